Context: an optimization exercise on an open-source flow, tuned for small area. The choices shown serve that exercise and are no tape-out recipe.
RTL that was checked went through simulation tests only; none was proved equivalent to the original.
Runs are listed by start time; runs that overlapped did not see each other's results, and the first one shown may already differ from the original design.
Some runs may be left out. An edit can pass the tests and still lose a function that they never use.
Function not checked in runs 5 and 6: the RTL went through the layout flow alone.
Power is estimated from default activity; no workload was simulated.

==> design/flow/run.sh <==
#!/bin/bash
# synth_recipe.tcl (not shown) runs the flow's synth.tcl, then flattens the netlist and writes it again
# the make line also repeats each setting of config.mk as NAME=value (left out here)
make -C /OpenROAD-flow-scripts/flow DESIGN_CONFIG=/design/flow/config.mk WORK_HOME=/design/flow/orfs CLKGATE_MAP_FILE= SYNTH_SCRIPT=/design/flow/synth_recipe.tcl finish
==> design/flow/config.mk <==
export PLATFORM = sky130hd
export DESIGN_NAME = sfi5_rx_if_v6_16bit
export DESIGN_NICKNAME = sfi5_rx_if_v6_16bit
export VERILOG_FILES = /design/flow/design.v
export SDC_FILE = /design/flow/constraint.sdc
export NUM_CORES = 4
export LEC_CHECK = 0
export CAP_MARGIN = 20
export CORE_MARGIN = 2
export CORE_UTILIZATION = 40
export SLEW_MARGIN = 20
==> design/flow/constraint.sdc <==
create_clock -name core_clock -period 5.0 [get_ports {i_CLK}]
set_input_delay 1.0000 -clock core_clock [delete_from_list [all_inputs] [get_ports {i_CLK}]]
set_output_delay 1.0000 -clock core_clock [all_outputs]
set_load 0.01 [all_outputs]
==> design/flow/design.v <==
`timescale  1 ns / 10 ps
module counter_64
(
	clk, 
	rst,
	init_value,
	ceiling_value, 
	count, 
	ud, 
	counter_value
);
input		clk, rst, count, ud;
input	[5:0]	init_value;
input	[5:0]	ceiling_value;
output	[5:0]	counter_value;
wire	[5:0]	counter_value_preserver;
reg	[5:0]	counter_value;
always@(posedge clk)
begin
	if(rst == 1'b1 || counter_value > ceiling_value)
		counter_value <= init_value;
	else begin
	case({count,ud})
		2'b00: counter_value <= counter_value_preserver;
		2'b01: counter_value <= init_value;
		2'b10: counter_value <= counter_value_preserver - 1;
		2'b11: counter_value <= counter_value_preserver + 1;
		default: counter_value <= init_value;
	endcase
	end
end
assign counter_value_preserver = counter_value;
endmodule
`timescale  1 ns / 10 ps
module counter_128
(
	clk, 
	rst, 
	count, 
	ud, 
	counter_value
);
input		clk, rst, count, ud;
output	[6:0]	counter_value;
wire	[6:0]	counter_value_preserver;
reg	[6:0]	counter_value;
always@(posedge clk)
begin
	if(rst == 1'b1)
		counter_value <= 7'h00;
	else begin
	case({count,ud})
		2'b00: counter_value <= counter_value_preserver;
		2'b01: counter_value <= 7'h00;
		2'b10: counter_value <= counter_value_preserver - 1;
		2'b11: counter_value <= counter_value_preserver + 1;
		default: counter_value <= 7'h00;
	endcase
	end
end
assign counter_value_preserver = counter_value;
endmodule
`timescale  1 ns / 10 ps
module counter_16bit
(
	clk, 
	rst, 
	count, 
	ud, 
	counter_value
);
input		clk, rst, count, ud;
output	[15:0]	counter_value;
wire	[15:0]	counter_value_preserver;
reg	[15:0]	counter_value;
always@(posedge clk)
begin
	if(rst == 1'b1)
		counter_value <= 16'h0000;
	else begin
	case({count,ud})
		2'b00: counter_value <= counter_value_preserver;
		2'b01: counter_value <= 16'h0000;
		2'b10: counter_value <= counter_value_preserver - 1;
		2'b11: counter_value <= counter_value_preserver + 1;
		default: counter_value <= 16'h0000;
	endcase
	end
end
assign counter_value_preserver = counter_value;
endmodule
`timescale  1 ns / 10 ps
module sfi5_rx_barrel_shifter_16bit
(
	i_CLK,
	i_SYNC_RST,
	iv_SHIFT_VALUE,
	iv_DATA,
	ov_DATA
);
input			i_CLK;		 
input			i_SYNC_RST;	 
input	[5:0]		iv_SHIFT_VALUE;	 
input	[15:0]		iv_DATA;	 
output	[15:0]		ov_DATA;	 
reg	[15:0]		ov_DATA;
reg	[78:0]		latched_data;	 
wire	[46:0]		data_mux_1;          
wire	[30:0]		data_mux_2;          
reg	[22:0]		data_mux_3;           
wire	[18:0]		data_mux_4;          
wire	[16:0]		data_mux_5;          
reg	[5:0]		shift_value_rt1;
always @ (posedge i_CLK) begin
	if (i_SYNC_RST) begin
		latched_data    <= 79'd0;
		ov_DATA         <= 16'd0;
	end
	else begin
		shift_value_rt1 <= iv_SHIFT_VALUE;					 
		latched_data <= {iv_DATA,latched_data[78:16]};				 
		data_mux_3 <= (~iv_SHIFT_VALUE[3]) ? data_mux_2[30:8] : data_mux_2[22:0]; 
		ov_DATA <= (~shift_value_rt1[0]) ? data_mux_5[16:1] : data_mux_5[15:0];	 
   	end
end
assign data_mux_1 = (~iv_SHIFT_VALUE[5]) ? latched_data[78:32] : latched_data[46:0];	 
assign data_mux_2 = (~iv_SHIFT_VALUE[4]) ? data_mux_1[46:16] : data_mux_1[30:0];	 
assign data_mux_4 = (~shift_value_rt1[2]) ? data_mux_3[22:4] : data_mux_3[18:0];	 
assign data_mux_5 = (~shift_value_rt1[1]) ? data_mux_4[18:2] : data_mux_4[16:0];	 
endmodule
`timescale 1ns / 1ps
module sfi5_rx_frame_sync
(
	i_CLK,
	i_RST,
	i_FRAMES2LOCK,
	i_FRAMES2UNLOCK,
	i_CLEAR_FRAME_ERRORS,
	iv_DESKEW_CHANNEL,
	ov_DESKEW_CHANNEL,
	o_RXLOF,
	o_RXLOF_HISTORY,
	ov_FRAME_ERRORS,
	ov_FRAMES_RECEIVED,
	o_FRAME_START,
	ov_RXFRAME_SHIFT
);
input		i_CLK;			 
input		i_RST;			 
input	[6:0]	i_FRAMES2LOCK;		 
input	[6:0]	i_FRAMES2UNLOCK;	 
input		i_CLEAR_FRAME_ERRORS;	 
input	[15:0]	iv_DESKEW_CHANNEL;	 
output	[15:0]	ov_DESKEW_CHANNEL;	 
output		o_RXLOF;		 
output		o_RXLOF_HISTORY;	 
output	[15:0]	ov_FRAME_ERRORS;	 
output	[15:0]	ov_FRAMES_RECEIVED;	 
output		o_FRAME_START;		 
output	[5:0]	ov_RXFRAME_SHIFT;	 
reg		o_RXLOF_HISTORY;
reg	[3:0]	CURRENT_STATE;
reg	[3:0]	NEXT_STATE;
reg		count_bitslip;
reg		ud_bitslip;
reg		count_timer;
reg		count_frames2lock;
reg		ud_frames2lock;
reg		count_frames2unlock;
reg		ud_frames2unlock;
reg		count_frames_received;
reg		ud_frames_received;
wire	[5:0]	shift_value;
wire	[6:0]	count_value;
wire	[6:0]	frames2lock;
wire	[15:0]	frames2unlock;
parameter	RESET		= 4'h0;
parameter	FRAME_FIND1	= 4'h1;
parameter	FRAME_FIND2	= 4'h2;
parameter	BITSLIP		= 4'h3;
parameter	WAIT_FRAME_LOCK1= 4'h4;
parameter	WAIT_FRAME_LOCK2= 4'h5;
parameter	FRAME_LOCK1	= 4'h6;
parameter	FRAME_LOCK2	= 4'h7;
parameter	FRAME1_MISMATCH	= 4'h8;
parameter	FRAME2_MISMATCH	= 4'h9;
assign		o_RXLOF		= ~(CURRENT_STATE == 4'h6 || CURRENT_STATE == 4'h7 || CURRENT_STATE == 4'h8 || CURRENT_STATE == 4'h9);
assign		ov_FRAME_ERRORS	= frames2unlock;
assign		o_FRAME_START	= (CURRENT_STATE == FRAME_LOCK2);
assign		ov_RXFRAME_SHIFT = shift_value;
always @(posedge i_CLK) begin
	if (i_CLEAR_FRAME_ERRORS)
		o_RXLOF_HISTORY <= 1'b0;
	else if (o_RXLOF)
		o_RXLOF_HISTORY <= 1'b1;
	else
		o_RXLOF_HISTORY <= o_RXLOF_HISTORY;
end
sfi5_rx_barrel_shifter_16bit sfi5_rx_barrel_shifter_16bit_dsc
(
	.i_CLK(i_CLK),
	.i_SYNC_RST(i_RST),
	.iv_SHIFT_VALUE(shift_value),
	.iv_DATA(iv_DESKEW_CHANNEL),
	.ov_DATA(ov_DESKEW_CHANNEL)
);
counter_64 counter_64_0
(
	.clk(i_CLK), 
	.rst(i_RST),
	.init_value(6'd24),
	.ceiling_value(6'd39), 
	.count(count_bitslip), 
	.ud(ud_bitslip), 
	.counter_value(shift_value)
);
counter_128 counter_128_0
(
	.clk(i_CLK), 
	.rst(i_RST), 
	.count(count_timer), 
	.ud(1'b1), 
	.counter_value(count_value)
);
counter_128 counter_128_1
(
	.clk(i_CLK), 
	.rst(i_RST), 
	.count(count_frames2lock), 
	.ud(ud_frames2lock), 
	.counter_value(frames2lock)
);
counter_16bit counter_32bit_0
(
	.clk(i_CLK), 
	.rst(i_RST || i_CLEAR_FRAME_ERRORS), 
	.count(count_frames2unlock), 
	.ud(ud_frames2unlock), 
	.counter_value(frames2unlock)
);
counter_16bit counter_32bit_1
(
	.clk(i_CLK), 
	.rst(i_RST), 
	.count(count_frames_received), 
	.ud(ud_frames_received), 
	.counter_value(ov_FRAMES_RECEIVED)
);
always @ (posedge i_CLK)
begin
	if (i_RST)
		CURRENT_STATE <= RESET;
	else
		CURRENT_STATE <= NEXT_STATE;
end
always @ (CURRENT_STATE or count_value or ov_DESKEW_CHANNEL or frames2lock or frames2unlock or i_FRAMES2LOCK or i_FRAMES2UNLOCK)
begin
	case (CURRENT_STATE)
		RESET:			NEXT_STATE <= FRAME_FIND1;
		FRAME_FIND1:		begin
					if (ov_DESKEW_CHANNEL == 16'hF6F6)
						NEXT_STATE <= FRAME_FIND2;
					else if (count_value < 7'd127)
						NEXT_STATE <= FRAME_FIND1;
					else
						NEXT_STATE <= BITSLIP;
					end
		FRAME_FIND2:		begin
					if (ov_DESKEW_CHANNEL == 16'h2828)
						NEXT_STATE <= WAIT_FRAME_LOCK1;
					else
						NEXT_STATE <= FRAME_FIND1;
					end
		BITSLIP:		NEXT_STATE <= FRAME_FIND1;
		WAIT_FRAME_LOCK1:	begin					
					if (count_value == 7'd66)
						begin
						if (ov_DESKEW_CHANNEL == 16'hF6F6)
							NEXT_STATE <= WAIT_FRAME_LOCK2;
						else
							NEXT_STATE <= FRAME_FIND1;
						end
					else
						NEXT_STATE <= WAIT_FRAME_LOCK1;
					end	
		WAIT_FRAME_LOCK2:	begin
					if (ov_DESKEW_CHANNEL == 16'h2828) 
						begin
						if (frames2lock == i_FRAMES2LOCK)
							NEXT_STATE <= FRAME_LOCK1;
						else
							NEXT_STATE <= WAIT_FRAME_LOCK1;
						end
					else	
						NEXT_STATE <= FRAME_FIND1;		
					end
		FRAME_LOCK1:		begin					
					if (count_value == 7'd66)
						begin
						if (ov_DESKEW_CHANNEL == 16'hF6F6)
							NEXT_STATE <= FRAME_LOCK2;
						else
							NEXT_STATE <= FRAME1_MISMATCH;
						end
					else
						NEXT_STATE <= FRAME_LOCK1;
					end
		FRAME_LOCK2:		begin
					if (ov_DESKEW_CHANNEL == 16'h2828) 
						NEXT_STATE <= FRAME_LOCK1;
					else	
						NEXT_STATE <= FRAME2_MISMATCH;		
					end
		FRAME1_MISMATCH:	begin
					if (frames2unlock == i_FRAMES2UNLOCK)
						NEXT_STATE <= FRAME_FIND1;
					else
						NEXT_STATE <= FRAME_LOCK1;
					end
		FRAME2_MISMATCH:	begin
					if (frames2unlock == i_FRAMES2UNLOCK)
						NEXT_STATE <= FRAME_FIND1;
					else
						NEXT_STATE <= FRAME_LOCK1;
					end
		default:		NEXT_STATE <= FRAME_FIND1;
	endcase
end
always @ (CURRENT_STATE)
begin
	case (CURRENT_STATE)
		RESET:			begin
					count_bitslip		<= 1'b0;
					ud_bitslip		<= 1'b1;
					count_timer		<= 1'b0;
					count_frames2lock	<= 1'b0;
					ud_frames2lock		<= 1'b1;
					count_frames2unlock	<= 1'b0;
					ud_frames2unlock	<= 1'b1;
					count_frames_received	<= 1'b0;
					ud_frames_received	<= 1'b1;
					end		
		FRAME_FIND1:		begin
					count_bitslip		<= 1'b0;
					ud_bitslip		<= 1'b0;
					count_timer		<= 1'b1;
					count_frames2lock	<= 1'b0;
					ud_frames2lock		<= 1'b1;
					count_frames2unlock	<= 1'b0;
					ud_frames2unlock	<= 1'b1;
					count_frames_received	<= 1'b0;
					ud_frames_received	<= 1'b1;
					end		
		FRAME_FIND2:		begin
					count_bitslip		<= 1'b0;
					ud_bitslip		<= 1'b0;
					count_timer		<= 1'b0;
					count_frames2lock	<= 1'b0;
					ud_frames2lock		<= 1'b1;
					count_frames2unlock	<= 1'b0;
					ud_frames2unlock	<= 1'b1;
					count_frames_received	<= 1'b0;
					ud_frames_received	<= 1'b1;
					end		
		BITSLIP:		begin
					count_bitslip		<= 1'b1;
					ud_bitslip		<= 1'b1;
					count_timer		<= 1'b0;
					count_frames2lock	<= 1'b0;
					ud_frames2lock		<= 1'b1;
					count_frames2unlock	<= 1'b0;
					ud_frames2unlock	<= 1'b1;
					count_frames_received	<= 1'b0;
					ud_frames_received	<= 1'b1;
					end		
		WAIT_FRAME_LOCK1:	begin
					count_bitslip		<= 1'b0;
					ud_bitslip		<= 1'b0;
					count_timer		<= 1'b1;
					count_frames2lock	<= 1'b0;
					ud_frames2lock		<= 1'b0;
					count_frames2unlock	<= 1'b0;
					ud_frames2unlock	<= 1'b1;
					count_frames_received	<= 1'b0;
					ud_frames_received	<= 1'b1;
					end
		WAIT_FRAME_LOCK2:	begin
					count_bitslip		<= 1'b0;
					ud_bitslip		<= 1'b0;
					count_timer		<= 1'b0;
					count_frames2lock	<= 1'b1;
					ud_frames2lock		<= 1'b1;
					count_frames2unlock	<= 1'b0;
					ud_frames2unlock	<= 1'b1;
					count_frames_received	<= 1'b0;
					ud_frames_received	<= 1'b1;
					end
		FRAME_LOCK1:		begin
					count_bitslip		<= 1'b0;
					ud_bitslip		<= 1'b0;
					count_timer		<= 1'b1;
					count_frames2lock	<= 1'b0;
					ud_frames2lock		<= 1'b0;
					count_frames2unlock	<= 1'b0;
					ud_frames2unlock	<= 1'b0;
					count_frames_received	<= 1'b0;
					ud_frames_received	<= 1'b0;
					end
		FRAME_LOCK2:		begin
					count_bitslip		<= 1'b0;
					ud_bitslip		<= 1'b0;
					count_timer		<= 1'b0;
					count_frames2lock	<= 1'b0;
					ud_frames2lock		<= 1'b0;
					count_frames2unlock	<= 1'b0;
					ud_frames2unlock	<= 1'b0;
					count_frames_received	<= 1'b1;
					ud_frames_received	<= 1'b1;
					end				
		FRAME1_MISMATCH:	begin
					count_bitslip		<= 1'b0;
					ud_bitslip		<= 1'b0;
					count_timer		<= 1'b0;
					count_frames2lock	<= 1'b0;
					ud_frames2lock		<= 1'b0;
					count_frames2unlock	<= 1'b1;
					ud_frames2unlock	<= 1'b1;
					count_frames_received	<= 1'b0;
					ud_frames_received	<= 1'b0;
					end
		FRAME2_MISMATCH:	begin
					count_bitslip		<= 1'b0;
					ud_bitslip		<= 1'b0;
					count_timer		<= 1'b1;
					count_frames2lock	<= 1'b0;
					ud_frames2lock		<= 1'b0;
					count_frames2unlock	<= 1'b1;
					ud_frames2unlock	<= 1'b1;
					count_frames_received	<= 1'b0;
					ud_frames_received	<= 1'b0;
					end
		default:		begin
					count_bitslip		<= 1'b0;
					ud_bitslip		<= 1'b1;
					count_timer		<= 1'b0;
					count_frames2lock	<= 1'b0;
					ud_frames2lock		<= 1'b1;
					count_frames2unlock	<= 1'b0;
					ud_frames2unlock	<= 1'b1;
					count_frames_received	<= 1'b0;
					ud_frames_received	<= 1'b1;
					end		
	endcase
end
endmodule
`timescale 1ns / 1ps
module sfi5_rx_data_sync
(
	i_CLK,
	i_RST,
	iv_DATA,
	iv_DSC,
	i_RXLOF,
	i_FRAME_START,
	iv_CHANNEL_OFFSET,
	iv_MISMATCHES_2_UNLOCK,
	i_CLEAR_MISMATCHES,
	ov_DATA,
	o_RXOOA,
	ov_RXDATA_SHIFT,
	ov_DATA_MISMATCHES
);
input		i_CLK;			 
input		i_RST;			 
input	[15:0]	iv_DATA;		 
input	[15:0]	iv_DSC;			 
input		i_RXLOF;		 
input		i_FRAME_START;		 
input	[4:0]	iv_CHANNEL_OFFSET;	 
input	[6:0]	iv_MISMATCHES_2_UNLOCK;	 
input		i_CLEAR_MISMATCHES;	 
output	[15:0]	ov_DATA;		 
output		o_RXOOA;		 
output	[5:0]	ov_RXDATA_SHIFT;	 
output	[15:0]	ov_DATA_MISMATCHES;	 
reg		rxooa;
reg		rxooa_enable;
reg	[3:0]	CURRENT_STATE;
reg	[3:0]	NEXT_STATE;
reg		count_data_position;
reg		count_consec_mismatch;
reg		ud_consec_mismatch;
reg		count_mismatch;
reg		ud_mismatch;
reg		count_shift_data;
reg		ud_shift_data;
wire	[6:0]	consecutive_mismatches;
wire	[6:0]	data_position;
wire	[5:0]	shift_data;
wire	[6:0]	channel_offset;
parameter	WAIT_FRAME_SYNC		= 4'h0;
parameter	WAIT_FRAME_START	= 4'h1;
parameter	WAIT_DATA_POSITION	= 4'h2;
parameter	DATA_MATCH_0		= 4'h3;
parameter	DATA_MATCH_1		= 4'h4;
parameter	DATA_MATCH_2		= 4'h5;
parameter	DATA_MATCH_3		= 4'h6;
parameter	COMPARE_ERROR		= 4'h7;
parameter	DATA_SHIFT		= 4'h8;
assign		channel_offset		= iv_CHANNEL_OFFSET*4 + 2;
assign		ov_RXDATA_SHIFT		= shift_data;
sfi5_rx_barrel_shifter_16bit sfi5_rx_barrel_shifter_16bit_0
(
	.i_CLK(i_CLK),
	.i_SYNC_RST(i_RST),
	.iv_SHIFT_VALUE(shift_data),
	.iv_DATA(iv_DATA),
	.ov_DATA(ov_DATA)
);
counter_64 counter_64_0
(
	.clk(i_CLK), 
	.rst(i_RST),
	.init_value(6'd0),
	.ceiling_value(6'd63), 
	.count(count_shift_data), 
	.ud(ud_shift_data), 
	.counter_value(shift_data)
);
counter_128 counter_128_0
(
	.clk(i_CLK), 
	.rst(i_RST), 
	.count(count_data_position), 
	.ud(1'b1), 
	.counter_value(data_position)
);
counter_128 counter_128_1
(
	.clk(i_CLK), 
	.rst(i_RST), 
	.count(count_consec_mismatch), 
	.ud(ud_consec_mismatch), 
	.counter_value(consecutive_mismatches)
);
counter_16bit counter_32bit_0
(
	.clk(i_CLK), 
	.rst(i_RST || i_CLEAR_MISMATCHES), 
	.count(count_mismatch), 
	.ud(ud_mismatch), 
	.counter_value(ov_DATA_MISMATCHES)
);
reg		o_RXOOA;
always @ (posedge i_CLK)
begin
	if (rxooa_enable)
		o_RXOOA <= rxooa;
end
always @ (posedge i_CLK)
begin
	if (i_RST || i_RXLOF)
		CURRENT_STATE <= WAIT_FRAME_SYNC;
	else
		CURRENT_STATE <= NEXT_STATE;
end
always @ (CURRENT_STATE or i_FRAME_START or channel_offset or data_position or iv_DSC or ov_DATA or consecutive_mismatches or iv_MISMATCHES_2_UNLOCK)
begin
	case (CURRENT_STATE)
		WAIT_FRAME_SYNC:	NEXT_STATE <= WAIT_FRAME_START;
		WAIT_FRAME_START:	begin
					if (i_FRAME_START)
						NEXT_STATE <= WAIT_DATA_POSITION;
					else
						NEXT_STATE <= WAIT_FRAME_START;
					end
		WAIT_DATA_POSITION:	begin
					if (data_position == channel_offset)
						begin
						if (ov_DATA == iv_DSC)
							NEXT_STATE <= DATA_MATCH_0;
						else
							NEXT_STATE <= COMPARE_ERROR;
						end
					else
						NEXT_STATE <= WAIT_DATA_POSITION;
					end
		DATA_MATCH_0:		begin
					if (ov_DATA == iv_DSC)
						NEXT_STATE <= DATA_MATCH_1;
					else
						NEXT_STATE <= COMPARE_ERROR;
					end
		DATA_MATCH_1:		begin
					if (ov_DATA == iv_DSC)
						NEXT_STATE <= DATA_MATCH_2;
					else
						NEXT_STATE <= COMPARE_ERROR;
					end
		DATA_MATCH_2:		begin
					if (ov_DATA == iv_DSC)
						NEXT_STATE <= DATA_MATCH_3;
					else
						NEXT_STATE <= COMPARE_ERROR;
					end
		DATA_MATCH_3:		NEXT_STATE <= WAIT_FRAME_START;
		COMPARE_ERROR:		begin
					if (consecutive_mismatches >= iv_MISMATCHES_2_UNLOCK)
						NEXT_STATE <= DATA_SHIFT;
					else
						NEXT_STATE <= WAIT_FRAME_START;
					end
		DATA_SHIFT:		NEXT_STATE <= WAIT_FRAME_SYNC;
		default:		NEXT_STATE <= WAIT_FRAME_SYNC;
	endcase
end
always @ (CURRENT_STATE)
begin
	case (CURRENT_STATE)
		WAIT_FRAME_SYNC:	begin
					count_data_position	<= 1'b0;
					count_shift_data	<= 1'b0;
					ud_shift_data		<= 1'b0;
					count_consec_mismatch	<= 1'b0;
					ud_consec_mismatch	<= 1'b1;
					count_mismatch		<= 1'b0;
					ud_mismatch		<= 1'b1;
					rxooa			<= 1'b1;
					rxooa_enable		<= 1'b1;
					end
		WAIT_FRAME_START:	begin
					count_data_position	<= 1'b0;
					count_shift_data	<= 1'b0;
					ud_shift_data		<= 1'b0;
					count_consec_mismatch	<= 1'b0;
					ud_consec_mismatch	<= 1'b0;
					count_mismatch		<= 1'b0;
					ud_mismatch		<= 1'b0;
					rxooa			<= 1'b0;
					rxooa_enable		<= 1'b0;
					end
		WAIT_DATA_POSITION:	begin
					count_data_position	<= 1'b1;
					count_shift_data	<= 1'b0;
					ud_shift_data		<= 1'b0;
					count_consec_mismatch	<= 1'b0;
					ud_consec_mismatch	<= 1'b0;
					count_mismatch		<= 1'b0;
					ud_mismatch		<= 1'b0;
					rxooa			<= 1'b0;
					rxooa_enable		<= 1'b0;
					end
		DATA_MATCH_0:		begin
					count_data_position	<= 1'b0;
					count_shift_data	<= 1'b0;
					ud_shift_data		<= 1'b0;
					count_consec_mismatch	<= 1'b0;
					ud_consec_mismatch	<= 1'b0;
					count_mismatch		<= 1'b0;
					ud_mismatch		<= 1'b0;
					rxooa			<= 1'b0;
					rxooa_enable		<= 1'b0;
					end
		DATA_MATCH_1:		begin
					count_data_position	<= 1'b0;
					count_shift_data	<= 1'b0;
					ud_shift_data		<= 1'b0;
					count_consec_mismatch	<= 1'b0;
					ud_consec_mismatch	<= 1'b0;
					count_mismatch		<= 1'b0;
					ud_mismatch		<= 1'b0;
					rxooa			<= 1'b0;
					rxooa_enable		<= 1'b0;
					end
		DATA_MATCH_2:		begin
					count_data_position	<= 1'b0;
					count_shift_data	<= 1'b0;
					ud_shift_data		<= 1'b0;
					count_consec_mismatch	<= 1'b0;
					ud_consec_mismatch	<= 1'b0;
					count_mismatch		<= 1'b0;
					ud_mismatch		<= 1'b0;
					rxooa			<= 1'b0;
					rxooa_enable		<= 1'b0;
					end
		DATA_MATCH_3:		begin
					count_data_position	<= 1'b0;
					count_shift_data	<= 1'b0;
					ud_shift_data		<= 1'b0;
					count_consec_mismatch	<= 1'b0;
					ud_consec_mismatch	<= 1'b1;
					count_mismatch		<= 1'b0;
					ud_mismatch		<= 1'b0;
					rxooa			<= 1'b0;
					rxooa_enable		<= 1'b1;
					end
		COMPARE_ERROR:		begin
					count_data_position	<= 1'b0;
					count_shift_data	<= 1'b0;
					ud_shift_data		<= 1'b0;
					count_consec_mismatch	<= 1'b1;
					ud_consec_mismatch	<= 1'b1;
					count_mismatch		<= 1'b1;
					ud_mismatch		<= 1'b1;
					rxooa			<= 1'b0;
					rxooa_enable		<= 1'b0;
					end
		DATA_SHIFT:		begin
					count_data_position	<= 1'b0;
					count_shift_data	<= 1'b1;
					ud_shift_data		<= 1'b1;
					count_consec_mismatch	<= 1'b0;
					ud_consec_mismatch	<= 1'b1;
					count_mismatch		<= 1'b0;
					ud_mismatch		<= 1'b0;
					rxooa			<= 1'b1;
					rxooa_enable		<= 1'b1;
					end
		default:		begin
					count_data_position	<= 1'b0;
					count_shift_data	<= 1'b0;
					ud_shift_data		<= 1'b0;
					count_consec_mismatch	<= 1'b0;
					ud_consec_mismatch	<= 1'b1;
					count_mismatch		<= 1'b0;
					ud_mismatch		<= 1'b1;
					rxooa			<= 1'b1;
					rxooa_enable		<= 1'b1;
					end
	endcase
end    
endmodule
`timescale 1ns / 1ps
module sfi5_rx_if_v6_16bit
(
	i_CLK,
	i_RST,
	iv_RXDATA00,
	iv_RXDATA01,
	iv_RXDATA02,
	iv_RXDATA03,
	iv_RXDATA04,
	iv_RXDATA05,
	iv_RXDATA06,
	iv_RXDATA07,
	iv_RXDATA08,
	iv_RXDATA09,
	iv_RXDATA10,
	iv_RXDATA11,
	iv_RXDATA12,
	iv_RXDATA13,
	iv_RXDATA14,
	iv_RXDATA15,
	iv_DESKEW_CHANNEL,
	i_FRAMES2LOCK,
	i_FRAMES2UNLOCK,
	iv_MISMATCHES_2_UNLOCK,
	i_CLEAR_FRAME_ERRORS,
	i_CLEAR_MISMATCHES,
	ov_RXDATA00,
	ov_RXDATA01,
	ov_RXDATA02,
	ov_RXDATA03,
	ov_RXDATA04,
	ov_RXDATA05,
	ov_RXDATA06,
	ov_RXDATA07,
	ov_RXDATA08,
	ov_RXDATA09,
	ov_RXDATA10,
	ov_RXDATA11,
	ov_RXDATA12,
	ov_RXDATA13,
	ov_RXDATA14,
	ov_RXDATA15,
	o_RXLOF,
	o_RXLOF_HISTORY,
	ov_FRAME_ERRORS,
	ov_FRAMES_RECEIVED,
	ov_DATA_MISMATCHES_CH00,
	ov_DATA_MISMATCHES_CH01,
	ov_DATA_MISMATCHES_CH02,
	ov_DATA_MISMATCHES_CH03,
	ov_DATA_MISMATCHES_CH04,
	ov_DATA_MISMATCHES_CH05,
	ov_DATA_MISMATCHES_CH06,
	ov_DATA_MISMATCHES_CH07,
	ov_DATA_MISMATCHES_CH08,
	ov_DATA_MISMATCHES_CH09,
	ov_DATA_MISMATCHES_CH10,
	ov_DATA_MISMATCHES_CH11,
	ov_DATA_MISMATCHES_CH12,
	ov_DATA_MISMATCHES_CH13,
	ov_DATA_MISMATCHES_CH14,
	ov_DATA_MISMATCHES_CH15,
	ov_RXFRAME_SHIFT,
	ov_RXDATA_SHIFT_CH00,
	ov_RXDATA_SHIFT_CH01,
	ov_RXDATA_SHIFT_CH02,
	ov_RXDATA_SHIFT_CH03,
	ov_RXDATA_SHIFT_CH04,
	ov_RXDATA_SHIFT_CH05,
	ov_RXDATA_SHIFT_CH06,
	ov_RXDATA_SHIFT_CH07,
	ov_RXDATA_SHIFT_CH08,
	ov_RXDATA_SHIFT_CH09,
	ov_RXDATA_SHIFT_CH10,
	ov_RXDATA_SHIFT_CH11,
	ov_RXDATA_SHIFT_CH12,
	ov_RXDATA_SHIFT_CH13,
	ov_RXDATA_SHIFT_CH14,
	ov_RXDATA_SHIFT_CH15,
	o_RXOOA
);
input		i_CLK;			 
input		i_RST;			 
input	[15:0]	iv_RXDATA00;		 
input	[15:0]	iv_RXDATA01;		 
input	[15:0]	iv_RXDATA02;		 
input	[15:0]	iv_RXDATA03;		 
input	[15:0]	iv_RXDATA04;		 
input	[15:0]	iv_RXDATA05;		 
input	[15:0]	iv_RXDATA06;		 
input	[15:0]	iv_RXDATA07;		 
input	[15:0]	iv_RXDATA08;		 
input	[15:0]	iv_RXDATA09;		 
input	[15:0]	iv_RXDATA10;		 
input	[15:0]	iv_RXDATA11;		 
input	[15:0]	iv_RXDATA12;		 
input	[15:0]	iv_RXDATA13;		 
input	[15:0]	iv_RXDATA14;		 
input	[15:0]	iv_RXDATA15;		 
input	[15:0]	iv_DESKEW_CHANNEL;	 
input	[6:0]	i_FRAMES2LOCK;		 
input	[6:0]	i_FRAMES2UNLOCK;	 
input	[6:0]	iv_MISMATCHES_2_UNLOCK;	 
input		i_CLEAR_FRAME_ERRORS;	 
input		i_CLEAR_MISMATCHES;	 
output	[15:0]	ov_RXDATA00;		 
output	[15:0]	ov_RXDATA01;		 
output	[15:0]	ov_RXDATA02;		 
output	[15:0]	ov_RXDATA03;		 
output	[15:0]	ov_RXDATA04;		 
output	[15:0]	ov_RXDATA05;		 
output	[15:0]	ov_RXDATA06;		 
output	[15:0]	ov_RXDATA07;		 
output	[15:0]	ov_RXDATA08;		 
output	[15:0]	ov_RXDATA09;		 
output	[15:0]	ov_RXDATA10;		 
output	[15:0]	ov_RXDATA11;		 
output	[15:0]	ov_RXDATA12;		 
output	[15:0]	ov_RXDATA13;		 
output	[15:0]	ov_RXDATA14;		 
output	[15:0]	ov_RXDATA15;		 
output		o_RXLOF;		 
output		o_RXLOF_HISTORY;	 
output	[15:0]	ov_FRAME_ERRORS;	 
output	[15:0]	ov_FRAMES_RECEIVED;	 
output	[15:0]	ov_DATA_MISMATCHES_CH00; 
output	[15:0]	ov_DATA_MISMATCHES_CH01; 
output	[15:0]	ov_DATA_MISMATCHES_CH02; 
output	[15:0]	ov_DATA_MISMATCHES_CH03; 
output	[15:0]	ov_DATA_MISMATCHES_CH04; 
output	[15:0]	ov_DATA_MISMATCHES_CH05; 
output	[15:0]	ov_DATA_MISMATCHES_CH06; 
output	[15:0]	ov_DATA_MISMATCHES_CH07; 
output	[15:0]	ov_DATA_MISMATCHES_CH08; 
output	[15:0]	ov_DATA_MISMATCHES_CH09; 
output	[15:0]	ov_DATA_MISMATCHES_CH10; 
output	[15:0]	ov_DATA_MISMATCHES_CH11; 
output	[15:0]	ov_DATA_MISMATCHES_CH12; 
output	[15:0]	ov_DATA_MISMATCHES_CH13; 
output	[15:0]	ov_DATA_MISMATCHES_CH14; 
output	[15:0]	ov_DATA_MISMATCHES_CH15; 
output	[5:0]	ov_RXFRAME_SHIFT;	 
output	[5:0]	ov_RXDATA_SHIFT_CH00;	 
output	[5:0]	ov_RXDATA_SHIFT_CH01;	 
output	[5:0]	ov_RXDATA_SHIFT_CH02;	 
output	[5:0]	ov_RXDATA_SHIFT_CH03;	 
output	[5:0]	ov_RXDATA_SHIFT_CH04;	 
output	[5:0]	ov_RXDATA_SHIFT_CH05;	 
output	[5:0]	ov_RXDATA_SHIFT_CH06;	 
output	[5:0]	ov_RXDATA_SHIFT_CH07;	 
output	[5:0]	ov_RXDATA_SHIFT_CH08;	 
output	[5:0]	ov_RXDATA_SHIFT_CH09;	 
output	[5:0]	ov_RXDATA_SHIFT_CH10;	 
output	[5:0]	ov_RXDATA_SHIFT_CH11;	 
output	[5:0]	ov_RXDATA_SHIFT_CH12;	 
output	[5:0]	ov_RXDATA_SHIFT_CH13;	 
output	[5:0]	ov_RXDATA_SHIFT_CH14;	 
output	[5:0]	ov_RXDATA_SHIFT_CH15;	 
output	[15:0]	o_RXOOA;		 
wire	[15:0]	aligned_deskew_channel;
wire		rxlof;
wire		frame_start;
wire	[3:0]	CURRENT_STATE_OUTPUT;
assign		o_RXLOF		= rxlof;
sfi5_rx_frame_sync sfi5_rx_frame_sync_0
(
	.i_CLK(i_CLK),
	.i_RST(i_RST),
	.i_FRAMES2LOCK(i_FRAMES2LOCK),
	.i_FRAMES2UNLOCK(i_FRAMES2UNLOCK),
	.i_CLEAR_FRAME_ERRORS(i_CLEAR_FRAME_ERRORS),
	.iv_DESKEW_CHANNEL(iv_DESKEW_CHANNEL),
	.ov_DESKEW_CHANNEL(aligned_deskew_channel),
	.o_RXLOF(rxlof),
	.o_RXLOF_HISTORY(o_RXLOF_HISTORY),
	.ov_FRAME_ERRORS(ov_FRAME_ERRORS),
	.ov_FRAMES_RECEIVED(ov_FRAMES_RECEIVED),
	.o_FRAME_START(frame_start),
	.ov_RXFRAME_SHIFT(ov_RXFRAME_SHIFT)
);
sfi5_rx_data_sync sfi5_rx_data_sync_CH00
(
	.i_CLK(i_CLK),
	.i_RST(i_RST),
	.iv_DATA(iv_RXDATA00),
	.iv_DSC(aligned_deskew_channel),
	.i_RXLOF(rxlof),
	.i_FRAME_START(frame_start),
	.iv_CHANNEL_OFFSET(5'd15),
	.iv_MISMATCHES_2_UNLOCK(iv_MISMATCHES_2_UNLOCK),
	.i_CLEAR_MISMATCHES(i_CLEAR_MISMATCHES),
	.ov_DATA(ov_RXDATA00),
	.o_RXOOA(o_RXOOA[0]),
	.ov_RXDATA_SHIFT(ov_RXDATA_SHIFT_CH00),
	.ov_DATA_MISMATCHES(ov_DATA_MISMATCHES_CH00)
);
sfi5_rx_data_sync sfi5_rx_data_sync_CH01
(
	.i_CLK(i_CLK),
	.i_RST(i_RST),
	.iv_DATA(iv_RXDATA01),
	.iv_DSC(aligned_deskew_channel),
	.i_RXLOF(rxlof),
	.i_FRAME_START(frame_start),
	.iv_CHANNEL_OFFSET(5'd14),
	.iv_MISMATCHES_2_UNLOCK(iv_MISMATCHES_2_UNLOCK),
	.i_CLEAR_MISMATCHES(i_CLEAR_MISMATCHES),
	.ov_DATA(ov_RXDATA01),
	.o_RXOOA(o_RXOOA[1]),
	.ov_RXDATA_SHIFT(ov_RXDATA_SHIFT_CH01),
	.ov_DATA_MISMATCHES(ov_DATA_MISMATCHES_CH01)
);
sfi5_rx_data_sync sfi5_rx_data_sync_CH02
(
	.i_CLK(i_CLK),
	.i_RST(i_RST),
	.iv_DATA(iv_RXDATA02),
	.iv_DSC(aligned_deskew_channel),
	.i_RXLOF(rxlof),
	.i_FRAME_START(frame_start),
	.iv_CHANNEL_OFFSET(5'd13),
	.iv_MISMATCHES_2_UNLOCK(iv_MISMATCHES_2_UNLOCK),
	.i_CLEAR_MISMATCHES(i_CLEAR_MISMATCHES),
	.ov_DATA(ov_RXDATA02),
	.o_RXOOA(o_RXOOA[2]),
	.ov_RXDATA_SHIFT(ov_RXDATA_SHIFT_CH02),
	.ov_DATA_MISMATCHES(ov_DATA_MISMATCHES_CH02)
);
sfi5_rx_data_sync sfi5_rx_data_sync_CH03
(
	.i_CLK(i_CLK),
	.i_RST(i_RST),
	.iv_DATA(iv_RXDATA03),
	.iv_DSC(aligned_deskew_channel),
	.i_RXLOF(rxlof),
	.i_FRAME_START(frame_start),
	.iv_CHANNEL_OFFSET(5'd12),
	.iv_MISMATCHES_2_UNLOCK(iv_MISMATCHES_2_UNLOCK),
	.i_CLEAR_MISMATCHES(i_CLEAR_MISMATCHES),
	.ov_DATA(ov_RXDATA03),
	.o_RXOOA(o_RXOOA[3]),
	.ov_RXDATA_SHIFT(ov_RXDATA_SHIFT_CH03),
	.ov_DATA_MISMATCHES(ov_DATA_MISMATCHES_CH03)
);
sfi5_rx_data_sync sfi5_rx_data_sync_CH04
(
	.i_CLK(i_CLK),
	.i_RST(i_RST),
	.iv_DATA(iv_RXDATA04),
	.iv_DSC(aligned_deskew_channel),
	.i_RXLOF(rxlof),
	.i_FRAME_START(frame_start),
	.iv_CHANNEL_OFFSET(5'd11),
	.iv_MISMATCHES_2_UNLOCK(iv_MISMATCHES_2_UNLOCK),
	.i_CLEAR_MISMATCHES(i_CLEAR_MISMATCHES),
	.ov_DATA(ov_RXDATA04),
	.o_RXOOA(o_RXOOA[4]),
	.ov_RXDATA_SHIFT(ov_RXDATA_SHIFT_CH04),
	.ov_DATA_MISMATCHES(ov_DATA_MISMATCHES_CH04)
);
sfi5_rx_data_sync sfi5_rx_data_sync_CH05
(
	.i_CLK(i_CLK),
	.i_RST(i_RST),
	.iv_DATA(iv_RXDATA05),
	.iv_DSC(aligned_deskew_channel),
	.i_RXLOF(rxlof),
	.i_FRAME_START(frame_start),
	.iv_CHANNEL_OFFSET(5'd10),
	.iv_MISMATCHES_2_UNLOCK(iv_MISMATCHES_2_UNLOCK),
	.i_CLEAR_MISMATCHES(i_CLEAR_MISMATCHES),
	.ov_DATA(ov_RXDATA05),
	.o_RXOOA(o_RXOOA[5]),
	.ov_RXDATA_SHIFT(ov_RXDATA_SHIFT_CH05),
	.ov_DATA_MISMATCHES(ov_DATA_MISMATCHES_CH05)
);
sfi5_rx_data_sync sfi5_rx_data_sync_CH06
(
	.i_CLK(i_CLK),
	.i_RST(i_RST),
	.iv_DATA(iv_RXDATA06),
	.iv_DSC(aligned_deskew_channel),
	.i_RXLOF(rxlof),
	.i_FRAME_START(frame_start),
	.iv_CHANNEL_OFFSET(5'd9),
	.iv_MISMATCHES_2_UNLOCK(iv_MISMATCHES_2_UNLOCK),
	.i_CLEAR_MISMATCHES(i_CLEAR_MISMATCHES),
	.ov_DATA(ov_RXDATA06),
	.o_RXOOA(o_RXOOA[6]),
	.ov_RXDATA_SHIFT(ov_RXDATA_SHIFT_CH06),
	.ov_DATA_MISMATCHES(ov_DATA_MISMATCHES_CH06)
);
sfi5_rx_data_sync sfi5_rx_data_sync_CH07
(
	.i_CLK(i_CLK),
	.i_RST(i_RST),
	.iv_DATA(iv_RXDATA07),
	.iv_DSC(aligned_deskew_channel),
	.i_RXLOF(rxlof),
	.i_FRAME_START(frame_start),
	.iv_CHANNEL_OFFSET(5'd8),
	.iv_MISMATCHES_2_UNLOCK(iv_MISMATCHES_2_UNLOCK),
	.i_CLEAR_MISMATCHES(i_CLEAR_MISMATCHES),
	.ov_DATA(ov_RXDATA07),
	.o_RXOOA(o_RXOOA[7]),
	.ov_RXDATA_SHIFT(ov_RXDATA_SHIFT_CH07),
	.ov_DATA_MISMATCHES(ov_DATA_MISMATCHES_CH07)
);
sfi5_rx_data_sync sfi5_rx_data_sync_CH08
(
	.i_CLK(i_CLK),
	.i_RST(i_RST),
	.iv_DATA(iv_RXDATA08),
	.iv_DSC(aligned_deskew_channel),
	.i_RXLOF(rxlof),
	.i_FRAME_START(frame_start),
	.iv_CHANNEL_OFFSET(5'd7),
	.iv_MISMATCHES_2_UNLOCK(iv_MISMATCHES_2_UNLOCK),
	.i_CLEAR_MISMATCHES(i_CLEAR_MISMATCHES),
	.ov_DATA(ov_RXDATA08),
	.o_RXOOA(o_RXOOA[8]),
	.ov_RXDATA_SHIFT(ov_RXDATA_SHIFT_CH08),
	.ov_DATA_MISMATCHES(ov_DATA_MISMATCHES_CH08)
);
sfi5_rx_data_sync sfi5_rx_data_sync_CH09
(
	.i_CLK(i_CLK),
	.i_RST(i_RST),
	.iv_DATA(iv_RXDATA09),
	.iv_DSC(aligned_deskew_channel),
	.i_RXLOF(rxlof),
	.i_FRAME_START(frame_start),
	.iv_CHANNEL_OFFSET(5'd6),
	.iv_MISMATCHES_2_UNLOCK(iv_MISMATCHES_2_UNLOCK),
	.i_CLEAR_MISMATCHES(i_CLEAR_MISMATCHES),
	.ov_DATA(ov_RXDATA09),
	.o_RXOOA(o_RXOOA[9]),
	.ov_RXDATA_SHIFT(ov_RXDATA_SHIFT_CH09),
	.ov_DATA_MISMATCHES(ov_DATA_MISMATCHES_CH09)
);
sfi5_rx_data_sync sfi5_rx_data_sync_CH10
(
	.i_CLK(i_CLK),
	.i_RST(i_RST),
	.iv_DATA(iv_RXDATA10),
	.iv_DSC(aligned_deskew_channel),
	.i_RXLOF(rxlof),
	.i_FRAME_START(frame_start),
	.iv_CHANNEL_OFFSET(5'd5),
	.iv_MISMATCHES_2_UNLOCK(iv_MISMATCHES_2_UNLOCK),
	.i_CLEAR_MISMATCHES(i_CLEAR_MISMATCHES),
	.ov_DATA(ov_RXDATA10),
	.o_RXOOA(o_RXOOA[10]),
	.ov_RXDATA_SHIFT(ov_RXDATA_SHIFT_CH10),
	.ov_DATA_MISMATCHES(ov_DATA_MISMATCHES_CH10)
);
sfi5_rx_data_sync sfi5_rx_data_sync_CH11
(
	.i_CLK(i_CLK),
	.i_RST(i_RST),
	.iv_DATA(iv_RXDATA11),
	.iv_DSC(aligned_deskew_channel),
	.i_RXLOF(rxlof),
	.i_FRAME_START(frame_start),
	.iv_CHANNEL_OFFSET(5'd4),
	.iv_MISMATCHES_2_UNLOCK(iv_MISMATCHES_2_UNLOCK),
	.i_CLEAR_MISMATCHES(i_CLEAR_MISMATCHES),
	.ov_DATA(ov_RXDATA11),
	.o_RXOOA(o_RXOOA[11]),
	.ov_RXDATA_SHIFT(ov_RXDATA_SHIFT_CH11),
	.ov_DATA_MISMATCHES(ov_DATA_MISMATCHES_CH11)
);
sfi5_rx_data_sync sfi5_rx_data_sync_CH12
(
	.i_CLK(i_CLK),
	.i_RST(i_RST),
	.iv_DATA(iv_RXDATA12),
	.iv_DSC(aligned_deskew_channel),
	.i_RXLOF(rxlof),
	.i_FRAME_START(frame_start),
	.iv_CHANNEL_OFFSET(5'd3),
	.iv_MISMATCHES_2_UNLOCK(iv_MISMATCHES_2_UNLOCK),
	.i_CLEAR_MISMATCHES(i_CLEAR_MISMATCHES),
	.ov_DATA(ov_RXDATA12),
	.o_RXOOA(o_RXOOA[12]),
	.ov_RXDATA_SHIFT(ov_RXDATA_SHIFT_CH12),
	.ov_DATA_MISMATCHES(ov_DATA_MISMATCHES_CH12)
);
sfi5_rx_data_sync sfi5_rx_data_sync_CH13
(
	.i_CLK(i_CLK),
	.i_RST(i_RST),
	.iv_DATA(iv_RXDATA13),
	.iv_DSC(aligned_deskew_channel),
	.i_RXLOF(rxlof),
	.i_FRAME_START(frame_start),
	.iv_CHANNEL_OFFSET(5'd2),
	.iv_MISMATCHES_2_UNLOCK(iv_MISMATCHES_2_UNLOCK),
	.i_CLEAR_MISMATCHES(i_CLEAR_MISMATCHES),
	.ov_DATA(ov_RXDATA13),
	.o_RXOOA(o_RXOOA[13]),
	.ov_RXDATA_SHIFT(ov_RXDATA_SHIFT_CH13),
	.ov_DATA_MISMATCHES(ov_DATA_MISMATCHES_CH13)
);
sfi5_rx_data_sync sfi5_rx_data_sync_CH14
(
	.i_CLK(i_CLK),
	.i_RST(i_RST),
	.iv_DATA(iv_RXDATA14),
	.iv_DSC(aligned_deskew_channel),
	.i_RXLOF(rxlof),
	.i_FRAME_START(frame_start),
	.iv_CHANNEL_OFFSET(5'd1),
	.iv_MISMATCHES_2_UNLOCK(iv_MISMATCHES_2_UNLOCK),
	.i_CLEAR_MISMATCHES(i_CLEAR_MISMATCHES),
	.ov_DATA(ov_RXDATA14),
	.o_RXOOA(o_RXOOA[14]),
	.ov_RXDATA_SHIFT(ov_RXDATA_SHIFT_CH14),
	.ov_DATA_MISMATCHES(ov_DATA_MISMATCHES_CH14)
);
sfi5_rx_data_sync sfi5_rx_data_sync_CH15
(
	.i_CLK(i_CLK),
	.i_RST(i_RST),
	.iv_DATA(iv_RXDATA15),
	.iv_DSC(aligned_deskew_channel),
	.i_RXLOF(rxlof),
	.i_FRAME_START(frame_start),
	.iv_CHANNEL_OFFSET(5'd0),
	.iv_MISMATCHES_2_UNLOCK(iv_MISMATCHES_2_UNLOCK),
	.i_CLEAR_MISMATCHES(i_CLEAR_MISMATCHES),
	.ov_DATA(ov_RXDATA15),
	.o_RXOOA(o_RXOOA[15]),
	.ov_RXDATA_SHIFT(ov_RXDATA_SHIFT_CH15),
	.ov_DATA_MISMATCHES(ov_DATA_MISMATCHES_CH15)
);
endmodule
==> results of run 1 <==
-- how the worst max path moves through the flow --
stage	slack, ns	cells after the start	endpoint
finish	0.89	3	o_RXLOF
global route	0.67	10	flop
CTS	0.83	3	o_RXLOF
detailed placement	0.75	11	sfi5_rx_data_sync_CH00.counter_128_1.ud
global placement	0.74	11	sfi5_rx_data_sync_CH00.counter_128_1.ud
floorplan	0.53	6	flop
-- final cells by class --
| type | count | area (sq um) | area share |
|---|---|---|---|
| Antenna cell | 11 | 27.5 | 0.000170 |
| Clock buffer | 468 | 9680 | 0.0597 |
| Clock inverter | 139 | 1580 | 0.00975 |
| Inverter | 358 | 1350 | 0.00834 |
| Multi-Input combinational cell | 9033 | 70500 | 0.435 |
| Sequential cell | 2891 | 62500 | 0.386 |
| Tap cell | 4557 | 5700 | 0.0352 |
| Timing Repair Buffer | 1087 | 10700 | 0.0661 |
-- synth_stat cells (354+ instances only) --
cell type  number
mux4_2        445
ha_1          553
dfxtp_1      2433
xor2_1        383
inv_1         354
mux2i_1       756
clkbuf_1      566
mux2_2        456
nor2_1       1260
nand2_1       505
nor2b_1      1425
o21ai_0       399
a21oi_1       731
edfxtp_1      458
-- kinds of logic (layout without fill, tap and decap cells) --
family,Yosys count,after routing,share of synthesized area
compound gates,1882,1882,0.0837
simple gates,4184,4184,0.160
flops,2891,2891,0.454
xor+xnor,704,704,0.0449
other cells,0,11,0
buf+inv,1129,2052,0.0331
fa+ha+maj,605,605,0.0579
mux,1658,1658,0.165
-- per-stage QoR --
| step | total power [mW] | instances |
|---|---|---|
| 6_report | 53.1 | 18500 |
| 5_1_grt | 55.0 | 18500 |
| 4_1_cts | 53.8 | 18500 |
| 3_5_place_dp | 28.7 | 17900 |
| 3_3_place_gp | 28.7 | 17900 |
| 2_1_floorplan | 27.1 | 13100 |
-- power by group --
group | leakage [nW] | switching [mW] | total (mW) | internal [mW]
combinational | 32.2 | 1.45 | 2.96 | 1.50
clock | 5.52 | 10.2 | 24.9 | 14.7
sequential | 24.5 | 0.861 | 25.2 | 24.3
total | 62.2 | 12.5 | 53.1 | 40.6
-- critical path, stage by stage (launching register included) --
cell	delay (ns)
dfxtp_1	0.55
nor2_2	0.15
a22oi_1	0.79
clkdlybuf4s50_1	0.70
-- metal layers --
metal  vias up  global-route usage  routed length [um]
li1      47100                   -                   -
met1     45800               0.288              174000
met2      2109               0.311              160000
met3       541              0.0408               22200
met4         2              0.0773               14900
met5         -                   0                  12
-- layout by cell type (no fill, tap or decap), types with 55 or more instances in the layout --
cell type	instances
clkbuf_8	56
nand2b_1	145
nor3_1	126
xnor2_1	320
clkbuf_16	346
nand2_1	505
nor4_1	72
nor2_1	1259
xor2_1	383
clkinv_2	59
edfxtp_1	458
ha_1	553
buf_4	116
a21oi_1	731
o21ai_0	399
nand3_1	124
a21o_1	191
mux4_2	445
nor3b_1	203
clkdlybuf4s50_1	959
dfxtp_1	2395
mux2_2	456
nor2b_1	1425
a211oi_1	55
inv_1	353
mux2i_1	756
o21a_1	65
clkbuf_1	66
==> results.json, run 1 <==
{
  "routed_via_density": 5.15,
  "critical_path.startpoint": "sfi5_rx_frame_sync_0.CURRENT_STATE[1]",
  "async_reset_ff_frac": 0,
  "hold_class": "reg -> reg",
  "die_h_um": 590,
  "layout.filler_cells": 31400,
  "cts_tree": "done",
  "setup.worst_path.start_class": "flop",
  "tightestPinTransition_ns": 1.10,
  "worst-setup-path-type": "reg -> out",
  "coreArea_sq_um": 342000,
  "synth_sequential_area_ratio": 0.454,
  "crit-reg2reg-launch": "sfi5_rx_data_sync_CH11.counter_32bit_0.ud",
  "drt_iter0_markers": 5779,
  "finalWorstPathRequiredPeriod_ns": 4.11,
  "post_synth_num_cell_types": 96,
  "first_global_vias": 90900,
  "timing.hold.worst_endpoint": "sfi5_rx_data_sync_CH15.o_RXOOA",
  "end_kind": "primary output",
  "report.final.hold_viol_count": 0,
  "grt_start_max_net_pins": 230,
  "worst_r2r_path_depth": 11,
  "postSynthRegisterBits": 2891,
  "layout.cell_area.non_filler_sq_um": 162000,
  "worst_ep_arrival_time_ns": 3.11,
  "dp_hpwl_um": 265000,
  "port_buffers": 960,
  "cts_buffers": 329,
  "syn_inst": 13100,
  "regToRegSetupSlack_ns": 0.96,
  "synth_top_cell_by_area": "dfxtp_1",
  "grt.overflow.total": 0,
  "final.period_utilization": 0.823,
  "drive_gt1_frac": 0.122,
  "p_per_area_nw_per_um2": 328,
  "clkTransAtPathRegs_ns": 0.06,
  "post_cts.repair.setup_buffers": 0,
  "total_negative_slack_for_setup_checks_ns": 0,
  "antenna_violating_nets_post_route": 0,
  "globalRouteTotalUtil": 0.205,
  "floorplan.die.width_um": 590,
  "place_area_sq_um": 151000,
  "design.die.area_sq_um": 348000,
  "cts-hold-fix-buffers": 0,
  "initial_core_util": 0.401,
  "top_level_pins": 961,
  "antenna_found_initial": 25,
  "synth.top_cell.area_share": 0.354,
  "postLayoutSetupSlackWorst_ns": 0.887,
  "number_of_enable_flip_flop_cells_after_synthesis": 458,
  "worst_skew_pair.late_latency_ns": 0.93,
  "synth_warnings": 6,
  "unrepaired_setup_endpoints_after_global_routing": "false",
  "drtPass1Iterations": 6,
  "synthesis.area_per_instance_sq_um": 10.5,
  "outcome": "complete, no violations",
  "final_nets": 14600,
  "maxSlewViolCount": 0,
  "post_cts_resize_count": 0,
  "power_leakage_nw": 62.2,
  "layout_utilization": 0.473,
  "cts_root_buf": "clkbuf_16",
  "postSynthNetCount": 14000,
  "hold_path_cells": 0,
  "finalSetupViolCount": 0,
  "std_cell_rows": 215,
  "routability_congestion_estimate_from_global_placement": 0.855,
  "clock_tree.buffer_depth": 4,
  "maxCapViolCount": 0,
  "place_ws_ns": 0.753,
  "worstPathRequired_ns": 4.00,
  "synth.cell_area_sq_um": 137000,
  "area_growth_pct": 17.9,
  "drc": 0,
  "cts.sinks": 2891,
  "totalWireLength_um": 371000,
  "cts_htree_levels": 5,
  "final.setup_skew_ns": 0.0647,
  "routed-via-count": 95500,
  "routedWlPerCell_um": 20.0,
  "largest_fanout_on_the_critical_path": 10,
  "timing.hold.ws_ns": 0.371,
  "yosys_most_used_dff": "dfxtp_1",
  "synth_area_leaders": "dfxtp_1, edfxtp_1, mux4_2",
  "slew_headroom": 0.269,
  "hold_path.startpoint": "sfi5_rx_data_sync_CH15.rxooa",
  "global_route_wire_length_before_repair_um": 557000,
  "vdd_ir_drop_max_mv": 0.286,
  "fmaxAchievable_mhz": 243
}
==> run 2, diff against run 1 <==
==> design/flow/design.v (replaced) <==
`timescale 1 ns / 10 ps
module sfi5_rx_barrel_shifter_16bit
(
	input			i_CLK,
	input			i_SYNC_RST,
	input		[5:0]	iv_SHIFT_VALUE,
	input		[4:0]	iv_AGE,
	input		[15:0]	iv_DATA,
	output	reg	[15:0]	ov_DATA
);
reg	[78:0]	L;
reg	[15:0]	Q;
reg	[30:0]	m2;
reg		vu, vl;
always @(*) begin
	case (iv_SHIFT_VALUE[5:4])
		2'd0: begin m2 = L[78:48]; vu = iv_AGE[0]; vl = iv_AGE[1]; end
		2'd1: begin m2 = L[62:32]; vu = iv_AGE[1]; vl = iv_AGE[2]; end
		2'd2: begin m2 = L[46:16]; vu = iv_AGE[2]; vl = iv_AGE[3]; end
		default: begin m2 = L[30:0]; vu = iv_AGE[3]; vl = iv_AGE[4]; end
	endcase
end
wire	[30:0]	m2m = {m2[30:15] & {16{vu}}, m2[14:0] & {15{vl}}};
wire	[15:0]	w = m2m >> (5'd15 - {1'b0, iv_SHIFT_VALUE[3:0]});
always @(posedge i_CLK) begin
	L <= {iv_DATA, L[78:16]};
	Q <= w;
	ov_DATA <= i_SYNC_RST ? 16'd0 : Q;
end
endmodule
`timescale 1ns / 1ps
module sfi5_rx_frame_sync
(
	input			i_CLK,
	input			i_RST,
	input		[6:0]	i_FRAMES2LOCK,
	input		[6:0]	i_FRAMES2UNLOCK,
	input			i_CLEAR_FRAME_ERRORS,
	input		[15:0]	iv_DESKEW_CHANNEL,
	output	reg	[15:0]	ov_DESKEW_CHANNEL,
	output			o_RXLOF,
	output	reg		o_RXLOF_HISTORY,
	output	reg	[15:0]	ov_FRAME_ERRORS,
	output	reg	[15:0]	ov_FRAMES_RECEIVED,
	output			o_FRAME_START,
	output		[5:0]	ov_RXFRAME_SHIFT,
	output	reg	[6:0]	ov_TIMER,
	output	reg	[4:0]	ov_AGE
);
localparam	RESET		= 4'h0;
localparam	FRAME_FIND1	= 4'h1;
localparam	FRAME_FIND2	= 4'h2;
localparam	BITSLIP		= 4'h3;
localparam	WAIT_FRAME_LOCK1= 4'h4;
localparam	WAIT_FRAME_LOCK2= 4'h5;
localparam	FRAME_LOCK1	= 4'h6;
localparam	FRAME_LOCK2	= 4'h7;
localparam	FRAME1_MISMATCH	= 4'h8;
localparam	FRAME2_MISMATCH	= 4'h9;
reg	[3:0]	state;
reg	[3:0]	next_state;
reg	[4:0]	t;
reg	[6:0]	f2l;
always @(posedge i_CLK)
	ov_AGE <= i_RST ? 5'd0 : {ov_AGE[3:0], 1'b1};
reg	[78:23]	L;
reg	[15:0]	Q;
wire	[31:0]	X = L[54:23] & {{8{ov_AGE[1]}}, {16{ov_AGE[2]}}, {8{ov_AGE[3]}}};
wire	[31:0]	Xs = X >> (5'd16 - t);
always @(posedge i_CLK) begin
	L <= {iv_DESKEW_CHANNEL, L[78:39]};
	if (!i_RST)
		Q <= Xs[15:0];	 
	ov_DESKEW_CHANNEL <= i_RST ? 16'd0 : Q;
end
wire	t34 = t[4] | t[3];
assign	ov_RXFRAME_SHIFT = {t34, ~t34, ~t[3], t[2:0]};
wire	is_f6 = (ov_DESKEW_CHANNEL == 16'hF6F6);
wire	is_28 = (ov_DESKEW_CHANNEL == 16'h2828);
wire	locked = (state == FRAME_LOCK1) || (state == FRAME_LOCK2) || (state == FRAME1_MISMATCH) || (state == FRAME2_MISMATCH);
assign	o_RXLOF = ~locked;
assign	o_FRAME_START = (state == FRAME_LOCK2);
always @(*) begin
	case (state)
		RESET:			next_state = FRAME_FIND1;
		FRAME_FIND1:		next_state = is_f6 ? FRAME_FIND2 : ((ov_TIMER != 7'd127) ? FRAME_FIND1 : BITSLIP);
		FRAME_FIND2:		next_state = is_28 ? WAIT_FRAME_LOCK1 : FRAME_FIND1;
		BITSLIP:		next_state = FRAME_FIND1;
		WAIT_FRAME_LOCK1:	next_state = (ov_TIMER == 7'd66) ? (is_f6 ? WAIT_FRAME_LOCK2 : FRAME_FIND1) : WAIT_FRAME_LOCK1;
		WAIT_FRAME_LOCK2:	next_state = is_28 ? ((f2l == i_FRAMES2LOCK) ? FRAME_LOCK1 : WAIT_FRAME_LOCK1) : FRAME_FIND1;
		FRAME_LOCK1:		next_state = (ov_TIMER == 7'd66) ? (is_f6 ? FRAME_LOCK2 : FRAME1_MISMATCH) : FRAME_LOCK1;
		FRAME_LOCK2:		next_state = is_28 ? FRAME_LOCK1 : FRAME2_MISMATCH;
		FRAME1_MISMATCH,
		FRAME2_MISMATCH:	next_state = (ov_FRAME_ERRORS == {9'd0, i_FRAMES2UNLOCK}) ? FRAME_FIND1 : FRAME_LOCK1;
		default:		next_state = FRAME_FIND1;
	endcase
end
wire	count_timer = (state == FRAME_FIND1) || (state == WAIT_FRAME_LOCK1) || (state == FRAME_LOCK1) || (state == FRAME2_MISMATCH);
wire	hold_f2l = (state == WAIT_FRAME_LOCK1) || locked;
wire	hold_fe = (state == FRAME_LOCK1) || (state == FRAME_LOCK2);
wire	inc_fe = (state == FRAME1_MISMATCH) || (state == FRAME2_MISMATCH);
wire	hold_fr = (state == FRAME_LOCK1) || inc_fe;
wire	init_t = (state == RESET) || (state > FRAME2_MISMATCH);
always @(posedge i_CLK) begin
	state <= i_RST ? RESET : next_state;
	if (i_RST || t[4] || init_t)
		t <= 5'd0;
	else if (state == BITSLIP)
		t <= t + 5'd1;
	if (i_RST || !count_timer)
		ov_TIMER <= 7'd0;
	else
		ov_TIMER <= ov_TIMER + 7'd1;
	if (i_RST)
		f2l <= 7'd0;
	else if (state == WAIT_FRAME_LOCK2)
		f2l <= f2l + 7'd1;
	else if (!hold_f2l)
		f2l <= 7'd0;
	if (i_RST || i_CLEAR_FRAME_ERRORS)
		ov_FRAME_ERRORS <= 16'd0;
	else if (inc_fe)
		ov_FRAME_ERRORS <= ov_FRAME_ERRORS + 16'd1;
	else if (!hold_fe)
		ov_FRAME_ERRORS <= 16'd0;
	if (i_RST)
		ov_FRAMES_RECEIVED <= 16'd0;
	else if (state == FRAME_LOCK2)
		ov_FRAMES_RECEIVED <= ov_FRAMES_RECEIVED + 16'd1;
	else if (!hold_fr)
		ov_FRAMES_RECEIVED <= 16'd0;
	if (i_CLEAR_FRAME_ERRORS)
		o_RXLOF_HISTORY <= 1'b0;
	else if (o_RXLOF)
		o_RXLOF_HISTORY <= 1'b1;
end
endmodule
`timescale 1ns / 1ps
module sfi5_rx_data_sync
(
	input			i_CLK,
	input			i_RST,
	input		[15:0]	iv_DATA,
	input		[15:0]	iv_DSC,
	input			i_RXLOF,
	input			i_FRAME_START,
	input			i_WIN,
	input			i_END,
	input		[4:0]	iv_AGE,
	input		[6:0]	iv_MISMATCHES_2_UNLOCK,
	input			i_CLEAR_MISMATCHES,
	output		[15:0]	ov_DATA,
	output	reg		o_RXOOA,
	output	reg	[5:0]	ov_RXDATA_SHIFT,
	output	reg	[15:0]	ov_DATA_MISMATCHES
);
localparam	WAIT_FRAME_SYNC		= 3'd0;
localparam	WAIT_FRAME_START	= 3'd1;
localparam	ACTIVE			= 3'd3;	 
localparam	COMPARE_ERROR		= 3'd2;
localparam	DATA_SHIFT		= 3'd6;
reg	[2:0]	state;
reg	[2:0]	next_state;
reg	[6:0]	consec;
sfi5_rx_barrel_shifter_16bit shifter
(
	.i_CLK(i_CLK),
	.i_SYNC_RST(i_RST),
	.iv_SHIFT_VALUE(ov_RXDATA_SHIFT),
	.iv_AGE(iv_AGE),
	.iv_DATA(iv_DATA),
	.ov_DATA(ov_DATA)
);
wire	match = (ov_DATA == iv_DSC);
wire	s_wfs = (state == WAIT_FRAME_SYNC) || (state == 3'd4) || (state == 3'd5) || (state == 3'd7);
wire	s_ce = (state == COMPARE_ERROR);
wire	s_ds = (state == DATA_SHIFT);
wire	s_dm3 = (state == ACTIVE) && i_END;
always @(*) begin
	case (state)
		WAIT_FRAME_SYNC:	next_state = WAIT_FRAME_START;
		WAIT_FRAME_START:	next_state = i_FRAME_START ? ACTIVE : WAIT_FRAME_START;
		ACTIVE:			next_state = i_WIN ? (match ? ACTIVE : COMPARE_ERROR) : (i_END ? WAIT_FRAME_START : ACTIVE);
		COMPARE_ERROR:		next_state = (consec >= iv_MISMATCHES_2_UNLOCK) ? DATA_SHIFT : WAIT_FRAME_START;
		default:		next_state = WAIT_FRAME_SYNC;
	endcase
end
always @(posedge i_CLK) begin
	if (i_RST || i_RXLOF)
		state <= WAIT_FRAME_SYNC;
	else
		state <= next_state;
	if (i_RST)
		ov_RXDATA_SHIFT <= 6'd0;
	else if (s_ds)
		ov_RXDATA_SHIFT <= ov_RXDATA_SHIFT + 6'd1;
	if (i_RST || s_wfs || s_ds || s_dm3)
		consec <= 7'd0;
	else if (s_ce)
		consec <= consec + 7'd1;
	if (i_RST || i_CLEAR_MISMATCHES || s_wfs)
		ov_DATA_MISMATCHES <= 16'd0;
	else if (s_ce)
		ov_DATA_MISMATCHES <= ov_DATA_MISMATCHES + 16'd1;
	if (s_wfs || s_ds)
		o_RXOOA <= 1'b1;
	else if (s_dm3)
		o_RXOOA <= 1'b0;
end
endmodule
`timescale 1ns / 1ps
module sfi5_rx_if_v6_16bit
(
	i_CLK,
	i_RST,
	iv_RXDATA00,
	iv_RXDATA01,
	iv_RXDATA02,
	iv_RXDATA03,
	iv_RXDATA04,
	iv_RXDATA05,
	iv_RXDATA06,
	iv_RXDATA07,
	iv_RXDATA08,
	iv_RXDATA09,
	iv_RXDATA10,
	iv_RXDATA11,
	iv_RXDATA12,
	iv_RXDATA13,
	iv_RXDATA14,
	iv_RXDATA15,
	iv_DESKEW_CHANNEL,
	i_FRAMES2LOCK,
	i_FRAMES2UNLOCK,
	iv_MISMATCHES_2_UNLOCK,
	i_CLEAR_FRAME_ERRORS,
	i_CLEAR_MISMATCHES,
	ov_RXDATA00,
	ov_RXDATA01,
	ov_RXDATA02,
	ov_RXDATA03,
	ov_RXDATA04,
	ov_RXDATA05,
	ov_RXDATA06,
	ov_RXDATA07,
	ov_RXDATA08,
	ov_RXDATA09,
	ov_RXDATA10,
	ov_RXDATA11,
	ov_RXDATA12,
	ov_RXDATA13,
	ov_RXDATA14,
	ov_RXDATA15,
	o_RXLOF,
	o_RXLOF_HISTORY,
	ov_FRAME_ERRORS,
	ov_FRAMES_RECEIVED,
	ov_DATA_MISMATCHES_CH00,
	ov_DATA_MISMATCHES_CH01,
	ov_DATA_MISMATCHES_CH02,
	ov_DATA_MISMATCHES_CH03,
	ov_DATA_MISMATCHES_CH04,
	ov_DATA_MISMATCHES_CH05,
	ov_DATA_MISMATCHES_CH06,
	ov_DATA_MISMATCHES_CH07,
	ov_DATA_MISMATCHES_CH08,
	ov_DATA_MISMATCHES_CH09,
	ov_DATA_MISMATCHES_CH10,
	ov_DATA_MISMATCHES_CH11,
	ov_DATA_MISMATCHES_CH12,
	ov_DATA_MISMATCHES_CH13,
	ov_DATA_MISMATCHES_CH14,
	ov_DATA_MISMATCHES_CH15,
	ov_RXFRAME_SHIFT,
	ov_RXDATA_SHIFT_CH00,
	ov_RXDATA_SHIFT_CH01,
	ov_RXDATA_SHIFT_CH02,
	ov_RXDATA_SHIFT_CH03,
	ov_RXDATA_SHIFT_CH04,
	ov_RXDATA_SHIFT_CH05,
	ov_RXDATA_SHIFT_CH06,
	ov_RXDATA_SHIFT_CH07,
	ov_RXDATA_SHIFT_CH08,
	ov_RXDATA_SHIFT_CH09,
	ov_RXDATA_SHIFT_CH10,
	ov_RXDATA_SHIFT_CH11,
	ov_RXDATA_SHIFT_CH12,
	ov_RXDATA_SHIFT_CH13,
	ov_RXDATA_SHIFT_CH14,
	ov_RXDATA_SHIFT_CH15,
	o_RXOOA
);
input		i_CLK;			 
input		i_RST;			 
input	[15:0]	iv_RXDATA00;		 
input	[15:0]	iv_RXDATA01;		 
input	[15:0]	iv_RXDATA02;		 
input	[15:0]	iv_RXDATA03;		 
input	[15:0]	iv_RXDATA04;		 
input	[15:0]	iv_RXDATA05;		 
input	[15:0]	iv_RXDATA06;		 
input	[15:0]	iv_RXDATA07;		 
input	[15:0]	iv_RXDATA08;		 
input	[15:0]	iv_RXDATA09;		 
input	[15:0]	iv_RXDATA10;		 
input	[15:0]	iv_RXDATA11;		 
input	[15:0]	iv_RXDATA12;		 
input	[15:0]	iv_RXDATA13;		 
input	[15:0]	iv_RXDATA14;		 
input	[15:0]	iv_RXDATA15;		 
input	[15:0]	iv_DESKEW_CHANNEL;	 
input	[6:0]	i_FRAMES2LOCK;		 
input	[6:0]	i_FRAMES2UNLOCK;	 
input	[6:0]	iv_MISMATCHES_2_UNLOCK;	 
input		i_CLEAR_FRAME_ERRORS;	 
input		i_CLEAR_MISMATCHES;	 
output	[15:0]	ov_RXDATA00;		 
output	[15:0]	ov_RXDATA01;		 
output	[15:0]	ov_RXDATA02;		 
output	[15:0]	ov_RXDATA03;		 
output	[15:0]	ov_RXDATA04;		 
output	[15:0]	ov_RXDATA05;		 
output	[15:0]	ov_RXDATA06;		 
output	[15:0]	ov_RXDATA07;		 
output	[15:0]	ov_RXDATA08;		 
output	[15:0]	ov_RXDATA09;		 
output	[15:0]	ov_RXDATA10;		 
output	[15:0]	ov_RXDATA11;		 
output	[15:0]	ov_RXDATA12;		 
output	[15:0]	ov_RXDATA13;		 
output	[15:0]	ov_RXDATA14;		 
output	[15:0]	ov_RXDATA15;		 
output		o_RXLOF;		 
output		o_RXLOF_HISTORY;	 
output	[15:0]	ov_FRAME_ERRORS;	 
output	[15:0]	ov_FRAMES_RECEIVED;	 
output	[15:0]	ov_DATA_MISMATCHES_CH00; 
output	[15:0]	ov_DATA_MISMATCHES_CH01; 
output	[15:0]	ov_DATA_MISMATCHES_CH02; 
output	[15:0]	ov_DATA_MISMATCHES_CH03; 
output	[15:0]	ov_DATA_MISMATCHES_CH04; 
output	[15:0]	ov_DATA_MISMATCHES_CH05; 
output	[15:0]	ov_DATA_MISMATCHES_CH06; 
output	[15:0]	ov_DATA_MISMATCHES_CH07; 
output	[15:0]	ov_DATA_MISMATCHES_CH08; 
output	[15:0]	ov_DATA_MISMATCHES_CH09; 
output	[15:0]	ov_DATA_MISMATCHES_CH10; 
output	[15:0]	ov_DATA_MISMATCHES_CH11; 
output	[15:0]	ov_DATA_MISMATCHES_CH12; 
output	[15:0]	ov_DATA_MISMATCHES_CH13; 
output	[15:0]	ov_DATA_MISMATCHES_CH14; 
output	[15:0]	ov_DATA_MISMATCHES_CH15; 
output	[5:0]	ov_RXFRAME_SHIFT;	 
output	[5:0]	ov_RXDATA_SHIFT_CH00;	 
output	[5:0]	ov_RXDATA_SHIFT_CH01;	 
output	[5:0]	ov_RXDATA_SHIFT_CH02;	 
output	[5:0]	ov_RXDATA_SHIFT_CH03;	 
output	[5:0]	ov_RXDATA_SHIFT_CH04;	 
output	[5:0]	ov_RXDATA_SHIFT_CH05;	 
output	[5:0]	ov_RXDATA_SHIFT_CH06;	 
output	[5:0]	ov_RXDATA_SHIFT_CH07;	 
output	[5:0]	ov_RXDATA_SHIFT_CH08;	 
output	[5:0]	ov_RXDATA_SHIFT_CH09;	 
output	[5:0]	ov_RXDATA_SHIFT_CH10;	 
output	[5:0]	ov_RXDATA_SHIFT_CH11;	 
output	[5:0]	ov_RXDATA_SHIFT_CH12;	 
output	[5:0]	ov_RXDATA_SHIFT_CH13;	 
output	[5:0]	ov_RXDATA_SHIFT_CH14;	 
output	[5:0]	ov_RXDATA_SHIFT_CH15;	 
output	[15:0]	o_RXOOA;		 
wire	[15:0]	dsc;
wire		rxlof;
wire		frame_start;
wire	[6:0]	timer;
wire	[4:0]	age;
assign		o_RXLOF		= rxlof;
sfi5_rx_frame_sync sfi5_rx_frame_sync_0
(
	.i_CLK(i_CLK),
	.i_RST(i_RST),
	.i_FRAMES2LOCK(i_FRAMES2LOCK),
	.i_FRAMES2UNLOCK(i_FRAMES2UNLOCK),
	.i_CLEAR_FRAME_ERRORS(i_CLEAR_FRAME_ERRORS),
	.iv_DESKEW_CHANNEL(iv_DESKEW_CHANNEL),
	.ov_DESKEW_CHANNEL(dsc),
	.o_RXLOF(rxlof),
	.o_RXLOF_HISTORY(o_RXLOF_HISTORY),
	.ov_FRAME_ERRORS(ov_FRAME_ERRORS),
	.ov_FRAMES_RECEIVED(ov_FRAMES_RECEIVED),
	.o_FRAME_START(frame_start),
	.ov_RXFRAME_SHIFT(ov_RXFRAME_SHIFT),
	.ov_TIMER(timer),
	.ov_AGE(age)
);
wire	[16:0]	pos;
genvar	k;
generate
	for (k = 0; k < 17; k = k + 1) begin : g_pos
		assign pos[k] = (timer[6:2] == k);
	end
endgenerate
wire	[15:0]	lane_in [0:15];
wire	[15:0]	lane_out [0:15];
wire	[15:0]	lane_mm [0:15];
wire	[5:0]	lane_shift [0:15];
assign lane_in[0] = iv_RXDATA00;
assign lane_in[1] = iv_RXDATA01;
assign lane_in[2] = iv_RXDATA02;
assign lane_in[3] = iv_RXDATA03;
assign lane_in[4] = iv_RXDATA04;
assign lane_in[5] = iv_RXDATA05;
assign lane_in[6] = iv_RXDATA06;
assign lane_in[7] = iv_RXDATA07;
assign lane_in[8] = iv_RXDATA08;
assign lane_in[9] = iv_RXDATA09;
assign lane_in[10] = iv_RXDATA10;
assign lane_in[11] = iv_RXDATA11;
assign lane_in[12] = iv_RXDATA12;
assign lane_in[13] = iv_RXDATA13;
assign lane_in[14] = iv_RXDATA14;
assign lane_in[15] = iv_RXDATA15;
generate
	for (k = 0; k < 16; k = k + 1) begin : g_lane
		wire win = timer[1] ? pos[15-k] : pos[16-k];
		wire fin = pos[16-k] & timer[1] & ~timer[0];
		sfi5_rx_data_sync lane
		(
			.i_CLK(i_CLK),
			.i_RST(i_RST),
			.iv_DATA(lane_in[k]),
			.iv_DSC(dsc),
			.i_RXLOF(rxlof),
			.i_FRAME_START(frame_start),
			.i_WIN(win),
			.i_END(fin),
			.iv_AGE(age),
			.iv_MISMATCHES_2_UNLOCK(iv_MISMATCHES_2_UNLOCK),
			.i_CLEAR_MISMATCHES(i_CLEAR_MISMATCHES),
			.ov_DATA(lane_out[k]),
			.o_RXOOA(o_RXOOA[k]),
			.ov_RXDATA_SHIFT(lane_shift[k]),
			.ov_DATA_MISMATCHES(lane_mm[k])
		);
	end
endgenerate
assign ov_RXDATA00 = lane_out[0];
assign ov_RXDATA01 = lane_out[1];
assign ov_RXDATA02 = lane_out[2];
assign ov_RXDATA03 = lane_out[3];
assign ov_RXDATA04 = lane_out[4];
assign ov_RXDATA05 = lane_out[5];
assign ov_RXDATA06 = lane_out[6];
assign ov_RXDATA07 = lane_out[7];
assign ov_RXDATA08 = lane_out[8];
assign ov_RXDATA09 = lane_out[9];
assign ov_RXDATA10 = lane_out[10];
assign ov_RXDATA11 = lane_out[11];
assign ov_RXDATA12 = lane_out[12];
assign ov_RXDATA13 = lane_out[13];
assign ov_RXDATA14 = lane_out[14];
assign ov_RXDATA15 = lane_out[15];
assign ov_DATA_MISMATCHES_CH00 = lane_mm[0];
assign ov_DATA_MISMATCHES_CH01 = lane_mm[1];
assign ov_DATA_MISMATCHES_CH02 = lane_mm[2];
assign ov_DATA_MISMATCHES_CH03 = lane_mm[3];
assign ov_DATA_MISMATCHES_CH04 = lane_mm[4];
assign ov_DATA_MISMATCHES_CH05 = lane_mm[5];
assign ov_DATA_MISMATCHES_CH06 = lane_mm[6];
assign ov_DATA_MISMATCHES_CH07 = lane_mm[7];
assign ov_DATA_MISMATCHES_CH08 = lane_mm[8];
assign ov_DATA_MISMATCHES_CH09 = lane_mm[9];
assign ov_DATA_MISMATCHES_CH10 = lane_mm[10];
assign ov_DATA_MISMATCHES_CH11 = lane_mm[11];
assign ov_DATA_MISMATCHES_CH12 = lane_mm[12];
assign ov_DATA_MISMATCHES_CH13 = lane_mm[13];
assign ov_DATA_MISMATCHES_CH14 = lane_mm[14];
assign ov_DATA_MISMATCHES_CH15 = lane_mm[15];
assign ov_RXDATA_SHIFT_CH00 = lane_shift[0];
assign ov_RXDATA_SHIFT_CH01 = lane_shift[1];
assign ov_RXDATA_SHIFT_CH02 = lane_shift[2];
assign ov_RXDATA_SHIFT_CH03 = lane_shift[3];
assign ov_RXDATA_SHIFT_CH04 = lane_shift[4];
assign ov_RXDATA_SHIFT_CH05 = lane_shift[5];
assign ov_RXDATA_SHIFT_CH06 = lane_shift[6];
assign ov_RXDATA_SHIFT_CH07 = lane_shift[7];
assign ov_RXDATA_SHIFT_CH08 = lane_shift[8];
assign ov_RXDATA_SHIFT_CH09 = lane_shift[9];
assign ov_RXDATA_SHIFT_CH10 = lane_shift[10];
assign ov_RXDATA_SHIFT_CH11 = lane_shift[11];
assign ov_RXDATA_SHIFT_CH12 = lane_shift[12];
assign ov_RXDATA_SHIFT_CH13 = lane_shift[13];
assign ov_RXDATA_SHIFT_CH14 = lane_shift[14];
assign ov_RXDATA_SHIFT_CH15 = lane_shift[15];
endmodule
--- a/design/flow/config.mk
+++ b/design/flow/config.mk
@@ -6,4 +6,5 @@
 export NUM_CORES = 4
 export LEC_CHECK = 0
+export ABC_AREA = 1
 export CAP_MARGIN = 20
 export CORE_MARGIN = 2
==> results.json, run 2 <==
{
  "maxSlewViolCount": 0,
  "grt.overflow.total": 0,
  "synth-adder-area-share": 0.0191,
  "routedWlPerCell_um": 20.0,
  "antenna_found_initial": 24,
  "area_growth_pct": 19.6,
  "synth.top_cell.area_share": 0.447,
  "synthesis.area_per_instance_sq_um": 7.21,
  "drc": 0,
  "postSynthRegisterBits": 2453,
  "synth.cell_area_sq_um": 109000,
  "worst_ep_arrival_time_ns": 2.94,
  "final.setup_skew_ns": 0.0503,
  "hold_path.startpoint": "sfi5_rx_frame_sync_0.L[61]",
  "antenna_violating_nets_post_route": 0,
  "floorplan.die.width_um": 526,
  "layout.cells.most_common_list": "nand3_1, nand2_1, dfxtp_1",
  "total_power_mw": 44.6,
  "cts.sinks": 2453,
  "max_flop_register": "g_lane.lane.shifter.L",
  "crit-reg2reg-launch": "g_lane[0].lane.ov_RXDATA_SHIFT[5]",
  "final_nets": 16200,
  "synth_mux_area_frac": 0.000734,
  "unrepaired_setup_endpoints_after_global_routing": "false",
  "maxCapViolCount": 0,
  "top_level_pins": 961,
  "post_cts.repair.setup_buffers": 0,
  "fmaxAchievable_mhz": 254,
  "async_reset_ff_frac": 0,
  "synth_top_cell_by_area": "dfxtp_1",
  "cts_root_buf": "clkbuf_16",
  "end_kind": "primary output",
  "number_of_enable_flip_flop_cells_after_synthesis": 16,
  "finalSetupViolCount": 0,
  "layout_utilization": 0.482,
  "cts_tree": "done",
  "syn_inst": 15100,
  "crit_chain": "buf_4, clkdlybuf4s50_1",
  "tightestPinTransition_ns": 1.24,
  "outcome": "complete, no violations",
  "dp_hpwl_um": 280000,
  "power_leakage_nw": 54.1,
  "largest_fanout_on_the_critical_path": 25,
  "postLayoutSetupSlackWorst_ns": 1.06,
  "postSynthNetCount": 15600,
  "hold_class": "reg -> reg",
  "initial_core_util": 0.403,
  "worstPathBufferInverterCount": 2,
  "std_cell_rows": 191,
  "largest_family_of_logic_cells_by_synthesized_area": "simple AND/OR/NAND/NOR gates",
  "timing.hold.ws_ns": 0.324,
  "slew_headroom": 0.171,
  "worstPathRequired_ns": 4.00,
  "synth_area_leaders": "dfxtp_1, nand3_1, nand2_1",
  "place_ws_ns": 1.37,
  "setup.worst_path.start_class": "flop",
  "report.final.hold_viol_count": 0,
  "design.die.area_sq_um": 277000,
  "synth_sequential_area_ratio": 0.451,
  "synth_commonest_cells": "nand3_1, nand2_1, dfxtp_1, inv_1, nor2_1",
  "vdd_ir_drop_max_mv": 0.332,
  "port_buffers": 960,
  "first_global_vias": 93300,
  "routed_via_density": 5.31,
  "drt_iter0_markers": 9756,
  "max_ffs_per_register": 1264,
  "total_negative_slack_for_setup_checks_ns": 0,
  "finalWorstPathRequiredPeriod_ns": 3.94,
  "worst-setup-path-type": "reg -> out",
  "worst_skew_pair.late_latency_ns": 0.91,
  "post_cts_resize_count": 0,
  "die_h_um": 526,
  "drive_gt1_frac": 0.0617,
  "totalWireLength_um": 390000,
  "regToRegSetupSlack_ns": 1.65,
  "xor_and_xnor_area_share_after_synthesis": 0.0257,
  "layout.filler_cells": 27100,
  "clkTransAtPathRegs_ns": 0.06,
  "most_common_library_cell_in_the_layout_ignoring_fill_and_taps": "nand3_1",
  "routed-via-count": 104000,
  "clock_tree.buffer_depth": 4,
  "coreArea_sq_um": 271000,
  "slowest_delay_ns": 0.88,
  "routability_congestion_estimate_from_global_placement": 0.958,
  "final.period_utilization": 0.788,
  "path_delay_family": "buffers and inverters",
  "globalRouteTotalUtil": 0.270,
  "yosys_most_used_dff": "dfxtp_1",
  "critPathSlowestCell": "dfxtp_1",
  "critical_path.startpoint": "g_lane[0].lane.ov_RXDATA_SHIFT[5]",
  "cts-hold-fix-buffers": 0,
  "global_route_wire_length_before_repair_um": 582000,
  "post_synth_and_or_nand_nor_area_fraction": 0.371,
  "drtPass1Iterations": 6,
  "cts_buffers": 280,
  "cts_htree_levels": 5,
  "synth_warnings": 4,
  "post-synth-top-count-cell": "nand3_1",
  "synth-compound-area-share": 0.0537,
  "grt_start_max_net_pins": 144,
  "post_synth_num_cell_types": 50,
  "p_per_area_nw_per_um2": 342
}
[run 2: kinds of logic (layout without fill, tap and decap cells)]
family,count (synthesis),after routing
muxes,8,8
adders and majority gates,167,167
xor gates and xnor gates,320,320
and+or+nand+nor,8969,8969
buffers and inverters,2098,2902
AOI/OAI and AO/OA,1114,1114
other,0,7
DFF,2453,2453
[run 2: final cells by class]
cell class / count / area, sq um / area share
Multi-Input combinational cell: 10600 / 51400 / 0.393
Sequential cell: 2453 / 49400 / 0.378
Timing Repair Buffer: 1134 / 11000 / 0.0843
Clock buffer: 396 / 8120 / 0.0622
Inverter: 1267 / 4760 / 0.0365
Tap cell: 3570 / 4470 / 0.0342
Clock inverter: 105 / 1440 / 0.0110
Antenna cell: 7 / 17.5 / 0.000134
[run 2: power breakdown]
part,total [mW],internal (mW),switching (mW)
sequential,21.0,20.4,0.643
combinational,2.24,0.932,1.31
clock,21.3,12.8,8.59
[run 2: path summary, 6_finish.rpt]
path,end,depth (start not counted)
worst max register to register,g_lane[0].lane.shifter.Q[11],11
worst max-delay path,ov_RXDATA_SHIFT_CH00[5],2
worst min-delay path,sfi5_rx_frame_sync_0.L[45],0
worst min register to register,sfi5_rx_frame_sync_0.L[45],0
[run 2: per-stage QoR]
stage / instances / instance area [sq um]
final: 19500 / 131000
after global routing: 19500 / 131000
after CTS: 19500 / 130000
after detailed placement: 19000 / 121000
after global placement: 19000 / 121000
after floorplan: 15100 / 109000
[run 2: routing by layer]
| layer | routed length (um) | global-route usage | vias to the layer above |
|---|---|---|---|
| met5 | 84 | 0 | - |
| met4 | 24800 | 0.152 | 14 |
| met3 | 28200 | 0.0488 | 738 |
| met2 | 166000 | 0.410 | 3724 |
| met1 | 171000 | 0.360 | 47900 |
| li1 | - | - | 51200 |
==> run 3, diff against run 2 <==
--- a/design/flow/design.v
+++ b/design/flow/design.v
@@ -1,3 +1,11 @@
 `timescale 1 ns / 10 ps
+module sfi5_rx_mux4oh
+(
+	input	[3:0]	d,
+	input	[3:0]	s,
+	output		y
+);
+assign y = |(d & s);
+endmodule
 module sfi5_rx_barrel_shifter_16bit
 (
@@ -11,19 +19,28 @@
 reg	[78:0]	L;
 reg	[15:0]	Q;
-reg	[30:0]	m2;
-reg		vu, vl;
-always @(*) begin
-	case (iv_SHIFT_VALUE[5:4])
-		2'd0: begin m2 = L[78:48]; vu = iv_AGE[0]; vl = iv_AGE[1]; end
-		2'd1: begin m2 = L[62:32]; vu = iv_AGE[1]; vl = iv_AGE[2]; end
-		2'd2: begin m2 = L[46:16]; vu = iv_AGE[2]; vl = iv_AGE[3]; end
-		default: begin m2 = L[30:0]; vu = iv_AGE[3]; vl = iv_AGE[4]; end
-	endcase
-end
-wire	[30:0]	m2m = {m2[30:15] & {16{vu}}, m2[14:0] & {15{vl}}};
-wire	[15:0]	w = m2m >> (5'd15 - {1'b0, iv_SHIFT_VALUE[3:0]});
+wire	[5:0]	s = iv_SHIFT_VALUE;
+wire	[3:0]	a = {s[5:4] == 2'd3, s[5:4] == 2'd2, s[5:4] == 2'd1, s[5:4] == 2'd0};
+wire	[3:0]	au = a & iv_AGE[3:0];	 
+wire	[3:0]	al = a & iv_AGE[4:1];	 
+wire	[3:0]	b = {s[3:2] == 2'd3, s[3:2] == 2'd2, s[3:2] == 2'd1, s[3:2] == 2'd0};
+wire	[3:0]	c = {s[1:0] == 2'd3, s[1:0] == 2'd2, s[1:0] == 2'd1, s[1:0] == 2'd0};
+wire	[30:0]	m2;	 
+wire	[18:0]	m4;	 
+wire	[15:0]	m6;	 
+genvar i;
+generate
+	for (i = 0; i < 31; i = i + 1) begin : g_a
+		sfi5_rx_mux4oh u (.d({L[i], L[16+i], L[32+i], L[48+i]}), .s((i >= 15) ? au : al), .y(m2[i]));
+	end
+	for (i = 0; i < 19; i = i + 1) begin : g_b
+		sfi5_rx_mux4oh u (.d({m2[i], m2[i+4], m2[i+8], m2[i+12]}), .s(b), .y(m4[i]));
+	end
+	for (i = 0; i < 16; i = i + 1) begin : g_c
+		sfi5_rx_mux4oh u (.d({m4[i], m4[i+1], m4[i+2], m4[i+3]}), .s(c), .y(m6[i]));
+	end
+endgenerate
 always @(posedge i_CLK) begin
 	L <= {iv_DATA, L[78:16]};
-	Q <= w;
+	Q <= m6;
 	ov_DATA <= i_SYNC_RST ? 16'd0 : Q;
 end
--- a/design/flow/config.mk
+++ b/design/flow/config.mk
@@ -6,7 +6,8 @@
 export NUM_CORES = 4
 export LEC_CHECK = 0
-export ABC_AREA = 1
 export CAP_MARGIN = 20
 export CORE_MARGIN = 2
 export CORE_UTILIZATION = 40
 export SLEW_MARGIN = 20
+export SYNTH_HIERARCHICAL = 1
+export SYNTH_MINIMUM_KEEP_SIZE = 0
==> results.json, run 3 <==
{
  "finalSetupViolCount": 0,
  "post-synth-top-count-cell": "dfxtp_1",
  "clkTransAtPathRegs_ns": 0.06,
  "area_growth_pct": 23.9,
  "cts_root_buf": "clkbuf_16",
  "tightestPinTransition_ns": 1.14,
  "largest_fanout_on_the_critical_path": 19,
  "p_int_mw": 33.5,
  "endpoint": "o_RXLOF",
  "routability_congestion_estimate_from_global_placement": 0.917,
  "fmaxAchievable_mhz": 236,
  "end_kind": "primary output",
  "grt_start_max_net_pins": 106,
  "grt.overflow.total": 0,
  "unrepaired_setup_endpoints_after_global_routing": "false",
  "coreArea_sq_um": 236000,
  "p_sw_frac": 0.228,
  "hold_class": "reg -> reg",
  "crit-reg2reg-launch": "sfi5_rx_frame_sync_0.ov_AGE[2]",
  "synth_top_cell_by_area": "dfxtp_1",
  "die_h_um": 492,
  "port_buffers": 960,
  "maxCapViolCount": 0,
  "total_negative_slack_for_setup_checks_ns": 0,
  "post_cts.repair.setup_buffers": 0,
  "drive_gt1_frac": 0.0854,
  "drt_iter0_markers": 7703,
  "initial_core_util": 0.403,
  "post_synth_num_cell_types": 84,
  "power.combinational.fraction": 0.046,
  "synthesis.area_per_instance_sq_um": 9.98,
  "floorplan.die.width_um": 492,
  "antenna_violating_nets_post_route": 1,
  "cts_htree_levels": 5,
  "worst-setup-path-type": "reg -> out",
  "postSynthNetCount": 9995,
  "layout.cells.most_common_list": "dfxtp_1, a22oi_1, nand2_1",
  "cts_tree": "done",
  "vdd_ir_drop_max_mv": 0.310,
  "critical_path.startpoint": "sfi5_rx_frame_sync_0.state[3]",
  "drtPass1Iterations": 7,
  "synth.cell_area_sq_um": 95100,
  "maxSlewViolCount": 0,
  "async_reset_ff_frac": 0,
  "cts_buffers": 282,
  "power_leakage_nw": 45.2,
  "regToRegSetupSlack_ns": 1.94,
  "synth_commonest_cells": "dfxtp_1, a22oi_1, nand2_1, nor2_1, xnor2_1",
  "top_level_pins": 961,
  "setup.worst_path.start_class": "flop",
  "worst_ep_arrival_time_ns": 3.23,
  "report.final.hold_viol_count": 0,
  "slew_headroom": 0.235,
  "layout_utilization": 0.500,
  "syn_inst": 9531,
  "routed_via_density": 5.70,
  "final_nets": 11200,
  "max_ffs_per_register": 1264,
  "synth_sequential_area_ratio": 0.518,
  "routedWlPerCell_um": 23.6,
  "worst_skew_pair.late_latency_ns": 0.94,
  "globalRouteTotalUtil": 0.263,
  "clock_tree.buffer_depth": 4,
  "synth_warnings": 10,
  "reg2reg_to": "g_lane[6].lane.shifter.Q[2]",
  "post_cts_resize_count": 0,
  "worst_r2r_path_depth": 8,
  "std_cell_rows": 178,
  "synth.top_cell.area_share": 0.513,
  "finalWorstPathRequiredPeriod_ns": 4.23,
  "totalWireLength_um": 333000,
  "worstPathRequired_ns": 4.00,
  "max_flop_register": "g_lane.lane.shifter.L",
  "synth_area_leaders": "dfxtp_1, a22oi_1, nand2_1",
  "first_global_vias": 76400,
  "share_clk_of_total_power": 0.469,
  "final.setup_skew_ns": 0.0642,
  "number_of_enable_flip_flop_cells_after_synthesis": 16,
  "design.die.area_sq_um": 242000,
  "yosys_most_used_dff": "dfxtp_1",
  "postSynthRegisterBits": 2453,
  "routed-via-count": 80400,
  "p_per_area_nw_per_um2": 368,
  "drc": 0,
  "cts.sinks": 2453,
  "switching_power_of_the_nets_mw": 9.89,
  "antenna_found_initial": 49,
  "hold_path.startpoint": "g_lane[12].lane.shifter.L[41]",
  "checkFailReasons": "antenna rules",
  "global_route_wire_length_before_repair_um": 492000,
  "p_seq_frac": 0.484,
  "dp_hpwl_um": 234000,
  "outcome": "failed layout checks",
  "final.period_utilization": 0.847,
  "cts-hold-fix-buffers": 0,
  "most_common_library_cell_in_the_layout_ignoring_fill_and_taps": "dfxtp_1"
}
-- run 3: changes by cell type after synthesis, sizes merged, moves of 200 or more --
cell | before | now
nand2 | 3497 | 1330
xnor2 | 246 | 446
clkbuf | 408 | 59
or2 | 232 | 21
a22oi | 5 | 2118
buf | 423 | 75
o21ai | 553 | 153
nor2 | 987 | 541
a21oi | 443 | 218
nor2b | 0 | 317
inv | 1231 | 172
nand4 | 456 | 147
nand3 | 3580 | 199
-- run 3: final cells by class --
cell class                 count  area, sq um
clock buffer                 387         8050
sequential                  2453        49300
antenna                       37         92.6
tap                         3150         3940
inverter                     173          651
fill                       21300       118000
clock inverter                86          998
multi-input combinational   6771        44500
timing repair buffer        1049        10300
-- run 3: per-stage QoR --
| stage | instance area [sq um] | setup slack [ns] | total power, mW | hold WS, ns | cells |
|---|---|---|---|---|---|
| after floorplan | 95100 | 2.47 | 22.2 | 0.310 | 9531 |
| after global placement | 109000 | 1.72 | 23.4 | 0.317 | 13600 |
| after detailed placement | 109000 | 1.67 | 23.4 | 0.314 | 13600 |
| after CTS | 118000 | 0.667 | 43.8 | 0.318 | 14100 |
| after global routing | 118000 | 0.606 | 44.8 | 0.325 | 14100 |
| final | 118000 | 0.767 | 43.4 | 0.320 | 14100 |
-- run 3: logic make-up (layout without fill, tap and decap cells) --
| kind of cell | Yosys count | count (layout) | synth area share |
|---|---|---|---|
| AND/OR/NAND/NOR | 3305 | 3305 | 0.179 |
| AO/OA/AOI/OAI | 2589 | 2589 | 0.196 |
| flip-flops | 2453 | 2453 | 0.518 |
| XOR/XNOR | 623 | 623 | 0.0577 |
| buffers and inverters | 307 | 1695 | 0.0157 |
| adder cells (fa/ha/maj) | 167 | 167 | 0.0220 |
| multiplexers | 87 | 87 | 0.0122 |
| other | 0 | 37 | 0 |
-- run 3: worst min-delay path by stage --
| stage | endpoint | cells after the start |
|---|---|---|
| after CTS | g_lane[12].lane.shifter.L[25] | 0 |
| after global placement | sfi5_rx_frame_sync_0.L[48] | 0 |
| after global routing | g_lane[12].lane.shifter.L[25] | 0 |
| after floorplan | sfi5_rx_frame_sync_0.L[39] | 0 |
| after detailed placement | sfi5_rx_frame_sync_0.L[56] | 0 |
| final | g_lane[12].lane.shifter.L[25] | 0 |
-- run 3: Yosys stat by module, one instance, submodules excluded --
module                        cells  cell area [sq um]
sfi5_rx_frame_sync              721               7080
sfi5_rx_barrel_shifter_16bit    144               2470
sfi5_rx_data_sync               205               1770
sfi5_rx_if_v6_16bit              58                372
sfi5_rx_mux4oh                    3               18.8
-- run 3: critical path, stage by stage, from the launching register on --
cell and delay (ns):
dfxtp_1 0.57, or3b_1 0.48, nand2_2 0.35, clkinv_2 0.28
clkdlybuf4s50_1 0.64
-- run 3: per-layer routing --
metal  GRT usage  vias up  wire length [um]
met4       0.111       10             13800
met5           0        -                62
met3      0.0553      568             24400
li1            -    37500                 -
met2       0.424     3147            154000
met1       0.342    39100            141000
-- run 3: power by group through the flow --
stage	clock, mW	sequential (mW)	combinational [mW]
final	20.4	21.0	2.00
after global placement	0	21.4	1.96
after global routing	21.6	21.1	2.16
after CTS	20.8	21.0	1.99
after floorplan	0	21.2	1.06
after detailed placement	0	21.4	1.98
==> run 4, diff against run 3 <==
--- a/design/flow/config.mk
+++ b/design/flow/config.mk
@@ -9,4 +9,6 @@
 export CORE_MARGIN = 2
 export CORE_UTILIZATION = 40
+export CTS_BUF_LIST = sky130_fd_sc_hd__clkbuf_4 sky130_fd_sc_hd__clkbuf_8
+export CTS_CLUSTER_SIZE = 30
 export SLEW_MARGIN = 20
 export SYNTH_HIERARCHICAL = 1
==> results.json, run 4 <==
{
  "outcome": "failed layout checks",
  "checkFailReasons": "antenna rules",
  "antenna_violating_nets_post_route": 1,
  "cts-hold-fix-buffers": 0,
  "globalRouteTotalUtil": 0.264,
  "grt.overflow.total": 0,
  "power.combinational.fraction": 0.047,
  "drive_gt1_frac": 0.113,
  "design.die.area_sq_um": 242000,
  "cts_htree_levels": 5,
  "maxSlewViolCount": 0,
  "antenna_found_initial": 52,
  "cts_root_buf": "clkbuf_8",
  "tightestPinTransition_ns": 1.12,
  "layout.cells.most_common_list": "dfxtp_1, a22oi_1, nand2_1",
  "power_leakage_nw": 45.7,
  "global_route.usage.met3": 0.0569,
  "unrepaired_setup_endpoints_after_global_routing": "false",
  "port_buffers": 960,
  "synth.cell_area_sq_um": 95100,
  "synth_area_leaders": "dfxtp_1, a22oi_1, nand2_1",
  "end_kind": "primary output",
  "place_area_sq_um": 109000,
  "post_synth_num_cell_types": 84,
  "clkTransAtPathRegs_ns": 0.07,
  "report.final.hold_viol_count": 0,
  "slew_headroom": 0.254,
  "postSynthNetCount": 9995,
  "fmaxAchievable_mhz": 228,
  "first_global_vias": 77500,
  "worstPathRequired_ns": 4.00,
  "multiInputGateArea_sq_um": 44500,
  "global_route_wire_length_before_repair_um": 495000,
  "grt-busiest-layer": "met2",
  "final.setup_skew_ns": 0.128,
  "switching_power_of_the_nets_mw": 10.0,
  "routability_congestion_estimate_from_global_placement": 0.917,
  "routedWlPerCell_um": 23.3,
  "worst_skew_pair.late_latency_ns": 1.09,
  "max_ffs_per_register": 1264,
  "cts_tree": "done",
  "drt_iter0_markers": 7248,
  "routed-via-count": 81100,
  "share_clk_of_total_power": 0.463,
  "drtPass1Iterations": 10,
  "final.period_utilization": 0.879,
  "maxCapViolCount": 0,
  "vdd_ir_drop_max_mv": 0.243,
  "worst_ep_arrival_time_ns": 3.40,
  "layout.cell_area.non_filler_sq_um": 118000,
  "post-synth-top-count-cell": "dfxtp_1",
  "cts_buffers": 420,
  "initial_core_util": 0.403,
  "floorplan.die.width_um": 492,
  "cts.sinks": 2453,
  "finalWorstPathRequiredPeriod_ns": 4.40,
  "yosys_most_used_dff": "dfxtp_1",
  "routed_via_density": 5.64,
  "coreArea_sq_um": 236000,
  "syn_inst": 9531,
  "postSynthRegisterBits": 2453,
  "p_sw_frac": 0.233,
  "number_of_enable_flip_flop_cells_after_synthesis": 16,
  "p_int_mw": 32.9,
  "setup.worst_path.start_class": "flop",
  "total_negative_slack_for_setup_checks_ns": 0,
  "final_nets": 11300,
  "most_common_library_cell_in_the_layout_ignoring_fill_and_taps": "dfxtp_1",
  "area_growth_pct": 24.3,
  "hold_class": "reg -> reg",
  "post_cts.repair.setup_buffers": 0,
  "post_cts_resize_count": 0,
  "gr-usage-met1": 0.340,
  "timing.hold.ws_ns": 0.303,
  "synth_warnings": 10,
  "synth_top_cell_by_area": "dfxtp_1",
  "p_seq_frac": 0.490,
  "std_cell_rows": 178,
  "hold_path_cells": 0,
  "drc": 0,
  "synth.top_cell.area_share": 0.513,
  "worst-setup-path-type": "reg -> out",
  "grt_start_max_net_pins": 106,
  "clock_tree.buffer_depth": 4,
  "synth_commonest_cells": "dfxtp_1, a22oi_1, nand2_1, nor2_1, xnor2_1",
  "dp_hpwl_um": 234000,
  "postLayoutSetupSlackWorst_ns": 0.605,
  "max_flop_register": "g_lane.lane.shifter.L",
  "synthesis.area_per_instance_sq_um": 9.98,
  "layout.filler_cells": 21400,
  "synth_sequential_area_ratio": 0.518,
  "top_level_pins": 961,
  "largest_fanout_on_the_critical_path": 19,
  "p_per_area_nw_per_um2": 363,
  "worst_r2r_path_depth": 8,
  "die_h_um": 492,
  "regArea_sq_um": 49300,
  "finalSetupViolCount": 0,
  "place_ws_ns": 1.67,
  "totalWireLength_um": 335000,
  "gr-usage-met2": 0.424,
  "async_reset_ff_frac": 0
}
run 4: cell count changes in the layout (fill, tap and decap cells not counted), moves of 4 or more:
| cell | delta |
|---|---|
| clkbuf_1 | -55 |
| clkbuf_16 | -291 |
| clkbuf_4 | +102 |
| clkbuf_8 | +503 |
| clkinv_2 | +32 |
| clkinv_4 | -7 |
| clkinvlp_4 | -6 |
| diode_2 | +5 |
| inv_6 | -4 |
run 4: layout make-up:
| class | instances | area share |
|---|---|---|
| diodes | 42 | 0.000889 |
| clock buffers | 646 | 0.0698 |
| clock inverters | 102 | 0.00913 |
| inverters | 173 | 0.00551 |
| multi-input cells | 6771 | 0.377 |
| flip-flops and latches | 2453 | 0.418 |
| well taps | 3150 | 0.0334 |
| repair buffers | 1049 | 0.0870 |
run 4: Yosys stat by module (local to each module, per instance):
module / cell area, sq um / flip-flops and latches / copies in the design / cells inside
sfi5_rx_frame_sync: 7080 / 149 / 1 / 721
sfi5_rx_barrel_shifter_16bit: 2470 / 111 / 16 / 144
sfi5_rx_data_sync: 1770 / 33 / 16 / 205
sfi5_rx_if_v6_16bit: 372 / 0 / 1 / 58
sfi5_rx_mux4oh: 18.8 / 0 / 1056 / 3
run 4: cells by family after synthesis:
| logic type | count (synthesis) | share of synthesized area |
|---|---|---|
| buffers and inverters | 307 | 0.0157 |
| AOI/OAI and AO/OA | 2589 | 0.196 |
| and+or+nand+nor | 3305 | 0.179 |
| DFF | 2453 | 0.518 |
| xor gates and xnor gates | 623 | 0.0577 |
| adders and majority gates | 167 | 0.0220 |
| muxes | 87 | 0.0122 |
run 4: critical path: stages (launching register included):
cell	delay, ns
dfxtp_1	0.58
or3b_1	0.48
nand2_2	0.35
clkinv_2	0.29
clkdlybuf4s50_1	0.64
run 4: metrics by stage:
stage | utilization | instances | power (mW)
after floorplan | - | 9531 | 22.2
after global routing | 0.501 | 14400 | 44.4
after CTS | 0.500 | 14300 | 43.3
after detailed placement | 0.461 | 13600 | 23.4
after global placement | 0.460 | 13600 | 23.4
final | 0.501 | 14400 | 42.9
run 4: worst paths after layout:
path | end | slack (ns) | from
setup / recovery | o_RXLOF | 0.60 | sfi5_rx_frame_sync_0.state[3]
hold / removal | g_lane[10].lane.shifter.L[60] | 0.30 | g_lane[10].lane.shifter.L[76]
setup reg to reg | g_lane[6].lane.shifter.Q[15] | 1.88 | sfi5_rx_frame_sync_0.ov_AGE[2]
hold reg to reg | g_lane[10].lane.shifter.L[60] | 0.30 | g_lane[10].lane.shifter.L[76]
run 4: routing by layer:
layer / wire length [um] / vias to the layer above / share of wire
met4: 14400 / 12 / 0.043
met2: 155000 / 3115 / 0.46
met1: 142000 / 39400 / 0.42
li1: - / 37900 / -
met5: 80 / - / 0.00024
met3: 24000 / 669 / 0.072
run 4: power groups by stage:
stage	Sequential, mW	Combinational [mW]	Clock, mW
5_1_grt	21.1	2.16	21.1
6_report	21.0	2.00	19.8
3_3_place_gp	21.4	1.96	0
2_1_floorplan	21.2	1.06	0
3_5_place_dp	21.4	1.98	0
4_1_cts	21.0	1.99	20.3
==> run 5, diff against run 4 <==
--- a/design/flow/design.v
+++ b/design/flow/design.v
@@ -1,10 +1,12 @@
 `timescale 1 ns / 10 ps
-module sfi5_rx_mux4oh
+module sfi5_rx_mux2n
 (
-	input	[3:0]	d,
-	input	[3:0]	s,
-	output		y
+	input	a,
+	input	b,
+	input	s,
+	input	sn,
+	output	y
 );
-assign y = |(d & s);
+assign y = ~((a | s) & (b | sn));
 endmodule
 module sfi5_rx_barrel_shifter_16bit
@@ -20,22 +22,37 @@
 reg	[15:0]	Q;
 wire	[5:0]	s = iv_SHIFT_VALUE;
-wire	[3:0]	a = {s[5:4] == 2'd3, s[5:4] == 2'd2, s[5:4] == 2'd1, s[5:4] == 2'd0};
-wire	[3:0]	au = a & iv_AGE[3:0];	 
-wire	[3:0]	al = a & iv_AGE[4:1];	 
-wire	[3:0]	b = {s[3:2] == 2'd3, s[3:2] == 2'd2, s[3:2] == 2'd1, s[3:2] == 2'd0};
-wire	[3:0]	c = {s[1:0] == 2'd3, s[1:0] == 2'd2, s[1:0] == 2'd1, s[1:0] == 2'd0};
-wire	[30:0]	m2;	 
-wire	[18:0]	m4;	 
-wire	[15:0]	m6;	 
+wire	[5:0]	sn = ~iv_SHIFT_VALUE;
+wire	vh0 = s[5] ? iv_AGE[2] : iv_AGE[0];	 
+wire	vh1 = s[5] ? iv_AGE[3] : iv_AGE[1];	 
+wire	vl1 = s[5] ? iv_AGE[4] : iv_AGE[2];	 
+wire	nah = s[4] | ~vh0;	 
+wire	nbh = sn[4] | ~vh1;	 
+wire	nal = s[4] | ~vh1;	 
+wire	nbl = sn[4] | ~vl1;	 
+wire	[46:0]	m1n;	 
+wire	[30:0]	m2;
+wire	[22:0]	m3n;	 
+wire	[18:0]	m4;
+wire	[16:0]	m5n;	 
+wire	[15:0]	m6;
 genvar i;
 generate
-	for (i = 0; i < 31; i = i + 1) begin : g_a
-		sfi5_rx_mux4oh u (.d({L[i], L[16+i], L[32+i], L[48+i]}), .s((i >= 15) ? au : al), .y(m2[i]));
+	for (i = 0; i < 47; i = i + 1) begin : g_1
+		sfi5_rx_mux2n u (.a(L[32+i]), .b(L[i]), .s(s[5]), .sn(sn[5]), .y(m1n[i]));
 	end
-	for (i = 0; i < 19; i = i + 1) begin : g_b
-		sfi5_rx_mux4oh u (.d({m2[i], m2[i+4], m2[i+8], m2[i+12]}), .s(b), .y(m4[i]));
+	for (i = 0; i < 31; i = i + 1) begin : g_2
+		sfi5_rx_mux2n u (.a(m1n[16+i]), .b(m1n[i]), .s((i >= 15) ? nah : nal), .sn((i >= 15) ? nbh : nbl), .y(m2[i]));
 	end
-	for (i = 0; i < 16; i = i + 1) begin : g_c
-		sfi5_rx_mux4oh u (.d({m4[i], m4[i+1], m4[i+2], m4[i+3]}), .s(c), .y(m6[i]));
+	for (i = 0; i < 23; i = i + 1) begin : g_3
+		sfi5_rx_mux2n u (.a(m2[8+i]), .b(m2[i]), .s(s[3]), .sn(sn[3]), .y(m3n[i]));
+	end
+	for (i = 0; i < 19; i = i + 1) begin : g_4
+		sfi5_rx_mux2n u (.a(m3n[4+i]), .b(m3n[i]), .s(s[2]), .sn(sn[2]), .y(m4[i]));
+	end
+	for (i = 0; i < 17; i = i + 1) begin : g_5
+		sfi5_rx_mux2n u (.a(m4[2+i]), .b(m4[i]), .s(s[1]), .sn(sn[1]), .y(m5n[i]));
+	end
+	for (i = 0; i < 16; i = i + 1) begin : g_6
+		sfi5_rx_mux2n u (.a(m5n[1+i]), .b(m5n[i]), .s(s[0]), .sn(sn[0]), .y(m6[i]));
 	end
 endgenerate
@@ -82,12 +99,39 @@
 	ov_AGE <= i_RST ? 5'd0 : {ov_AGE[3:0], 1'b1};
 reg	[78:23]	L;
-reg	[15:0]	Q;
+reg	[15:0]	Qn;	 
 wire	[31:0]	X = L[54:23] & {{8{ov_AGE[1]}}, {16{ov_AGE[2]}}, {8{ov_AGE[3]}}};
-wire	[31:0]	Xs = X >> (5'd16 - t);
+wire	[4:0]	tn = ~t;
+wire	[30:0]	s4n;	 
+wire	[22:0]	s3;	 
+wire	[18:0]	s2n;	 
+wire	[16:0]	s1;	 
+wire	[15:0]	s0n;
+genvar	i;
+generate
+	for (i = -15; i < 16; i = i + 1) begin : g_4
+		if (i >= 0) begin : g_m
+			sfi5_rx_mux2n u (.a(X[16+i]), .b(X[i]), .s(t[4]), .sn(tn[4]), .y(s4n[i+15]));
+		end else begin : g_w
+			assign s4n[i+15] = ~X[16+i];
+		end
+	end
+	for (i = -7; i < 16; i = i + 1) begin : g_3
+		sfi5_rx_mux2n u (.a(s4n[i+15]), .b(s4n[i+7]), .s(t[3]), .sn(tn[3]), .y(s3[i+7]));
+	end
+	for (i = -3; i < 16; i = i + 1) begin : g_2
+		sfi5_rx_mux2n u (.a(s3[i+7]), .b(s3[i+3]), .s(t[2]), .sn(tn[2]), .y(s2n[i+3]));
+	end
+	for (i = -1; i < 16; i = i + 1) begin : g_1
+		sfi5_rx_mux2n u (.a(s2n[i+3]), .b(s2n[i+1]), .s(t[1]), .sn(tn[1]), .y(s1[i+1]));
+	end
+	for (i = 0; i < 16; i = i + 1) begin : g_0
+		sfi5_rx_mux2n u (.a(s1[i+1]), .b(s1[i]), .s(t[0]), .sn(tn[0]), .y(s0n[i]));
+	end
+endgenerate
 always @(posedge i_CLK) begin
 	L <= {iv_DESKEW_CHANNEL, L[78:39]};
 	if (!i_RST)
-		Q <= Xs[15:0];	 
-	ov_DESKEW_CHANNEL <= i_RST ? 16'd0 : Q;
+		Qn <= s0n;	 
+	ov_DESKEW_CHANNEL <= ~(Qn | {16{i_RST}});
 end
 wire	t34 = t[4] | t[3];
@@ -172,11 +216,5 @@
 	output	reg	[15:0]	ov_DATA_MISMATCHES
 );
-localparam	WAIT_FRAME_SYNC		= 3'd0;
-localparam	WAIT_FRAME_START	= 3'd1;
-localparam	ACTIVE			= 3'd3;	 
-localparam	COMPARE_ERROR		= 3'd2;
-localparam	DATA_SHIFT		= 3'd6;
 reg	[2:0]	state;
-reg	[2:0]	next_state;
 reg	[6:0]	consec;
 sfi5_rx_barrel_shifter_16bit shifter
@@ -190,22 +228,16 @@
 );
 wire	match = (ov_DATA == iv_DSC);
-wire	s_wfs = (state == WAIT_FRAME_SYNC) || (state == 3'd4) || (state == 3'd5) || (state == 3'd7);
-wire	s_ce = (state == COMPARE_ERROR);
-wire	s_ds = (state == DATA_SHIFT);
-wire	s_dm3 = (state == ACTIVE) && i_END;
-always @(*) begin
-	case (state)
-		WAIT_FRAME_SYNC:	next_state = WAIT_FRAME_START;
-		WAIT_FRAME_START:	next_state = i_FRAME_START ? ACTIVE : WAIT_FRAME_START;
-		ACTIVE:			next_state = i_WIN ? (match ? ACTIVE : COMPARE_ERROR) : (i_END ? WAIT_FRAME_START : ACTIVE);
-		COMPARE_ERROR:		next_state = (consec >= iv_MISMATCHES_2_UNLOCK) ? DATA_SHIFT : WAIT_FRAME_START;
-		default:		next_state = WAIT_FRAME_SYNC;
-	endcase
-end
+wire	s_wfs = ~state[1] & ~state[0];
+wire	s_wst = ~state[1] & state[0];
+wire	s_ce = state[1] & ~state[0];
+wire	s_act = ~state[2] & state[1] & state[0];
+wire	s_ds = state[2];
+wire	s_dm3 = s_act & i_END;
+wire	ge = (consec >= iv_MISMATCHES_2_UNLOCK);
+wire	go = ~(i_RST | i_RXLOF);
 always @(posedge i_CLK) begin
-	if (i_RST || i_RXLOF)
-		state <= WAIT_FRAME_SYNC;
-	else
-		state <= next_state;
+	state[0] <= go & ~s_ds & ~(s_act & i_WIN & ~match);
+	state[1] <= go & ((s_wst & i_FRAME_START) | (s_act & (i_WIN | ~i_END)) | (s_ce & ge));
+	state[2] <= go & s_ce & ge;
 	if (i_RST)
 		ov_RXDATA_SHIFT <= 6'd0;
--- a/design/flow/config.mk
+++ b/design/flow/config.mk
@@ -9,6 +9,7 @@
 export CORE_MARGIN = 2
 export CORE_UTILIZATION = 40
-export CTS_BUF_LIST = sky130_fd_sc_hd__clkbuf_4 sky130_fd_sc_hd__clkbuf_8
-export CTS_CLUSTER_SIZE = 30
+export CTS_BUF_LIST = sky130_fd_sc_hd__clkbuf_8
+export CTS_CLUSTER_DIAMETER = 60
+export CTS_CLUSTER_SIZE = 20
 export SLEW_MARGIN = 20
 export SYNTH_HIERARCHICAL = 1
==> results.json, run 5 <==
{
  "power_leakage_nw": 36.4,
  "cts_htree_levels": 4,
  "post_synth_num_cell_types": 69,
  "drtPass1Iterations": 6,
  "synth_area_leaders": "dfxtp_1, o22ai_1, xnor2_1",
  "cts_tree": "done",
  "report.final.hold_viol_count": 0,
  "drc": 0,
  "grt.overflow.total": 0,
  "yosys_most_used_dff": "dfxtp_1",
  "synth_commonest_cells": "o22ai_1, dfxtp_1, nor2_1, xnor2_1, nand2_1",
  "max_ffs_per_register": 1264,
  "total_negative_slack_for_setup_checks_ns": 0,
  "final_nets": 10100,
  "largest_fanout_on_the_critical_path": 18,
  "floorplan.die.width_um": 474,
  "synth_warnings": 10,
  "drive_gt1_frac": 0.0624,
  "number_of_enable_flip_flop_cells_after_synthesis": 16,
  "end_kind": "primary output",
  "first_global_vias": 68300,
  "port_buffers": 960,
  "area_growth_pct": 19.8,
  "synth.top_cell.area_share": 0.552,
  "maxSlewViolCount": 0,
  "global_route_wire_length_before_repair_um": 425000,
  "async_reset_ff_frac": 0,
  "finalWorstPathRequiredPeriod_ns": 4.33,
  "finalSetupViolCount": 0,
  "hold_class": "reg -> reg",
  "cts_buffers": 182,
  "routability_congestion_estimate_from_global_placement": 0.933,
  "grt_start_max_net_pins": 168,
  "most_common_library_cell_in_the_layout_ignoring_fill_and_taps": "o22ai_1",
  "fmaxAchievable_mhz": 231,
  "routedWlPerCell_um": 22.6,
  "globalRouteTotalUtil": 0.245,
  "clkTransAtPathRegs_ns": 0.12,
  "max_flop_register": "g_lane.lane.shifter.L",
  "coreArea_sq_um": 220000,
  "postSynthRegisterBits": 2453,
  "final.period_utilization": 0.865,
  "clock_tree.buffer_depth": 3,
  "antenna_violating_nets_post_route": 0,
  "routed_via_density": 5.67,
  "unrepaired_setup_endpoints_after_global_routing": "false",
  "layout_utilization": 0.482,
  "vdd_ir_drop_max_mv": 0.242,
  "tightestPinTransition_ns": 1.13,
  "worst-setup-path-type": "reg -> out",
  "worst_ep_arrival_time_ns": 3.33,
  "place_ws_ns": 1.52,
  "synth.cell_area_sq_um": 88500,
  "synthesis.area_per_instance_sq_um": 10.3,
  "initial_core_util": 0.403,
  "outcome": "complete, no violations",
  "worst_skew_pair.late_latency_ns": 0.99,
  "slew_headroom": 0.237,
  "post_cts_resize_count": 0,
  "cts_root_buf": "clkbuf_8",
  "worstPathRequired_ns": 4.00,
  "top_level_pins": 961,
  "std_cell_rows": 172,
  "cts-hold-fix-buffers": 0,
  "postSynthNetCount": 9033,
  "totalWireLength_um": 289000,
  "postLayoutSetupSlackWorst_ns": 0.674,
  "antenna_found_initial": 38,
  "setup.worst_path.start_class": "flop",
  "syn_inst": 8570,
  "synth_top_cell_by_area": "dfxtp_1",
  "die_h_um": 474,
  "cts.sinks": 2453,
  "design.die.area_sq_um": 225000,
  "dp_hpwl_um": 211000,
  "layout.cells.most_common_list": "o22ai_1, dfxtp_1, clkdlybuf4s50_1",
  "maxCapViolCount": 0,
  "p_per_area_nw_per_um2": 325,
  "routed-via-count": 72400,
  "final.setup_skew_ns": 0.0529,
  "drt_iter0_markers": 5381,
  "post_cts.repair.setup_buffers": 0,
  "synth_sequential_area_ratio": 0.557,
  "post-synth-top-count-cell": "o22ai_1"
}
## run 5: cell types whose count changed in the layout (fill, tap and decap cells not counted), sizes merged, moves of 37 or more
| cell | change |
|---|---|
| a22oi | -2099 |
| and3 | -56 |
| inv | +129 |
| xnor2 | -37 |
| o22ai | +2534 |
| and2b | -96 |
| nor2b | -52 |
| mux2 | +38 |
| clkbuf | -452 |
| and3b | -65 |
| nor2 | -39 |
| nand4 | +57 |
| nand2 | -1060 |
| nand3 | -68 |
## run 5: final timing paths
check / startpoint / end / slack, ns / cells past startpoint
hold reg to reg: g_lane[15].lane.shifter.L[18] / g_lane[15].lane.shifter.L[2] / 0.31 / 0
hold / removal: g_lane[15].lane.shifter.L[18] / g_lane[15].lane.shifter.L[2] / 0.31 / 0
setup reg to reg: sfi5_rx_frame_sync_0.ov_AGE[1] / g_lane[9].lane.shifter.Q[8] / 1.74 / 8
setup / recovery: sfi5_rx_frame_sync_0.state[3] / o_RXLOF / 0.67 / 5
## run 5: per-stage QoR
| step | area (sq um) | power, mW | hold WS, ns | std cells |
|---|---|---|---|---|
| final | 106000 | 34.5 | 0.314 | 12800 |
| after global routing | 106000 | 35.8 | 0.325 | 12800 |
| after CTS | 106000 | 34.8 | 0.319 | 12800 |
| after detailed placement | 102000 | 23.4 | 0.312 | 12500 |
| after global placement | 102000 | 23.3 | 0.312 | 12500 |
| after floorplan | 88500 | 22.3 | 0.310 | 8570 |
## run 5: cell type report
type                            instances  area [sq um]
Clock inverter                        113          1300
Sequential cell                      2453         49300
Timing Repair Buffer                 1049         10300
Tap cell                             2958          3700
Antenna cell                           18          45.0
Fill cell                           20300        114000
Inverter                              254           956
Multi-Input combinational cell       5736         37700
Clock buffer                          194          2670
## run 5: per-module statistics from Yosys, one instance, submodules excluded
module / flops+latches / cell area (sq um)
sfi5_rx_frame_sync: 149 / 5420
sfi5_rx_barrel_shifter_16bit: 111 / 2400
sfi5_rx_data_sync: 33 / 1780
sfi5_rx_if_v6_16bit: 0 / 372
sfi5_rx_mux2n: 0 / 6.26
## run 5: critical path, stage by stage (launching register included)
cell and delay, ns:
dfxtp_1 0.67, or3b_2 0.62, nand2_1 0.11, buf_4 0.28, clkinv_2 0.16, clkdlybuf4s50_1 0.51
## run 5: logic make-up (layout without fill, tap and decap cells)
| kind of cell | after synthesis | in the layout | synth area share |
|---|---|---|---|
| mux | 120 | 120 | 0.0143 |
| xor+xnor | 616 | 616 | 0.0610 |
| fa+ha+maj | 166 | 166 | 0.0235 |
| compound gates | 2945 | 2945 | 0.205 |
| buf+inv | 381 | 1610 | 0.0172 |
| simple gates | 1889 | 1889 | 0.122 |
| other cells | 0 | 18 | 0 |
| flops | 2453 | 2453 | 0.557 |
## run 5: report_power, final
part	internal, mW	switching (mW)	total (mW)
Sequential	20.3	0.507	20.8
Combinational	1.07	1.02	2.10
Clock	4.36	7.15	11.5
Total	25.8	8.68	34.5
## run 5: per-layer routing
layer / vias to the layer above / share of wire / track usage
met2: 2132 / 0.45 / 0.390
li1: 35100 / - / -
met4: 26 / 0.049 / 0.115
met1: 34700 / 0.44 / 0.318
met3: 481 / 0.062 / 0.0487
met5: - / 0.00053 / 0
==> run 6, diff against run 5 <==
==> design/flow/flow/run.sh (new file) <==
#!/bin/bash
# The standard layout (standard.sh, standard synthesis unchanged) with two
# changes: ports are buffered with the smallest buffer, and clock tree synthesis
# uses small buffers without dummy loads. Each tool's output goes to its own log
# under orfs/logs; make's own output goes to flow_make.log here.
set -euo pipefail
export BUFFER_PORTS_ARGS="-buffer_cell sky130_fd_sc_hd__buf_1"
export CTS_ARGS="-sink_clustering_enable -repair_clock_nets -dont_use_dummy_load -buf_list sky130_fd_sc_hd__clkbuf_8 -sink_clustering_size 14 -sink_clustering_max_diameter 80"
bash standard.sh > flow_make.log 2>&1
==> design/flow/standard.sh (new file) <==
#!/bin/bash
# synth_recipe.tcl (not shown) runs the flow's synth.tcl, then flattens the netlist and writes it again
# the make line also repeats each setting of config.mk as NAME=value (left out here)
make -C /OpenROAD-flow-scripts/flow DESIGN_CONFIG=/design/flow/config.mk WORK_HOME=/design/flow/orfs CLKGATE_MAP_FILE= SYNTH_SCRIPT=/design/flow/synth_recipe.tcl "${@:-finish}"
--- a/design/flow/config.mk
+++ b/design/flow/config.mk
@@ -10,6 +10,6 @@
 export CORE_UTILIZATION = 40
 export CTS_BUF_LIST = sky130_fd_sc_hd__clkbuf_8
-export CTS_CLUSTER_DIAMETER = 60
-export CTS_CLUSTER_SIZE = 20
+export CTS_CLUSTER_DIAMETER = 80
+export CTS_CLUSTER_SIZE = 14
 export SLEW_MARGIN = 20
 export SYNTH_HIERARCHICAL = 1
removed: design/flow/run.sh
==> results.json, run 6 <==
{
  "synth_warnings": 10,
  "setup.worst_path.start_class": "flop",
  "multiInputGateArea_sq_um": 37700,
  "cts.sinks": 2453,
  "synth.cell_area_sq_um": 88500,
  "layout.cell_area.non_filler_sq_um": 99100,
  "cts-hold-fix-buffers": 46,
  "max_flop_register": "g_lane.lane.shifter.L",
  "global_route_wire_length_before_repair_um": 418000,
  "regArea_sq_um": 49300,
  "routability_congestion_estimate_from_global_placement": 0.925,
  "number_of_enable_flip_flop_cells_after_synthesis": 16,
  "regToRegSetupSlack_ns": 1.63,
  "top_level_pins": 961,
  "postSynthNetCount": 9033,
  "synth-compound-area-share": 0.205,
  "final.setup_skew_ns": 0.123,
  "routed-via-count": 72600,
  "antenna_violating_nets_post_route": 0,
  "slew_headroom": 0.241,
  "hold_class": "in -> reg",
  "routed_via_density": 5.72,
  "clock_tree.buffer_depth": 3,
  "max_ffs_per_register": 1264,
  "synth_commonest_cells": "o22ai_1, dfxtp_1, nor2_1, xnor2_1, nand2_1",
  "report.final.hold_viol_count": 0,
  "outcome": "complete, no violations",
  "cts_htree_levels": 4,
  "layout.cells.most_common_list": "o22ai_1, dfxtp_1, buf_1",
  "cts_root_buf": "clkbuf_8",
  "worst-setup-path-type": "reg -> out",
  "fmaxAchievable_mhz": 253,
  "port_buffers": 960,
  "synth_top_cell_by_area": "dfxtp_1",
  "p_per_area_nw_per_um2": 327,
  "grt.overflow.total": 0,
  "tightestPinTransition_ns": 1.13,
  "power_leakage_nw": 33.6,
  "die_h_um": 474,
  "postSynthRegisterBits": 2453,
  "post_synth_num_cell_types": 69,
  "floorplan.die.width_um": 474,
  "yosys_most_used_dff": "dfxtp_1",
  "drc": 0,
  "synth_area_leaders": "dfxtp_1, o22ai_1, xnor2_1",
  "worst_skew_pair.late_latency_ns": 1.04,
  "maxCapViolCount": 0,
  "post_synth_and_or_nand_nor_area_fraction": 0.122,
  "worst_r2r_path_depth": 7,
  "clkTransAtPathRegs_ns": 0.09,
  "post-synth-top-count-cell": "o22ai_1",
  "largest_fanout_on_the_critical_path": 27,
  "critical_path.startpoint": "sfi5_rx_frame_sync_0.t[3]",
  "design.die.area_sq_um": 225000,
  "slowest_delay_ns": 0.81,
  "globalRouteTotalUtil": 0.241,
  "finalSetupViolCount": 0,
  "dp_hpwl_um": 207000,
  "synth_sequential_area_ratio": 0.557,
  "reg2reg_to": "g_lane[2].lane.shifter.Q[2]",
  "synth-adder-area-share": 0.0235,
  "largest_family_of_logic_cells_by_synthesized_area": "compound AO/OA/AOI/OAI gates",
  "drive_gt1_frac": 0.0514,
  "crit-reg2reg-launch": "sfi5_rx_frame_sync_0.ov_AGE[2]",
  "grt_start_max_net_pins": 128,
  "cts_buffers": 198,
  "synthesis.area_per_instance_sq_um": 10.3,
  "async_reset_ff_frac": 0,
  "area_growth_pct": 12.0,
  "xor_and_xnor_area_share_after_synthesis": 0.0610,
  "antenna_found_initial": 24,
  "post_cts.repair.setup_buffers": 0,
  "total_negative_slack_for_setup_checks_ns": 0,
  "first_global_vias": 67900,
  "std_cell_rows": 172,
  "syn_inst": 8570,
  "cts_tree": "done",
  "critPathSlowestCell": "dfxtp_1",
  "final.period_utilization": 0.789,
  "maxSlewViolCount": 0,
  "unrepaired_setup_endpoints_after_global_routing": "false",
  "final_nets": 10200,
  "worstPathRequired_ns": 4.00,
  "routedWlPerCell_um": 22.5,
  "most_common_library_cell_in_the_layout_ignoring_fill_and_taps": "o22ai_1",
  "layout.filler_cells": 21100,
  "totalWireLength_um": 286000,
  "initial_core_util": 0.403,
  "end_kind": "primary output",
  "post_cts_resize_count": 0,
  "endpoint": "ov_RXFRAME_SHIFT[4]",
  "coreArea_sq_um": 220000,
  "finalWorstPathRequiredPeriod_ns": 3.95,
  "crit_chain": "inv_1, nand2_1, inv_1, buf_1",
  "vdd_ir_drop_max_mv": 0.246,
  "synth_mux_area_frac": 0.0143,
  "synth.top_cell.area_share": 0.552,
  "critPathMostFrequentCell": "inv_1",
  "place_area_sq_um": 95900,
  "worst_ep_arrival_time_ns": 2.95,
  "drt_iter0_markers": 5175,
  "drtPass1Iterations": 6
}
## run 6: cell count changes in the layout (fill, tap and decap cells not counted), sizes merged
cell           before   now
clkdlybuf4s50     958     0
buf                91  1030
inv               307   252
dlygate4sd3         0    46
clkinv             34     2
clkinvlp           18     0
bufinv              8     0
clkbuf            194   202
## run 6: stage by stage
stage | worst slack, ns | hold slack [ns] | instances | power, mW | utilization
4_1_cts | 1.03 | 0.00112 | 12700 | 32.7 | 0.451
6_report | 1.05 | 0.0839 | 12700 | 32.4 | 0.451
5_1_grt | 0.768 | 0.00448 | 12700 | 33.7 | 0.451
2_1_floorplan | 1.79 | 0.310 | 8570 | 22.3 | -
3_5_place_dp | 1.82 | 0.313 | 12400 | 23.1 | 0.436
3_3_place_gp | 1.69 | 0.313 | 12400 | 23.1 | 0.436
## run 6: worst min-delay path by stage
stage | from | endpoint | slack [ns] | cells past startpoint
2_1_floorplan | sfi5_rx_frame_sync_0.L[55] | sfi5_rx_frame_sync_0.L[39] | 0.31 | 0
3_3_place_gp | sfi5_rx_frame_sync_0.L[70] | sfi5_rx_frame_sync_0.L[54] | 0.31 | 0
3_5_place_dp | sfi5_rx_frame_sync_0.L[55] | sfi5_rx_frame_sync_0.L[39] | 0.31 | 0
4_1_cts | iv_RXDATA10[1] | g_lane[10].lane.shifter.L[64] | 0.001 | 1
5_1_grt | iv_RXDATA10[12] | g_lane[10].lane.shifter.L[75] | 0.004 | 1
6_report | iv_RXDATA10[7] | g_lane[10].lane.shifter.L[70] | 0.08 | 1
## run 6: worst max-delay path, delay by kind of cell, from the launching register on
kind                   cells  cell delay, ns
flip-flops                 1            0.81
buffers and inverters      3            0.79
AND/OR/NAND/NOR            1            0.40
## run 6: report_power, final
part / internal, mW / switching, mW / leakage (nW)
Combinational: 0.840 / 1.02 / 11.8
Clock: 3.52 / 6.20 / 1.42
Sequential: 20.3 / 0.533 / 20.4
Total: 24.7 / 7.74 / 33.6
## run 6: area by class of cell
| class | instances | share of cell area |
|---|---|---|
| flip-flops and latches | 2453 | 0.498 |
| clock buffers | 198 | 0.0275 |
| diodes | 18 | 0.000454 |
| well taps | 2958 | 0.0373 |
| multi-input cells | 5736 | 0.380 |
| repair buffers | 1080 | 0.0469 |
| inverters | 254 | 0.00963 |
## run 6: layer usage
metal,GRT usage,routed length (um),share of wire,vias to the layer above
met5,0,84,0.00029,-
met2,0.373,125000,0.44,2274
met3,0.0458,18100,0.063,561
met4,0.138,17900,0.063,14
li1,-,-,-,35100
met1,0.312,124000,0.44,34700
## run 6: cells by family after synthesis
family | Yosys count
and+or+nand+nor | 1889
adders and majority gates | 166
muxes | 120
xor gates and xnor gates | 616
buffers and inverters | 381
DFF | 2453
AOI/OAI and AO/OA | 2945
## run 6: Yosys stat by module (local to each module, per instance)
module / cells inside / flip-flops and latches / copies in the design / area (sq um)
sfi5_rx_frame_sync: 549 / 149 / 1 / 5420
sfi5_rx_data_sync: 199 / 33 / 16 / 1780
sfi5_rx_if_v6_16bit: 58 / 0 / 1 / 372
sfi5_rx_barrel_shifter_16bit: 140 / 111 / 16 / 2400
sfi5_rx_mux2n: 1 / 0 / 2539 / 6.26
==> run 7, diff against run 6 <==
--- a/design/flow/design.v
+++ b/design/flow/design.v
@@ -15,5 +15,5 @@
 	input			i_SYNC_RST,
 	input		[5:0]	iv_SHIFT_VALUE,
-	input		[4:0]	iv_AGE,
+	input			i_NEW,	 
 	input		[15:0]	iv_DATA,
 	output	reg	[15:0]	ov_DATA
@@ -23,11 +23,8 @@
 wire	[5:0]	s = iv_SHIFT_VALUE;
 wire	[5:0]	sn = ~iv_SHIFT_VALUE;
-wire	vh0 = s[5] ? iv_AGE[2] : iv_AGE[0];	 
-wire	vh1 = s[5] ? iv_AGE[3] : iv_AGE[1];	 
-wire	vl1 = s[5] ? iv_AGE[4] : iv_AGE[2];	 
-wire	nah = s[4] | ~vh0;	 
-wire	nbh = sn[4] | ~vh1;	 
-wire	nal = s[4] | ~vh1;	 
-wire	nbl = sn[4] | ~vl1;	 
+wire	nah = s[4] | (sn[5] & ~i_NEW);	 
+wire	nbh = sn[4];			 
+wire	nal = s[4];			 
+wire	nbl = sn[4];			 
 wire	[46:0]	m1n;	 
 wire	[30:0]	m2;
@@ -80,5 +77,5 @@
 	output		[5:0]	ov_RXFRAME_SHIFT,
 	output	reg	[6:0]	ov_TIMER,
-	output	reg	[4:0]	ov_AGE
+	output	reg	[2:0]	ov_AGE
 );
 localparam	RESET		= 4'h0;
@@ -97,8 +94,8 @@
 reg	[6:0]	f2l;
 always @(posedge i_CLK)
-	ov_AGE <= i_RST ? 5'd0 : {ov_AGE[3:0], 1'b1};
+	ov_AGE <= i_RST ? 3'd0 : {ov_AGE[1:0], 1'b1};
 reg	[78:23]	L;
 reg	[15:0]	Qn;	 
-wire	[31:0]	X = L[54:23] & {{8{ov_AGE[1]}}, {16{ov_AGE[2]}}, {8{ov_AGE[3]}}};
+wire	[31:0]	X = {L[54:47] & {8{ov_AGE[1]}}, L[46:39] & {8{ov_AGE[2]}}, L[38:23]};
 wire	[4:0]	tn = ~t;
 wire	[30:0]	s4n;	 
@@ -109,19 +106,19 @@
 genvar	i;
 generate
-	for (i = -15; i < 16; i = i + 1) begin : g_4
-		if (i >= 0) begin : g_m
-			sfi5_rx_mux2n u (.a(X[16+i]), .b(X[i]), .s(t[4]), .sn(tn[4]), .y(s4n[i+15]));
+	for (i = 0; i < 31; i = i + 1) begin : g_4
+		if (i >= 15) begin : g_m
+			sfi5_rx_mux2n u (.a(X[i+1]), .b(X[i-15]), .s(t[4]), .sn(tn[4]), .y(s4n[i]));
 		end else begin : g_w
-			assign s4n[i+15] = ~X[16+i];
+			assign s4n[i] = ~X[i+1];
 		end
 	end
-	for (i = -7; i < 16; i = i + 1) begin : g_3
-		sfi5_rx_mux2n u (.a(s4n[i+15]), .b(s4n[i+7]), .s(t[3]), .sn(tn[3]), .y(s3[i+7]));
+	for (i = 0; i < 23; i = i + 1) begin : g_3
+		sfi5_rx_mux2n u (.a(s4n[i+8]), .b(s4n[i]), .s(t[3]), .sn(tn[3]), .y(s3[i]));
 	end
-	for (i = -3; i < 16; i = i + 1) begin : g_2
-		sfi5_rx_mux2n u (.a(s3[i+7]), .b(s3[i+3]), .s(t[2]), .sn(tn[2]), .y(s2n[i+3]));
+	for (i = 0; i < 19; i = i + 1) begin : g_2
+		sfi5_rx_mux2n u (.a(s3[i+4]), .b(s3[i]), .s(t[2]), .sn(tn[2]), .y(s2n[i]));
 	end
-	for (i = -1; i < 16; i = i + 1) begin : g_1
-		sfi5_rx_mux2n u (.a(s2n[i+3]), .b(s2n[i+1]), .s(t[1]), .sn(tn[1]), .y(s1[i+1]));
+	for (i = 0; i < 17; i = i + 1) begin : g_1
+		sfi5_rx_mux2n u (.a(s2n[i+2]), .b(s2n[i]), .s(t[1]), .sn(tn[1]), .y(s1[i]));
 	end
 	for (i = 0; i < 16; i = i + 1) begin : g_0
@@ -163,32 +160,36 @@
 wire	hold_fr = (state == FRAME_LOCK1) || inc_fe;
 wire	init_t = (state == RESET) || (state > FRAME2_MISMATCH);
+wire	inc_f2l = (state == WAIT_FRAME_LOCK2);
+wire	inc_fr = (state == FRAME_LOCK2);
+wire	[5:0]	c_t;
+wire	[7:0]	c_v;
+wire	[7:0]	c_l;
+wire	[16:0]	c_e;
+wire	[16:0]	c_r;
+assign	c_t[0] = (state == BITSLIP);
+assign	c_v[0] = 1'b1;
+assign	c_l[0] = inc_f2l;
+assign	c_e[0] = inc_fe;
+assign	c_r[0] = inc_fr;
+generate
+	for (i = 0; i < 5; i = i + 1) begin : g_ct
+		assign c_t[i+1] = c_t[i] & t[i];
+	end
+	for (i = 0; i < 7; i = i + 1) begin : g_cv
+		assign c_v[i+1] = c_v[i] & ov_TIMER[i];
+		assign c_l[i+1] = c_l[i] & f2l[i];
+	end
+	for (i = 0; i < 16; i = i + 1) begin : g_ce
+		assign c_e[i+1] = c_e[i] & ov_FRAME_ERRORS[i];
+		assign c_r[i+1] = c_r[i] & ov_FRAMES_RECEIVED[i];
+	end
+endgenerate
 always @(posedge i_CLK) begin
 	state <= i_RST ? RESET : next_state;
-	if (i_RST || t[4] || init_t)
-		t <= 5'd0;
-	else if (state == BITSLIP)
-		t <= t + 5'd1;
-	if (i_RST || !count_timer)
-		ov_TIMER <= 7'd0;
-	else
-		ov_TIMER <= ov_TIMER + 7'd1;
-	if (i_RST)
-		f2l <= 7'd0;
-	else if (state == WAIT_FRAME_LOCK2)
-		f2l <= f2l + 7'd1;
-	else if (!hold_f2l)
-		f2l <= 7'd0;
-	if (i_RST || i_CLEAR_FRAME_ERRORS)
-		ov_FRAME_ERRORS <= 16'd0;
-	else if (inc_fe)
-		ov_FRAME_ERRORS <= ov_FRAME_ERRORS + 16'd1;
-	else if (!hold_fe)
-		ov_FRAME_ERRORS <= 16'd0;
-	if (i_RST)
-		ov_FRAMES_RECEIVED <= 16'd0;
-	else if (state == FRAME_LOCK2)
-		ov_FRAMES_RECEIVED <= ov_FRAMES_RECEIVED + 16'd1;
-	else if (!hold_fr)
-		ov_FRAMES_RECEIVED <= 16'd0;
+	t <= (t ^ c_t[4:0]) & {5{~(i_RST | t[4] | init_t)}};
+	ov_TIMER <= (ov_TIMER ^ c_v[6:0]) & {7{~(i_RST | ~count_timer)}};
+	f2l <= (f2l ^ c_l[6:0]) & {7{~(i_RST | ~(inc_f2l | hold_f2l))}};
+	ov_FRAME_ERRORS <= (ov_FRAME_ERRORS ^ c_e[15:0]) & {16{~(i_RST | i_CLEAR_FRAME_ERRORS | ~(inc_fe | hold_fe))}};
+	ov_FRAMES_RECEIVED <= (ov_FRAMES_RECEIVED ^ c_r[15:0]) & {16{~(i_RST | ~(inc_fr | hold_fr))}};
 	if (i_CLEAR_FRAME_ERRORS)
 		o_RXLOF_HISTORY <= 1'b0;
@@ -208,5 +209,5 @@
 	input			i_WIN,
 	input			i_END,
-	input		[4:0]	iv_AGE,
+	input			i_NEW,
 	input		[6:0]	iv_MISMATCHES_2_UNLOCK,
 	input			i_CLEAR_MISMATCHES,
@@ -223,5 +224,5 @@
 	.i_SYNC_RST(i_RST),
 	.iv_SHIFT_VALUE(ov_RXDATA_SHIFT),
-	.iv_AGE(iv_AGE),
+	.i_NEW(i_NEW),
 	.iv_DATA(iv_DATA),
 	.ov_DATA(ov_DATA)
@@ -234,22 +235,35 @@
 wire	s_ds = state[2];
 wire	s_dm3 = s_act & i_END;
-wire	ge = (consec >= iv_MISMATCHES_2_UNLOCK);
+wire	ge;
 wire	go = ~(i_RST | i_RXLOF);
+wire	[6:0]	c_s;
+wire	[7:0]	c_c;
+wire	[16:0]	c_m;
+wire	[7:0]	c_g;
+assign	c_s[0] = s_ds;
+assign	c_c[0] = s_ce;
+assign	c_m[0] = s_ce;
+assign	c_g[0] = 1'b1;
+genvar	i;
+generate
+	for (i = 0; i < 6; i = i + 1) begin : g_s
+		assign c_s[i+1] = c_s[i] & ov_RXDATA_SHIFT[i];
+	end
+	for (i = 0; i < 7; i = i + 1) begin : g_c
+		assign c_c[i+1] = c_c[i] & consec[i];
+		assign c_g[i+1] = (consec[i] & ~iv_MISMATCHES_2_UNLOCK[i]) | ((consec[i] | ~iv_MISMATCHES_2_UNLOCK[i]) & c_g[i]);
+	end
+	for (i = 0; i < 16; i = i + 1) begin : g_m
+		assign c_m[i+1] = c_m[i] & ov_DATA_MISMATCHES[i];
+	end
+endgenerate
+assign	ge = c_g[7];
 always @(posedge i_CLK) begin
 	state[0] <= go & ~s_ds & ~(s_act & i_WIN & ~match);
 	state[1] <= go & ((s_wst & i_FRAME_START) | (s_act & (i_WIN | ~i_END)) | (s_ce & ge));
 	state[2] <= go & s_ce & ge;
-	if (i_RST)
-		ov_RXDATA_SHIFT <= 6'd0;
-	else if (s_ds)
-		ov_RXDATA_SHIFT <= ov_RXDATA_SHIFT + 6'd1;
-	if (i_RST || s_wfs || s_ds || s_dm3)
-		consec <= 7'd0;
-	else if (s_ce)
-		consec <= consec + 7'd1;
-	if (i_RST || i_CLEAR_MISMATCHES || s_wfs)
-		ov_DATA_MISMATCHES <= 16'd0;
-	else if (s_ce)
-		ov_DATA_MISMATCHES <= ov_DATA_MISMATCHES + 16'd1;
+	ov_RXDATA_SHIFT <= (ov_RXDATA_SHIFT ^ c_s[5:0]) & {6{~i_RST}};
+	consec <= (consec ^ c_c[6:0]) & {7{~(i_RST | s_wfs | s_ds | s_dm3)}};
+	ov_DATA_MISMATCHES <= (ov_DATA_MISMATCHES ^ c_m[15:0]) & {16{~(i_RST | i_CLEAR_MISMATCHES | s_wfs)}};
 	if (s_wfs || s_ds)
 		o_RXOOA <= 1'b1;
@@ -422,5 +436,5 @@
 wire		frame_start;
 wire	[6:0]	timer;
-wire	[4:0]	age;
+wire	[2:0]	age;
 assign		o_RXLOF		= rxlof;
 sfi5_rx_frame_sync sfi5_rx_frame_sync_0
@@ -483,5 +497,5 @@
 			.i_WIN(win),
 			.i_END(fin),
-			.iv_AGE(age),
+			.i_NEW(age[0]),
 			.iv_MISMATCHES_2_UNLOCK(iv_MISMATCHES_2_UNLOCK),
 			.i_CLEAR_MISMATCHES(i_CLEAR_MISMATCHES),
--- a/design/flow/config.mk
+++ b/design/flow/config.mk
@@ -8,5 +8,5 @@
 export CAP_MARGIN = 20
 export CORE_MARGIN = 2
-export CORE_UTILIZATION = 40
+export CORE_UTILIZATION = 75
 export CTS_BUF_LIST = sky130_fd_sc_hd__clkbuf_8
 export CTS_CLUSTER_DIAMETER = 80
==> results.json, run 7 <==
{
  "power_leakage_nw": 38.0,
  "clkTransAtPathRegs_ns": 0.09,
  "top_level_pins": 961,
  "synth_area_leaders": "dfxtp_1, o22ai_1, ha_1",
  "dp_hpwl_um": 181000,
  "grt.overflow.total": 0,
  "slowest_delay_ns": 0.55,
  "routedWlPerCell_um": 24.6,
  "crit_chain": "and2b_4, nand3_1, inv_1, ha_1, ha_1, ha_1, ha_1, ha_1, ha_1, ha_1, ha_1, ha_1, ha_1, ha_1, ha_1, ha_1, ha_1, ha_1, xnor2_1, nor3_1",
  "globalRouteTotalUtil": 0.415,
  "regArea_sq_um": 49200,
  "drt_iter0_markers": 6819,
  "die_h_um": 341,
  "end_kind": "flop",
  "postSynthNetCount": 8307,
  "fmaxAchievable_mhz": 246,
  "maxCapViolCount": 0,
  "finalWorstPathRequiredPeriod_ns": 4.07,
  "clock_tree.buffer_depth": 3,
  "largest_fanout_on_the_critical_path": 12,
  "synth_warnings": 10,
  "cts_htree_levels": 4,
  "slew_headroom": 0.295,
  "cts_root_buf": "clkbuf_8",
  "total_power_mw": 31.9,
  "first_global_vias": 65100,
  "finalSetupViolCount": 0,
  "worstPathBufferInverterCount": 1,
  "layout.cell_area.non_filler_sq_um": 93800,
  "post_cts_resize_count": 0,
  "cts-hold-fix-buffers": 0,
  "maxSlewViolCount": 0,
  "synth_commonest_cells": "o22ai_1, dfxtp_1, ha_1, and2_1, xor2_1",
  "number_of_enable_flip_flop_cells_after_synthesis": 16,
  "layout.filler_cells": 6517,
  "totalWireLength_um": 253000,
  "hold_class": "in -> reg",
  "synthesis.area_per_instance_sq_um": 11.3,
  "max_flop_register": "g_lane.lane.shifter.L",
  "worst-setup-path-type": "reg -> reg",
  "report.final.hold_viol_count": 0,
  "multiInputGateArea_sq_um": 34900,
  "antenna_violating_nets_post_route": 0,
  "final-instance-count-excl-fill": 10300,
  "port_buffers": 960,
  "outcome": "complete, no violations",
  "place_area_sq_um": 91100,
  "final.setup_skew_ns": 0.0650,
  "floorplan.die.width_um": 341,
  "postSynthRegisterBits": 2451,
  "max_ffs_per_register": 1264,
  "routability_congestion_estimate_from_global_placement": 0.984,
  "cts_buffers": 193,
  "post_cts.repair.setup_buffers": 0,
  "synth.cell_area_sq_um": 85300,
  "post_synth_num_cell_types": 63,
  "path_delay_family": "adder cells",
  "final.period_utilization": 0.815,
  "setup.worst_path.start_class": "flop",
  "worstPathRequired_ns": 5.75,
  "critPathSlowestCell": "dfxtp_1",
  "drive_gt1_frac": 0.0678,
  "std_cell_rows": 123,
  "worst_skew_pair.late_latency_ns": 0.92,
  "synth_top_cell_by_area": "dfxtp_1",
  "coreArea_sq_um": 113000,
  "routed-via-count": 69000,
  "final_nets": 9502,
  "numPlacedInstances": 10000,
  "layout.cells.most_common_list": "o22ai_1, dfxtp_1, buf_1",
  "routed_via_density": 6.72,
  "critPathMostFrequentCell": "ha_1",
  "yosys_most_used_dff": "dfxtp_1",
  "area_growth_pct": 9.99,
  "layout_utilization": 0.833,
  "most_common_library_cell_in_the_layout_ignoring_fill_and_taps": "o22ai_1",
  "synth_sequential_area_ratio": 0.577,
  "global_route_wire_length_before_repair_um": 376000,
  "cts.sinks": 2451,
  "total_negative_slack_for_setup_checks_ns": 0,
  "design.die.area_sq_um": 116000,
  "tightestPinTransition_ns": 1.06,
  "grt_start_max_net_pins": 90,
  "drtPass1Iterations": 6,
  "async_reset_ff_frac": 0,
  "syn_inst": 7548,
  "unrepaired_setup_endpoints_after_global_routing": "false",
  "antenna_found_initial": 32,
  "drc": 0,
  "synth.top_cell.area_share": 0.571,
  "p_per_area_nw_per_um2": 340,
  "initial_core_util": 0.757,
  "post-synth-top-count-cell": "o22ai_1",
  "vdd_ir_drop_max_mv": 0.447,
  "cts_tree": "done",
  "worst_ep_arrival_time_ns": 4.83
}
## run 7: cells by family (layout without fill, tap and decap cells)
kind of cell               count (synthesis)  after routing  synth area share
AOI/OAI and AO/OA                       2727           2727             0.203
buffers and inverters                    253           1446            0.0143
DFF                                     2451           2451             0.577
xor gates and xnor gates                 323            323            0.0332
muxes                                     17             17           0.00199
adders and majority gates                478            478            0.0696
and+or+nand+nor                         1299           1299             0.101
other                                      0             30                 0
## run 7: modules after synthesis (local to each module, per instance)
module | flops+latches | cells
sfi5_rx_barrel_shifter_16bit | 111 | 135
sfi5_rx_data_sync | 33 | 149
sfi5_rx_frame_sync | 147 | 407
sfi5_rx_mux2n | 0 | 1
sfi5_rx_if_v6_16bit | 0 | 58
## run 7: final timing paths
check / depth (start not counted) / startpoint / slack [ns] / to
setup reg to reg: 20 / sfi5_rx_frame_sync_0.state[3] / 0.93 / sfi5_rx_frame_sync_0.ov_FRAMES_RECEIVED[15]
setup / recovery: 20 / sfi5_rx_frame_sync_0.state[3] / 0.93 / sfi5_rx_frame_sync_0.ov_FRAMES_RECEIVED[15]
hold reg to reg: 0 / g_lane[0].lane.shifter.L[61] / 0.29 / g_lane[0].lane.shifter.L[45]
hold / removal: 1 / iv_RXDATA04[4] / 0.14 / g_lane[4].lane.shifter.L[67]
## run 7: report_power, final
part / total [mW] / internal [mW] / switching (mW)
logic: 1.79 / 0.797 / 0.995
clock network: 9.36 / 3.44 / 5.92
registers: 20.8 / 20.3 / 0.492
total: 31.9 / 24.5 / 7.41
## run 7: per-layer routing
layer | track usage | up-vias | share of wire
met2 | 0.666 | 3882 | 0.46
met3 | 0.117 | 985 | 0.10
met1 | 0.480 | 32600 | 0.36
met4 | 0.296 | 8 | 0.081
li1 | - | 31500 | -
met5 | 0 | - | 0.00021
## run 7: final cells by class
cell class                      count  area share
Clock buffer                      193      0.0283
Multi-Input combinational cell   4844       0.372
Sequential cell                  2451       0.525
Antenna cell                       30    0.000800
Timing Repair Buffer             1050      0.0462
Tap cell                         1500      0.0200
Inverter                          203     0.00812
## run 7: metrics by stage
stage               setup slack, ns  hold WS [ns]
global placement              0.958         0.311
floorplan                      1.23         0.310
CTS                           0.935        0.0745
finish                        0.927         0.139
detailed placement            0.913         0.312
global route                  0.727         0.104
==> run 8, diff against run 7 <==
--- a/design/flow/config.mk
+++ b/design/flow/config.mk
@@ -8,5 +8,5 @@
 export CAP_MARGIN = 20
 export CORE_MARGIN = 2
-export CORE_UTILIZATION = 75
+export CORE_UTILIZATION = 60
 export CTS_BUF_LIST = sky130_fd_sc_hd__clkbuf_8
 export CTS_CLUSTER_DIAMETER = 80
==> results.json, run 8 <==
{
  "critPathMostFrequentCell": "ha_1",
  "globalRouteTotalUtil": 0.322,
  "synth_warnings": 10,
  "cts_buffers": 193,
  "global_route.usage.met3": 0.0853,
  "timing.hold.ws_ns": 0.150,
  "regToRegSetupSlack_ns": 0.83,
  "layout.filler_cells": 11500,
  "synth.cell_area_sq_um": 85300,
  "gr-usage-met1": 0.404,
  "drt_iter0_markers": 4825,
  "dp_hpwl_um": 180000,
  "drive_gt1_frac": 0.0680,
  "post_cts_resize_count": 0,
  "number_of_enable_flip_flop_cells_after_synthesis": 16,
  "unrepaired_setup_endpoints_after_global_routing": "false",
  "cts_htree_levels": 4,
  "tightestPinTransition_ns": 1.15,
  "cts-hold-fix-buffers": 0,
  "setup.worst_path.start_class": "flop",
  "slowest_delay_ns": 0.54,
  "vdd_ir_drop_max_mv": 0.318,
  "yosys_most_used_dff": "dfxtp_1",
  "worst-setup-path-type": "reg -> reg",
  "synth_commonest_cells": "o22ai_1, dfxtp_1, ha_1, and2_1, xor2_1",
  "maxSlewViolCount": 0,
  "routedWlPerCell_um": 22.9,
  "fmaxAchievable_mhz": 240,
  "cts_tree": "done",
  "largest_fanout_on_the_critical_path": 12,
  "gr-usage-met2": 0.515,
  "worst_ep_arrival_time_ns": 4.93,
  "post-synth-top-count-cell": "o22ai_1",
  "async_reset_ff_frac": 0,
  "routability_congestion_estimate_from_global_placement": 0.968,
  "p_per_area_nw_per_um2": 338,
  "worstPathRequired_ns": 5.76,
  "worstPathBufferInverterCount": 1,
  "antenna_violating_nets_post_route": 0,
  "drtPass1Iterations": 6,
  "post_synth_num_cell_types": 63,
  "grt_start_max_net_pins": 122,
  "max_flop_register": "g_lane.lane.shifter.L",
  "hold_class": "in -> reg",
  "grt.overflow.total": 0,
  "routed-via-count": 65600,
  "initial_core_util": 0.603,
  "syn_inst": 7548,
  "floorplan.die.width_um": 381,
  "top_level_pins": 961,
  "final.setup_skew_ns": 0.0730,
  "drc": 0,
  "antenna_found_initial": 23,
  "crit_chain": "and2b_4, nand3_1, inv_1, ha_1, ha_1, ha_1, ha_1, ha_1, ha_1, ha_1, ha_1, ha_1, ha_1, ha_1, ha_1, ha_1, ha_1, ha_1, xnor2_1, nor3_1",
  "end_kind": "flop",
  "first_global_vias": 60600,
  "coreArea_sq_um": 141000,
  "synth_top_cell_by_area": "dfxtp_1",
  "totalWireLength_um": 244000,
  "slew_headroom": 0.236,
  "worst_skew_pair.late_latency_ns": 0.93,
  "post_cts.repair.setup_buffers": 0,
  "postSynthNetCount": 8307,
  "finalSetupViolCount": 0,
  "max_ffs_per_register": 1264,
  "routed_via_density": 6.17,
  "std_cell_rows": 138,
  "synthesis.area_per_instance_sq_um": 11.3,
  "synth_area_leaders": "dfxtp_1, o22ai_1, ha_1",
  "outcome": "complete, no violations",
  "power_leakage_nw": 38.0,
  "cts.sinks": 2451,
  "critPathSlowestCell": "dfxtp_1",
  "global_route_wire_length_before_repair_um": 363000,
  "synth.top_cell.area_share": 0.571,
  "cts_root_buf": "clkbuf_8",
  "port_buffers": 960,
  "layout.cells.most_common_list": "o22ai_1, dfxtp_1, buf_1",
  "grt-busiest-layer": "met2",
  "clkTransAtPathRegs_ns": 0.10,
  "postSynthRegisterBits": 2451,
  "maxCapViolCount": 0,
  "finalWorstPathRequiredPeriod_ns": 4.17,
  "die_h_um": 381,
  "most_common_library_cell_in_the_layout_ignoring_fill_and_taps": "o22ai_1",
  "total_negative_slack_for_setup_checks_ns": 0,
  "final_nets": 9501,
  "synth_sequential_area_ratio": 0.577,
  "clock_tree.buffer_depth": 3,
  "design.die.area_sq_um": 145000,
  "path_delay_family": "adder cells",
  "area_growth_pct": 10.5,
  "report.final.hold_viol_count": 0,
  "final.period_utilization": 0.833
}
-- run 8: changes by cell type in the layout (fill, tap and decap cells not counted), sizes merged --
cell,delta
clkbuf,+1
buf,-2
diode,-15
-- run 8: Yosys stat by module, one instance, submodules excluded --
module | flip-flops and latches | cells inside | cell area [sq um]
sfi5_rx_frame_sync | 147 | 407 | 4970
sfi5_rx_barrel_shifter_16bit | 111 | 135 | 2400
sfi5_rx_data_sync | 33 | 149 | 1610
sfi5_rx_mux2n | 0 | 1 | 6.26
sfi5_rx_if_v6_16bit | 0 | 58 | 372
-- run 8: worst paths after layout --
check / start / endpoint / depth (start not counted)
setup / recovery: sfi5_rx_frame_sync_0.state[3] / sfi5_rx_frame_sync_0.ov_FRAMES_RECEIVED[15] / 20
hold / removal: iv_RXDATA15[8] / g_lane[15].lane.shifter.L[71] / 1
setup reg to reg: sfi5_rx_frame_sync_0.state[3] / sfi5_rx_frame_sync_0.ov_FRAMES_RECEIVED[15] / 20
hold reg to reg: g_lane[15].lane.shifter.L[21] / g_lane[15].lane.shifter.L[5] / 0
-- run 8: cells by family after synthesis --
family | after synthesis | share of synthesized area
AOI/OAI and AO/OA | 2727 | 0.203
xor gates and xnor gates | 323 | 0.0332
adders and majority gates | 478 | 0.0696
buffers and inverters | 253 | 0.0143
DFF | 2451 | 0.577
muxes | 17 | 0.00199
and+or+nand+nor | 1299 | 0.101
-- run 8: final cells by class --
cell class	instances	area, sq um	share of cell area
Antenna cell	15	37.5	0.000398
Inverter	203	762	0.00808
Multi-Input combinational cell	4844	34900	0.370
Tap cell	1890	2360	0.0251
Clock buffer	193	2660	0.0282
Timing Repair Buffer	1049	4310	0.0457
Sequential cell	2451	49300	0.522
-- run 8: layer usage --
| metal | up-vias | wire length [um] | part of all wire |
|---|---|---|---|
| met1 | 31200 | 101000 | 0.41 |
| met2 | 2364 | 111000 | 0.46 |
| met3 | 490 | 19400 | 0.080 |
| met4 | 16 | 12500 | 0.051 |
| li1 | 31500 | - | - |
| met5 | - | 109 | 0.00045 |
-- run 8: per-stage QoR --
| step | cells | total power [mW] | cell area (sq um) | utilization | setup WS [ns] |
|---|---|---|---|---|---|
| 2_1_floorplan | 7548 | 22.2 | 85300 | - | 1.23 |
| 3_3_place_gp | 10400 | 22.9 | 91600 | 0.647 | 0.895 |
| 3_5_place_dp | 10400 | 22.9 | 91600 | 0.648 | 0.865 |
| 4_1_cts | 10600 | 32.0 | 94200 | 0.666 | 0.843 |
| 5_1_grt | 10600 | 33.0 | 94300 | 0.666 | 0.598 |
| 6_report | 10600 | 31.9 | 94300 | 0.667 | 0.833 |
-- run 8: worst register-to-register path: stages (launching register included) --
cell and delay (ns):
dfxtp_1 0.54, and2b_4 0.27, nand3_1 0.11, inv_1 0.12
ha_1 0.20, ha_1 0.18, ha_1 0.18, ha_1 0.18
ha_1 0.19, ha_1 0.19, ha_1 0.18, ha_1 0.19
ha_1 0.19, ha_1 0.19, ha_1 0.19, ha_1 0.19
ha_1 0.19, ha_1 0.18, ha_1 0.18, xnor2_1 0.17
nor3_1 0.06
-- run 8: power breakdown --
group / internal (mW) / total [mW] / leakage (nW) / switching, mW
logic: 0.796 / 1.79 / 16.2 / 0.996
clock network: 3.44 / 9.32 / 1.39 / 5.88
registers: 20.3 / 20.7 / 20.4 / 0.439
==> run 9, diff against run 8 <==
==> design/flow/run.sh (new file) <==
#!/bin/bash
# synth_recipe.tcl (not shown) runs the flow's synth.tcl, then flattens the netlist and writes it again
# the make line also repeats each setting of config.mk as NAME=value (left out here)
make -C /OpenROAD-flow-scripts/flow DESIGN_CONFIG=/design/flow/config.mk WORK_HOME=/design/flow/orfs CLKGATE_MAP_FILE= SYNTH_SCRIPT=/design/flow/synth_recipe.tcl finish
removed: design/flow/flow/run.sh
removed: design/flow/standard.sh
==> results.json, run 9 <==
{
  "area_growth_pct": 17.8,
  "global_route_wire_length_before_repair_um": 365000,
  "synth_top_cell_by_area": "dfxtp_1",
  "clkTransAtPathRegs_ns": 0.09,
  "hold_path.startpoint": "sfi5_rx_frame_sync_0.L[55]",
  "finalSetupViolCount": 0,
  "std_cell_rows": 138,
  "report.final.hold_viol_count": 0,
  "reg2reg_to": "sfi5_rx_frame_sync_0.ov_FRAMES_RECEIVED[15]",
  "synth-compound-area-share": 0.203,
  "largest_fanout_on_the_critical_path": 25,
  "cts.sinks": 2451,
  "xor_and_xnor_area_share_after_synthesis": 0.0332,
  "grt.overflow.total": 0,
  "finalWorstPathRequiredPeriod_ns": 4.25,
  "synth.top_cell.area_share": 0.571,
  "synth_sequential_area_ratio": 0.577,
  "slew_headroom": 0.208,
  "totalWireLength_um": 246000,
  "synth_warnings": 10,
  "final.period_utilization": 0.851,
  "synth_mux_area_frac": 0.00199,
  "post_cts_resize_count": 0,
  "largest_family_of_logic_cells_by_synthesized_area": "compound AO/OA/AOI/OAI gates",
  "antenna_found_initial": 36,
  "routed-via-count": 65600,
  "post_synth_num_cell_types": 63,
  "max_ffs_per_register": 1264,
  "top_level_pins": 961,
  "worst-setup-path-type": "reg -> out",
  "floorplan.die.width_um": 381,
  "hold_path_cells": 0,
  "drive_gt1_frac": 0.0693,
  "port_buffers": 960,
  "total_power_mw": 32.4,
  "most_common_library_cell_in_the_layout_ignoring_fill_and_taps": "o22ai_1",
  "power_leakage_nw": 40.4,
  "synthesis.area_per_instance_sq_um": 11.3,
  "post-synth-top-count-cell": "o22ai_1",
  "cts_buffers": 193,
  "synth.cell_area_sq_um": 85300,
  "cts_root_buf": "clkbuf_8",
  "worst_skew_pair.late_latency_ns": 0.96,
  "routability_congestion_estimate_from_global_placement": 0.958,
  "setup.worst_path.start_class": "flop",
  "clock_tree.buffer_depth": 3,
  "yosys_most_used_dff": "dfxtp_1",
  "crit-reg2reg-launch": "sfi5_rx_frame_sync_0.state[3]",
  "critPathSlowestCell": "dfxtp_1",
  "postSynthNetCount": 8307,
  "slowest_delay_ns": 0.83,
  "crit_chain": "inv_1, nand2_1, clkdlybuf4s50_1",
  "worst_ep_arrival_time_ns": 3.25,
  "syn_inst": 7548,
  "cts_tree": "done",
  "total_negative_slack_for_setup_checks_ns": 0,
  "end_kind": "primary output",
  "initial_core_util": 0.603,
  "antenna_violating_nets_post_route": 0,
  "drt_iter0_markers": 5200,
  "number_of_enable_flip_flop_cells_after_synthesis": 16,
  "layout.cells.most_common_list": "o22ai_1, dfxtp_1, clkdlybuf4s50_1",
  "routed_via_density": 6.15,
  "path_delay_family": "buffers and inverters",
  "p_per_area_nw_per_um2": 323,
  "layout_utilization": 0.710,
  "final.setup_skew_ns": 0.0410,
  "die_h_um": 381,
  "regToRegSetupSlack_ns": 0.87,
  "worstPathBufferInverterCount": 2,
  "synth_area_leaders": "dfxtp_1, o22ai_1, ha_1",
  "cts_htree_levels": 4,
  "synth_commonest_cells": "o22ai_1, dfxtp_1, ha_1, and2_1, xor2_1",
  "globalRouteTotalUtil": 0.324,
  "coreArea_sq_um": 141000,
  "fmaxAchievable_mhz": 235,
  "maxSlewViolCount": 0,
  "worstPathRequired_ns": 4.00,
  "post_cts.repair.setup_buffers": 0,
  "drc": 0,
  "dp_hpwl_um": 181000,
  "drtPass1Iterations": 7,
  "postSynthRegisterBits": 2451,
  "cts-hold-fix-buffers": 0,
  "vdd_ir_drop_max_mv": 0.312,
  "post_synth_and_or_nand_nor_area_fraction": 0.101,
  "hold_class": "reg -> reg",
  "design.die.area_sq_um": 145000,
  "final_nets": 9497,
  "maxCapViolCount": 0,
  "synth-adder-area-share": 0.0696,
  "max_flop_register": "g_lane.lane.shifter.L",
  "outcome": "complete, no violations",
  "timing.hold.worst_endpoint": "sfi5_rx_frame_sync_0.L[39]",
  "async_reset_ff_frac": 0,
  "routedWlPerCell_um": 23.1,
  "worst_r2r_path_depth": 20,
  "unrepaired_setup_endpoints_after_global_routing": "false",
  "grt_start_max_net_pins": 107,
  "tightestPinTransition_ns": 1.19,
  "first_global_vias": 61000
}
## run 9: cell counts after synthesis
No cell type changed its count.
## run 9: cell families (layout without fill, tap and decap cells)
group,after synthesis,after routing
compound gates,2727,2727
flops,2451,2451
simple gates,1299,1299
fa+ha+maj,478,478
xor+xnor,323,323
buf+inv,253,1464
mux,17,17
other cells,0,20
## run 9: worst max path at each step
stage,from,end,slack [ns],cells after the start
final,sfi5_rx_frame_sync_0.t[3],ov_RXFRAME_SHIFT[5],0.75,3
after global routing,sfi5_rx_frame_sync_0.t[3],ov_RXFRAME_SHIFT[5],0.48,3
after detailed placement,sfi5_rx_frame_sync_0.state[3],sfi5_rx_frame_sync_0.ov_FRAMES_RECEIVED[15],0.92,20
after global placement,sfi5_rx_frame_sync_0.state[3],sfi5_rx_frame_sync_0.ov_FRAMES_RECEIVED[15],0.93,20
after CTS,sfi5_rx_frame_sync_0.t[3],ov_RXFRAME_SHIFT[5],0.69,3
after floorplan,sfi5_rx_frame_sync_0.state[2],sfi5_rx_frame_sync_0.ov_FRAMES_RECEIVED[15],1.23,20
## run 9: area by class of cell
type                    instances  area, sq um
diodes                         20         50.0
well taps                    1890         2360
multi-input cells            4844        34900
inverters                     203          762
repair buffers               1045        10300
clock buffers                 195         2680
flip-flops and latches       2451        49300
fillers                     10500        40900
clock inverters                21          214
## run 9: power by group
group          internal, mW  switching (mW)  leakage [nW]
Sequential             20.3           0.444          20.4
Combinational          1.04           0.978          18.5
Clock                  3.57            6.09          1.53
Total                  24.9            7.52          40.4
## run 9: modules after synthesis (local to each module, per instance)
module	times used	cell area (sq um)	flip-flops and latches	cells inside
sfi5_rx_mux2n	2539	6.26	0	1
sfi5_rx_barrel_shifter_16bit	16	2400	111	135
sfi5_rx_data_sync	16	1610	33	149
sfi5_rx_frame_sync	1	4970	147	407
sfi5_rx_if_v6_16bit	1	372	0	58
## run 9: routing by layer
layer  global-route usage  up-vias  part of all wire  wire length, um
met3               0.0822      543             0.078            19100
met2                0.523     2432              0.46           113000
met1                0.396    31100              0.40            99400
li1                     -    31600                 -                -
met4                0.182       22             0.060            14800
met5                    0        -           0.00058              142
## run 9: per-stage QoR
step	hold WS (ns)	cell area, sq um	cells	setup WS, ns
4_1_cts	0.317	100000	10600	0.695
6_report	0.315	100000	10700	0.746
3_5_place_dp	0.312	97500	10400	0.919
5_1_grt	0.320	100000	10700	0.482
2_1_floorplan	0.310	85300	7548	1.23
3_3_place_gp	0.313	97500	10400	0.930
==> run 10, diff against run 9 <==
--- a/design/flow/design.v
+++ b/design/flow/design.v
@@ -20,5 +20,6 @@
 );
 reg	[78:0]	L;
-reg	[15:0]	Q;
+reg	[16:0]	Qn;	 
+reg		s0d;	 
 wire	[5:0]	s = iv_SHIFT_VALUE;
 wire	[5:0]	sn = ~iv_SHIFT_VALUE;
@@ -33,4 +34,6 @@
 wire	[16:0]	m5n;	 
 wire	[15:0]	m6;
+wire		s6 = s0d | i_SYNC_RST;
+wire		s6n = ~s0d | i_SYNC_RST;
 genvar i;
 generate
@@ -51,11 +54,12 @@
 	end
 	for (i = 0; i < 16; i = i + 1) begin : g_6
-		sfi5_rx_mux2n u (.a(m5n[1+i]), .b(m5n[i]), .s(s[0]), .sn(sn[0]), .y(m6[i]));
+		sfi5_rx_mux2n u (.a(Qn[1+i]), .b(Qn[i]), .s(s6), .sn(s6n), .y(m6[i]));
 	end
 endgenerate
 always @(posedge i_CLK) begin
 	L <= {iv_DATA, L[78:16]};
-	Q <= m6;
-	ov_DATA <= i_SYNC_RST ? 16'd0 : Q;
+	Qn <= m5n;
+	s0d <= s[0];
+	ov_DATA <= m6;
 end
 endmodule
==> design/flow/flow/run.sh (new file) <==
#!/bin/bash
# The standard layout (standard.sh, standard synthesis unchanged) with two
# changes: ports are buffered with the smallest buffer, and clock tree synthesis
# uses small buffers without dummy loads. Each tool's output goes to its own log
# under orfs/logs; make's own output goes to flow_make.log here.
set -euo pipefail
export BUFFER_PORTS_ARGS="-buffer_cell sky130_fd_sc_hd__buf_1"
export CTS_ARGS="-sink_clustering_enable -repair_clock_nets -dont_use_dummy_load -buf_list sky130_fd_sc_hd__clkbuf_8 -sink_clustering_size 14 -sink_clustering_max_diameter 80"
bash standard.sh > flow_make.log 2>&1
==> design/flow/standard.sh (new file) <==
#!/bin/bash
# synth_recipe.tcl (not shown) runs the flow's synth.tcl, then flattens the netlist and writes it again
# the make line also repeats each setting of config.mk as NAME=value (left out here)
make -C /OpenROAD-flow-scripts/flow DESIGN_CONFIG=/design/flow/config.mk WORK_HOME=/design/flow/orfs CLKGATE_MAP_FILE= SYNTH_SCRIPT=/design/flow/synth_recipe.tcl "${@:-finish}"
removed: design/flow/run.sh
==> results.json, run 10 <==
{
  "end_kind": "flop",
  "finalSetupViolCount": 0,
  "synthesis.area_per_instance_sq_um": 11.4,
  "maxSlewViolCount": 0,
  "p_sw_frac": 0.230,
  "hold_class": "in -> reg",
  "total_power_mw": 32.2,
  "syn_inst": 7324,
  "post_cts_resize_count": 0,
  "grt.overflow.total": 0,
  "cts_tree": "done",
  "area_growth_pct": 11.0,
  "worstPathRequired_ns": 5.77,
  "final.setup_skew_ns": 0.0730,
  "floorplan.die.width_um": 378,
  "p_per_area_nw_per_um2": 346,
  "clock_tree.buffer_depth": 3,
  "crit_chain": "and2b_4, nand3_1, inv_1, ha_1, ha_1, ha_1, ha_1, ha_1, ha_1, ha_1, ha_1, ha_1, ha_1, ha_1, ha_1, ha_1, ha_1, ha_1, xnor2_1, nor3_1",
  "vdd_ir_drop_max_mv": 0.339,
  "layout.cells.most_common_list": "o22ai_1, dfxtp_1, buf_1",
  "post-synth-top-count-cell": "o22ai_1",
  "coreArea_sq_um": 139000,
  "post_synth_num_cell_types": 62,
  "final-instance-count-excl-fill": 10400,
  "worst_ep_arrival_time_ns": 4.73,
  "final.period_utilization": 0.791,
  "clkTransAtPathRegs_ns": 0.09,
  "routability_congestion_estimate_from_global_placement": 0.971,
  "slew_headroom": 0.189,
  "max_flop_register": "g_lane.lane.shifter.L",
  "p_int_mw": 24.8,
  "initial_core_util": 0.603,
  "synth.cell_area_sq_um": 83800,
  "final_nets": 9304,
  "setup.worst_path.start_class": "flop",
  "drtPass1Iterations": 8,
  "power_leakage_nw": 37.4,
  "timing.hold.ws_ns": 0.144,
  "share_clk_of_total_power": 0.295,
  "finalWorstPathRequiredPeriod_ns": 3.96,
  "unrepaired_setup_endpoints_after_global_routing": "false",
  "dp_hpwl_um": 179000,
  "synth_warnings": 10,
  "numPlacedInstances": 10200,
  "port_buffers": 960,
  "cts-hold-fix-buffers": 0,
  "yosys_most_used_dff": "dfxtp_1",
  "top_level_pins": 961,
  "tightestPinTransition_ns": 1.22,
  "antenna_found_initial": 34,
  "post_cts.repair.setup_buffers": 0,
  "worst_skew_pair.late_latency_ns": 0.94,
  "p_seq_frac": 0.655,
  "place_area_sq_um": 90300,
  "largest_fanout_on_the_critical_path": 12,
  "power.combinational.fraction": 0.050,
  "cts_htree_levels": 4,
  "fmaxAchievable_mhz": 253,
  "most_common_library_cell_in_the_layout_ignoring_fill_and_taps": "o22ai_1",
  "design.die.area_sq_um": 143000,
  "grt_start_max_net_pins": 79,
  "first_global_vias": 59500,
  "number_of_enable_flip_flop_cells_after_synthesis": 16,
  "global_route_wire_length_before_repair_um": 360000,
  "critPathMostFrequentCell": "ha_1",
  "antenna_violating_nets_post_route": 0,
  "routed-via-count": 64700,
  "reg.largest.list": "g_lane.lane.shifter.L (1264), g_lane.lane.shifter.Qn (272)",
  "cts_root_buf": "clkbuf_8",
  "max_ffs_per_register": 1264,
  "cts_buffers": 195,
  "drt_iter0_markers": 5021,
  "layout.cell_area.non_filler_sq_um": 93000,
  "totalWireLength_um": 245000,
  "synth_top_cell_by_area": "dfxtp_1",
  "maxCapViolCount": 0,
  "path_delay_family": "adder cells",
  "globalRouteTotalUtil": 0.329,
  "report.final.hold_viol_count": 0,
  "async_reset_ff_frac": 0,
  "postSynthRegisterBits": 2483,
  "synth_commonest_cells": "o22ai_1, dfxtp_1, ha_1, and2_1, xor2_1",
  "routed_via_density": 6.20,
  "cts.sinks": 2483,
  "routedWlPerCell_um": 23.5,
  "switching_power_of_the_nets_mw": 7.42,
  "postSynthNetCount": 8083,
  "synth_area_leaders": "dfxtp_1, o22ai_1, ha_1",
  "outcome": "complete, no violations",
  "worstPathBufferInverterCount": 1,
  "slowest_delay_ns": 0.55,
  "die_h_um": 378,
  "synth_sequential_area_ratio": 0.595,
  "total_negative_slack_for_setup_checks_ns": 0,
  "std_cell_rows": 137,
  "synth.top_cell.area_share": 0.589,
  "critPathSlowestCell": "dfxtp_1",
  "drc": 0,
  "worst-setup-path-type": "reg -> reg",
  "drive_gt1_frac": 0.0462
}
-- run 10: cell types whose count changed after synthesis, sizes merged --
cell,delta
and2b,-96
buf,-16
dfxtp,+32
inv,-16
nand2b,+16
nor2b,-160
or2,+16
-- run 10: per-stage QoR --
| step | utilization | worst slack [ns] |
|---|---|---|
| floorplan | - | 1.23 |
| global placement | 0.649 | 1.03 |
| detailed placement | 0.649 | 1.03 |
| CTS | 0.669 | 1.05 |
| global route | 0.669 | 0.802 |
| finish | 0.669 | 1.04 |
-- run 10: final cells by class --
type / count / area [sq um]
sequential: 2483 / 49900
fill: 11300 / 46000
multi-input combinational: 4620 / 33000
timing repair buffer: 1058 / 4370
clock buffer: 195 / 2680
tap: 1876 / 2350
inverter: 187 / 702
antenna: 15 / 37.5
-- run 10: per-layer routing --
layer | GRT usage | part of all wire | vias up | wire length, um
li1 | - | - | 31000 | -
met5 | 0 | 0.00074 | - | 181
met3 | 0.0909 | 0.087 | 620 | 21400
met4 | 0.195 | 0.066 | 26 | 16200
met2 | 0.507 | 0.44 | 2522 | 108000
met1 | 0.411 | 0.41 | 30600 | 99500
-- run 10: worst paths after layout --
kind | slack (ns) | start | end | depth (start not counted)
max | 1.04 | sfi5_rx_frame_sync_0.state[3] | sfi5_rx_frame_sync_0.ov_FRAMES_RECEIVED[15] | 20
max reg2reg | 1.04 | sfi5_rx_frame_sync_0.state[3] | sfi5_rx_frame_sync_0.ov_FRAMES_RECEIVED[15] | 20
min reg2reg | 0.31 | g_lane[3].lane.shifter.L[20] | g_lane[3].lane.shifter.L[4] | 0
min | 0.14 | iv_RXDATA07[14] | g_lane[7].lane.shifter.L[77] | 1
-- run 10: cell families after synthesis --
logic type               share of synthesized area
flip-flops                                   0.595
XOR/XNOR                                    0.0338
AO/OA/AOI/OAI                                0.207
AND/OR/NAND/NOR                             0.0799
adder cells (fa/ha/maj)                     0.0709
buffers and inverters                       0.0117
multiplexers                               0.00203
-- run 10: power by group through the flow --
stage               clock [mW]  sequential [mW]  combinational, mW
CTS                       9.68             21.1               1.59
floorplan                    0             21.4               1.00
finish                    9.49             21.1               1.62
detailed placement           0             21.5               1.58
global placement             0             21.5               1.57
global route              10.4             21.2               1.75
-- run 10: Yosys stat by module, one instance, submodules excluded --
| module | cells inside | area [sq um] | flip-flops and latches |
|---|---|---|---|
| sfi5_rx_data_sync | 149 | 1610 | 33 |
| sfi5_rx_frame_sync | 407 | 4970 | 147 |
| sfi5_rx_mux2n | 1 | 6.26 | 0 |
| sfi5_rx_barrel_shifter_16bit | 121 | 2300 | 113 |
| sfi5_rx_if_v6_16bit | 58 | 372 | 0 |
==> run 11, diff against run 10 <==
--- a/design/flow/flow/run.sh
+++ b/design/flow/flow/run.sh
@@ -6,4 +6,4 @@
 set -euo pipefail
 export BUFFER_PORTS_ARGS="-buffer_cell sky130_fd_sc_hd__buf_1"
-export CTS_ARGS="-sink_clustering_enable -repair_clock_nets -dont_use_dummy_load -buf_list sky130_fd_sc_hd__clkbuf_8 -sink_clustering_size 14 -sink_clustering_max_diameter 80"
+export CTS_ARGS="-sink_clustering_enable -repair_clock_nets -dont_use_dummy_load -buf_list sky130_fd_sc_hd__clkbuf_8 -sink_clustering_size 15 -sink_clustering_max_diameter 120"
 bash standard.sh > flow_make.log 2>&1
--- a/design/flow/config.mk
+++ b/design/flow/config.mk
@@ -9,7 +9,4 @@
 export CORE_MARGIN = 2
 export CORE_UTILIZATION = 60
-export CTS_BUF_LIST = sky130_fd_sc_hd__clkbuf_8
-export CTS_CLUSTER_DIAMETER = 80
-export CTS_CLUSTER_SIZE = 14
 export SLEW_MARGIN = 20
 export SYNTH_HIERARCHICAL = 1
==> results.json, run 11 <==
{
  "top_level_pins": 961,
  "postSynthRegisterBits": 2483,
  "slew_headroom": 0.238,
  "p_int_mw": 24.6,
  "initial_core_util": 0.603,
  "drc": 0,
  "post-synth-top-count-cell": "o22ai_1",
  "final.setup_skew_ns": 0.0767,
  "worst_r2r_path_depth": 20,
  "drt_iter0_markers": 5232,
  "reg.largest.list": "g_lane.lane.shifter.L (1264), g_lane.lane.shifter.Qn (272)",
  "global_route_wire_length_before_repair_um": 359000,
  "path_delay_family": "adder cells",
  "globalRouteTotalUtil": 0.328,
  "drive_gt1_frac": 0.0449,
  "synthesis.area_per_instance_sq_um": 11.4,
  "grt_start_max_net_pins": 79,
  "cts-hold-fix-buffers": 0,
  "timing.hold.worst_endpoint": "g_lane[5].lane.shifter.L[74]",
  "async_reset_ff_frac": 0,
  "synth.top_cell.area_share": 0.589,
  "dp_hpwl_um": 179000,
  "routedWlPerCell_um": 23.5,
  "p_seq_frac": 0.660,
  "synth_area_leaders": "dfxtp_1, o22ai_1, ha_1",
  "grt.overflow.total": 0,
  "post_cts.repair.setup_buffers": 0,
  "postSynthNetCount": 8083,
  "critical_path.startpoint": "sfi5_rx_frame_sync_0.state[3]",
  "design.die.area_sq_um": 143000,
  "worstPathBufferInverterCount": 1,
  "cts_buffers": 183,
  "p_sw_frac": 0.230,
  "finalSetupViolCount": 0,
  "cts.sinks": 2483,
  "setup.worst_path.start_class": "flop",
  "clkTransAtPathRegs_ns": 0.10,
  "fmaxAchievable_mhz": 253,
  "finalWorstPathRequiredPeriod_ns": 3.96,
  "cts_root_buf": "clkbuf_8",
  "yosys_most_used_dff": "dfxtp_1",
  "tightestPinTransition_ns": 1.14,
  "area_growth_pct": 10.8,
  "most_common_library_cell_in_the_layout_ignoring_fill_and_taps": "o22ai_1",
  "worst_skew_pair.late_latency_ns": 0.94,
  "maxCapViolCount": 0,
  "max_flop_register": "g_lane.lane.shifter.L",
  "power_leakage_nw": 37.3,
  "largest_fanout_on_the_critical_path": 12,
  "drtPass1Iterations": 6,
  "p_per_area_nw_per_um2": 344,
  "outcome": "complete, no violations",
  "critPathSlowestCell": "dfxtp_1",
  "worst_ep_arrival_time_ns": 4.76,
  "routed_via_density": 6.20,
  "reg2reg_to": "sfi5_rx_frame_sync_0.ov_FRAMES_RECEIVED[15]",
  "final.period_utilization": 0.791,
  "worst-setup-path-type": "reg -> reg",
  "routability_congestion_estimate_from_global_placement": 0.971,
  "antenna_violating_nets_post_route": 0,
  "coreArea_sq_um": 139000,
  "regToRegSetupSlack_ns": 1.04,
  "end_kind": "flop",
  "crit-reg2reg-launch": "sfi5_rx_frame_sync_0.state[3]",
  "std_cell_rows": 137,
  "power.combinational.fraction": 0.051,
  "total_negative_slack_for_setup_checks_ns": 0,
  "crit_chain": "and2b_4, nand3_1, inv_1, ha_1, ha_1, ha_1, ha_1, ha_1, ha_1, ha_1, ha_1, ha_1, ha_1, ha_1, ha_1, ha_1, ha_1, ha_1, xnor2_1, nor3_1",
  "synth_top_cell_by_area": "dfxtp_1",
  "max_ffs_per_register": 1264,
  "post_cts_resize_count": 0,
  "synth_commonest_cells": "o22ai_1, dfxtp_1, ha_1, and2_1, xor2_1",
  "total_power_mw": 31.9,
  "floorplan.die.width_um": 378,
  "antenna_found_initial": 29,
  "final_nets": 9292,
  "clock_tree.buffer_depth": 3,
  "number_of_enable_flip_flop_cells_after_synthesis": 16,
  "totalWireLength_um": 244000,
  "post_synth_num_cell_types": 62,
  "critPathMostFrequentCell": "ha_1",
  "die_h_um": 378,
  "vdd_ir_drop_max_mv": 0.331,
  "worstPathRequired_ns": 5.80,
  "synth_sequential_area_ratio": 0.595,
  "report.final.hold_viol_count": 0,
  "routed-via-count": 64600,
  "port_buffers": 960,
  "unrepaired_setup_endpoints_after_global_routing": "false",
  "synth.cell_area_sq_um": 83800,
  "share_clk_of_total_power": 0.289,
  "layout.cells.most_common_list": "o22ai_1, dfxtp_1, buf_1",
  "syn_inst": 7324,
  "synth_warnings": 10,
  "cts_tree": "done",
  "hold_class": "in -> reg",
  "hold_path_cells": 1,
  "cts_htree_levels": 4,
  "maxSlewViolCount": 0,
  "hold_path.startpoint": "iv_RXDATA05[11]",
  "switching_power_of_the_nets_mw": 7.34,
  "first_global_vias": 59400,
  "slowest_delay_ns": 0.54
}
run 11: cell counts after synthesis:
Identical to the previous run, type by type.
run 11: power by group through the flow:
stage	Combinational, mW	Sequential, mW	Clock [mW]
finish	1.62	21.1	9.22
global route	1.74	21.2	10.1
CTS	1.59	21.1	9.40
detailed placement	1.58	21.5	0
global placement	1.57	21.5	0
floorplan	1.00	21.4	0
run 11: stage by stage:
| stage | setup WS, ns | hold slack (ns) | utilization | cell area (sq um) | cells |
|---|---|---|---|---|---|
| detailed placement | 1.03 | 0.312 | 0.649 | 90300 | 10200 |
| finish | 1.04 | 0.133 | 0.668 | 92800 | 10400 |
| CTS | 1.04 | 0.0389 | 0.667 | 92800 | 10400 |
| global placement | 1.03 | 0.311 | 0.649 | 90300 | 10200 |
| floorplan | 1.23 | 0.310 | - | 83800 | 7324 |
| global route | 0.813 | 0.0792 | 0.668 | 92800 | 10400 |
run 11: layout make-up:
type                    instances  area, sq um
inverters                     187          702
diodes                         11         27.5
multi-input cells            4620        33000
fillers                     11300        46200
flip-flops and latches       2483        49900
repair buffers               1058         4370
clock buffers                 183         2520
well taps                    1876         2350
run 11: cell families (layout without fill, tap and decap cells):
family	after synthesis	after routing	synth area share
AO/OA/AOI/OAI	2727	2727	0.207
XOR/XNOR	323	323	0.0338
adder cells (fa/ha/maj)	478	478	0.0709
buffers and inverters	221	1428	0.0117
flip-flops	2483	2483	0.595
multiplexers	17	17	0.00203
other	0	11	0
AND/OR/NAND/NOR	1075	1075	0.0799
run 11: how the worst max path moves through the flow:
stage / end / slack, ns / cells past startpoint
floorplan: sfi5_rx_frame_sync_0.ov_FRAMES_RECEIVED[15] / 1.23 / 20
global placement: sfi5_rx_frame_sync_0.ov_FRAMES_RECEIVED[15] / 1.03 / 20
detailed placement: sfi5_rx_frame_sync_0.ov_FRAMES_RECEIVED[15] / 1.03 / 20
CTS: sfi5_rx_frame_sync_0.ov_FRAMES_RECEIVED[15] / 1.04 / 20
global route: sfi5_rx_frame_sync_0.ov_FRAMES_RECEIVED[15] / 0.81 / 20
finish: sfi5_rx_frame_sync_0.ov_FRAMES_RECEIVED[15] / 1.04 / 20
run 11: per-layer routing:
layer  vias up  part of all wire  wire [um]  track usage
li1      30900                 -          -            -
met1     30600              0.41      99600        0.412
met2      2384              0.44     108000        0.507
met3       580             0.086      21000       0.0885
met4        24             0.064      15600        0.192
met5         -           0.00068        165            0
run 11: Yosys stat by module, one instance, submodules excluded:
| module | flops+latches | cells |
|---|---|---|
| sfi5_rx_frame_sync | 147 | 407 |
| sfi5_rx_mux2n | 0 | 1 |
| sfi5_rx_data_sync | 33 | 149 |
| sfi5_rx_barrel_shifter_16bit | 113 | 121 |
| sfi5_rx_if_v6_16bit | 0 | 58 |
==> run 12, diff against run 11 <==
--- a/design/flow/config.mk
+++ b/design/flow/config.mk
@@ -8,5 +8,5 @@
 export CAP_MARGIN = 20
 export CORE_MARGIN = 2
-export CORE_UTILIZATION = 60
+export CORE_UTILIZATION = 70
 export SLEW_MARGIN = 20
 export SYNTH_HIERARCHICAL = 1
==> results.json, run 12 <==
{
  "grt.overflow.total": 0,
  "global_route.usage.met3": 0.109,
  "synth_top_cell_by_area": "dfxtp_1",
  "multiInputGateArea_sq_um": 33000,
  "worstPathBufferInverterCount": 1,
  "critPathMostFrequentCell": "ha_1",
  "worst_skew_pair.late_latency_ns": 0.95,
  "postSynthRegisterBits": 2483,
  "vdd_ir_drop_max_mv": 0.377,
  "drt_iter0_markers": 6391,
  "layout.filler_cells": 8120,
  "end_kind": "flop",
  "synthesis.area_per_instance_sq_um": 11.4,
  "cts.sinks": 2483,
  "dp_hpwl_um": 174000,
  "finalSetupViolCount": 0,
  "final_nets": 9281,
  "p_int_mw": 24.6,
  "drc": 0,
  "initial_core_util": 0.708,
  "report.final.hold_viol_count": 0,
  "fmaxAchievable_mhz": 239,
  "synth.cell_area_sq_um": 83800,
  "routedWlPerCell_um": 23.6,
  "clock_tree.buffer_depth": 3,
  "p_seq_frac": 0.662,
  "first_global_vias": 60900,
  "final-instance-count-excl-fill": 10200,
  "worst_ep_arrival_time_ns": 4.96,
  "std_cell_rows": 126,
  "routed-via-count": 65700,
  "antenna_violating_nets_post_route": 0,
  "most_common_library_cell_in_the_layout_ignoring_fill_and_taps": "o22ai_1",
  "syn_inst": 7324,
  "globalRouteTotalUtil": 0.375,
  "share_clk_of_total_power": 0.288,
  "numPlacedInstances": 9937,
  "p_per_area_nw_per_um2": 344,
  "design.die.area_sq_um": 123000,
  "post-synth-top-count-cell": "o22ai_1",
  "die_h_um": 350,
  "yosys_most_used_dff": "dfxtp_1",
  "synth_warnings": 10,
  "slew_headroom": 0.261,
  "synth_sequential_area_ratio": 0.595,
  "totalWireLength_um": 240000,
  "reg.largest.list": "g_lane.lane.shifter.L (1264), g_lane.lane.shifter.Qn (272)",
  "final.setup_skew_ns": 0.0789,
  "cts_htree_levels": 4,
  "maxSlewViolCount": 0,
  "synth.top_cell.area_share": 0.589,
  "grt-busiest-layer": "met2",
  "antenna_found_initial": 59,
  "synth_commonest_cells": "o22ai_1, dfxtp_1, ha_1, and2_1, xor2_1",
  "hold_class": "in -> reg",
  "cts-hold-fix-buffers": 0,
  "drive_gt1_frac": 0.0438,
  "hold_path.startpoint": "iv_RXDATA07[7]",
  "drtPass1Iterations": 6,
  "tightestPinTransition_ns": 1.11,
  "layout.cells.most_common_list": "o22ai_1, dfxtp_1, buf_1",
  "path_delay_family": "adder cells",
  "post_cts_resize_count": 0,
  "worstPathRequired_ns": 5.78,
  "clkTransAtPathRegs_ns": 0.10,
  "regArea_sq_um": 49900,
  "slowest_delay_ns": 0.54,
  "regToRegSetupSlack_ns": 0.81,
  "post_synth_num_cell_types": 62,
  "crit-reg2reg-launch": "sfi5_rx_frame_sync_0.state[3]",
  "worst-setup-path-type": "reg -> reg",
  "postLayoutSetupSlackWorst_ns": 0.815,
  "top_level_pins": 961,
  "finalWorstPathRequiredPeriod_ns": 4.19,
  "number_of_enable_flip_flop_cells_after_synthesis": 16,
  "p_sw_frac": 0.229,
  "floorplan.die.width_um": 350,
  "power.combinational.fraction": 0.051,
  "unrepaired_setup_endpoints_after_global_routing": "false",
  "outcome": "complete, no violations",
  "max_ffs_per_register": 1264,
  "critical_path.startpoint": "sfi5_rx_frame_sync_0.state[3]",
  "coreArea_sq_um": 118000,
  "postSynthNetCount": 8083,
  "crit_chain": "and2b_4, nand3_1, inv_1, ha_1, ha_1, ha_1, ha_1, ha_1, ha_1, ha_1, ha_1, ha_1, ha_1, ha_1, ha_1, ha_1, ha_1, ha_1, xnor2_1, nor3_1",
  "cts_root_buf": "clkbuf_8",
  "async_reset_ff_frac": 0,
  "total_negative_slack_for_setup_checks_ns": 0,
  "power_leakage_nw": 37.3,
  "cts_buffers": 183,
  "place_ws_ns": 0.865,
  "area_growth_pct": 10.3,
  "setup.worst_path.start_class": "flop",
  "gr-usage-met2": 0.586,
  "critPathSlowestCell": "dfxtp_1",
  "largest_fanout_on_the_critical_path": 12,
  "max_flop_register": "g_lane.lane.shifter.L",
  "port_buffers": 960,
  "maxCapViolCount": 0,
  "grt_start_max_net_pins": 85,
  "synth_area_leaders": "dfxtp_1, o22ai_1, ha_1",
  "gr-usage-met1": 0.457,
  "layout_utilization": 0.781,
  "global_route_wire_length_before_repair_um": 355000,
  "post_cts.repair.setup_buffers": 0,
  "routed_via_density": 6.47,
  "cts_tree": "done",
  "routability_congestion_estimate_from_global_placement": 0.962,
  "switching_power_of_the_nets_mw": 7.28,
  "final.period_utilization": 0.837
}
-- run 12: power by group through the flow --
stage / clock network [mW] / logic [mW] / registers (mW)
after floorplan: 0 / 1.00 / 21.4
after global placement: 0 / 1.54 / 21.5
after detailed placement: 0 / 1.56 / 21.5
after CTS: 9.24 / 1.58 / 21.1
after global routing: 9.99 / 1.73 / 21.1
final: 9.16 / 1.61 / 21.1
-- run 12: per-stage QoR --
| stage | total power, mW | area, sq um | hold slack [ns] |
|---|---|---|---|
| final | 31.8 | 92500 | 0.141 |
| after global routing | 32.9 | 92400 | 0.0809 |
| after CTS | 31.9 | 92400 | 0.0487 |
| after detailed placement | 23.1 | 89800 | 0.312 |
| after global placement | 23.0 | 89800 | 0.313 |
| after floorplan | 22.4 | 83800 | 0.310 |
-- run 12: layer usage --
| layer | wire, um | share of wire |
|---|---|---|
| met1 | 92000 | 0.38 |
| met2 | 108000 | 0.45 |
| met3 | 23600 | 0.099 |
| met4 | 16300 | 0.068 |
| met5 | 186 | 0.00078 |
-- run 12: worst reg2reg max path, stage by stage (launching register included) --
cell	delay, ns
dfxtp_1	0.54
and2b_4	0.27
nand3_1	0.10
inv_1	0.13
ha_1	0.21
ha_1	0.18
ha_1	0.18
ha_1	0.18
ha_1	0.18
ha_1	0.18
ha_1	0.18
ha_1	0.18
ha_1	0.18
ha_1	0.19
ha_1	0.19
ha_1	0.19
ha_1	0.19
ha_1	0.18
ha_1	0.19
xnor2_1	0.19
nor3_1	0.06
-- run 12: cells by family (layout without fill, tap and decap cells) --
kind of cell / Yosys count / after routing / synth area share
adders and majority gates: 478 / 478 / 0.0709
buffers and inverters: 221 / 1417 / 0.0117
other: 0 / 43 / 0
muxes: 17 / 17 / 0.00203
AOI/OAI and AO/OA: 2727 / 2727 / 0.207
and+or+nand+nor: 1075 / 1075 / 0.0799
xor gates and xnor gates: 323 / 323 / 0.0338
DFF: 2483 / 2483 / 0.595
-- run 12: path summary, 6_finish.rpt --
check	to	cells past startpoint
max	sfi5_rx_frame_sync_0.ov_FRAMES_RECEIVED[15]	20
max reg2reg	sfi5_rx_frame_sync_0.ov_FRAMES_RECEIVED[15]	20
min reg2reg	g_lane[7].lane.shifter.L[3]	0
min	g_lane[7].lane.shifter.L[70]	1
-- run 12: per-module statistics from Yosys (local to each module, per instance) --
module,flip-flops and latches,times used
sfi5_rx_data_sync,33,16
sfi5_rx_frame_sync,147,1
sfi5_rx_barrel_shifter_16bit,113,16
sfi5_rx_if_v6_16bit,0,1
sfi5_rx_mux2n,0,2539
-- run 12: final cells by class --
| class | count | area share |
|---|---|---|
| repair buffers | 1047 | 0.0463 |
| inverters | 187 | 0.00759 |
| multi-input cells | 4620 | 0.357 |
| clock buffers | 183 | 0.0272 |
| diodes | 43 | 0.00116 |
| well taps | 1600 | 0.0217 |
| flip-flops and latches | 2483 | 0.540 |

[what the ideal ports hide]
The results above use ideal ports. As a check the final layouts listed here were re-extracted and re-timed, cells and wires unchanged.
Step 1: set_driving_cell puts a clkbuf_16 on i_CLK and a buf_2 on each other input, an assumption about the parent block.
Step 2, shift: input delay + t, output delay - t, t = (earliest + latest rising clock arrival at the registers) / 2. This alone moves slack from input paths to output paths.
Three values: ideal ports, drivers, drivers and shift; two values: the first two.
run	t (ns)	setup WS [ns]	hold slack, ns
run 1	1.010	0.887 / 0.780 / 0.672	0.371 / 0.371 / 0.371
run 2	0.980	1.061 / 0.962 / 1.367	0.324 / 0.324 / 0.324
run 3	0.988	0.767 / 0.680 / 1.668	0.320 / 0.320 / 0.320
run 4	1.120	0.605 / 0.509 / 1.629	0.303 / 0.303 / 0.303
run 5	1.039	0.674 / 0.592 / 1.380	0.314 / 0.314 / 0.314
run 6	1.046	1.054 / 0.970 / 1.631	0.084 / 0.023 / 0.279
run 7	0.981	0.927 / 0.927 / 0.927	0.139 / 0.087 / 0.294
run 8	0.977	0.833 / 0.833 / 0.833	0.150 / 0.090 / 0.305
run 9	1.014	0.746 / 0.662 / 0.872	0.315 / 0.315 / 0.315
run 10	0.982	1.043 / 1.043 / 1.043	0.144 / 0.081 / 0.307
run 11	0.985	1.043 / 1.043 / 1.043	0.133 / 0.080 / 0.312
run 12	0.990	0.815 / 0.815 / 0.815	0.141 / 0.082 / 0.310
For run 1, which loses most, drivers alone change the setup slack by -0.107 ns; drivers and shift together by -0.215 ns.
